From an optimization exercise on the open Yosys and OpenROAD flow, aimed at small area; shortcuts taken in it are not production practice.
At most, simulation tests tie the RTL to the original design; equivalence was not proved.
Order is by start time. A run may have started before the one above it ended, and the first run may already hold edits.
The series may have gaps, and a smaller design here may also do less where the tests do not look.
The RTL of runs 2 to 5 was laid out without a check of its function.
Power figures rest on the tool's default switching activity, not on a simulated workload.

### flow/run.sh
#!/bin/bash
# synth_recipe.tcl (not shown) runs the flow's synth.tcl, then flattens the netlist and writes it again
# the make line also repeats each setting of config.mk as NAME=value (left out here)
make -C /OpenROAD-flow-scripts/flow DESIGN_CONFIG=/design/flow/config.mk WORK_HOME=/design/flow/orfs CLKGATE_MAP_FILE= SYNTH_SCRIPT=/design/flow/synth_recipe.tcl finish
### flow/config.mk
export PLATFORM = sky130hd
export DESIGN_NAME = Top_Module
export DESIGN_NICKNAME = Top_Module
export VERILOG_FILES = /design/flow/design.v
export SDC_FILE = /design/flow/constraint.sdc
export NUM_CORES = 8
export LEC_CHECK = 0
export CAP_MARGIN = 20
export CORE_MARGIN = 2
export CORE_UTILIZATION = 40
export PLACE_DENSITY = 0.6
export SLEW_MARGIN = 20
### flow/constraint.sdc
create_clock -name core_clock -period 10.0 [get_ports {clk}]
set_input_delay 2.0000 -clock core_clock [delete_from_list [all_inputs] [get_ports {clk}]]
set_output_delay 2.0000 -clock core_clock [all_outputs]
set_load 0.01 [all_outputs]
### flow/design.v
module custom_clock (
    input clk,
    input rst,
    input [25:0] max_count,
    output reg slow_clk,
    output rise              
);
    reg [25:0] count;
    assign rise = (count == max_count) && !slow_clk;
    always @ (posedge clk) begin
        if (rst) begin
            count <= 0;
            slow_clk <= 0;
        end else begin
            count <= count + 1;
            if (count == max_count) begin
                slow_clk <= ~slow_clk;
                count <= 0;
            end
        end
    end
endmodule
module debouncer (
    input clk,
    input rst,
    input btn,
    output reg pulse
);
    localparam LOCKOUT = 200;
    reg btn_prev;
    reg [7:0] hold;
    always @ (posedge clk) begin
        if (rst) begin
            btn_prev <= 0;
            hold <= 0;
            pulse <= 0;
        end else begin
            btn_prev <= btn;
            pulse <= 0;
            if (hold != 0)
                hold <= hold - 1;
            else if (btn && !btn_prev) begin
                pulse <= 1;
                hold <= LOCKOUT;
            end
        end
    end
endmodule
module led_position(
    input clk,
    input rst,
    input start_flag,
    input move_en,
    output reg [3:0] position
);
    always @(posedge clk) begin
        if (rst) begin
            position <= 4'd0;
        end else if (move_en) begin
            if (!start_flag) begin
                position <= 4'd0;
            end else begin
                if (position == 4'd8)
                    position <= 4'd0;
                else
                    position <= position + 1;
            end
        end
    end
endmodule
module pos_decoder_9bit(
    input clk,
    input rst,
    input [3:0] pos,
    output reg [8:0] led
);
    always @(posedge clk) begin
        if (rst) led <= 9'b000000000;
        else
        case (pos)
            4'd0: led <= 9'b000000001;
            4'd1: led <= 9'b000000010;
            4'd2: led <= 9'b000000100;
            4'd3: led <= 9'b000001000;
            4'd4: led <= 9'b000010000;
            4'd5: led <= 9'b000100000;
            4'd6: led <= 9'b001000000;
            4'd7: led <= 9'b010000000;
            4'd8: led <= 9'b100000000;
            default: led <= 9'b000000000;
        endcase
    end
endmodule
module check_win(
    input clk,
    input rst,
    input reset_flag,
    input [17:0] grid_state,
    output reg is_win
    );
    always @ (posedge clk) begin
        if (rst || reset_flag) is_win <= 0;
        else begin
            if ((grid_state[17:16] == grid_state[11:10] && grid_state[11:10] == grid_state[5:4] && grid_state[17:16] != 0) ||
                (grid_state[15:14] == grid_state[9:8] && grid_state[9:8] == grid_state[3:2] && grid_state[15:14] != 0) ||
                (grid_state[13:12] == grid_state[7:6] && grid_state[7:6] == grid_state[1:0] && grid_state[13:12] != 0)) begin
                is_win <= 1;
            end
            else if ((grid_state[17:16] == grid_state[15:14] && grid_state[15:14] == grid_state[13:12] && grid_state[17:16] != 0) ||
                     (grid_state[11:10] == grid_state[9:8] && grid_state[9:8] == grid_state[7:6] && grid_state[11:10] != 0) ||
                     (grid_state[5:4] == grid_state[3:2] && grid_state[3:2] == grid_state[1:0] && grid_state[5:4] != 0)) begin
                is_win <= 1;
            end
            else if ((grid_state[17:16] == grid_state[9:8] && grid_state[9:8] == grid_state[1:0] && grid_state[17:16] != 0) ||
                     (grid_state[13:12] == grid_state[9:8] && grid_state[9:8] == grid_state[5:4] && grid_state[13:12] != 0)) begin
                is_win <= 1;
            end
            else begin is_win <= 0; end 
        end     
    end        
endmodule
module ai_max(input clk, input [8:0] x, input [8:0] o, output [3:0] Move);
    reg [3:0] temp1, move;
    function [3:0] n_moves(input [8:0] x, input [8:0] o);
    begin
        n_moves = (x[0]+x[1]+x[2]+x[3]+x[4]+x[5]+x[6]+x[7]+x[8])+(o[0]+o[1]+o[2]+o[3]+o[4]+o[5]+o[6]+o[7]+o[8]);
    end
    endfunction
    function [3:0] get_empty_move(input [8:0] board);
    begin
        if(!board[0]) get_empty_move = 0;
        else if(!board[1]) get_empty_move = 1;
        else if(!board[2]) get_empty_move = 2;
        else if(!board[3]) get_empty_move = 3;
        else if(!board[4]) get_empty_move = 4;
        else if(!board[5]) get_empty_move = 5;
        else if(!board[6]) get_empty_move = 6;
        else if(!board[7]) get_empty_move = 7;
        else if(!board[8]) get_empty_move = 8;
        else get_empty_move = 9;
    end
    endfunction
    function [3:0] get_winning_move(input [8:0] o, input [8:0] x);
    begin
        if(!x[0] && !o[0] && x[1] && x[2]) get_winning_move = 0;
        else if(!x[1] && !o[1] && x[0] && x[2]) get_winning_move = 1;
        else if(!x[2] && !o[2] && x[0] && x[1]) get_winning_move = 2;
        else if(!x[3] && !o[3] && x[4] && x[5]) get_winning_move = 3;
        else if(!x[4] && !o[4] && x[3] && x[5]) get_winning_move = 4;
        else if(!x[5] && !o[5] && x[3] && x[4]) get_winning_move = 5;
        else if(!x[6] && !o[6] && x[7] && x[8]) get_winning_move = 6;
        else if(!x[7] && !o[7] && x[6] && x[8]) get_winning_move = 7;
        else if(!x[8] && !o[8] && x[6] && x[7]) get_winning_move = 8;
        else if(!x[0] && !o[0] && x[3] && x[6]) get_winning_move = 0;
        else if(!x[3] && !o[3] && x[0] && x[6]) get_winning_move = 3;
        else if(!x[6] && !o[6] && x[0] && x[3]) get_winning_move = 6;
        else if(!x[1] && !o[1] && x[4] && x[7]) get_winning_move = 1;
        else if(!x[4] && !o[4] && x[1] && x[7]) get_winning_move = 4;
        else if(!x[7] && !o[7] && x[1] && x[4]) get_winning_move = 7;
        else if(!x[2] && !o[2] && x[5] && x[8]) get_winning_move = 2;
        else if(!x[5] && !o[5] && x[2] && x[8]) get_winning_move = 5;
        else if(!x[8] && !o[8] && x[2] && x[5]) get_winning_move = 8;
        else if(!x[0] && !o[0] && x[4] && x[8]) get_winning_move = 0;
        else if(!x[4] && !o[4] && x[0] && x[8]) get_winning_move = 4;
        else if(!x[8] && !o[8] && x[0] && x[4]) get_winning_move = 8;
        else if(!x[2] && !o[2] && x[4] && x[6]) get_winning_move = 2;
        else if(!x[4] && !o[4] && x[2] && x[6]) get_winning_move = 4;
        else if(!x[6] && !o[6] && x[2] && x[4]) get_winning_move = 6;
        else get_winning_move = 9;
    end
    endfunction
    function [3:0] create_fork(input [8:0] o, input [8:0] x);
        reg [3:0] i, fork_count;
        reg [3:0] candidate;
        reg [3:0] sim_x, sim_o;
        begin
            candidate = 9;
            for(i = 0; i < 9; i = i + 1) begin
                if(!o[i] && !x[i]) begin
                    fork_count = 0;
                    if(i < 3) begin
                        sim_x = ((i==0 ? 1 : x[0]) + (i==1 ? 1 : x[1]) + (i==2 ? 1 : x[2]));
                        sim_o = (o[0] + o[1] + o[2]);
                        if((sim_x == 2) && (sim_o == 0))
                            fork_count = fork_count + 1;
                    end else if(i < 6) begin
                        sim_x = ((i==3 ? 1 : x[3]) + (i==4 ? 1 : x[4]) + (i==5 ? 1 : x[5]));
                        sim_o = (o[3] + o[4] + o[5]);
                        if((sim_x == 2) && (sim_o == 0))
                            fork_count = fork_count + 1;
                    end else begin
                        sim_x = ((i==6 ? 1 : x[6]) + (i==7 ? 1 : x[7]) + (i==8 ? 1 : x[8]));
                        sim_o = (o[6] + o[7] + o[8]);
                        if((sim_x == 2) && (sim_o == 0))
                            fork_count = fork_count + 1;
                    end
                    if(i % 3 == 0) begin
                        sim_x = ((i==0 ? 1 : x[0]) + (i==3 ? 1 : x[3]) + (i==6 ? 1 : x[6]));
                        sim_o = (o[0] + o[3] + o[6]);
                        if((sim_x == 2) && (sim_o == 0))
                            fork_count = fork_count + 1;
                    end else if(i % 3 == 1) begin
                        sim_x = ((i==1 ? 1 : x[1]) + (i==4 ? 1 : x[4]) + (i==7 ? 1 : x[7]));
                        sim_o = (o[1] + o[4] + o[7]);
                        if((sim_x == 2) && (sim_o == 0))
                            fork_count = fork_count + 1;
                    end else if(i % 3 == 2) begin
                        sim_x = ((i==2 ? 1 : x[2]) + (i==5 ? 1 : x[5]) + (i==8 ? 1 : x[8]));
                        sim_o = (o[2] + o[5] + o[8]);
                        if((sim_x == 2) && (sim_o == 0))
                            fork_count = fork_count + 1;
                    end
                    if((i == 0) || (i == 4) || (i == 8)) begin
                        sim_x = ((i==0 ? 1 : x[0]) + (i==4 ? 1 : x[4]) + (i==8 ? 1 : x[8]));
                        sim_o = (o[0] + o[4] + o[8]);
                        if((sim_x == 2) && (sim_o == 0))
                            fork_count = fork_count + 1;
                    end
                    if((i == 2) || (i == 4) || (i == 6)) begin
                        sim_x = ((i==2 ? 1 : x[2]) + (i==4 ? 1 : x[4]) + (i==6 ? 1 : x[6]));
                        sim_o = (o[2] + o[4] + o[6]);
                        if((sim_x == 2) && (sim_o == 0))
                            fork_count = fork_count + 1;
                    end
                    if(fork_count >= 2)
                        candidate = i;
                end
            end
            create_fork = candidate;
        end
    endfunction
    function [3:0] prevent_fork(input [8:0] x, input [8:0] o);
        reg [3:0] i, fork_count;
        begin
            for(i = 0; i < 9; i = i + 1) begin
                if(!o[i]) begin
                    fork_count = 0;
                    if(!x[3*(i/3)] && !x[3*(i/3)+1] && !x[3*(i/3)+2])
                        fork_count = fork_count + 1;
                    if(!x[i%3] && !x[i%3+3] && !x[i%3+6])
                        fork_count = fork_count + 1;
                    if((i==0)||(i==2)||(i==4)||(i==6)||(i==8)) begin
                        if(!x[0] && !x[4] && !x[8])
                            fork_count = fork_count + 1;
                        if(!x[2] && !x[4] && !x[6])
                            fork_count = fork_count + 1;
                    end
                    if(fork_count > 1)
                        prevent_fork = i;
                end
            end
            prevent_fork = 9;
        end
    endfunction
    always @(*) begin
        temp1 = 9;
        case(n_moves(x,o))
            0: move = 4;
            1: move = (x[4] | o[4]) ? 0 : 4;
            2: begin
                if(o[4] | x[4]) begin
                    if(((x|o) & 9'b111_000_111) != 9'b000_000_000) begin
                        move = 3;
                    end 
                    else move = 1;
                end
                else move = 4;
            end
            3,4,5,6,7: begin
                temp1 = get_winning_move(o,x);
                if(temp1 != 9)
                    move = temp1;
                else begin
                    temp1 = get_winning_move(x,o);
                    if(temp1 != 9)
                        move = temp1;
                    else begin
                        temp1 = create_fork(o,x);
                        if(temp1 != 9)
                            move = temp1;
                        else begin
                            temp1 = create_fork(x,o);
                            if(temp1 != 9)
                                move = temp1;
                            else
                                move = get_empty_move(x|o);
                        end
                    end
                end
            end
            8: move = get_empty_move(x|o);
            default: move = get_empty_move(x|o);
        endcase
    end
    assign Move = move;
endmodule
module ai_medium (input clk, input [8:0] x, input [8:0] o, output [3:0] Move);
    reg [3:0] temp1, move;
    function [3:0] n_moves(input [8:0] x, input [8:0] o);
    begin
        n_moves = (x[0]+x[1]+x[2]+x[3]+x[4]+x[5]+x[6]+x[7]+x[8])+(o[0]+o[1]+o[2]+o[3]+o[4]+o[5]+o[6]+o[7]+o[8]);
    end
    endfunction
    function [3:0] get_empty_move(input [8:0] board);
    begin
        if(!board[0]) get_empty_move = 0;
        else if(!board[1]) get_empty_move = 1;
        else if(!board[2]) get_empty_move = 2;
        else if(!board[3]) get_empty_move = 3;
        else if(!board[4]) get_empty_move = 4;
        else if(!board[5]) get_empty_move = 5;
        else if(!board[6]) get_empty_move = 6;
        else if(!board[7]) get_empty_move = 7;
        else if(!board[8]) get_empty_move = 8;
        else get_empty_move = 9;
    end
    endfunction
    function [3:0] get_winning_move(input [8:0] o, input [8:0] x);
    begin
        if(!x[0] && !o[0] && x[1] && x[2]) get_winning_move = 0;
        else if(!x[1] && !o[1] && x[0] && x[2]) get_winning_move = 1;
        else if(!x[2] && !o[2] && x[0] && x[1]) get_winning_move = 2;
        else if(!x[3] && !o[3] && x[4] && x[5]) get_winning_move = 3;
        else if(!x[4] && !o[4] && x[3] && x[5]) get_winning_move = 4;
        else if(!x[5] && !o[5] && x[3] && x[4]) get_winning_move = 5;
        else if(!x[6] && !o[6] && x[7] && x[8]) get_winning_move = 6;
        else if(!x[7] && !o[7] && x[6] && x[8]) get_winning_move = 7;
        else if(!x[8] && !o[8] && x[6] && x[7]) get_winning_move = 8;
        else if(!x[0] && !o[0] && x[3] && x[6]) get_winning_move = 0;
        else if(!x[3] && !o[3] && x[0] && x[6]) get_winning_move = 3;
        else if(!x[6] && !o[6] && x[0] && x[3]) get_winning_move = 6;
        else if(!x[1] && !o[1] && x[4] && x[7]) get_winning_move = 1;
        else if(!x[4] && !o[4] && x[1] && x[7]) get_winning_move = 4;
        else if(!x[7] && !o[7] && x[1] && x[4]) get_winning_move = 7;
        else if(!x[2] && !o[2] && x[5] && x[8]) get_winning_move = 2;
        else if(!x[5] && !o[5] && x[2] && x[8]) get_winning_move = 5;
        else if(!x[8] && !o[8] && x[2] && x[5]) get_winning_move = 8;
        else if(!x[0] && !o[0] && x[4] && x[8]) get_winning_move = 0;
        else if(!x[4] && !o[4] && x[0] && x[8]) get_winning_move = 4;
        else if(!x[8] && !o[8] && x[0] && x[4]) get_winning_move = 8;
        else if(!x[2] && !o[2] && x[4] && x[6]) get_winning_move = 2;
        else if(!x[4] && !o[4] && x[2] && x[6]) get_winning_move = 4;
        else if(!x[6] && !o[6] && x[2] && x[4]) get_winning_move = 6;
        else get_winning_move = 9;
    end
    endfunction
    always @(*) begin
        temp1 = 9;
        case(n_moves(x,o))
            0: move = 4;
            1: move = (x[4] | o[4]) ? 0 : 4;
            2: begin
                if(o[4] | x[4]) begin
                    if(((x|o)  & 9'b111_000_111) != 9'b000_000_000) begin
                        move = 3;
                    end 
                    else move = 1;
                end
                else move = 4;
            end
            3,4,5,6,7: begin
                temp1 = get_winning_move(o,x);
                if(temp1 != 9)
                    move = temp1;
                else begin
                    temp1 = get_winning_move(x,o);
                    if(temp1 != 9)
                        move = temp1;
                    else begin
                        move = get_empty_move(x|o);
                        end
                    end
                end
            8: move = get_empty_move(x|o);
            default: move = get_empty_move(x|o);
        endcase
    end
    assign Move = move;
endmodule
module ai_intigrated(input clk, input rst, input start, input [17:0] board, input [1:0] level , input btnC, output  [17:0] out_board, output [8:0] mv);
reg[3:0] move, random_move;
wire [3:0] medium_move, max_move;
wire med_done, max_done;
 wire [8:0] o = { board[16], board[14], board[12], board[10],
                    board[8], board[6], board[4], board[2], board[0] };
   wire [8:0] x = { board[17], board[15], board[13], board[11],
                    board[9], board[7], board[5], board[3], board[1] };
ai_level_medium med(clk, board,start, medium_move, med_done);
ai_level_max max(clk, board,start, max_move, max_done);
assign mv = move;
reg [17:0] board2;
function [3:0] get_empty_move(input [8:0] board);
    begin
        if(!board[0]) get_empty_move = 0;
        else if(!board[3]) get_empty_move = 3;
        else if(!board[6]) get_empty_move = 6;
        else if(!board[1]) get_empty_move = 1;
        else if(!board[4]) get_empty_move = 4;
        else if(!board[7]) get_empty_move = 7;
        else if(!board[2]) get_empty_move = 2;
        else if(!board[5]) get_empty_move = 5;
        else if(!board[8]) get_empty_move = 8;
        else get_empty_move = 9;
    end
    endfunction
reg [3:0] random_next, move_next;
always@(posedge clk) begin
       if (rst) begin
           random_move <= 0;
           move <= 0;
           board2 <= 0;
       end else begin
       begin
       if(random_move > 7)
                   random_next = 0;
               else random_next = random_move + 1;
            case(level) 
                0: move_next = random_next;
                1: move_next = medium_move;
                2,3:  move_next = max_move;
            endcase
        end
        if((x|o) == 0)
            move_next = 4;
        random_move <= random_next;
        move <= move_next;
        board2 <= board | (2'b10 << (move_next * 2));
       end
    end
    assign out_board = board2;
endmodule 
module ai_level_max (
    input clk,
    input [17:0] board,
    input think,
    output  [3:0] move,  
    output animate
);
    wire [8:0] o = { board[16], board[14], board[12], board[10],
                     board[8], board[6], board[4], board[2], board[0] };
    wire [8:0] x = { board[17], board[15], board[13], board[11],
                     board[9], board[7], board[5], board[3], board[1] };
    reg [1:0] state;
    localparam IDLE        = 2'd0,
               ANIMATE     = 2'd1,
               OUTPUT_MOVE = 2'd2;
    reg [31:0] counter;
    parameter TWO_SEC_COUNT = 200_000_000; 
    reg think_prev;
    wire [3:0] ai_move;
    ai_max max (
        .clk(clk),
        .x(x),
        .o(o),
        .Move(move)
    );
    assign animate = 1;
endmodule
module ai_level_medium (
    input clk,
    input [17:0] board,
    input think,
    output  [3:0] move,  
    output animate
);
    wire [8:0] o = { board[16], board[14], board[12], board[10],
                     board[8], board[6], board[4], board[2], board[0] };
    wire [8:0] x = { board[17], board[15], board[13], board[11],
                     board[9], board[7], board[5], board[3], board[1] };
    reg [1:0] state;
    localparam IDLE        = 2'd0,
               ANIMATE     = 2'd1,
               OUTPUT_MOVE = 2'd2;
    reg [31:0] counter;
    parameter TWO_SEC_COUNT = 200_000_000; 
    reg think_prev;
    wire [3:0] ai_move;
    ai_medium ai_inst (
        .clk(clk),
        .x(x),
        .o(o),
        .Move(move)
    );
    assign animate = 1;
endmodule
module playerVSai(
    input clk,
    input rst,
    input btnC, btnReset,
    input reset_flag,
    input [1:0] ai_level,
    input [8:0] sw,
    output reg [8:0] led,
    output [17:0] grid_state_disp,
    output reg ai_waiting,  
    output reg [1:0] game_result
);
    localparam AI_THINK = 2_000;
    reg [1:0] player_icon;   
    reg [8:0] confirmed_leds;
    reg [8:0] selected_led;
    wire [8:0] valid_sw = sw & ~confirmed_leds;
    reg turn; 
    reg start_ai;
    reg [31:0] wait_count;   
    wire [8:0] mv;
    wire animate;
    reg [17:0] grid_state;
    wire [3:0] grid_box;
    wire [17:0] ai_grid_state;
    wire is_win;
    ai_intigrated ai_inst (clk, rst, start_ai, grid_state, ai_level, btnC, ai_grid_state, mv );
    check_win win (clk, rst, reset_flag, grid_state, is_win);
    wire clk40Hz, clk10Hz, blink_10hz;
    wire clk40Hz_rise, clk10Hz_rise, blink_10hz_rise;
    custom_clock clk_5hz (clk, rst, 25, clk40Hz, clk40Hz_rise);  
    custom_clock clk_10hz (clk, rst, 100, clk10Hz, clk10Hz_rise);  
    custom_clock clk_20hz (clk, rst, 50, blink_10hz, blink_10hz_rise);  
    wire [3:0] position;
    wire [8:0] running_led;
    led_position win_pos (clk, rst, is_win, clk40Hz_rise, position);
    pos_decoder_9bit win_decode (clk, rst, position, running_led);
    reg blink_toggle;
    wire [8:0] alt_blink_pattern = blink_toggle ? 9'b111100000 : 9'b000001111;
    always @(posedge clk) begin
        if (rst)
            blink_toggle <= 0;
        else if (clk10Hz_rise) begin
            if (game_result == 2'b11)
                blink_toggle <= ~blink_toggle;
            else
                blink_toggle <= 0;
        end
    end
    assign grid_state_disp = grid_state | ((selected_led != 0) ? 2'b11 << ((grid_box - 1) * 2) : 0);
    assign grid_box = (selected_led == 9'b000000001) ? 1 :
                      (selected_led == 9'b000000010) ? 2 :
                      (selected_led == 9'b000000100) ? 3 :
                      (selected_led == 9'b000001000) ? 4 :
                      (selected_led == 9'b000010000) ? 5 :
                      (selected_led == 9'b000100000) ? 6 :
                      (selected_led == 9'b001000000) ? 7 :
                      (selected_led == 9'b010000000) ? 8 :
                      (selected_led == 9'b100000000) ? 9 : 0;
    always @(posedge clk) begin
        if (rst) begin
            led <= 0;
            player_icon <= 2'b10;   
            confirmed_leds <= 0;
            selected_led <= 0;
            grid_state <= 0;
            game_result <= 0;
            turn <= 1;
            ai_waiting <= 0;
            start_ai <= 0;
            wait_count <= 0;
        end
        else if (reset_flag) begin
            led <= 0;
            player_icon <= 2'b10;
            confirmed_leds <= 0;
            selected_led <= 0;
            grid_state <= 0;
            game_result <= 0;
            turn <= 1;
            ai_waiting <= 0;
            start_ai <= 1;
            wait_count <= 0;
        end 
        else begin
            if (is_win) begin  
                game_result <= (player_icon == 2'b01) ? 2'b10 : 2'b01;
                turn <= (player_icon == 2'b01) ? 1 : 0;
            end else if (confirmed_leds == 9'b111111111) begin  
                game_result <= 2'b11;
            end else begin
                if (ai_waiting) begin
                    if (wait_count > 0) begin
                        wait_count <= wait_count - 1;
                        start_ai <= 0;
                    end
                    else begin
                        start_ai <= 1;
                    end
                end
                else begin
                    start_ai <= 0;
                end
                if (player_icon == 2'b01) begin
                    if (btnC && selected_led != 0 && grid_box != 0) begin
                        confirmed_leds <= confirmed_leds | selected_led;
                        grid_state <= grid_state | (2'b01 << ((grid_box - 1) * 2));
                        turn <= ~turn;
                        player_icon <= 2'b10;  
                        selected_led <= 0;
                        ai_waiting <= 1;
                        wait_count <= AI_THINK;
                    end 
                    else begin
                        selected_led <= valid_sw;
                    end
                end
                else if (player_icon == 2'b10 && start_ai == 1) begin
                    if(grid_state[mv * 2] | grid_state[mv* 2 + 1]) begin
                        ai_waiting <= 1;
                         wait_count <= 5;
                         start_ai <= 1;
                    end else begin
                    grid_state <= ai_grid_state;
                    confirmed_leds <= confirmed_leds | (1 << mv);
                    turn <= ~turn;
                    ai_waiting <= 0; 
                    player_icon <= 2'b01;  
                    end
                end
            end
             if (game_result == 2'b01) begin
                  led <= running_led;   
              end else if (game_result == 2'b10) begin
                  led <= {9{clk10Hz}};   
              end else if (game_result == 2'b11) begin
                  led <= alt_blink_pattern;   
              end else begin
                  led <= confirmed_leds | (blink_10hz ? selected_led : 0);  
              end                        
        end
    end
    assign animate = ai_waiting;
endmodule
module playerVSplayer(
    input clk,
    input rst,
    input btnC, btnReset,
    input reset_flag,
    input [8:0] sw,
    output reg [8:0] led,
    output [17:0] grid_state_disp,
    output reg turn,  
    output reg [1:0] game_result
);
    reg [1:0] player_icon;   
    reg [8:0] confirmed_leds;
    reg [8:0] selected_led;
    wire [8:0] valid_sw = sw & ~confirmed_leds;
    reg [17:0] grid_state;
    wire [3:0] grid_box;
    wire is_win;
    assign grid_state_disp = grid_state | ((selected_led != 0) ? 2'b11 << ((grid_box - 1) * 2) : 0);
    wire clk40Hz, clk10Hz, blink_10hz;
    wire clk40Hz_rise, clk10Hz_rise, blink_10hz_rise;
    custom_clock clk_5hz (clk, rst, 25, clk40Hz, clk40Hz_rise);  
    custom_clock clk_10hz (clk, rst, 100, clk10Hz, clk10Hz_rise);  
    custom_clock clk_20hz (clk, rst, 50, blink_10hz, blink_10hz_rise);  
    wire [3:0] position;
    wire [8:0] running_led;
    led_position win_pos (clk, rst, is_win, clk40Hz_rise, position);
    pos_decoder_9bit win_decode (clk, rst, position, running_led);
    reg blink_toggle;
    wire [8:0] alt_blink_pattern = blink_toggle ? 9'b111100000 : 9'b000001111;
    always @(posedge clk) begin
        if (rst)
            blink_toggle <= 0;
        else if (clk10Hz_rise) begin
            if (game_result == 2'b11)
                blink_toggle <= ~blink_toggle;
            else
                blink_toggle <= 0;
        end
    end
    check_win win (clk, rst, reset_flag, grid_state, is_win);
    assign grid_box = (selected_led == 9'b000000001) ? 1 :
                      (selected_led == 9'b000000010) ? 2 :
                      (selected_led == 9'b000000100) ? 3 :
                      (selected_led == 9'b000001000) ? 4 :
                      (selected_led == 9'b000010000) ? 5 :
                      (selected_led == 9'b000100000) ? 6 :
                      (selected_led == 9'b001000000) ? 7 :
                      (selected_led == 9'b010000000) ? 8 :
                      (selected_led == 9'b100000000) ? 9 : 0;
    always @(posedge clk) begin
        if (rst || reset_flag || btnReset) begin
            led <= 0;
            player_icon <= 2'b01;
            confirmed_leds <= 0;
            selected_led <= 0;
            grid_state <= 0;
            game_result <= 0;
            turn <= 0;
        end else begin
            if (is_win) begin  
                led <= running_led;
                game_result <= (player_icon == 2'b01) ? 2'b10: 2'b01;
                turn <= (player_icon == 2'b01) ? 0 : 1;
            end else if (confirmed_leds == 9'b111111111) begin  
                led <= alt_blink_pattern;
                game_result <= 2'b11;
            end else begin  
                if (btnC && selected_led != 0 && grid_box != 0) begin
                    confirmed_leds <= confirmed_leds | selected_led;
                    grid_state <= grid_state | (player_icon << ((grid_box - 1) * 2));
                    player_icon <= (player_icon == 2'b01) ? 2'b10 : 2'b01;  
                    turn <= ~turn;
                    selected_led <= 0;
                end else begin
                    selected_led <= valid_sw;
                end
                led <= confirmed_leds | (blink_10hz ? selected_led : 0);
            end
        end            
    end
endmodule
module handle_screen_state (
    input clk,
    input rst,
    input btnC, btnU, btnD, btnL, btnR,
    input [8:0] sw,
    input [1:0] pvp_game_status,
    input [1:0] pvp_game_status_final,
    input [1:0] ai_game_status,
    output reg [1:0] level_ai,
    output reg grid_reset_flag,
    output grid_reset_any,
    output reg general_reset,
    output reg [4:0] state
    );
    parameter HOME = 5'd0, MODE_SELECT_PVP = 5'd1, MODE_SELECT_AI = 5'd2, 
        PVP = 5'd3, PVP_RESULT = 5'd4, PVP_FINAL = 5'd7,
        AI = 5'd5, AI_RESULT = 5'd6;    
    localparam FIVE_SEC = 5_000, TEN_SEC = 10_000;
    wire deb_btnC, deb_btnU, deb_btnD, deb_btnL, deb_btnR;
    debouncer debounce_C (clk, rst, btnC, deb_btnC);
    debouncer debounce_U (clk, rst, btnU, deb_btnU);
    debouncer debounce_D (clk, rst, btnD, deb_btnD);
    debouncer debounce_L (clk, rst, btnL, deb_btnL);
    debouncer debounce_R (clk, rst, btnR, deb_btnR);
    reg [30:0] count;  
    assign grid_reset_any = grid_reset_flag ||
        (!rst && (state == HOME || state == MODE_SELECT_PVP || state == MODE_SELECT_AI ||
                  (state == PVP_RESULT && pvp_game_status_final == 2'b00 && count == FIVE_SEC) ||
                  ((state == PVP_FINAL || state == AI_RESULT) && count == TEN_SEC)));
    always @ (posedge clk) begin
        if (rst) begin
            state <= HOME;
            grid_reset_flag <= 0;
            general_reset <= 0;
            level_ai <= 0;
            count <= 0;
        end else if (state == HOME) begin
            general_reset <= 1;
            state <= ((deb_btnC) && sw == 0) ? MODE_SELECT_PVP : HOME;
                grid_reset_flag <= 1; 
                level_ai <= 0;
        end else if (state == MODE_SELECT_PVP) begin
            general_reset <= 1;
            state <= (deb_btnC && sw == 0) ? PVP :  
                (deb_btnL) ? HOME :  
                (deb_btnD) ? MODE_SELECT_AI : MODE_SELECT_PVP;
            grid_reset_flag <= 1;                
        end else if (state == MODE_SELECT_AI) begin
            general_reset <= 1;
            state <= (deb_btnC  && sw == 0) ? AI :  
                (deb_btnL) ? HOME :  
                (deb_btnU) ? MODE_SELECT_PVP : MODE_SELECT_AI;
            grid_reset_flag <= 1;                
        end else if (state == PVP) begin
            general_reset <= 0;
            state <= (deb_btnL) ? MODE_SELECT_PVP :  
                (pvp_game_status == 2'b00) ? PVP : PVP_RESULT;  
            grid_reset_flag <= 0;
        end else if (state == PVP_RESULT) begin
            general_reset <= 0;
            if (pvp_game_status_final != 00) state <= PVP_FINAL;
            else begin
                if (count == FIVE_SEC) begin
                    count <= 0;
                    state <= PVP;
                    grid_reset_flag <= 1;
                end else begin
                    count <= count + 1;
                end
            end
        end else if (state == PVP_FINAL) begin
            general_reset <= 0;
            if (count == TEN_SEC) begin
                count <= 0;
                state <= MODE_SELECT_PVP;  
                grid_reset_flag <= 1;
            end else begin
                count <= count + 1;
            end
        end else if (state == AI) begin
            general_reset <= 0;
            state <= (deb_btnL) ? MODE_SELECT_AI :  
                (ai_game_status == 2'b00) ? AI : AI_RESULT;  
            grid_reset_flag <= 0;
        end else if (state == AI_RESULT) begin
            general_reset <= 0;
            if (count == TEN_SEC) begin
                count <= 0;
                grid_reset_flag <= 1;
                if (ai_game_status == 2'b01) begin  
                    if (level_ai == 2'b10) begin  
                        level_ai <= 0;
                        state <= MODE_SELECT_AI;
                    end else begin
                        level_ai <= level_ai + 1;
                        state <= AI;
                    end
                end else if (ai_game_status == 2'b10) begin  
                    level_ai <= 0;
                    state <= AI;  
                end else if (ai_game_status == 2'b11) begin  
                    level_ai <= level_ai;
                    state <= AI;  
                end
            end else begin
                count <= count + 1;
            end
        end
    end
endmodule
module scoreboard(input clk, rst, reset, input [1:0] round_result, output reg [1:0] win_result, output reg [7:0] SEG, output reg [3:0] AN);
    parameter [7:0] symbol_o = 8'b10100011;
    parameter [7:0] symbol_x = 8'b10001001;
    wire clk500hz, clk500hz_rise;
    custom_clock segment_clock (clk, rst, 1, clk500hz, clk500hz_rise);
    reg round_done;
    reg [1:0] x_score, o_score;
    reg [1:0] prev_result;
    always @ (posedge clk) begin
        if (rst) begin
            prev_result <= 0;
            round_done <= 0;
        end else begin
            prev_result <= round_result;
            round_done <= (prev_result != round_result);
        end
        if (rst || reset) begin
            x_score <= 0;
            o_score <= 0;
        end else if (round_done) begin 
            if (round_result == 2'b01)  
                x_score <= x_score + 1;
            else if (round_result == 2'b10)  
                o_score <= o_score + 1;
        end
    end
    wire [7:0] x_score_seg, o_score_seg;
    decoder x_score_decode (clk, rst, {2'b00, x_score}, x_score_seg);
    decoder o_score_decode (clk, rst, {2'b00, o_score}, o_score_seg);
    reg [1:0] count;
    always @ (posedge clk) begin
        if (rst) begin
            count <= 0;
            SEG <= 0;
            AN <= 0;
        end else if (clk500hz_rise) begin
            count <= count + 1;
            if (count == 0) begin
                SEG <= symbol_o;
                AN <= 4'b0111;
            end
            if (count == 1) begin
                SEG <= o_score_seg & 8'b01111111;
                AN <= 4'b1011;
            end
            if (count == 2) begin
                SEG <= symbol_x;
                AN <= 4'b1101;
            end
            if (count == 3) begin
                SEG <= x_score_seg;
                AN <= 4'b1110;
            end
        end
    end
    always @ (posedge clk) begin
        if (rst) win_result <= 0;
        else if (x_score == 3) win_result <= 01;
        else if (o_score == 3) win_result <= 10;
        else win_result <= 00;
    end
endmodule
module timer(input clk, rst, hold, reset, output reg [7:0] SEG, output reg [3:0] AN);
    reg [3:0] AN_blk;
    wire clk500hz, clk2hz, clk1hz;
    wire clk500hz_rise, clk2hz_rise, clk1hz_rise;
    custom_clock segment_clock (clk, rst, 1, clk500hz, clk500hz_rise);
    custom_clock counter_clock (clk, rst, 500, clk1hz, clk1hz_rise);
    custom_clock blink_clock (clk, rst, 250, clk2hz, clk2hz_rise);
    wire [3:0] second, ten_second, minute, ten_minute;
    wire [7:0] digit1, digit2, digit3, digit4;
    count counter (clk, rst, clk1hz_rise, hold, reset, second, ten_second, minute, ten_minute);
    decoder seconds (clk, rst, second, digit1);
    decoder ten_seconds (clk, rst, ten_second, digit2);
    decoder minutes (clk, rst, minute, digit3);
    decoder ten_minutes (clk, rst, ten_minute, digit4);
    reg [1:0] count;
    always @ (posedge clk) begin
        if (rst)
            AN_blk <= 4'b0000;
        else if (clk2hz_rise) begin
            if (hold) AN_blk <= ~AN_blk;
            else AN_blk <= 4'b0000;
        end
    end
    always @ (posedge clk) begin
        if (rst) begin
            count <= 0;
            SEG <= 0;
            AN <= 0;
        end else if (clk500hz_rise) begin
            count <= count + 1;
            if (count == 0) begin
                SEG <= digit4;
                AN <= 4'b0111 | AN_blk;
            end
            if (count == 1) begin
                SEG <= digit3 & 8'b01111111;
                AN <= 4'b1011 | AN_blk;
            end
            if (count == 2) begin
                SEG <= digit2;
                AN <= 4'b1101 | AN_blk;
            end
            if (count == 3) begin
                SEG <= digit1;
                AN <= 4'b1110 | AN_blk;
            end
        end
    end
endmodule
module decoder(input clk, rst, input [3:0] number, output reg [7:0] segment);
    always @ (posedge clk) begin
        if (rst)
            segment <= 8'b00000000;
        else begin
        if (number == 0)
            segment <= 8'b11000000;
        if (number == 1)
            segment <= 8'b11111001;
        if (number == 2)
            segment <= 8'b10100100;
        if (number == 3)
            segment <= 8'b10110000;
        if (number == 4)
            segment <= 8'b10011001;
        if (number == 5)
            segment <= 8'b10010010;
        if (number == 6)
            segment <= 8'b10000010;
        if (number == 7)
            segment <= 8'b11111000;
        if (number == 8)
            segment <= 8'b10000000;
        if (number == 9)
            segment <= 8'b10010000;
        end
    end
endmodule
module count(input clk, rst, tick, hold, reset,
        output reg [3:0] second, ten_second, minute, ten_minute);
    always @ (posedge clk) begin
        if (rst || reset) begin
            second <= 0;
            ten_second <= 0;
            minute <= 0;
            ten_minute <= 0;
        end
        else if (tick) begin
        second <= second == 9 ? 0 : second + 1;
        if (hold) begin
            second <= second;
            ten_second <= ten_second;
            minute <= minute;
            ten_minute <= ten_minute;
        end
        else if (ten_minute == 9 && minute == 9 && 
                ten_second == 5 && second == 9) begin
            second <= 9;
            ten_second <= 5;
            minute <= 9;
            ten_minute <= 9;
        end
        else if (second == 9) begin
            ten_second <= ten_second == 5 ? 0 : ten_second + 1;
            if (ten_second == 5) begin
                minute <= minute == 9 ? 0 : minute + 1;
                if (minute == 9)
                    ten_minute <= ten_minute + 1;
            end
        end
        end
    end
endmodule
module Top_Module (
    input clk,
    input rst,
    input [8:0] sw, 
    input btnC, btnU, btnD, btnL, btnR,
    output reg [15:0] led,
    output reg [7:0] seg,
    output reg [3:0] an,
    output [4:0] screen_state,
    output reg [17:0] grid_state,
    output reg turn,
    output ai_waiting,
    output [1:0] game_status_pvp,
    output [1:0] game_status_pvp_final,
    output [1:0] game_status_ai,
    output [1:0] ai_level
    );
    wire grid_reset_flag, grid_reset_any;
    wire [8:0] led_pvp, led_ai;
    wire [3:0] an_pvp, an_ai;
    wire [7:0] seg_pvp, seg_ai;
    wire [17:0] grid_state_pvp, grid_state_ai;
    wire turn_pvp;
    wire general_reset;
    playerVSplayer pVpInput (clk, rst, btnC, btnR, grid_reset_any, sw, led_pvp, grid_state_pvp, turn_pvp, game_status_pvp);
    playerVSai pVaiInput (clk, rst, btnC, btnR, grid_reset_any, ai_level, sw, led_ai, grid_state_ai, ai_waiting, game_status_ai);
    handle_screen_state update_screen_state (clk, rst, btnC, btnU, btnD, btnL, btnR, sw[8:0], game_status_pvp, game_status_pvp_final, game_status_ai, ai_level, grid_reset_flag, grid_reset_any, general_reset, screen_state);  
    scoreboard pvp_score (clk, rst, general_reset, game_status_pvp, game_status_pvp_final, seg_pvp, an_pvp);
    reg ai_round_done, ai_timer_hold, ai_timer_reset;
    wire ai_timer_reset_any = ai_timer_reset || (!rst && (general_reset || grid_reset_flag));
    timer ai_timer (clk, rst, ai_timer_hold, ai_timer_reset_any, seg_ai, an_ai);
    reg [1:0] ai_prev_result;
    always @ (posedge clk) begin
        if (rst) begin
            ai_prev_result <= 0;
            ai_round_done <= 0;
            ai_timer_reset <= 0;
            ai_timer_hold <= 0;
        end else begin
        ai_prev_result <= game_status_ai;
        ai_round_done <= (ai_prev_result != game_status_ai);
        if (general_reset || grid_reset_flag) ai_timer_reset <= 1;
        else ai_timer_reset <= 0;
        if (game_status_ai != 2'b00) ai_timer_hold <= 1;
        else ai_timer_hold <= 0; 
        end
    end
        parameter HOME = 5'd0, MODE_SELECT_PVP = 5'd1, MODE_SELECT_AI = 5'd2, 
            PVP = 5'd3, PVP_RESULT = 5'd4, PVP_FINAL = 5'd7,
            AI = 5'd5, AI_RESULT = 5'd6;
        always @ (*) begin        
            led = 16'd0;
            an = 4'b1111;
            seg = 8'b11111111;
            grid_state = 18'd0;
            turn = 1'b0;
            if (screen_state == PVP || screen_state == PVP_RESULT || screen_state == PVP_FINAL) begin
                led[8:0] = led_pvp;
                an = an_pvp;
                seg = seg_pvp;
                grid_state = grid_state_pvp;
                turn = turn_pvp;
            end else if (screen_state == AI || screen_state == AI_RESULT) begin
                led[8:0] = led_ai;
                an = an_ai;
                seg = seg_ai;
                grid_state = grid_state_ai;
            end
        end
    endmodule
==> out/summary.txt, run 1 <==
initial antenna violation count -> 0
Main synth FF type -> dfxtp_1
sequential element share of the synthesized area -> 37.15%
Worst path max stage delay -> 0.56 ns
Resize count post-CTS -> 0
die width -> 297.2 um
#FFs+latches synth -> 638
post-synthesis cell type count -> 108
GRT Total Usage -> 19.08%
min Tclk post-route -> 6.466 ns
global route overflow -> 0
largest net degree at the start of global routing -> 77
total number of yosys warnings -> 26
Clock Latency Late Sink -> 0.61 ns
crit path DAT -> 6.97 ns
Rel. slew slack -> 27.08%
drt first pass iters -> 6
static leakage -> 14.30 nW
Post-Synthesis Cell Area -> 34380 sq um
RSZ-0062 raised after global routing -> no
pre-CTS setup slack -> 3.697 ns
Layout area overhead -> 11.22%
DP HPWL -> 59880 um
Setup WS post-layout -> 3.534 ns
Buffers on Ports -> 67
layout cell share with drive strength beyond 1 -> 5.344%
DR iter-0 viols -> 2098
row cnt -> 107
number of global-route vias before repair -> 27130
Max Transition Viols Final -> 0
Synth area leaders -> dfxtp_1 (37%), nor2_1 (7.7%), xor2_1 (5.0%)
Avg WL per Cell -> 16.11 um
top-area cell type share of the netlist area -> 37.15%
syn avg cell area -> 8.092 sq um
fillers -> 8580
most frequent CP cell -> fa_1
Post-synth EDFFs -> 0
Worst Tran Pin Value -> 1.094 ns
Startpoint Class -> flip-flop
worst clock skew -> 0.02653 ns
CTS Hold Bufs -> 0
fmax -> 154.6 MHz
Final Setup Violations -> 0
RD Place Congestion -> 0.9445
Max VDD drop -> 0.1238 mV
Final Hold Viols -> 0
Root Driver -> clkbuf_16
CTS max path bufs -> 3
Yosys top cell by area -> dfxtp_1
Period Utilization, post-route -> 64.66%
I/O pin count -> 77
Worst Path Required -> 10.51 ns
Final TNS setup -> 0 ns
# Max-Cap Violations -> 0
cells along the critical path -> buf_4 -> inv_1 -> fa_1 -> fa_1 -> inv_1 -> fa_1 -> fa_1 -> inv_1 -> fa_1 -> inv_1 -> ha_1 -> a21o_1 -> a21oi_1 -> xor2_1 -> nand2b_1 -> and4b_1 -> a31oi_2 -> o32ai_4 -> nand2_2 -> or3_1 -> o22ai_1
pwr/cell area -> 156.4 nW/um^2
Cells after Synth -> 4249
TritonCTS clock tree -> built
slowest CP cell -> fa_1
post-route ant nets -> 0
Core Util, Final -> 44.91%
H-tree Lvls -> 3
Synth async-reset ratio -> 0%
Crit Path Category -> reg2reg
Crit. End Element -> flip-flop
Final #Nets -> 4369
critical path peak fanout -> 31
Hold/Removal Path Class -> reg2reg
Routed WL -> 86900 um
drt drc -> 0
Post-CTS Repair Setup Buffers -> 0
vias per cell -> 5.403
Num CTS Buffers -> 71
first-pass GRT wire length -> 142100 um
Die ar. -> 88320 sq um
DIE HEIGHT -> 297.2 um
Core Box Area -> 85150 sq um
status -> finished clean
Clock Pin Slew Worst Setup and Hold Paths -> 0.06 ns
Power, Total -> 5.979 mW
worst reg-to-reg setup slack -> 3.53 ns
via count -> 29150
TritonCTS Sinks -> 638
Starting Density -> 40.38%
where the power goes:
part           total (mW)  switching [mW]  internal, mW
clock                2.72            1.08          1.64
combinational       0.531           0.309         0.222
sequential           2.73          0.0873          2.64
total                5.98            1.48          4.50
kinds of logic after synthesis:
logic type / Yosys count / share of synthesized area, %
xor+xnor: 328 / 8.355
simple gates: 1936 / 28.19
flops: 638 / 37.15
fa+ha+maj: 155 / 6.223
other cells: 1 / 0.01091
buf+inv: 399 / 4.713
mux: 36 / 1.132
compound gates: 756 / 14.23
area by class of cell:
cell class	count	area, sq um	share of cell area (%)
Multi-Input combinational cell	3220	20040	52.41
Timing Repair Buffer	104	949.7	2.484
Clock inverter	23	386.6	1.011
Inverter	164	615.6	1.610
Antenna cell	2	5.005	0.01309
Clock buffer	99	2036	5.324
Sequential cell	638	12770	33.40
Tap cell	1144	1431	3.743
per-layer routing:
metal / share of wire (%) / vias up / track usage (%)
met2: 43 / 654 / 29.91
met1: 49 / 13620 / 26.85
met3: 5.4 / 143 / 3.352
met4: 2.5 / 0 / 5.339
li1: - / 14730 / -
met5: 0 / - / 0
cells in the mapped netlist (all sizes together) (8+ instances only):
cell type and n:
or4 16, nor4bb 22, o21ai 155, nor2 707, o31ai 21, nor2b 40
nor3b 29, a21o 11, a21oi 268, o22a 12, and4 15, or2 36
xnor2 131, a22o 24, nand3 181, xor2 197, nand3b 13, ha 127
a31oi 49, nand2b 52, clkbuf 173, a32oi 8, nor3 154, fa 27
dfxtp 638, a221oi 8, and3 87, and2 28, inv 164, o211ai 10
nor4b 15, nand4 66, o21a 14, o22ai 22, nand4b 26, nor4 88
a211oi 53, or3 49, and4bb 8, mux2i 31, a311oi 15, buf 62
nand2 287
cell usage in the layout, fill, tap and decap left out, drive strengths merged, types with 127 or more instances in the layout:
cell   synthesis  routed
nand2        287     287
dfxtp        638     638
nor3         154     154
a21oi        268     268
xor2         197     197
ha           127     127
nor2         707     707
xnor2        131     131
inv          164     166
o21ai        155     155
nand3        181     181
critical path, delay by kind of cell (launching register included):
family,cells,cell delay [ns]
buffers and inverters,5,0.75
AO/OA/AOI/OAI,5,0.98
AND/OR/NAND/NOR,4,1.08
adder cells (fa/ha/maj),6,2.86
flip-flops,1,0.31
XOR/XNOR,1,0.39
sequential cells by signal (all words and copies together) (netlist names), 9 cells and up:
name                           flops
pVaiInput.wait_count              32
update_screen_state.count         31
ai_timer.blink_clock.count        26
ai_timer.counter_clock.count      26
ai_timer.segment_clock.count      26
pVaiInput.clk_10hz.count          26
pVaiInput.clk_20hz.count          26
pVaiInput.clk_5hz.count           26
pVpInput.clk_10hz.count           26
pVpInput.clk_20hz.count           26
pVpInput.clk_5hz.count            26
pvp_score.segment_clock.count     26
pVaiInput.ai_inst.board2          18
pVaiInput.grid_state              18
pVpInput.grid_state               18
pVaiInput.confirmed_leds           9
pVaiInput.led                      9
pVaiInput.selected_led             9
pVaiInput.win_decode.led           9
pVpInput.confirmed_leds            9
pVpInput.led                       9
pVpInput.selected_led              9
pVpInput.win_decode.led            9
path summary, 6_finish.rpt:
kind                                                         start                                                to  depth (start not counted)
hold reg to reg   pvp_score.x_score_decode.segment[4]$_SDFFE_PP0P_  pvp_score.x_score_decode.segment[4]$_SDFFE_PP0P_                          2
setup reg to reg              pVaiInput.grid_state[5]$_SDFFE_PP0P_           pVaiInput.ai_inst.board2[13]$_SDFF_PP0_                         21
setup / recovery              pVaiInput.grid_state[5]$_SDFFE_PP0P_           pVaiInput.ai_inst.board2[13]$_SDFF_PP0_                         21
hold / removal    pvp_score.x_score_decode.segment[4]$_SDFFE_PP0P_  pvp_score.x_score_decode.segment[4]$_SDFFE_PP0P_                          2
through the flow:
stage               instance area (sq um)  instances  hold WS (ns)
floorplan                           34410       4257        0.4256
global placement                    35800       5270        0.4419
detailed placement                  35800       5270        0.4501
CTS                                 38230       5392        0.4585
global route                        38230       5392        0.4803
finish                              38240       5394        0.4566
==> run 2: changes to the inputs <==
==> flow/design.v (replaced) <==
module ai_max(input clk, input [8:0] x, input [8:0] o, output [3:0] Move);
    reg [3:0] temp1, move;
    function [3:0] n_moves(input [8:0] x, input [8:0] o);
    begin
        n_moves = (x[0]+x[1]+x[2]+x[3]+x[4]+x[5]+x[6]+x[7]+x[8])+(o[0]+o[1]+o[2]+o[3]+o[4]+o[5]+o[6]+o[7]+o[8]);
    end
    endfunction
    function [3:0] get_empty_move(input [8:0] board);
    begin
        if(!board[0]) get_empty_move = 0;
        else if(!board[1]) get_empty_move = 1;
        else if(!board[2]) get_empty_move = 2;
        else if(!board[3]) get_empty_move = 3;
        else if(!board[4]) get_empty_move = 4;
        else if(!board[5]) get_empty_move = 5;
        else if(!board[6]) get_empty_move = 6;
        else if(!board[7]) get_empty_move = 7;
        else if(!board[8]) get_empty_move = 8;
        else get_empty_move = 9;
    end
    endfunction
    function [3:0] get_winning_move(input [8:0] o, input [8:0] x);
    begin
        if(!x[0] && !o[0] && x[1] && x[2]) get_winning_move = 0;
        else if(!x[1] && !o[1] && x[0] && x[2]) get_winning_move = 1;
        else if(!x[2] && !o[2] && x[0] && x[1]) get_winning_move = 2;
        else if(!x[3] && !o[3] && x[4] && x[5]) get_winning_move = 3;
        else if(!x[4] && !o[4] && x[3] && x[5]) get_winning_move = 4;
        else if(!x[5] && !o[5] && x[3] && x[4]) get_winning_move = 5;
        else if(!x[6] && !o[6] && x[7] && x[8]) get_winning_move = 6;
        else if(!x[7] && !o[7] && x[6] && x[8]) get_winning_move = 7;
        else if(!x[8] && !o[8] && x[6] && x[7]) get_winning_move = 8;
        else if(!x[0] && !o[0] && x[3] && x[6]) get_winning_move = 0;
        else if(!x[3] && !o[3] && x[0] && x[6]) get_winning_move = 3;
        else if(!x[6] && !o[6] && x[0] && x[3]) get_winning_move = 6;
        else if(!x[1] && !o[1] && x[4] && x[7]) get_winning_move = 1;
        else if(!x[4] && !o[4] && x[1] && x[7]) get_winning_move = 4;
        else if(!x[7] && !o[7] && x[1] && x[4]) get_winning_move = 7;
        else if(!x[2] && !o[2] && x[5] && x[8]) get_winning_move = 2;
        else if(!x[5] && !o[5] && x[2] && x[8]) get_winning_move = 5;
        else if(!x[8] && !o[8] && x[2] && x[5]) get_winning_move = 8;
        else if(!x[0] && !o[0] && x[4] && x[8]) get_winning_move = 0;
        else if(!x[4] && !o[4] && x[0] && x[8]) get_winning_move = 4;
        else if(!x[8] && !o[8] && x[0] && x[4]) get_winning_move = 8;
        else if(!x[2] && !o[2] && x[4] && x[6]) get_winning_move = 2;
        else if(!x[4] && !o[4] && x[2] && x[6]) get_winning_move = 4;
        else if(!x[6] && !o[6] && x[2] && x[4]) get_winning_move = 6;
        else get_winning_move = 9;
    end
    endfunction
    function [3:0] create_fork(input [8:0] o, input [8:0] x);
        reg [3:0] i, fork_count;
        reg [3:0] candidate;
        reg [3:0] sim_x, sim_o;
        begin
            candidate = 9;
            for(i = 0; i < 9; i = i + 1) begin
                if(!o[i] && !x[i]) begin
                    fork_count = 0;
                    if(i < 3) begin
                        sim_x = ((i==0 ? 1 : x[0]) + (i==1 ? 1 : x[1]) + (i==2 ? 1 : x[2]));
                        sim_o = (o[0] + o[1] + o[2]);
                        if((sim_x == 2) && (sim_o == 0))
                            fork_count = fork_count + 1;
                    end else if(i < 6) begin
                        sim_x = ((i==3 ? 1 : x[3]) + (i==4 ? 1 : x[4]) + (i==5 ? 1 : x[5]));
                        sim_o = (o[3] + o[4] + o[5]);
                        if((sim_x == 2) && (sim_o == 0))
                            fork_count = fork_count + 1;
                    end else begin
                        sim_x = ((i==6 ? 1 : x[6]) + (i==7 ? 1 : x[7]) + (i==8 ? 1 : x[8]));
                        sim_o = (o[6] + o[7] + o[8]);
                        if((sim_x == 2) && (sim_o == 0))
                            fork_count = fork_count + 1;
                    end
                    if(i % 3 == 0) begin
                        sim_x = ((i==0 ? 1 : x[0]) + (i==3 ? 1 : x[3]) + (i==6 ? 1 : x[6]));
                        sim_o = (o[0] + o[3] + o[6]);
                        if((sim_x == 2) && (sim_o == 0))
                            fork_count = fork_count + 1;
                    end else if(i % 3 == 1) begin
                        sim_x = ((i==1 ? 1 : x[1]) + (i==4 ? 1 : x[4]) + (i==7 ? 1 : x[7]));
                        sim_o = (o[1] + o[4] + o[7]);
                        if((sim_x == 2) && (sim_o == 0))
                            fork_count = fork_count + 1;
                    end else if(i % 3 == 2) begin
                        sim_x = ((i==2 ? 1 : x[2]) + (i==5 ? 1 : x[5]) + (i==8 ? 1 : x[8]));
                        sim_o = (o[2] + o[5] + o[8]);
                        if((sim_x == 2) && (sim_o == 0))
                            fork_count = fork_count + 1;
                    end
                    if((i == 0) || (i == 4) || (i == 8)) begin
                        sim_x = ((i==0 ? 1 : x[0]) + (i==4 ? 1 : x[4]) + (i==8 ? 1 : x[8]));
                        sim_o = (o[0] + o[4] + o[8]);
                        if((sim_x == 2) && (sim_o == 0))
                            fork_count = fork_count + 1;
                    end
                    if((i == 2) || (i == 4) || (i == 6)) begin
                        sim_x = ((i==2 ? 1 : x[2]) + (i==4 ? 1 : x[4]) + (i==6 ? 1 : x[6]));
                        sim_o = (o[2] + o[4] + o[6]);
                        if((sim_x == 2) && (sim_o == 0))
                            fork_count = fork_count + 1;
                    end
                    if(fork_count >= 2)
                        candidate = i;
                end
            end
            create_fork = candidate;
        end
    endfunction
    function [3:0] prevent_fork(input [8:0] x, input [8:0] o);
        reg [3:0] i, fork_count;
        begin
            for(i = 0; i < 9; i = i + 1) begin
                if(!o[i]) begin
                    fork_count = 0;
                    if(!x[3*(i/3)] && !x[3*(i/3)+1] && !x[3*(i/3)+2])
                        fork_count = fork_count + 1;
                    if(!x[i%3] && !x[i%3+3] && !x[i%3+6])
                        fork_count = fork_count + 1;
                    if((i==0)||(i==2)||(i==4)||(i==6)||(i==8)) begin
                        if(!x[0] && !x[4] && !x[8])
                            fork_count = fork_count + 1;
                        if(!x[2] && !x[4] && !x[6])
                            fork_count = fork_count + 1;
                    end
                    if(fork_count > 1)
                        prevent_fork = i;
                end
            end
            prevent_fork = 9;
        end
    endfunction
    always @(*) begin
        temp1 = 9;
        case(n_moves(x,o))
            0: move = 4;
            1: move = (x[4] | o[4]) ? 0 : 4;
            2: begin
                if(o[4] | x[4]) begin
                    if(((x|o) & 9'b111_000_111) != 9'b000_000_000) begin
                        move = 3;
                    end 
                    else move = 1;
                end
                else move = 4;
            end
            3,4,5,6,7: begin
                temp1 = get_winning_move(o,x);
                if(temp1 != 9)
                    move = temp1;
                else begin
                    temp1 = get_winning_move(x,o);
                    if(temp1 != 9)
                        move = temp1;
                    else begin
                        temp1 = create_fork(o,x);
                        if(temp1 != 9)
                            move = temp1;
                        else begin
                            temp1 = create_fork(x,o);
                            if(temp1 != 9)
                                move = temp1;
                            else
                                move = get_empty_move(x|o);
                        end
                    end
                end
            end
            8: move = get_empty_move(x|o);
            default: move = get_empty_move(x|o);
        endcase
    end
    assign Move = move;
endmodule
module ai_medium (input clk, input [8:0] x, input [8:0] o, output [3:0] Move);
    reg [3:0] temp1, move;
    function [3:0] n_moves(input [8:0] x, input [8:0] o);
    begin
        n_moves = (x[0]+x[1]+x[2]+x[3]+x[4]+x[5]+x[6]+x[7]+x[8])+(o[0]+o[1]+o[2]+o[3]+o[4]+o[5]+o[6]+o[7]+o[8]);
    end
    endfunction
    function [3:0] get_empty_move(input [8:0] board);
    begin
        if(!board[0]) get_empty_move = 0;
        else if(!board[1]) get_empty_move = 1;
        else if(!board[2]) get_empty_move = 2;
        else if(!board[3]) get_empty_move = 3;
        else if(!board[4]) get_empty_move = 4;
        else if(!board[5]) get_empty_move = 5;
        else if(!board[6]) get_empty_move = 6;
        else if(!board[7]) get_empty_move = 7;
        else if(!board[8]) get_empty_move = 8;
        else get_empty_move = 9;
    end
    endfunction
    function [3:0] get_winning_move(input [8:0] o, input [8:0] x);
    begin
        if(!x[0] && !o[0] && x[1] && x[2]) get_winning_move = 0;
        else if(!x[1] && !o[1] && x[0] && x[2]) get_winning_move = 1;
        else if(!x[2] && !o[2] && x[0] && x[1]) get_winning_move = 2;
        else if(!x[3] && !o[3] && x[4] && x[5]) get_winning_move = 3;
        else if(!x[4] && !o[4] && x[3] && x[5]) get_winning_move = 4;
        else if(!x[5] && !o[5] && x[3] && x[4]) get_winning_move = 5;
        else if(!x[6] && !o[6] && x[7] && x[8]) get_winning_move = 6;
        else if(!x[7] && !o[7] && x[6] && x[8]) get_winning_move = 7;
        else if(!x[8] && !o[8] && x[6] && x[7]) get_winning_move = 8;
        else if(!x[0] && !o[0] && x[3] && x[6]) get_winning_move = 0;
        else if(!x[3] && !o[3] && x[0] && x[6]) get_winning_move = 3;
        else if(!x[6] && !o[6] && x[0] && x[3]) get_winning_move = 6;
        else if(!x[1] && !o[1] && x[4] && x[7]) get_winning_move = 1;
        else if(!x[4] && !o[4] && x[1] && x[7]) get_winning_move = 4;
        else if(!x[7] && !o[7] && x[1] && x[4]) get_winning_move = 7;
        else if(!x[2] && !o[2] && x[5] && x[8]) get_winning_move = 2;
        else if(!x[5] && !o[5] && x[2] && x[8]) get_winning_move = 5;
        else if(!x[8] && !o[8] && x[2] && x[5]) get_winning_move = 8;
        else if(!x[0] && !o[0] && x[4] && x[8]) get_winning_move = 0;
        else if(!x[4] && !o[4] && x[0] && x[8]) get_winning_move = 4;
        else if(!x[8] && !o[8] && x[0] && x[4]) get_winning_move = 8;
        else if(!x[2] && !o[2] && x[4] && x[6]) get_winning_move = 2;
        else if(!x[4] && !o[4] && x[2] && x[6]) get_winning_move = 4;
        else if(!x[6] && !o[6] && x[2] && x[4]) get_winning_move = 6;
        else get_winning_move = 9;
    end
    endfunction
    always @(*) begin
        temp1 = 9;
        case(n_moves(x,o))
            0: move = 4;
            1: move = (x[4] | o[4]) ? 0 : 4;
            2: begin
                if(o[4] | x[4]) begin
                    if(((x|o)  & 9'b111_000_111) != 9'b000_000_000) begin
                        move = 3;
                    end 
                    else move = 1;
                end
                else move = 4;
            end
            3,4,5,6,7: begin
                temp1 = get_winning_move(o,x);
                if(temp1 != 9)
                    move = temp1;
                else begin
                    temp1 = get_winning_move(x,o);
                    if(temp1 != 9)
                        move = temp1;
                    else begin
                        move = get_empty_move(x|o);
                        end
                    end
                end
            8: move = get_empty_move(x|o);
            default: move = get_empty_move(x|o);
        endcase
    end
    assign Move = move;
endmodule
module Top_Module (
    input clk,
    input rst,
    input [8:0] sw,
    input btnC, btnU, btnD, btnL, btnR,
    output [15:0] led,
    output [7:0] seg,
    output [3:0] an,
    output [4:0] screen_state,
    output [17:0] grid_state,
    output turn,
    output ai_waiting,
    output [1:0] game_status_pvp,
    output [1:0] game_status_pvp_final,
    output [1:0] game_status_ai,
    output [1:0] ai_level
    );
    localparam HOME = 3'd0, MS_PVP = 3'd1, MS_AI = 3'd2, PVP = 3'd3,
               PVP_RESULT = 3'd4, PVP_FINAL = 3'd7, AI = 3'd5, AI_RESULT = 3'd6;
    reg [4:0] c25;  reg s25;
    reg [5:0] c50;  reg s50;
    reg [6:0] c100; reg s100;
    reg [7:0] c250; reg s250;
    reg [8:0] c500; reg s500;
    wire w25 = (c25 == 5'd25);
    wire w50 = (c50 == 6'd50);
    wire w100 = (c100 == 7'd100);
    wire w250 = (c250 == 8'd250);
    wire w500 = (c500 == 9'd500);
    wire rise25 = w25 & ~s25;
    wire rise100 = w100 & ~s100;
    wire rise250 = w250 & ~s250;
    wire tick_d = (c500 == 9'd0) & s500;    
    always @(posedge clk) begin
        if (rst) begin
            c25 <= 0; s25 <= 0; c50 <= 0; s50 <= 0; c100 <= 0; s100 <= 0;
            c250 <= 0; s250 <= 0; c500 <= 0; s500 <= 0;
        end else begin
            c25 <= w25 ? 5'd0 : c25 + 5'd1;    s25 <= s25 ^ w25;
            c50 <= w50 ? 6'd0 : c50 + 6'd1;    s50 <= s50 ^ w50;
            c100 <= w100 ? 7'd0 : c100 + 7'd1; s100 <= s100 ^ w100;
            c250 <= w250 ? 8'd0 : c250 + 8'd1; s250 <= s250 ^ w250;
            c500 <= w500 ? 9'd0 : c500 + 9'd1; s500 <= s500 ^ w500;
        end
    end
    reg [3:0] ph;
    always @(posedge clk) ph <= rst ? 4'd14 : ph + 4'd1;
    wire seg_rise = (ph[1:0] == 2'b11);
    wire [1:0] idx = ph[3:2];
    wire [1:0] nidx = ph[3:2] + 2'd1;
    wire deb_C, deb_U, deb_D, deb_L;
    debouncer dC (clk, rst, btnC, deb_C);
    debouncer dU (clk, rst, btnU, deb_U);
    debouncer dD (clk, rst, btnD, deb_D);
    debouncer dL (clk, rst, btnL, deb_L);
    reg [2:0] state;
    reg grid_reset_flag, general_reset;
    reg [1:0] level;
    reg [13:0] count;
    reg [1:0] gr_p, gr_a;
    wire [1:0] win_result;
    wire sw0 = (sw == 9'd0);
    wire c5k = (count == 14'd5000);
    wire c10k = (count == 14'd10000);
    wire grid_reset_any = grid_reset_flag ||
        (!rst && (state == HOME || state == MS_PVP || state == MS_AI ||
                  (state == PVP_RESULT && win_result == 2'b00 && c5k) ||
                  ((state == PVP_FINAL || state == AI_RESULT) && c10k)));
    reg [2:0] ns;
    always @(*) begin
        ns = state;
        if (rst) ns = HOME;
        else case (state)
            HOME:   ns = (deb_C && sw0) ? MS_PVP : HOME;
            MS_PVP: ns = (deb_C && sw0) ? PVP : deb_L ? HOME : deb_D ? MS_AI : MS_PVP;
            MS_AI:  ns = (deb_C && sw0) ? AI : deb_L ? HOME : deb_U ? MS_PVP : MS_AI;
            PVP:    ns = deb_L ? MS_PVP : (gr_p == 2'b00) ? PVP : PVP_RESULT;
            PVP_RESULT: ns = (win_result != 2'b00) ? PVP_FINAL : c5k ? PVP : PVP_RESULT;
            PVP_FINAL:  ns = c10k ? MS_PVP : PVP_FINAL;
            AI:     ns = deb_L ? MS_AI : (gr_a == 2'b00) ? AI : AI_RESULT;
            AI_RESULT: ns = (c10k && gr_a == 2'b01) ? ((level == 2'b10) ? MS_AI : AI) :
                            (c10k && gr_a[1]) ? AI : AI_RESULT;
            default: ns = state;
        endcase
    end
    always @(posedge clk) begin
        state <= ns;
        if (rst) begin
            grid_reset_flag <= 0;
            general_reset <= 0;
            level <= 0;
            count <= 0;
        end else case (state)
            HOME: begin
                general_reset <= 1; grid_reset_flag <= 1; level <= 0;
            end
            MS_PVP, MS_AI: begin
                general_reset <= 1; grid_reset_flag <= 1;
            end
            PVP, AI: begin
                general_reset <= 0; grid_reset_flag <= 0;
            end
            PVP_RESULT: begin
                general_reset <= 0;
                if (win_result == 2'b00) begin
                    if (c5k) begin count <= 0; grid_reset_flag <= 1; end
                    else count <= count + 14'd1;
                end
            end
            PVP_FINAL: begin
                general_reset <= 0;
                if (c10k) begin count <= 0; grid_reset_flag <= 1; end
                else count <= count + 14'd1;
            end
            AI_RESULT: begin
                general_reset <= 0;
                if (c10k) begin
                    count <= 0; grid_reset_flag <= 1;
                    if (gr_a == 2'b01) level <= (level == 2'b10) ? 2'b00 : level + 2'd1;
                    else if (gr_a == 2'b10) level <= 0;
                end else count <= count + 14'd1;
            end
        endcase
    end
    reg [17:0] grid_p;
    reg [8:0] sel_p;
    reg turn_p;           
    reg win_p;
    reg blink_p;
    reg [3:0] pos_p;
    reg [8:0] run_p;
    wire [8:0] xs_p = {grid_p[16], grid_p[14], grid_p[12], grid_p[10], grid_p[8], grid_p[6], grid_p[4], grid_p[2], grid_p[0]};
    wire [8:0] os_p = {grid_p[17], grid_p[15], grid_p[13], grid_p[11], grid_p[9], grid_p[7], grid_p[5], grid_p[3], grid_p[1]};
    wire [8:0] conf_p = xs_p | os_p;
    wire oh_p = (sel_p != 0) && ((sel_p & (sel_p - 9'd1)) == 0);
    wire full_p = (conf_p == 9'h1ff);
    function [17:0] spread;    
        input [8:0] m;
        input [1:0] v;
        integer k;
        begin
            for (k = 0; k < 9; k = k + 1) spread[2*k +: 2] = m[k] ? v : 2'b00;
        end
    endfunction
    function haswin;
        input [8:0] a;
        begin
            haswin = (a[0]&a[1]&a[2]) | (a[3]&a[4]&a[5]) | (a[6]&a[7]&a[8]) |
                     (a[0]&a[3]&a[6]) | (a[1]&a[4]&a[7]) | (a[2]&a[5]&a[8]) |
                     (a[0]&a[4]&a[8]) | (a[2]&a[4]&a[6]);
        end
    endfunction
    function [8:0] dec9;
        input [3:0] p;
        begin
            dec9 = (p <= 4'd8) ? (9'd1 << p) : 9'd0;
        end
    endfunction
    wire rst_gp = rst || grid_reset_any || btnR;
    always @(posedge clk) begin
        if (rst_gp) begin
            grid_p <= 0; sel_p <= 0; gr_p <= 0; turn_p <= 0;
        end else if (win_p) begin
            gr_p <= turn_p ? 2'b01 : 2'b10;
        end else if (full_p) begin
            gr_p <= 2'b11;
        end else if (btnC && oh_p) begin
            grid_p <= grid_p | spread(sel_p, turn_p ? 2'b10 : 2'b01);
            turn_p <= ~turn_p;
            sel_p <= 0;
        end else begin
            sel_p <= sw & ~conf_p;
        end
        if (rst || grid_reset_any) win_p <= 0;
        else win_p <= haswin(xs_p) | haswin(os_p);
        if (rst) pos_p <= 0;
        else if (rise25) pos_p <= (!win_p || pos_p == 4'd8) ? 4'd0 : pos_p + 4'd1;
        run_p <= rst ? 9'd0 : dec9(pos_p);
        if (rst) blink_p <= 0;
        else if (rise100) blink_p <= (gr_p == 2'b11) ? ~blink_p : 1'b0;
    end
    wire [8:0] led_p_next = rst_gp ? 9'd0 :
                            win_p ? run_p :
                            full_p ? (blink_p ? 9'b111100000 : 9'b000001111) :
                            conf_p | (s50 ? sel_p : 9'd0);
    wire [17:0] disp_p = grid_p | (oh_p ? spread(sel_p, 2'b11) : 18'd0);
    reg [17:0] grid_a;
    reg [8:0] sel_a;
    reg ai_turn;          
    reg aw, start_ai;
    reg [10:0] wc;
    reg win_a;
    reg blink_a;
    reg [3:0] pos_a;
    reg [8:0] run_a;
    reg [3:0] rnd;
    wire [8:0] ps_a = {grid_a[16], grid_a[14], grid_a[12], grid_a[10], grid_a[8], grid_a[6], grid_a[4], grid_a[2], grid_a[0]};
    wire [8:0] as_a = {grid_a[17], grid_a[15], grid_a[13], grid_a[11], grid_a[9], grid_a[7], grid_a[5], grid_a[3], grid_a[1]};
    wire [8:0] conf_a = ps_a | as_a;
    wire oh_a = (sel_a != 0) && ((sel_a & (sel_a - 9'd1)) == 0);
    wire full_a = (conf_a == 9'h1ff);
    wire [3:0] med_move, max_move;
    ai_medium med (clk, as_a, ps_a, med_move);
    ai_max mx (clk, as_a, ps_a, max_move);
    wire [3:0] mv = (conf_a == 9'd0) ? 4'd4 :
                    (level == 2'd0) ? rnd :
                    (level == 2'd1) ? med_move : max_move;
    wire [8:0] mv_oh = 9'd1 << mv;
    wire mv_taken = |(conf_a & mv_oh);
    always @(posedge clk) begin
        if (rst) rnd <= 0;
        else rnd <= (rnd > 4'd7) ? 4'd0 : rnd + 4'd1;
        if (rst || grid_reset_any) begin
            grid_a <= 0; sel_a <= 0; gr_a <= 0; ai_turn <= 1; aw <= 0; wc <= 0;
            start_ai <= !rst;
        end else if (win_a) begin
            gr_a <= ai_turn ? 2'b01 : 2'b10;
        end else if (full_a) begin
            gr_a <= 2'b11;
        end else begin
            if (aw) begin
                if (wc != 0) begin wc <= wc - 11'd1; start_ai <= 0; end
                else start_ai <= 1;
            end else start_ai <= 0;
            if (!ai_turn) begin
                if (btnC && oh_a) begin
                    grid_a <= grid_a | spread(sel_a, 2'b01);
                    ai_turn <= 1;
                    sel_a <= 0;
                    aw <= 1;
                    wc <= 11'd2000;
                end else sel_a <= sw & ~conf_a;
            end else if (start_ai) begin
                if (mv_taken) begin
                    aw <= 1; wc <= 11'd5; start_ai <= 1;
                end else begin
                    grid_a <= grid_a | spread(mv_oh, 2'b10);
                    aw <= 0;
                    ai_turn <= 0;
                end
            end
        end
        if (rst || grid_reset_any) win_a <= 0;
        else win_a <= haswin(ps_a) | haswin(as_a);
        if (rst) pos_a <= 0;
        else if (rise25) pos_a <= (!win_a || pos_a == 4'd8) ? 4'd0 : pos_a + 4'd1;
        run_a <= rst ? 9'd0 : dec9(pos_a);
        if (rst) blink_a <= 0;
        else if (rise100) blink_a <= (gr_a == 2'b11) ? ~blink_a : 1'b0;
    end
    wire [8:0] led_a_next = (rst || grid_reset_any) ? 9'd0 :
                            (gr_a == 2'b01) ? run_a :
                            (gr_a == 2'b10) ? {9{s100}} :
                            (gr_a == 2'b11) ? (blink_a ? 9'b111100000 : 9'b000001111) :
                            conf_a | (s50 ? sel_a : 9'd0);
    wire [17:0] disp_a = grid_a | (oh_a ? spread(sel_a, 2'b11) : 18'd0);
    wire ns_pvp = (ns == PVP) || (ns == PVP_RESULT) || (ns == PVP_FINAL);
    wire ns_ai = (ns == AI) || (ns == AI_RESULT);
    reg [8:0] led_r;
    always @(posedge clk)
        led_r <= ns_pvp ? led_p_next : ns_ai ? led_a_next : 9'd0;
    reg [1:0] prev_p;
    reg round_done;
    reg [1:0] xsc, osc;      
    reg [1:0] xsd, osd;      
    reg [1:0] cap_s;         
    always @(posedge clk) begin
        if (rst) begin
            prev_p <= 0; round_done <= 0;
        end else begin
            prev_p <= gr_p;
            round_done <= (prev_p != gr_p);
        end
        if (rst || general_reset) begin
            xsc <= 0; osc <= 0;
        end else if (round_done) begin
            if (gr_p == 2'b01) xsc <= xsc + 2'd1;
            else if (gr_p == 2'b10) osc <= osc + 2'd1;
        end
        if (rst) begin xsd <= 0; osd <= 0; end
        else begin xsd <= xsc; osd <= osc; end
        if (seg_rise) cap_s <= nidx[1] ? xsd : osd;
    end
    assign win_result = (xsd == 2'd3) ? 2'b01 : (osd == 2'd3) ? 2'b10 : 2'b00;
    reg tr;           
    reg rq;           
    reg hold, hold_d;
    reg blk, blk_cap;
    reg [3:0] t_s, t_m, t_tm;
    reg [2:0] t_ts;
    reg [3:0] cap_t;
    always @(posedge clk) begin
        tr <= !rst && (general_reset || grid_reset_flag);
        rq <= rst || tr;
        hold <= !rst && (gr_a != 2'b00);
        hold_d <= hold;
        if (rst) blk <= 0;
        else if (rise250) blk <= hold ? ~blk : 1'b0;
        if (rq || tr) begin
            t_s <= 0; t_ts <= 0; t_m <= 0; t_tm <= 0;
        end else if (tick_d && !hold_d) begin
            if (t_tm == 4'd9 && t_m == 4'd9 && t_ts == 3'd5 && t_s == 4'd9) begin
            end else begin
                t_s <= (t_s == 4'd9) ? 4'd0 : t_s + 4'd1;
                if (t_s == 4'd9) begin
                    t_ts <= (t_ts == 3'd5) ? 3'd0 : t_ts + 3'd1;
                    if (t_ts == 3'd5) begin
                        t_m <= (t_m == 4'd9) ? 4'd0 : t_m + 4'd1;
                        if (t_m == 4'd9) t_tm <= t_tm + 4'd1;
                    end
                end
            end
        end
        if (seg_rise) begin
            case (nidx)
                2'd0: cap_t <= t_tm;
                2'd1: cap_t <= t_m;
                2'd2: cap_t <= {1'b0, t_ts};
                default: cap_t <= t_s;
            endcase
            blk_cap <= blk;
        end
    end
    function [6:0] seg7;
        input [3:0] n;
        begin
            case (n)
                4'd0: seg7 = 7'b1000000;
                4'd1: seg7 = 7'b1111001;
                4'd2: seg7 = 7'b0100100;
                4'd3: seg7 = 7'b0110000;
                4'd4: seg7 = 7'b0011001;
                4'd5: seg7 = 7'b0010010;
                4'd6: seg7 = 7'b0000010;
                4'd7: seg7 = 7'b1111000;
                4'd8: seg7 = 7'b0000000;
                default: seg7 = 7'b0010000;
            endcase
        end
    endfunction
    wire scr_pvp = (state == PVP) || (state == PVP_RESULT) || (state == PVP_FINAL);
    wire scr_ai = (state == AI) || (state == AI_RESULT);
    wire [7:0] seg_p = (idx == 2'd0) ? 8'b10100011 :
                       (idx == 2'd2) ? 8'b10001001 :
                       {idx == 2'd3, seg7({2'b00, cap_s})};
    wire [7:0] seg_a = {idx != 2'd1, seg7(cap_t)};
    wire [3:0] an_pat = ~(4'b1000 >> idx);
    assign seg = scr_pvp ? seg_p : scr_ai ? seg_a : 8'hff;
    assign an = an_pat | {4{~(scr_pvp | scr_ai) | (scr_ai & blk_cap)}};
    assign led = {7'd0, led_r};
    assign screen_state = {2'b00, state};
    assign grid_state = scr_pvp ? disp_p : scr_ai ? disp_a : 18'd0;
    assign turn = scr_pvp & turn_p;
    assign ai_waiting = aw;
    assign game_status_pvp = gr_p;
    assign game_status_pvp_final = win_result;
    assign game_status_ai = gr_a;
    assign ai_level = level;
endmodule
module debouncer (
    input clk,
    input rst,
    input btn,
    output reg pulse
);
    reg btn_prev;
    reg [7:0] hold;
    always @(posedge clk) begin
        if (rst) begin
            btn_prev <= 0; hold <= 0; pulse <= 0;
        end else begin
            btn_prev <= btn;
            pulse <= 0;
            if (hold != 0) hold <= hold - 8'd1;
            else if (btn && !btn_prev) begin
                pulse <= 1;
                hold <= 8'd200;
            end
        end
    end
endmodule
==> out/summary.txt, run 2 <==
static leakage -> 7.562 nW
CTS Hold Bufs -> 0
Yosys top cell by area -> dfxtp_1
pwr/cell area -> 144.6 nW/um^2
global route overflow -> 0
fmax -> 136.6 MHz
number of global-route vias before repair -> 15050
Worst Tran Pin Value -> 1.130 ns
Crit. End Element -> flip-flop
Root Driver -> clkbuf_16
Main synth FF type -> dfxtp_1
CP endpoint -> wc[1]$_SDFFE_PP0P_
Final Hold Viols -> 0
worst reg-to-reg setup slack -> 2.68 ns
Hold/Removal Path Class -> reg2reg
GRT Total Usage -> 22.51%
Starting Density -> 40.24%
Post-Synthesis Cell Area -> 17220 sq um
n_diodes -> 0
Crit Path Category -> reg2reg
fillers -> 4231
critical path peak fanout -> 19
commonest non-fill, non-tap cell in the layout -> nor2_1
Final TNS setup -> 0 ns
RSZ-0062 raised after global routing -> no
worst clock skew -> 0.03602 ns
Max Transition Viols Final -> 0
Final Cell Area -> 19370 sq um
total number of yosys warnings -> 4
Post-CTS Repair Setup Buffers -> 0
Routed WL -> 51210 um
slowest CP cell -> dfxtp_1
initial antenna violation count -> 1
status -> finished clean
cells along the critical path -> inv_1 -> fa_1 -> inv_1 -> ha_1 -> ha_1 -> inv_1 -> fa_1 -> fa_1 -> inv_1 -> ha_1 -> a21o_1 -> a21oi_1 -> xnor2_1 -> nor3_1 -> nor4b_1 -> or4bb_1 -> or3_1 -> a31oi_1 -> nor2b_1 -> a2bb2oi_2 -> nand3_1 -> o32ai_1
top-count cell post-synth -> nor2_1
top flop regs -> grid_a x18, grid_p x18, count x14
FF-to-FF Start -> grid_a[3]$_SDFFE_PP0P_
syn avg cell area -> 7.990 sq um
Synth area leaders -> dfxtp_1 (30%), ha_1 (9.1%), nor2_1 (6.2%)
Clock Latency Late Sink -> 0.59 ns
most frequent CP cell -> inv_1
Core Box Area -> 42790 sq um
drt first pass iters -> 8
via count -> 15730
crit path DAT -> 7.78 ns
drt drc -> 0
Num CTS Buffers -> 29
row cnt -> 76
min Tclk post-route -> 7.319 ns
CP top delay family -> adder cells
TritonCTS clock tree -> built
H-tree Lvls -> 1
Period Utilization, post-route -> 73.19%
Startpoint Class -> flip-flop
Max VDD drop -> 0.1831 mV
TritonCTS Sinks -> 266
Worst path max stage delay -> 0.84 ns
Layout area overhead -> 12.47%
Reg2Reg Depth -> 22
post-synthesis cell type count -> 90
RD Place Congestion -> 0.9955
Clock Pin Slew Worst Setup and Hold Paths -> 0.07 ns
top-area cell type share of the netlist area -> 30.00%
Cell Area, Placed -> 18250 sq um
largest net degree at the start of global routing -> 68
Buf+Inv Stages, Crit Path -> 4
DR iter-0 viols -> 1201
die width -> 211.5 um
Synth top cells by count -> nor2_1 (285), dfxtp_1 (258), a21oi_1 (178)
Resize count post-CTS -> 0
sequential element share of the synthesized area -> 31.39%
first-pass GRT wire length -> 81130 um
# Max-Cap Violations -> 0
crit path launch -> grid_a[3]$_SDFFE_PP0P_
post-route ant nets -> 0
Avg WL per Cell -> 18.82 um
CTS max path bufs -> 3
layout cell share with drive strength beyond 1 -> 6.023%
commonest cells after routing, fill and taps aside -> nor2_1 (283), dfxtp_1 (258), a21oi_1 (177), nand2_1 (142), ha_1 (125)
Buffers on Ports -> 67
Post-synth EDFFs -> 8
DIE HEIGHT -> 211.5 um
Final Setup Violations -> 0
Worst Path Required -> 10.47 ns
I/O pin count -> 77
Worst R2R End -> wc[1]$_SDFFE_PP0P_
Synth async-reset ratio -> 0%
#FFs+latches synth -> 266
DP HPWL -> 37070 um
Rel. slew slack -> 24.66%
vias per cell -> 5.780
Final #Nets -> 2320
Cells after Synth -> 2155
CP Depth -> 22
Die ar. -> 44720 sq um
[run 2: layer usage]
layer / global-route usage (%) / part of all wire, %
met4: 10.00 / 4.2
met2: 38.23 / 47
met3: 2.967 / 6.0
met1: 28.52 / 42
met5: 0 / 0.025
[run 2: how the worst min path moves through the flow]
stage,startpoint,to,cells after the start
4_1_cts,hold$_DFF_P_,hold_d$_DFF_P_,0
6_report,hold$_DFF_P_,hold_d$_DFF_P_,0
3_5_place_dp,hold$_DFF_P_,hold_d$_DFF_P_,0
5_1_grt,hold$_DFF_P_,hold_d$_DFF_P_,0
2_1_floorplan,hold$_DFF_P_,hold_d$_DFF_P_,0
3_3_place_gp,hold$_DFF_P_,hold_d$_DFF_P_,0
[run 2: cells by family (layout without fill, tap and decap cells)]
| family | after synthesis | in the layout | synth area share, % |
|---|---|---|---|
| XOR/XNOR | 109 | 109 | 5.544 |
| adder cells (fa/ha/maj) | 153 | 153 | 12.22 |
| flip-flops | 266 | 266 | 31.39 |
| AND/OR/NAND/NOR | 865 | 865 | 25.42 |
| multiplexers | 15 | 15 | 0.9156 |
| AO/OA/AOI/OAI | 492 | 492 | 18.57 |
| buffers and inverters | 254 | 266 | 5.915 |
| other | 1 | 9 | 0.02178 |
[run 2: stage by stage]
step           setup WS [ns]  instances  utilization (%)  hold WS (ns)  power, mW
2_1_floorplan          3.489       2163                -        0.3311      1.508
3_3_place_gp           3.015       2668            42.64        0.3543      1.568
3_5_place_dp           2.898       2668            42.64        0.3476      1.583
4_1_cts                2.823       2721            45.25        0.3591      2.829
5_1_grt                2.358       2721            45.26        0.3719      2.942
6_report               2.681       2721            45.26        0.3567      2.800
[run 2: power by group]
group	internal, mW	switching (mW)
clock network	0.778	0.459
logic	0.163	0.204
registers	1.13	0.0613
total	2.08	0.724
[run 2: cell type report]
class / instances / area (sq um) / share of cell area (%)
multi-input combinational: 1643 / 10840 / 55.96
sequential: 266 / 5405 / 27.91
timing repair buffer: 95 / 878.3 / 4.535
clock buffer: 34 / 795.8 / 4.109
tap: 546 / 683.2 / 3.528
inverter: 118 / 442.9 / 2.287
clock inverter: 19 / 322.8 / 1.667
==> run 3: changes to the inputs <==
--- a/flow/config.mk
+++ b/flow/config.mk
@@ -6,7 +6,8 @@
 export NUM_CORES = 8
 export LEC_CHECK = 0
+export ABC_AREA = 1
 export CAP_MARGIN = 20
 export CORE_MARGIN = 2
-export CORE_UTILIZATION = 40
-export PLACE_DENSITY = 0.6
+export CORE_UTILIZATION = 70
+export PLACE_DENSITY = 0.8
 export SLEW_MARGIN = 20
==> out/summary.txt, run 3 <==
Final Setup Violations -> 0
slowest CP cell -> dfxtp_1
Worst path max stage delay -> 0.76 ns
static leakage -> 8.496 nW
Yosys top cell by area -> dfxtp_1
Max Transition Viols Final -> 0
Main synth FF type -> dfxtp_1
commonest non-fill, non-tap cell in the layout -> nand2_1
Num CTS Buffers -> 28
Hold Startpoint -> hold$_DFF_P_
DR iter-0 viols -> 1881
TritonCTS clock tree -> built
Worst Path Required -> 10.46 ns
DP HPWL -> 37260 um
I/O pin count -> 77
RD Place Congestion -> 1.037
crit path DAT -> 6.89 ns
global route overflow -> 0
FF-to-FF Start -> grid_a[5]$_SDFFE_PP0P_
TritonCTS Sinks -> 266
Layout area overhead -> 10.57%
total number of yosys warnings -> 4
Hold Path Sink -> hold_d$_DFF_P_
status -> finished clean
most frequent CP cell -> inv_1
worst reg-to-reg setup slack -> 3.57 ns
Worst Tran Pin Value -> 1.052 ns
number of global-route vias before repair -> 16040
#FFs+latches synth -> 266
Cells after Synth -> 2500
min Tclk post-route -> 6.427 ns
Avg WL per Cell -> 17.41 um
Post-synth EDFFs -> 8
fmax -> 155.6 MHz
post-synthesis cell type count -> 64
Period Utilization, post-route -> 64.27%
Post-CTS Repair Setup Buffers -> 0
drt drc -> 0
commonest cells after routing, fill and taps aside -> nand2_1 (477), inv_1 (384), nor2_1 (341), dfxtp_1 (258), a21oi_1 (157)
Hold Path Depth -> 0
Hold/Removal Path Class -> reg2reg
via count -> 17030
Clock Latency Late Sink -> 0.56 ns
vias per cell -> 5.881
pre-CTS setup slack -> 3.797 ns
GRT Total Usage -> 38.15%
Startpoint Class -> flip-flop
RSZ-0062 raised after global routing -> no
Reg2Reg Depth -> 31
top flop regs -> grid_a x18, grid_p x18, count x14
Max VDD drop -> 0.2142 mV
Clock Pin Slew Worst Setup and Hold Paths -> 0.07 ns
pwr/cell area -> 139.2 nW/um^2
die width -> 160.7 um
Final #Nets -> 2717
Final Cell Area -> 19010 sq um
Rel. slew slack -> 29.61%
Synth top cells by count -> nand2_1 (477), inv_1 (384), nor2_1 (342)
# Max-Cap Violations -> 0
CTS max path bufs -> 3
worst clock skew -> 0.02886 ns
Core Util, Final -> 78.42%
Root Driver -> clkbuf_16
Post-Synthesis Cell Area -> 17200 sq um
n_diodes -> 0
first-pass GRT wire length -> 80170 um
Routed WL -> 50400 um
largest net degree at the start of global routing -> 62
Core Box Area -> 24250 sq um
Final TNS setup -> 0 ns
row cnt -> 57
Final Hold Viols -> 0
Resize count post-CTS -> 0
Buffers on Ports -> 67
syn avg cell area -> 6.879 sq um
critical path peak fanout -> 17
Setup WS post-layout -> 3.573 ns
initial antenna violation count -> 0
top-area cell type share of the netlist area -> 30.03%
sequential element share of the synthesized area -> 31.43%
layout cell share with drive strength beyond 1 -> 5.134%
top-count cell post-synth -> nand2_1
drt first pass iters -> 7
Cell Area, Placed -> 18050 sq um
CTS Hold Bufs -> 0
post-route ant nets -> 0
Crit Path Category -> reg2reg
DIE HEIGHT -> 160.7 um
Die ar. -> 25840 sq um
Synth async-reset ratio -> 0%
Crit. End Element -> flip-flop
Starting Density -> 70.92%
Worst R2R End -> aw$_SDFFE_PP0P_
Synth area leaders -> dfxtp_1 (30%), nand2_1 (10%), ha_1 (9.1%)
H-tree Lvls -> 1
-- run 3: cell count changes after synthesis, moves of 45 or more --
cell      change
inv_1       +266
nor2_1       +57
clkbuf_1     -58
nand2_1     +335
o21ai_0      +72
nand2b_1     -45
-- run 3: logic make-up after synthesis --
kind of cell	synth area share (%)
other	0.02181
XOR/XNOR	1.572
multiplexers	0.05821
AND/OR/NAND/NOR	28.33
flip-flops	31.43
AO/OA/AOI/OAI	15.73
adder cells (fa/ha/maj)	12.12
buffers and inverters	10.74
-- run 3: worst max path at each step --
stage,start,to,slack [ns]
after global placement,grid_a[5]$_SDFFE_PP0P_,start_ai$_DFFE_PP_,3.96
final,grid_a[5]$_SDFFE_PP0P_,aw$_SDFFE_PP0P_,3.57
after detailed placement,grid_a[5]$_SDFFE_PP0P_,start_ai$_DFFE_PP_,3.80
after CTS,grid_a[5]$_SDFFE_PP0P_,aw$_SDFFE_PP0P_,3.75
after global routing,grid_a[5]$_SDFFE_PP0P_,start_ai$_DFFE_PP_,3.15
after floorplan,grid_a[5]$_SDFFE_PP0P_,start_ai$_DFFE_PP_,4.62
-- run 3: metrics by stage --
| step | total power [mW] | hold WS (ns) | instances |
|---|---|---|---|
| finish | 2.648 | 0.3630 | 2895 |
| global route | 2.751 | 0.3745 | 2895 |
| CTS | 2.637 | 0.3618 | 2895 |
| detailed placement | 1.579 | 0.3540 | 2844 |
| global placement | 1.555 | 0.3516 | 2844 |
| floorplan | 1.495 | 0.3311 | 2508 |
-- run 3: critical path, delay by kind of cell, from the launching register on --
family / cells / cell delay (ns)
DFF: 1 / 0.76
xor gates and xnor gates: 1 / 0.33
adders and majority gates: 6 / 2.40
buffers and inverters: 9 / 0.92
AOI/OAI and AO/OA: 5 / 0.82
and+or+nand+nor: 10 / 1.11
-- run 3: area by class of cell --
type | instances | area (sq um)
Clock inverter | 11 | 138.9
Multi-Input combinational cell | 1775 | 9977
Sequential cell | 266 | 5405
Fill cell | 1757 | 5234
Tap cell | 324 | 405.4
Inverter | 399 | 1498
Clock buffer | 40 | 827.0
Timing Repair Buffer | 80 | 763.2
-- run 3: report_power, final --
group	internal, mW	total [mW]	switching, mW
Combinational	0.135	0.381	0.246
Sequential	1.14	1.20	0.0545
Clock	0.630	1.07	0.438
Total	1.91	2.65	0.739
-- run 3: routing by layer --
layer	wire [um]	GRT usage, %	vias to the layer above
met5	0	0	-
met4	2347	17.13	0
met3	5026	8.729	177
met2	22500	61.70	845
met1	20520	48.95	7750
li1	-	-	8254
==> run 4: changes to the inputs <==
==> flow/design.v (replaced) <==
module ai_new(input [8:0] a, input [8:0] p, input fk, output [8:0] mv);
    wire [8:0] e = ~(a | p);
    function [7:0] two;  
        input [8:0] m; input [8:0] n;
        begin
            two[0] = (m[0]&m[1]&~n[2]) | (m[0]&m[2]&~n[1]) | (m[1]&m[2]&~n[0]);
            two[1] = (m[3]&m[4]&~n[5]) | (m[3]&m[5]&~n[4]) | (m[4]&m[5]&~n[3]);
            two[2] = (m[6]&m[7]&~n[8]) | (m[6]&m[8]&~n[7]) | (m[7]&m[8]&~n[6]);
            two[3] = (m[0]&m[3]&~n[6]) | (m[0]&m[6]&~n[3]) | (m[3]&m[6]&~n[0]);
            two[4] = (m[1]&m[4]&~n[7]) | (m[1]&m[7]&~n[4]) | (m[4]&m[7]&~n[1]);
            two[5] = (m[2]&m[5]&~n[8]) | (m[2]&m[8]&~n[5]) | (m[5]&m[8]&~n[2]);
            two[6] = (m[0]&m[4]&~n[8]) | (m[0]&m[8]&~n[4]) | (m[4]&m[8]&~n[0]);
            two[7] = (m[2]&m[4]&~n[6]) | (m[2]&m[6]&~n[4]) | (m[4]&m[6]&~n[2]);
        end
    endfunction
    function [7:0] one;  
        input [8:0] m; input [8:0] n;
        begin
            one[0] = ~(n[0]|n[1]|n[2]) & (m[0]^m[1]^m[2]) & ~(m[0]&m[1]&m[2]);
            one[1] = ~(n[3]|n[4]|n[5]) & (m[3]^m[4]^m[5]) & ~(m[3]&m[4]&m[5]);
            one[2] = ~(n[6]|n[7]|n[8]) & (m[6]^m[7]^m[8]) & ~(m[6]&m[7]&m[8]);
            one[3] = ~(n[0]|n[3]|n[6]) & (m[0]^m[3]^m[6]) & ~(m[0]&m[3]&m[6]);
            one[4] = ~(n[1]|n[4]|n[7]) & (m[1]^m[4]^m[7]) & ~(m[1]&m[4]&m[7]);
            one[5] = ~(n[2]|n[5]|n[8]) & (m[2]^m[5]^m[8]) & ~(m[2]&m[5]&m[8]);
            one[6] = ~(n[0]|n[4]|n[8]) & (m[0]^m[4]^m[8]) & ~(m[0]&m[4]&m[8]);
            one[7] = ~(n[2]|n[4]|n[6]) & (m[2]^m[4]^m[6]) & ~(m[2]&m[4]&m[6]);
        end
    endfunction
    function [8:0] wincell;
        input [7:0] l; input [8:0] e;
        reg [7:0] f;
        begin
            f[0] = l[0];
            f[1] = l[1] & ~l[0];
            f[2] = l[2] & ~|l[1:0];
            f[3] = l[3] & ~|l[2:0];
            f[4] = l[4] & ~|l[3:0];
            f[5] = l[5] & ~|l[4:0];
            f[6] = l[6] & ~|l[5:0];
            f[7] = l[7] & ~|l[6:0];
            wincell[0] = e[0] & (f[0]|f[3]|f[6]);
            wincell[1] = e[1] & (f[0]|f[4]);
            wincell[2] = e[2] & (f[0]|f[5]|f[7]);
            wincell[3] = e[3] & (f[1]|f[3]);
            wincell[4] = e[4] & (f[1]|f[4]|f[6]|f[7]);
            wincell[5] = e[5] & (f[1]|f[5]);
            wincell[6] = e[6] & (f[2]|f[3]|f[7]);
            wincell[7] = e[7] & (f[2]|f[4]);
            wincell[8] = e[8] & (f[2]|f[5]|f[6]);
        end
    endfunction
    function [8:0] forks;
        input [7:0] s; input [8:0] e;
        begin
            forks[0] = e[0] & ((s[0]&s[3]) | (s[0]&s[6]) | (s[3]&s[6]));
            forks[1] = e[1] & s[0] & s[4];
            forks[2] = e[2] & ((s[0]&s[5]) | (s[0]&s[7]) | (s[5]&s[7]));
            forks[3] = e[3] & s[1] & s[3];
            forks[4] = e[4] & ((s[1]&s[4]) | (s[1]&s[6]) | (s[1]&s[7]) | (s[4]&s[6]) | (s[4]&s[7]) | (s[6]&s[7]));
            forks[5] = e[5] & s[1] & s[5];
            forks[6] = e[6] & ((s[2]&s[3]) | (s[2]&s[7]) | (s[3]&s[7]));
            forks[7] = e[7] & s[2] & s[4];
            forks[8] = e[8] & ((s[2]&s[5]) | (s[2]&s[6]) | (s[5]&s[6]));
        end
    endfunction
    function [8:0] last1;
        input [8:0] v; integer i; reg seen;
        begin
            seen = 0;
            for (i = 8; i >= 0; i = i - 1) begin
                last1[i] = v[i] & ~seen; seen = seen | v[i];
            end
        end
    endfunction
    function [8:0] first1;
        input [8:0] v; integer i; reg seen;
        begin
            seen = 0;
            for (i = 0; i < 9; i = i + 1) begin
                first1[i] = v[i] & ~seen; seen = seen | v[i];
            end
        end
    endfunction
    wire [7:0] wa = two(a, p), wp = two(p, a);
    wire [8:0] fa = forks(one(a, p), e), fp = forks(one(p, a), e);
    wire few = ((a & (a - 9'd1)) == 9'd0);    
    wire [8:0] opening = e[4] ? 9'b000010000 :
                         ((~e & 9'b111000111) != 0) ? 9'b000001000 : 9'b000000010;
    assign mv = few ? opening :
                (|wa) ? wincell(wa, e) :
                (|wp) ? wincell(wp, e) :
                (fk && |fa) ? last1(fa) :
                (fk && |fp) ? last1(fp) :
                first1(e);
endmodule
module Top_Module (
    input clk,
    input rst,
    input [8:0] sw,
    input btnC, btnU, btnD, btnL, btnR,
    output [15:0] led,
    output [7:0] seg,
    output [3:0] an,
    output [4:0] screen_state,
    output [17:0] grid_state,
    output turn,
    output ai_waiting,
    output [1:0] game_status_pvp,
    output [1:0] game_status_pvp_final,
    output [1:0] game_status_ai,
    output [1:0] ai_level
    );
    localparam HOME = 3'd0, MS_PVP = 3'd1, MS_AI = 3'd2, PVP = 3'd3,
               PVP_RESULT = 3'd4, PVP_FINAL = 3'd7, AI = 3'd5, AI_RESULT = 3'd6;
    reg [4:0] c25;  reg s25;
    reg [5:0] c50;  reg s50;
    reg [6:0] c100; reg s100;
    reg [7:0] c250; reg s250;
    reg [8:0] c500; reg s500;
    wire w25 = (c25 == 5'd0);
    wire w50 = (c50 == 6'd0);
    wire w100 = (c100 == 7'd0);
    wire w250 = (c250 == 8'd0);
    wire w500 = (c500 == 9'd0);
    wire rise25_d = (c25 == 5'd18) & s25;   
    wire rise100 = w100 & ~s100;
    wire rise250 = w250 & ~s250;
    wire tick_d = (c500 == 9'd388) & s500;  
    always @(posedge clk) begin
        c25 <= (rst | w25) ? 5'd18 : {c25[3:0], ~(c25[4] ^ c25[1])};
        c50 <= (rst | w50) ? 6'd50 : {c50[4:0], ~(c50[5] ^ c50[0])};
        c100 <= (rst | w100) ? 7'd5 : {c100[5:0], ~(c100[6] ^ c100[2])};
        c250 <= (rst | w250) ? 8'd18 : {c250[6:0], ~(c250[7] ^ c250[6] ^ c250[1] ^ c250[0])};
        c500 <= (rst | w500) ? 9'd388 : {c500[7:0], ~(c500[8] ^ c500[3])};
        if (rst) begin
            s25 <= 0; s50 <= 0; s100 <= 0; s250 <= 0; s500 <= 0;
        end else begin
            s25 <= s25 ^ w25; s50 <= s50 ^ w50; s100 <= s100 ^ w100;
            s250 <= s250 ^ w250; s500 <= s500 ^ w500;
        end
    end
    reg [1:0] jc, idx;
    wire seg_rise = (jc == 2'b00);
    wire [1:0] nidx = {idx[0], ~idx[1]};
    always @(posedge clk) begin
        jc <= rst ? 2'b10 : {jc[0], ~jc[1]};
        if (rst) idx <= 2'b10;
        else if (seg_rise) idx <= nidx;
    end
    wire idx0 = (idx == 2'b00), idx1 = (idx == 2'b01), idx2 = (idx == 2'b11), idx3 = (idx == 2'b10);
    wire deb_C, deb_U, deb_D, deb_L;
    debouncer dC (clk, rst, btnC, deb_C);
    debouncer dU (clk, rst, btnU, deb_U);
    debouncer dD (clk, rst, btnD, deb_D);
    debouncer dL (clk, rst, btnL, deb_L);
    localparam [13:0] CZ = 14'd3988, C5K = 14'd128, C10K = 14'd289;
    reg [2:0] state;
    reg grid_reset_flag, general_reset;
    reg [1:0] level;
    reg [13:0] count;
    reg [1:0] gr_p, gr_a;
    wire [1:0] win_result;
    wire sw0 = (sw == 9'd0);
    wire c5k = (count == C5K);
    wire c10k = (count == C10K);
    wire [13:0] count_step = {count[12:0], ~(count[13] ^ count[0])};
    wire grid_reset_any = grid_reset_flag ||
        (!rst && (state == HOME || state == MS_PVP || state == MS_AI ||
                  (state == PVP_RESULT && win_result == 2'b00 && c5k) ||
                  ((state == PVP_FINAL || state == AI_RESULT) && c10k)));
    reg [2:0] ns;
    always @(*) begin
        ns = state;
        if (rst) ns = HOME;
        else case (state)
            HOME:   ns = (deb_C && sw0) ? MS_PVP : HOME;
            MS_PVP: ns = (deb_C && sw0) ? PVP : deb_L ? HOME : deb_D ? MS_AI : MS_PVP;
            MS_AI:  ns = (deb_C && sw0) ? AI : deb_L ? HOME : deb_U ? MS_PVP : MS_AI;
            PVP:    ns = deb_L ? MS_PVP : (gr_p == 2'b00) ? PVP : PVP_RESULT;
            PVP_RESULT: ns = (win_result != 2'b00) ? PVP_FINAL : c5k ? PVP : PVP_RESULT;
            PVP_FINAL:  ns = c10k ? MS_PVP : PVP_FINAL;
            AI:     ns = deb_L ? MS_AI : (gr_a == 2'b00) ? AI : AI_RESULT;
            AI_RESULT: ns = (c10k && gr_a == 2'b01) ? ((level == 2'b10) ? MS_AI : AI) :
                            (c10k && gr_a[1]) ? AI : AI_RESULT;
            default: ns = state;
        endcase
    end
    always @(posedge clk) begin
        state <= ns;
        if (rst) begin
            grid_reset_flag <= 0;
            general_reset <= 0;
            level <= 0;
            count <= CZ;
        end else case (state)
            HOME: begin
                general_reset <= 1; grid_reset_flag <= 1; level <= 0;
            end
            MS_PVP, MS_AI: begin
                general_reset <= 1; grid_reset_flag <= 1;
            end
            PVP, AI: begin
                general_reset <= 0; grid_reset_flag <= 0;
            end
            PVP_RESULT: begin
                general_reset <= 0;
                if (win_result == 2'b00) begin
                    if (c5k) begin count <= CZ; grid_reset_flag <= 1; end
                    else count <= count_step;
                end
            end
            PVP_FINAL: begin
                general_reset <= 0;
                if (c10k) begin count <= CZ; grid_reset_flag <= 1; end
                else count <= count_step;
            end
            AI_RESULT: begin
                general_reset <= 0;
                if (c10k) begin
                    count <= CZ; grid_reset_flag <= 1;
                    if (gr_a == 2'b01) level <= (level == 2'b10) ? 2'b00 : level + 2'd1;
                    else if (gr_a == 2'b10) level <= 0;
                end else count <= count_step;
            end
        endcase
    end
    function [17:0] spread;    
        input [8:0] m;
        input [1:0] v;
        integer k;
        begin
            for (k = 0; k < 9; k = k + 1) spread[2*k +: 2] = m[k] ? v : 2'b00;
        end
    endfunction
    function haswin;
        input [8:0] a;
        begin
            haswin = (a[0]&a[1]&a[2]) | (a[3]&a[4]&a[5]) | (a[6]&a[7]&a[8]) |
                     (a[0]&a[3]&a[6]) | (a[1]&a[4]&a[7]) | (a[2]&a[5]&a[8]) |
                     (a[0]&a[4]&a[8]) | (a[2]&a[4]&a[6]);
        end
    endfunction
    function onehot9;          
        input [8:0] v;
        reg [2:0] any, many;
        begin
            any = {|v[8:6], |v[5:3], |v[2:0]};
            many = {(v[8]&v[7]) | (v[8]&v[6]) | (v[7]&v[6]),
                    (v[5]&v[4]) | (v[5]&v[3]) | (v[4]&v[3]),
                    (v[2]&v[1]) | (v[2]&v[0]) | (v[1]&v[0])};
            onehot9 = (|any) & ~(|many) & ~((any[0]&any[1]) | (any[0]&any[2]) | (any[1]&any[2]));
        end
    endfunction
    localparam [3:0] P0 = 4'd6, P8 = 4'd0;
    function [3:0] pstep;
        input [3:0] p;
        pstep = {p[2:0], ~(p[3] ^ p[2])};
    endfunction
    function [8:0] pdec;      
        input [3:0] p;
        begin
            pdec[0] = (p == 4'd6);
            pdec[1] = (p == 4'd12);
            pdec[2] = (p == 4'd9);
            pdec[3] = (p == 4'd2);
            pdec[4] = (p == 4'd5);
            pdec[5] = (p == 4'd10);
            pdec[6] = (p == 4'd4);
            pdec[7] = (p == 4'd8);
            pdec[8] = (p == 4'd0);
        end
    endfunction
    reg [17:0] grid_p;
    reg [8:0] sel_p;
    reg turn_p;           
    reg win_p;
    reg blink_p;
    reg [3:0] pos_p;      
    reg win_pd;
    wire [8:0] xs_p = {grid_p[16], grid_p[14], grid_p[12], grid_p[10], grid_p[8], grid_p[6], grid_p[4], grid_p[2], grid_p[0]};
    wire [8:0] os_p = {grid_p[17], grid_p[15], grid_p[13], grid_p[11], grid_p[9], grid_p[7], grid_p[5], grid_p[3], grid_p[1]};
    wire [8:0] conf_p = xs_p | os_p;
    wire oh_p = onehot9(sel_p);
    wire full_p = &conf_p;
    wire rst_gp = rst || grid_reset_any || btnR;
    always @(posedge clk) begin
        if (rst_gp) begin
            grid_p <= 0; sel_p <= 0; gr_p <= 0; turn_p <= 0;
        end else if (win_p) begin
            gr_p <= turn_p ? 2'b01 : 2'b10;
        end else if (full_p) begin
            gr_p <= 2'b11;
        end else if (btnC && oh_p) begin
            grid_p <= grid_p | spread(sel_p, turn_p ? 2'b10 : 2'b01);
            turn_p <= ~turn_p;
            sel_p <= 0;
        end else begin
            sel_p <= sw & ~conf_p;
        end
        if (rst || grid_reset_any) win_p <= 0;
        else win_p <= haswin(xs_p) | haswin(os_p);
        win_pd <= win_p;
        if (rise25_d) pos_p <= (!win_pd || pos_p == P8) ? P0 : pstep(pos_p);
        if (rst) blink_p <= 0;
        else if (rise100) blink_p <= (gr_p == 2'b11) ? ~blink_p : 1'b0;
    end
    localparam [10:0] WC2000 = 11'd1838, WC5 = 11'd1984;
    reg [17:0] grid_a;
    reg [8:0] sel_a;
    reg ai_turn;          
    reg aw, start_ai;
    reg [10:0] wc;
    reg win_a;
    reg blink_a;
    reg [3:0] pos_a;
    reg win_ad;
    reg [3:0] rnd;        
    wire [8:0] ps_a = {grid_a[16], grid_a[14], grid_a[12], grid_a[10], grid_a[8], grid_a[6], grid_a[4], grid_a[2], grid_a[0]};
    wire [8:0] as_a = {grid_a[17], grid_a[15], grid_a[13], grid_a[11], grid_a[9], grid_a[7], grid_a[5], grid_a[3], grid_a[1]};
    wire [8:0] conf_a = ps_a | as_a;
    wire oh_a = onehot9(sel_a);
    wire full_a = &conf_a;
    wire [8:0] rnd_oh = pdec(rnd);
    wire [8:0] ai_oh;
    ai_new ai_move (as_a, ps_a, level[1], ai_oh);
    wire lvl0 = (level == 2'd0);
    wire [8:0] mv_oh = (lvl0 && conf_a != 9'd0) ? rnd_oh : ai_oh;
    wire mv_taken = lvl0 && |(conf_a & rnd_oh);
    wire rst_ga = rst || grid_reset_any;
    always @(posedge clk) begin
        rnd <= (rst || rnd == P8) ? P0 : pstep(rnd);
        if (rst_ga) begin
            grid_a <= 0; sel_a <= 0; gr_a <= 0; ai_turn <= 1; aw <= 0; wc <= 0;
            start_ai <= !rst;
        end else if (win_a) begin
            gr_a <= ai_turn ? 2'b01 : 2'b10;
        end else if (full_a) begin
            gr_a <= 2'b11;
        end else begin
            if (aw) begin
                if (wc != 0) begin wc <= {wc[9:0], ~(wc[10] ^ wc[1])}; start_ai <= 0; end
                else start_ai <= 1;
            end else start_ai <= 0;
            if (!ai_turn) begin
                if (btnC && oh_a) begin
                    grid_a <= grid_a | spread(sel_a, 2'b01);
                    ai_turn <= 1;
                    sel_a <= 0;
                    aw <= 1;
                    wc <= WC2000;
                end else sel_a <= sw & ~conf_a;
            end else if (start_ai) begin
                if (mv_taken) begin
                    aw <= 1; wc <= WC5; start_ai <= 1;
                end else begin
                    grid_a <= grid_a | spread(mv_oh, 2'b10);
                    aw <= 0;
                    ai_turn <= 0;
                end
            end
        end
        if (rst_ga) win_a <= 0;
        else win_a <= haswin(ps_a) | haswin(as_a);
        win_ad <= win_a;
        if (rise25_d) pos_a <= (!win_ad || pos_a == P8) ? P0 : pstep(pos_a);
        if (rst) blink_a <= 0;
        else if (rise100) blink_a <= (gr_a == 2'b11) ? ~blink_a : 1'b0;
    end
    wire ns_pvp = (ns == PVP) || (ns == PVP_RESULT) || (ns == PVP_FINAL);
    wire ns_ai = (ns == AI) || (ns == AI_RESULT);
    wire l_zero = ~(ns_pvp | ns_ai) | grid_reset_any | (~ns_ai & btnR);
    wire l_run = ns_ai ? (gr_a == 2'b01) : win_p;
    wire l_all = ns_ai & (gr_a == 2'b10);
    wire l_alt = ns_ai ? (gr_a == 2'b11) : full_p;
    wire [3:0] l_pos = ns_ai ? pos_a : pos_p;
    wire l_blink = ns_ai ? blink_a : blink_p;
    wire [8:0] l_conf = ns_ai ? conf_a : conf_p;
    wire [8:0] l_sel = ns_ai ? sel_a : sel_p;
    reg [8:0] led_r;
    always @(posedge clk)
        led_r <= l_zero ? 9'd0 :
                 l_run ? pdec(l_pos) :
                 l_all ? {9{s100}} :
                 l_alt ? (l_blink ? 9'b111100000 : 9'b000001111) :
                 l_conf | (s50 ? l_sel : 9'd0);
    reg [1:0] prev_p;
    reg round_done;
    reg [1:0] xsc, osc;      
    reg [1:0] xsd, osd;      
    reg [1:0] cap_s;         
    always @(posedge clk) begin
        if (rst) begin
            prev_p <= 0; round_done <= 0;
        end else begin
            prev_p <= gr_p;
            round_done <= (prev_p != gr_p);
        end
        if (rst || general_reset) begin
            xsc <= 0; osc <= 0;
        end else if (round_done) begin
            if (gr_p == 2'b01) xsc <= xsc + 2'd1;
            else if (gr_p == 2'b10) osc <= osc + 2'd1;
        end
        if (rst) begin xsd <= 0; osd <= 0; end
        else begin xsd <= xsc; osd <= osc; end
        if (seg_rise) cap_s <= nidx[1] ? xsd : osd;
    end
    assign win_result = (xsd == 2'd3) ? 2'b01 : (osd == 2'd3) ? 2'b10 : 2'b00;
    localparam [3:0] DZ = 4'd11, D5 = 4'd5, D9 = 4'd0;
    function [3:0] dstep;
        input [3:0] d;
        dstep = {d[2:0], ~(d[3] ^ d[2])};
    endfunction
    reg tr;           
    reg rq;           
    reg hold, hold_d;
    reg blk, blk_cap;
    reg [3:0] t_s, t_ts, t_m, t_tm;
    reg [3:0] cap_t;
    always @(posedge clk) begin
        tr <= !rst && (general_reset || grid_reset_flag);
        rq <= rst || tr;
        hold <= !rst && (gr_a != 2'b00);
        hold_d <= hold;
        if (rst) blk <= 0;
        else if (rise250) blk <= hold ? ~blk : 1'b0;
        if (rq || tr) begin
            t_s <= DZ; t_ts <= DZ; t_m <= DZ; t_tm <= DZ;
        end else if (tick_d && !hold_d &&
                     !(t_tm == D9 && t_m == D9 && t_ts == D5 && t_s == D9)) begin
            t_s <= (t_s == D9) ? DZ : dstep(t_s);
            if (t_s == D9) begin
                t_ts <= (t_ts == D5) ? DZ : dstep(t_ts);
                if (t_ts == D5) begin
                    t_m <= (t_m == D9) ? DZ : dstep(t_m);
                    if (t_m == D9) t_tm <= dstep(t_tm);
                end
            end
        end
        if (seg_rise) begin
            case (nidx)
                2'b00: cap_t <= t_tm;
                2'b01: cap_t <= t_m;
                2'b11: cap_t <= t_ts;
                default: cap_t <= t_s;
            endcase
            blk_cap <= blk;
        end
    end
    function [6:0] seg7;
        input [3:0] n;
        reg [9:0] d;
        integer k;
        begin
            d[0] = (n == 4'd11);
            d[1] = (n == 4'd6);
            d[2] = (n == 4'd12);
            d[3] = (n == 4'd9);
            d[4] = (n == 4'd2);
            d[5] = (n == 4'd5);
            d[6] = (n == 4'd10);
            d[7] = (n == 4'd4);
            d[8] = (n == 4'd8);
            d[9] = (n == 4'd0);
            seg7[0] = d[1] | d[4];
            seg7[1] = d[5] | d[6];
            seg7[2] = d[2];
            seg7[3] = d[1] | d[4] | d[7];
            seg7[4] = d[1] | d[3] | d[4] | d[5] | d[7] | d[9];
            seg7[5] = d[1] | d[2] | d[3] | d[7];
            seg7[6] = d[0] | d[1] | d[7];
        end
    endfunction
    function [6:0] seg7s;      
        input [1:0] n;
        reg [3:0] d;
        begin
            d = {n == 2'd3, n == 2'd2, n == 2'd1, n == 2'd0};
            seg7s[0] = d[1];
            seg7s[1] = 1'b0;
            seg7s[2] = d[2];
            seg7s[3] = d[1];
            seg7s[4] = d[1] | d[3];
            seg7s[5] = d[1] | d[2] | d[3];
            seg7s[6] = d[0] | d[1];
        end
    endfunction
    wire scr_pvp = (state == PVP) || (state == PVP_RESULT) || (state == PVP_FINAL);
    wire scr_ai = (state == AI) || (state == AI_RESULT);
    wire [7:0] seg_p = idx0 ? 8'b10100011 :
                       idx2 ? 8'b10001001 :
                       {idx3, seg7s(cap_s)};
    wire [7:0] seg_a = {~idx1, seg7(cap_t)};
    wire [3:0] an_pat = {~idx0, ~idx1, ~idx2, ~idx3};
    assign seg = scr_pvp ? seg_p : scr_ai ? seg_a : 8'hff;
    assign an = an_pat | {4{~(scr_pvp | scr_ai) | (scr_ai & blk_cap)}};
    assign led = {7'd0, led_r};
    assign screen_state = {2'b00, state};
    assign grid_state = scr_pvp ? (grid_p | (oh_p ? spread(sel_p, 2'b11) : 18'd0)) :
                        scr_ai ? (grid_a | (oh_a ? spread(sel_a, 2'b11) : 18'd0)) : 18'd0;
    assign turn = scr_pvp & turn_p;
    assign ai_waiting = aw;
    assign game_status_pvp = gr_p;
    assign game_status_pvp_final = win_result;
    assign game_status_ai = gr_a;
    assign ai_level = level;
endmodule
module debouncer (
    input clk,
    input rst,
    input btn,
    output pulse
);
    localparam [7:0] LOAD = 8'd130;
    reg btn_prev;
    reg [7:0] hold;
    assign pulse = (hold == LOAD);    
    always @(posedge clk) begin
        if (rst) begin
            btn_prev <= 0; hold <= 0;
        end else begin
            btn_prev <= btn;
            if (hold != 0) hold <= {hold[6:0], ~(hold[7] ^ hold[4])};
            else if (btn && !btn_prev) hold <= LOAD;
        end
    end
endmodule
--- a/flow/config.mk
+++ b/flow/config.mk
@@ -6,8 +6,7 @@
 export NUM_CORES = 8
 export LEC_CHECK = 0
-export ABC_AREA = 1
 export CAP_MARGIN = 20
 export CORE_MARGIN = 2
-export CORE_UTILIZATION = 70
-export PLACE_DENSITY = 0.8
+export CORE_UTILIZATION = 40
+export PLACE_DENSITY = 0.6
 export SLEW_MARGIN = 20
==> out/summary.txt, run 4 <==
TritonCTS Sinks -> 240
Avg WL per Cell -> 19.46 um
n_diodes -> 0
Post-Synthesis Cell Area -> 13350 sq um
TritonCTS clock tree -> built
Hold/Removal Path Class -> reg2reg
Worst Tran Pin Value -> 1.016 ns
Crit. End Element -> flip-flop
dpl cells -> 2116
Layout area overhead -> 14.25%
crit path DAT -> 5.98 ns
via count -> 12650
Starting Density -> 40.81%
pre-CTS setup slack -> 3.957 ns
Setup WS post-layout -> 4.430 ns
Synth area leaders -> dfxtp_1 (34%), a21oi_1 (5.8%), nor2_1 (5.1%)
die width -> 186.7 um
post-synthesis cell type count -> 79
GRT Total Usage -> 23.37%
Main synth FF type -> dfxtp_1
Resize count post-CTS -> 0
Worst Path Required -> 10.41 ns
RD Place Congestion -> 0.9524
Rel. slew slack -> 32.24%
static leakage -> 5.549 nW
Clock Latency Late Sink -> 0.57 ns
Final Hold Viols -> 0
Root Driver -> clkbuf_16
H-tree Lvls -> 1
row cnt -> 66
CTS max path bufs -> 3
I/O pin count -> 77
DP HPWL -> 30610 um
Final Setup Violations -> 0
min Tclk post-route -> 5.570 ns
area of the multi-input gates -> 7772 sq um
drt first pass iters -> 8
Num CTS Buffers -> 28
Max VDD drop -> 0.1539 mV
Die ar. -> 34840 sq um
Hold Path Depth -> 0
Post-CTS Repair Setup Buffers -> 0
top-area cell type share of the netlist area -> 33.60%
Register Area -> 4965 sq um
initial antenna violation count -> 1
Yosys top cell by area -> dfxtp_1
vias per cell -> 5.839
fmax -> 179.5 MHz
fillers -> 3247
Clock Pin Slew Worst Setup and Hold Paths -> 0.06 ns
largest net degree at the start of global routing -> 45
commonest cells after routing, fill and taps aside -> dfxtp_1 (224), nor2_1 (181), a21oi_1 (154), nand2_1 (150), o21ai_0 (105)
CTS Hold Bufs -> 0
Reg2Reg Depth -> 12
Routed WL -> 42150 um
DIE HEIGHT -> 186.7 um
commonest non-fill, non-tap cell in the layout -> dfxtp_1
Cells after Synth -> 1677
fin cells -> 2166
drt drc -> 0
post-route ant nets -> 0
first-pass GRT wire length -> 66260 um
#FFs+latches synth -> 240
Core Util, Final -> 46.63%
Max Transition Viols Final -> 0
Post-synth EDFFs -> 16
layout cell share with drive strength beyond 1 -> 5.858%
sequential element share of the synthesized area -> 37.20%
top flop regs -> grid_a x18, grid_p x18, count x14
Synth async-reset ratio -> 0%
worst clock skew -> 0.04194 ns
Startpoint Class -> input port
critical path peak fanout -> 26
Core Box Area -> 32700 sq um
syn avg cell area -> 7.959 sq um
Final TNS setup -> 0 ns
Crit Path Category -> in2reg
Buffers on Ports -> 67
status -> finished clean
pwr/cell area -> 146.3 nW/um^2
Final #Nets -> 1768
RSZ-0062 raised after global routing -> no
top-count cell post-synth -> dfxtp_1
Synth top cells by count -> dfxtp_1 (224), nor2_1 (181), a21oi_1 (154)
# Max-Cap Violations -> 0
number of global-route vias before repair -> 11860
DR iter-0 viols -> 1154
Period Utilization, post-route -> 55.70%
global route overflow -> 0
total number of yosys warnings -> 3
-- run 4: cell types whose count changed in the layout (fill, tap and decap cells not counted), moves of 31 or more --
cell and change:
inv_1 -327, nor2_1 -160, dfxtp_1 -34, ha_1 -77, nand3_1 -49, nor2b_1 +81
nor3_1 -31, nand2_1 -327, o21ai_0 -31
-- run 4: final timing paths --
kind                                             start  slack, ns                endpoint
worst max-delay path                             sw[2]       4.43     led_r[6]$_SDFF_PP0_
worst min-delay path                      hold$_DFF_P_       0.36          hold_d$_DFF_P_
worst max register to register  grid_a[9]$_SDFFE_PP0P_       5.19  grid_a[7]$_SDFFE_PP0P_
worst min register to register            hold$_DFF_P_       0.36          hold_d$_DFF_P_
-- run 4: cells by family (layout without fill, tap and decap cells) --
logic type | Yosys count | after routing | share of synthesized area [%]
AO/OA/AOI/OAI | 468 | 468 | 22.19
XOR/XNOR | 27 | 27 | 1.772
adder cells (fa/ha/maj) | 58 | 58 | 5.250
buffers and inverters | 159 | 198 | 4.790
flip-flops | 240 | 240 | 37.20
multiplexers | 21 | 21 | 2.053
other | 1 | 9 | 0.02810
AND/OR/NAND/NOR | 703 | 703 | 26.72
-- run 4: area by class of cell --
cell class              count  share of cell area, %
well taps                 442                  3.627
flip-flops and latches    240                  32.56
repair buffers             88                  5.399
inverters                  60                  1.477
multi-input cells        1286                  50.97
clock inverters            12                 0.9272
clock buffers              38                  5.038
-- run 4: critical path: stages --
cell             delay, ns
clkdlybuf4s50_1       0.45
or4_1                 0.55
or4b_4                0.55
nor4b_4               0.32
a2111oi_2             0.09
a211oi_4              0.32
xnor2_1               0.20
or2_1                 0.72
mux2_4                0.36
a221o_1               0.29
o2bb2ai_1             0.12
-- run 4: metrics by stage --
stage | hold slack, ns | power (mW) | cell area, sq um
after floorplan | 0.3311 | 1.203 | 13380
after global placement | 0.3502 | 1.248 | 14340
after detailed placement | 0.3488 | 1.250 | 14340
after CTS | 0.3592 | 2.252 | 15250
after global routing | 0.3641 | 2.325 | 15250
final | 0.3557 | 2.231 | 15250
-- run 4: report_power, final --
part | switching, mW | total [mW] | internal (mW)
combinational | 0.101 | 0.177 | 0.0766
clock | 0.409 | 1.00 | 0.591
sequential | 0.0384 | 1.05 | 1.02
total | 0.548 | 2.23 | 1.68
-- run 4: layer usage --
| layer | wire, um | GRT usage, % |
|---|---|---|
| met1 | 18190 | 30.36 |
| met2 | 19220 | 38.68 |
| met3 | 3048 | 4.269 |
| met4 | 1678 | 8.669 |
| met5 | 13 | 0 |
==> run 5: changes to the inputs <==
--- a/flow/config.mk
+++ b/flow/config.mk
@@ -8,5 +8,7 @@
 export CAP_MARGIN = 20
 export CORE_MARGIN = 2
-export CORE_UTILIZATION = 40
-export PLACE_DENSITY = 0.6
+export CORE_UTILIZATION = 70
+export CTS_BUF_LIST = sky130_fd_sc_hd__clkbuf_4
+export CTS_CLUSTER_SIZE = 30
+export PLACE_DENSITY = 0.8
 export SLEW_MARGIN = 20
==> out/summary.txt, run 5 <==
RD Place Congestion -> 0.9893
Synth area leaders -> dfxtp_1 (34%), a21oi_1 (5.8%), nor2_1 (5.1%)
top flop regs -> grid_a x18, grid_p x18, count x14
min Tclk post-route -> 5.693 ns
total number of yosys warnings -> 3
Max VDD drop -> 0.1361 mV
Core Util, Final -> 78.76%
DIE HEIGHT -> 142.1 um
Synth top cells by count -> dfxtp_1 (224), nor2_1 (181), a21oi_1 (154)
crit path DAT -> 3.69 ns
drt drc -> 0
sequential element share of the synthesized area -> 37.20%
Final Setup Violations -> 0
hold slack -> 0.3634 ns
fmax -> 175.7 MHz
RSZ-0062 raised after global routing -> no
via count -> 13480
TritonCTS clock tree -> built
top-area cell type share of the netlist area -> 33.60%
critical path peak fanout -> 16
number of global-route vias before repair -> 12690
static leakage -> 5.487 nW
Rel. slew slack -> 32.21%
Final TNS setup -> 0 ns
Core Box Area -> 18710 sq um
Clock Pin Slew Worst Setup and Hold Paths -> 0.07 ns
Power, Total -> 2.033 mW
TritonCTS Sinks -> 240
worst clock skew -> 0.02543 ns
I/O pin count -> 77
Die ar. -> 20190 sq um
Num CTS Buffers -> 58
DR iter-0 viols -> 1956
global route overflow -> 0
first-pass GRT wire length -> 65510 um
CTS Hold Bufs -> 0
Avg WL per Cell -> 20.68 um
Post-Synthesis Cell Area -> 13350 sq um
top-count cell post-synth -> dfxtp_1
Worst Path Required -> 8.00 ns
commonest cells after routing, fill and taps aside -> dfxtp_1 (224), nor2_1 (181), a21oi_1 (154), nand2_1 (150), o21ai_0 (105)
GRT Total Usage -> 40.40%
Resize count post-CTS -> 0
Routed WL -> 41340 um
post-synthesis cell type count -> 79
Post-synth EDFFs -> 16
Worst Tran Pin Value -> 1.008 ns
commonest non-fill, non-tap cell in the layout -> dfxtp_1
Hold/Removal Path Class -> reg2reg
Setup WS post-layout -> 4.307 ns
drt first pass iters -> 9
Post-CTS Repair Setup Buffers -> 0
initial antenna violation count -> 1
pwr/cell area -> 138.0 nW/um^2
Crit Path Category -> reg2out
Period Utilization, post-route -> 56.93%
#FFs+latches synth -> 240
status -> finished clean
vias per cell -> 6.743
largest net degree at the start of global routing -> 72
CTS max path bufs -> 3
Starting Density -> 71.35%
Final Hold Viols -> 0
Root Driver -> clkbuf_4
Startpoint Class -> flip-flop
Main synth FF type -> dfxtp_1
Layout area overhead -> 10.38%
row cnt -> 50
H-tree Lvls -> 2
post-route ant nets -> 0
pre-CTS setup slack -> 3.900 ns
Max Transition Viols Final -> 0
die width -> 142.1 um
Clock Latency Late Sink -> 0.71 ns
syn avg cell area -> 7.959 sq um
Synth async-reset ratio -> 0%
layout cell share with drive strength beyond 1 -> 7.766%
Final #Nets -> 1790
Crit. End Element -> output pin
DP HPWL -> 29210 um
Cells after Synth -> 1677
Buffers on Ports -> 67
# Max-Cap Violations -> 0
Yosys top cell by area -> dfxtp_1
run 5: cell counts after synthesis:
No cell type changed its count.
run 5: where the power goes:
part	switching [mW]	total (mW)	internal, mW
Combinational	0.109	0.185	0.0764
Sequential	0.0418	1.06	1.01
Clock	0.394	0.792	0.397
Total	0.545	2.03	1.49
run 5: cells by family (layout without fill, tap and decap cells):
family          count (synthesis)  in the layout  share of synthesized area, %
compound gates                468            468                         22.19
xor+xnor                       27             27                         1.772
fa+ha+maj                      58             58                         5.250
buf+inv                       159            238                         4.790
flops                         240            240                         37.20
mux                            21             21                         2.053
other cells                     1             10                       0.02810
simple gates                  703            703                         26.72
run 5: worst max-delay path, stage by stage, from the launching register on:
cell             delay, ns
dfxtp_1               0.46
nor3_1                0.35
nand2_1               0.11
nor4_1                0.38
a21oi_1               0.11
a2111oi_2             0.37
buf_4                 0.29
a21oi_1               0.09
o22ai_1               0.24
clkdlybuf4s50_1       0.59
run 5: per-stage QoR:
step                std cells  area [sq um]
floorplan                1685         13380
global placement         1900         14020
detailed placement       1900         14020
CTS                      1998         14730
global route             1999         14730
finish                   1999         14730
run 5: per-layer routing:
layer | vias up | part of all wire (%) | global-route usage, %
li1 | 6129 | - | -
met1 | 6206 | 38 | 50.47
met2 | 952 | 46 | 66.16
met3 | 193 | 11 | 9.926
met4 | 0 | 4.8 | 18.53
met5 | - | 0 | 0
run 5: worst paths after layout:
kind	startpoint	to	slack (ns)	depth (start not counted)
max	sel_p[8]$_SDFFE_PP0P_	grid_state[8]	4.31	9
min	hold$_DFF_P_	hold_d$_DFF_P_	0.36	0
max reg2reg	grid_a[9]$_SDFFE_PP0P_	grid_a[7]$_SDFFE_PP0P_	5.16	12
min reg2reg	hold$_DFF_P_	hold_d$_DFF_P_	0.36	0
run 5: final cells by class:
class	count	area [sq um]
clock inverter	17	97.59
tap	234	292.8
clock buffer	81	608.1
sequential	240	4965
multi-input combinational	1286	7777
inverter	60	225.2
antenna	1	2.502
fill	1350	3974
timing repair buffer	80	763.2
==> run 6: changes to the inputs <==
--- a/flow/design.v
+++ b/flow/design.v
@@ -1,95 +1,65 @@
 module ai_new(input [8:0] a, input [8:0] p, input fk, output [8:0] mv);
     wire [8:0] e = ~(a | p);
-    function [7:0] two;  
-        input [8:0] m; input [8:0] n;
-        begin
-            two[0] = (m[0]&m[1]&~n[2]) | (m[0]&m[2]&~n[1]) | (m[1]&m[2]&~n[0]);
-            two[1] = (m[3]&m[4]&~n[5]) | (m[3]&m[5]&~n[4]) | (m[4]&m[5]&~n[3]);
-            two[2] = (m[6]&m[7]&~n[8]) | (m[6]&m[8]&~n[7]) | (m[7]&m[8]&~n[6]);
-            two[3] = (m[0]&m[3]&~n[6]) | (m[0]&m[6]&~n[3]) | (m[3]&m[6]&~n[0]);
-            two[4] = (m[1]&m[4]&~n[7]) | (m[1]&m[7]&~n[4]) | (m[4]&m[7]&~n[1]);
-            two[5] = (m[2]&m[5]&~n[8]) | (m[2]&m[8]&~n[5]) | (m[5]&m[8]&~n[2]);
-            two[6] = (m[0]&m[4]&~n[8]) | (m[0]&m[8]&~n[4]) | (m[4]&m[8]&~n[0]);
-            two[7] = (m[2]&m[4]&~n[6]) | (m[2]&m[6]&~n[4]) | (m[4]&m[6]&~n[2]);
-        end
-    endfunction
-    function [7:0] one;  
-        input [8:0] m; input [8:0] n;
-        begin
-            one[0] = ~(n[0]|n[1]|n[2]) & (m[0]^m[1]^m[2]) & ~(m[0]&m[1]&m[2]);
-            one[1] = ~(n[3]|n[4]|n[5]) & (m[3]^m[4]^m[5]) & ~(m[3]&m[4]&m[5]);
-            one[2] = ~(n[6]|n[7]|n[8]) & (m[6]^m[7]^m[8]) & ~(m[6]&m[7]&m[8]);
-            one[3] = ~(n[0]|n[3]|n[6]) & (m[0]^m[3]^m[6]) & ~(m[0]&m[3]&m[6]);
-            one[4] = ~(n[1]|n[4]|n[7]) & (m[1]^m[4]^m[7]) & ~(m[1]&m[4]&m[7]);
-            one[5] = ~(n[2]|n[5]|n[8]) & (m[2]^m[5]^m[8]) & ~(m[2]&m[5]&m[8]);
-            one[6] = ~(n[0]|n[4]|n[8]) & (m[0]^m[4]^m[8]) & ~(m[0]&m[4]&m[8]);
-            one[7] = ~(n[2]|n[4]|n[6]) & (m[2]^m[4]^m[6]) & ~(m[2]&m[4]&m[6]);
-        end
-    endfunction
-    function [8:0] wincell;
-        input [7:0] l; input [8:0] e;
-        reg [7:0] f;
-        begin
-            f[0] = l[0];
-            f[1] = l[1] & ~l[0];
-            f[2] = l[2] & ~|l[1:0];
-            f[3] = l[3] & ~|l[2:0];
-            f[4] = l[4] & ~|l[3:0];
-            f[5] = l[5] & ~|l[4:0];
-            f[6] = l[6] & ~|l[5:0];
-            f[7] = l[7] & ~|l[6:0];
-            wincell[0] = e[0] & (f[0]|f[3]|f[6]);
-            wincell[1] = e[1] & (f[0]|f[4]);
-            wincell[2] = e[2] & (f[0]|f[5]|f[7]);
-            wincell[3] = e[3] & (f[1]|f[3]);
-            wincell[4] = e[4] & (f[1]|f[4]|f[6]|f[7]);
-            wincell[5] = e[5] & (f[1]|f[5]);
-            wincell[6] = e[6] & (f[2]|f[3]|f[7]);
-            wincell[7] = e[7] & (f[2]|f[4]);
-            wincell[8] = e[8] & (f[2]|f[5]|f[6]);
-        end
-    endfunction
-    function [8:0] forks;
+    wire [7:0] ma = {((a[2] & a[4]) | (a[2] & a[6]) | (a[4] & a[6])), ((a[0] & a[4]) | (a[0] & a[8]) | (a[4] & a[8])), ((a[2] & a[5]) | (a[2] & a[8]) | (a[5] & a[8])), ((a[1] & a[4]) | (a[1] & a[7]) | (a[4] & a[7])), ((a[0] & a[3]) | (a[0] & a[6]) | (a[3] & a[6])), ((a[6] & a[7]) | (a[6] & a[8]) | (a[7] & a[8])), ((a[3] & a[4]) | (a[3] & a[5]) | (a[4] & a[5])), ((a[0] & a[1]) | (a[0] & a[2]) | (a[1] & a[2]))};
+    wire [7:0] mp = {((p[2] & p[4]) | (p[2] & p[6]) | (p[4] & p[6])), ((p[0] & p[4]) | (p[0] & p[8]) | (p[4] & p[8])), ((p[2] & p[5]) | (p[2] & p[8]) | (p[5] & p[8])), ((p[1] & p[4]) | (p[1] & p[7]) | (p[4] & p[7])), ((p[0] & p[3]) | (p[0] & p[6]) | (p[3] & p[6])), ((p[6] & p[7]) | (p[6] & p[8]) | (p[7] & p[8])), ((p[3] & p[4]) | (p[3] & p[5]) | (p[4] & p[5])), ((p[0] & p[1]) | (p[0] & p[2]) | (p[1] & p[2]))};
+    wire [7:0] oa = {(a[2] | a[4] | a[6]), (a[0] | a[4] | a[8]), (a[2] | a[5] | a[8]), (a[1] | a[4] | a[7]), (a[0] | a[3] | a[6]), (a[6] | a[7] | a[8]), (a[3] | a[4] | a[5]), (a[0] | a[1] | a[2])};
+    wire [7:0] op = {(p[2] | p[4] | p[6]), (p[0] | p[4] | p[8]), (p[2] | p[5] | p[8]), (p[1] | p[4] | p[7]), (p[0] | p[3] | p[6]), (p[6] | p[7] | p[8]), (p[3] | p[4] | p[5]), (p[0] | p[1] | p[2])};
+    wire [7:0] wa = ma & ~op;           
+    wire [7:0] wp = mp & ~oa;           
+    wire [7:0] sa = oa & ~ma & ~op;     
+    wire [7:0] sp = op & ~mp & ~oa;     
+    function [8:0] forks;               
         input [7:0] s; input [8:0] e;
         begin
-            forks[0] = e[0] & ((s[0]&s[3]) | (s[0]&s[6]) | (s[3]&s[6]));
+            forks[0] = e[0] & ((s[0] & s[3]) | (s[0] & s[6]) | (s[3] & s[6]));
             forks[1] = e[1] & s[0] & s[4];
-            forks[2] = e[2] & ((s[0]&s[5]) | (s[0]&s[7]) | (s[5]&s[7]));
+            forks[2] = e[2] & ((s[0] & s[5]) | (s[0] & s[7]) | (s[5] & s[7]));
             forks[3] = e[3] & s[1] & s[3];
-            forks[4] = e[4] & ((s[1]&s[4]) | (s[1]&s[6]) | (s[1]&s[7]) | (s[4]&s[6]) | (s[4]&s[7]) | (s[6]&s[7]));
+            forks[4] = e[4] & ((s[1]|s[4]) & (s[6]|s[7]) | (s[1]&s[4]) | (s[6]&s[7]));
             forks[5] = e[5] & s[1] & s[5];
-            forks[6] = e[6] & ((s[2]&s[3]) | (s[2]&s[7]) | (s[3]&s[7]));
+            forks[6] = e[6] & ((s[2] & s[3]) | (s[2] & s[7]) | (s[3] & s[7]));
             forks[7] = e[7] & s[2] & s[4];
-            forks[8] = e[8] & ((s[2]&s[5]) | (s[2]&s[6]) | (s[5]&s[6]));
+            forks[8] = e[8] & ((s[2] & s[5]) | (s[2] & s[6]) | (s[5] & s[6]));
         end
     endfunction
-    function [8:0] last1;
+    function [8:0] first1;
         input [8:0] v; integer i; reg seen;
         begin
             seen = 0;
-            for (i = 8; i >= 0; i = i - 1) begin
-                last1[i] = v[i] & ~seen; seen = seen | v[i];
+            for (i = 0; i < 9; i = i + 1) begin
+                first1[i] = v[i] & ~seen; seen = seen | v[i];
+            end
+        end
+    endfunction
+    function [15:0] first16;
+        input [15:0] v; integer i; reg seen;
+        begin
+            seen = 0;
+            for (i = 0; i < 16; i = i + 1) begin
+                first16[i] = v[i] & ~seen; seen = seen | v[i];
             end
         end
     endfunction
-    function [8:0] first1;
-        input [8:0] v; integer i; reg seen;
+    wire [15:0] fl = first16({wp, wa});
+    wire [7:0] f = fl[7:0] | fl[15:8];
+    wire [8:0] wcell = e & {f[2]|f[5]|f[6], f[2]|f[4], f[2]|f[3]|f[7], f[1]|f[5], f[1]|f[4]|f[6]|f[7],
+                            f[1]|f[3], f[0]|f[5]|f[7], f[0]|f[4], f[0]|f[3]|f[6]};
+    function [17:0] last18;
+        input [17:0] v; integer i; reg seen;
         begin
             seen = 0;
-            for (i = 0; i < 9; i = i + 1) begin
-                first1[i] = v[i] & ~seen; seen = seen | v[i];
+            for (i = 17; i >= 0; i = i - 1) begin
+                last18[i] = v[i] & ~seen; seen = seen | v[i];
             end
         end
     endfunction
-    wire [7:0] wa = two(a, p), wp = two(p, a);
-    wire [8:0] fa = forks(one(a, p), e), fp = forks(one(p, a), e);
-    wire few = ((a & (a - 9'd1)) == 9'd0);    
-    wire [8:0] opening = e[4] ? 9'b000010000 :
-                         ((~e & 9'b111000111) != 0) ? 9'b000001000 : 9'b000000010;
+    wire [17:0] fsel = last18({forks(sa, e), forks(sp, e)});
+    wire [8:0] fcell = fsel[17:9] | fsel[8:0];
+    wire [2:0] ga = {|a[8:6], |a[5:3], |a[2:0]};
+    wire few = ~(((a[0] & a[1]) | (a[0] & a[2]) | (a[1] & a[2])) | ((a[3] & a[4]) | (a[3] & a[5]) | (a[4] & a[5])) | ((a[6] & a[7]) | (a[6] & a[8]) | (a[7] & a[8])) | ((ga[0] & ga[1]) | (ga[0] & ga[2]) | (ga[1] & ga[2])));
+    wire [8:0] opening = e[4] ? 9'b000010000 : (a[3] | a[5] | p[3] | p[5]) ? 9'b000000010 : 9'b000001000;
     assign mv = few ? opening :
-                (|wa) ? wincell(wa, e) :
-                (|wp) ? wincell(wp, e) :
-                (fk && |fa) ? last1(fa) :
-                (fk && |fp) ? last1(fp) :
+                (|{wa, wp}) ? wcell :
+                (fk && |fcell) ? fcell :
                 first1(e);
 endmodule
@@ -302,6 +272,5 @@
         win_pd <= win_p;
         if (rise25_d) pos_p <= (!win_pd || pos_p == P8) ? P0 : pstep(pos_p);
-        if (rst) blink_p <= 0;
-        else if (rise100) blink_p <= (gr_p == 2'b11) ? ~blink_p : 1'b0;
+        if (rise100) blink_p <= (gr_p == 2'b11) ? ~blink_p : 1'b0;
     end
     localparam [10:0] WC2000 = 11'd1838, WC5 = 11'd1984;
@@ -331,5 +300,5 @@
         rnd <= (rst || rnd == P8) ? P0 : pstep(rnd);
         if (rst_ga) begin
-            grid_a <= 0; sel_a <= 0; gr_a <= 0; ai_turn <= 1; aw <= 0; wc <= 0;
+            grid_a <= 0; sel_a <= 0; gr_a <= 0; ai_turn <= 1; aw <= 0;    
             start_ai <= !rst;
         end else if (win_a) begin
@@ -364,6 +333,5 @@
         win_ad <= win_a;
         if (rise25_d) pos_a <= (!win_ad || pos_a == P8) ? P0 : pstep(pos_a);
-        if (rst) blink_a <= 0;
-        else if (rise100) blink_a <= (gr_a == 2'b11) ? ~blink_a : 1'b0;
+        if (rise100) blink_a <= (gr_a == 2'b11) ? ~blink_a : 1'b0;
     end
     wire ns_pvp = (ns == PVP) || (ns == PVP_RESULT) || (ns == PVP_FINAL);
@@ -390,10 +358,6 @@
     reg [1:0] cap_s;         
     always @(posedge clk) begin
-        if (rst) begin
-            prev_p <= 0; round_done <= 0;
-        end else begin
-            prev_p <= gr_p;
-            round_done <= (prev_p != gr_p);
-        end
+        prev_p <= gr_p;
+        round_done <= (prev_p != gr_p);
         if (rst || general_reset) begin
             xsc <= 0; osc <= 0;
==> flow/flow/run.sh (new file) <==
#!/bin/bash
# Layout flow: the standard flow (standard.sh) with
#  - an area-oriented ABC mapping script (flow/abc_area.script) in a private
#    copy of the ORFS scripts; registers are mapped before ABC, as usual,
#  - port buffers of the smallest buffer cell,
#  - clock tree synthesis with small clusters of clkbuf_4 and no dummy loads.
# Each tool's output goes to a log file in this folder.
set -euo pipefail
W=$PWD
cp -r "$FLOW_HOME/scripts" "$W/scripts"
cp "$W/flow/abc_area.script" "$W/scripts/abc_area.script"
bash standard.sh SCRIPTS_DIR="$W/scripts" ABC_AREA=1 \
  BUFFER_PORTS_ARGS="-buffer_cell sky130_fd_sc_hd__buf_1" \
  CTS_ARGS="-sink_clustering_enable -repair_clock_nets -dont_use_dummy_load -buf_list sky130_fd_sc_hd__clkbuf_4 -sink_clustering_size 8 -sink_clustering_max_diameter 40" \
  finish > standard.log 2>&1
==> flow/flow/abc_area.script (new file) <==
strash
balance
rewrite
refactor
balance
rewrite
rewrite -z
balance
refactor -z
rewrite -z
balance
dch -f
map -a
topo
stime -c
==> flow/standard.sh (new file) <==
#!/bin/bash
# synth_recipe.tcl (not shown) runs the flow's synth.tcl, then flattens the netlist and writes it again
# the make line also repeats each setting of config.mk as NAME=value (left out here)
make -C /OpenROAD-flow-scripts/flow DESIGN_CONFIG=/design/flow/config.mk WORK_HOME=/design/flow/orfs CLKGATE_MAP_FILE= SYNTH_SCRIPT=/design/flow/synth_recipe.tcl "${@:-finish}"
--- a/flow/config.mk
+++ b/flow/config.mk
@@ -8,7 +8,5 @@
 export CAP_MARGIN = 20
 export CORE_MARGIN = 2
-export CORE_UTILIZATION = 70
-export CTS_BUF_LIST = sky130_fd_sc_hd__clkbuf_4
-export CTS_CLUSTER_SIZE = 30
-export PLACE_DENSITY = 0.8
+export CORE_UTILIZATION = 60
+export PLACE_DENSITY = 0.7
 export SLEW_MARGIN = 20
removed: flow/run.sh
==> out/summary.txt, run 6 <==
Clock Latency Late Sink -> 0.63 ns
fmax -> 179.9 MHz
via count -> 12260
drt first pass iters -> 5
top flop regs -> grid_a x18, grid_p x18, count x14
Buffers on Ports -> 67
die width -> 145.7 um
Crit. End Element -> flip-flop
vias per cell -> 5.883
Final Setup Violations -> 0
drt drc -> 0
Max VDD drop -> 0.1402 mV
Synth async-reset ratio -> 0%
layout cell share with drive strength beyond 1 -> 4.015%
Worst Path Required -> 10.49 ns
Num CTS Buffers -> 39
number of global-route vias before repair -> 11270
#FFs+latches synth -> 240
DIE HEIGHT -> 145.7 um
min Tclk post-route -> 5.560 ns
Startpoint Class -> input port
syn avg cell area -> 7.044 sq um
Hold Startpoint -> hold$_DFF_P_
# Max-Cap Violations -> 0
Starting Density -> 61.45%
TritonCTS clock tree -> built
Resize count post-CTS -> 0
DR iter-0 viols -> 891
post-synthesis cell type count -> 44
DP HPWL -> 27630 um
worst reg-to-reg setup slack -> 4.79 ns
RD Place Congestion -> 1.028
Power, Total -> 1.735 mW
Final Hold Viols -> 0
pwr/cell area -> 134.4 nW/um^2
Core Box Area -> 19590 sq um
GRT Total Usage -> 33.16%
Root Driver -> clkbuf_4
sequential element share of the synthesized area -> 42.32%
Core Util, Final -> 65.91%
Period Utilization, post-route -> 55.60%
largest net degree at the start of global routing -> 71
hold slack -> 0.3773 ns
top-area cell type share of the netlist area -> 35.09%
TritonCTS Sinks -> 240
top-count cell post-synth -> clkinv_1
I/O pin count -> 77
CTS max path bufs -> 3
Synth top cells by count -> clkinv_1 (301), nor2_1 (293), dfxtp_1 (211)
Worst Tran Pin Value -> 1.092 ns
RSZ-0062 raised after global routing -> no
commonest cells after routing, fill and taps aside -> clkinv_1 (301), nor2_1 (293), dfxtp_1 (211), nand2_1 (190), a21oi_1 (162)
commonest non-fill, non-tap cell in the layout -> clkinv_1
static leakage -> 4.427 nW
Rel. slew slack -> 26.90%
Yosys top cell by area -> dfxtp_1
total number of yosys warnings -> 3
initial antenna violation count -> 1
Die ar. -> 21210 sq um
Final #Nets -> 1848
Layout area overhead -> 7.244%
post-route ant nets -> 0
row cnt -> 51
crit path DAT -> 6.05 ns
Hold/Removal Path Class -> reg2reg
worst clock skew -> 0.06829 ns
crit path launch -> sw[5]
Crit Path Category -> in2reg
Synth area leaders -> dfxtp_1 (35%), clkinv_1 (9.4%), nor2_1 (9.1%)
FF-to-FF Start -> grid_a[17]$_SDFFE_PP0P_
Routed WL -> 35970 um
Post-synth EDFFs -> 29
first-pass GRT wire length -> 57300 um
CTS Hold Bufs -> 0
status -> finished clean
H-tree Lvls -> 2
Avg WL per Cell -> 17.26 um
Post-Synthesis Cell Area -> 12040 sq um
critical path peak fanout -> 26
Max Transition Viols Final -> 0
Main synth FF type -> dfxtp_1
Final TNS setup -> 0 ns
Cells after Synth -> 1709
global route overflow -> 0
Clock Pin Slew Worst Setup and Hold Paths -> 0.08 ns
Post-CTS Repair Setup Buffers -> 0
==> run 6: stage by stage <==
| stage | cells | worst slack, ns | cell area [sq um] |
|---|---|---|---|
| after global routing | 2084 | 3.958 | 12910 |
| after floorplan | 1717 | 4.919 | 12070 |
| after global placement | 2044 | 4.125 | 12620 |
| after CTS | 2083 | 4.576 | 12910 |
| final | 2084 | 4.440 | 12910 |
| after detailed placement | 2044 | 3.973 | 12620 |
==> run 6: worst paths after layout <==
path,endpoint,cells after the start
min reg2reg,hold_d$_DFF_P_,0
max reg2reg,grid_a[5]$_SDFFE_PP0P_,26
max,led_r[0]$_SDFF_PP0_,18
min,hold_d$_DFF_P_,0
==> run 6: cell families (layout without fill, tap and decap cells) <==
group | Yosys count | in the layout | share of synthesized area [%]
AOI/OAI and AO/OA | 426 | 426 | 20.35
xor gates and xnor gates | 7 | 7 | 0.5093
adders and majority gates | 12 | 12 | 1.247
buffers and inverters | 311 | 412 | 10.01
DFF | 240 | 240 | 42.32
other | 1 | 10 | 0.03115
and+or+nand+nor | 712 | 712 | 25.54
==> run 6: area by class of cell <==
cell class                 count  area (sq um)
fill                        1835          6679
multi-input combinational   1166          5769
sequential                   240          5095
inverter                     301          1130
tap                          265         331.6
clock buffer                  39         292.8
timing repair buffer          72         290.3
antenna                        1         2.502
==> run 6: report_power, final <==
part           switching [mW]  internal (mW)
Sequential             0.0382           1.03
Combinational           0.116         0.0610
Clock                   0.313          0.180
Total                   0.468           1.27
==> run 6: routing by layer <==
| layer | track usage [%] | vias up | wire (um) |
|---|---|---|---|
| met5 | 0 | - | 0 |
| li1 | - | 6016 | - |
| met1 | 41.43 | 5599 | 14720 |
| met2 | 53.63 | 515 | 16440 |
| met3 | 6.458 | 131 | 2669 |
| met4 | 19.46 | 0 | 2137 |
==> run 6: worst max-delay path: stages <==
cell and delay (ns):
buf_1 0.10, nor4_1 0.26, nand2_1 0.18, nor3_1 0.51, clkinv_1 0.20, o31ai_1 0.15, nor2_1 0.09, o21ai_0 0.24
nand3_1 0.11, o21a_1 0.20, nand2_1 0.56, clkinv_1 0.44, nand2_1 0.18, nor2_1 0.08, nor2_1 0.32, clkinv_1 0.13
o21ai_0 0.20, a21oi_1 0.09
==> run 7: changes to the inputs <==
--- a/flow/flow/run.sh
+++ b/flow/flow/run.sh
@@ -1,6 +1,4 @@
 #!/bin/bash
 # Layout flow: the standard flow (standard.sh) with
-#  - an area-oriented ABC mapping script (flow/abc_area.script) in a private
-#    copy of the ORFS scripts; registers are mapped before ABC, as usual,
 #  - port buffers of the smallest buffer cell,
 #  - clock tree synthesis with small clusters of clkbuf_4 and no dummy loads.
==> flow/flow/abc_area.script (replaced) <==
strash
&get -n
&deepsyn -T 60
&put
&get -n
&st
&dch -f
&nf -a -F 8 -A 4 -p
&put
topo
stime -c
==> out/summary.txt, run 7 <==
Final Cell Area -> 12140 sq um
Resize count post-CTS -> 0
fmax -> 187.8 MHz
first-pass GRT wire length -> 50780 um
Root Driver -> clkbuf_4
Final #Nets -> 1418
top-area cell type share of the netlist area -> 37.53%
Avg WL per Cell -> 19.79 um
Yosys top cell by area -> dfxtp_1
Starting Density -> 60.58%
Worst Path Required -> 8.00 ns
slowest CP cell -> dfxtp_1
Post-Synthesis Cell Area -> 11260 sq um
Clock Latency Late Sink -> 0.65 ns
Period Utilization, post-route -> 53.23%
Cell Area, Placed -> 11850 sq um
CTS Hold Bufs -> 0
Startpoint Class -> flip-flop
Main synth FF type -> dfxtp_1
GRT Total Usage -> 31.92%
Core Box Area -> 18580 sq um
Final TNS setup -> 0 ns
Register Area -> 5095 sq um
Clock Pin Slew Worst Setup and Hold Paths -> 0.08 ns
RD Place Congestion -> 0.9601
fillers -> 1676
Max VDD drop -> 0.1316 mV
Synth async-reset ratio -> 0%
Synth top cells by count -> dfxtp_1 (211), nor2_1 (142), nand2_1 (126)
Final Setup Violations -> 0
Die ar. -> 19870 sq um
Routed WL -> 32120 um
most frequent CP cell -> buf_4
Post-CTS Repair Setup Buffers -> 0
Hold/Removal Path Class -> reg2reg
Core Util, Final -> 65.36%
Worst Tran Pin Value -> 1.053 ns
dpl cells -> 1584
TritonCTS clock tree -> built
Rel. slew slack -> 29.23%
# Max-Cap Violations -> 0
commonest cells after routing, fill and taps aside -> dfxtp_1 (211), nor2_1 (142), nand2_1 (126), nor2b_1 (77), a21oi_1 (68)
sequential element share of the synthesized area -> 45.26%
number of global-route vias before repair -> 9732
row cnt -> 50
Crit Path Category -> reg2out
DR iter-0 viols -> 1033
drt drc -> 0
CP top delay family -> flip-flops
vias per cell -> 6.414
Worst path max stage delay -> 0.76 ns
cells along the critical path -> nand2b_1 -> o21ai_2 -> buf_4 -> nor2b_1 -> buf_4 -> and2_0 -> a22oi_1 -> nand2_1 -> buf_1
static leakage -> 4.216 nW
#FFs+latches synth -> 240
global route overflow -> 0
DP HPWL -> 23190 um
drt first pass iters -> 9
post-synthesis cell type count -> 69
via count -> 10410
critical path peak fanout -> 26
top flop regs -> grid_a x18, grid_p x18, count x14
total number of yosys warnings -> 3
TritonCTS Sinks -> 240
Buffers on Ports -> 67
top-count cell post-synth -> dfxtp_1
Layout area overhead -> 7.892%
Post-synth EDFFs -> 29
post-route ant nets -> 0
commonest non-fill, non-tap cell in the layout -> dfxtp_1
Crit. End Element -> output pin
layout cell share with drive strength beyond 1 -> 3.818%
crit path DAT -> 3.32 ns
largest net degree at the start of global routing -> 60
die width -> 141.0 um
initial antenna violation count -> 1
Final Hold Viols -> 0
worst clock skew -> 0.09684 ns
Synth area leaders -> dfxtp_1 (38%), edfxtp_1 (7.7%), nor2_1 (4.7%)
fin cells -> 1623
min Tclk post-route -> 5.323 ns
syn avg cell area -> 8.835 sq um
Max Transition Viols Final -> 0
pwr/cell area -> 132.2 nW/um^2
H-tree Lvls -> 2
Buf+Inv Stages, Crit Path -> 3
hold slack -> 0.3391 ns
Num CTS Buffers -> 38
area of the multi-input gates -> 5947 sq um
RSZ-0062 raised after global routing -> no
I/O pin count -> 77
status -> finished clean
CTS max path bufs -> 3
DIE HEIGHT -> 141.0 um
Cells after Synth -> 1274
run 7: final cells by class:
class	instances	share of cell area, %
Multi-Input combinational cell	983	48.97
Sequential cell	240	41.95
Timing Repair Buffer	78	2.782
Tap cell	234	2.411
Clock buffer	38	2.349
Inverter	49	1.515
Antenna cell	1	0.02061
run 7: final timing paths:
| kind | from | end | slack (ns) | cells after the start |
|---|---|---|---|---|
| worst max-delay path | state[2]$_DFF_P_ | grid_state[0] | 4.68 | 9 |
| worst min-delay path | hold$_DFF_P_ | hold_d$_DFF_P_ | 0.34 | 0 |
| worst max register to register | grid_a[13]$_SDFFE_PP0P_ | grid_a[9]$_SDFFE_PP0P_ | 4.81 | 15 |
| worst min register to register | hold$_DFF_P_ | hold_d$_DFF_P_ | 0.34 | 0 |
run 7: cell families (layout without fill, tap and decap cells):
group	count (synthesis)	in the layout	synth area share [%]
compound gates	357	357	22.38
xor+xnor	19	19	1.478
flops	240	240	45.26
fa+ha+maj	24	24	2.401
mux	5	5	0.4669
simple gates	569	569	25.68
other cells	1	10	0.03332
buf+inv	59	165	2.301
run 7: stage by stage:
stage	setup WS, ns	power [mW]
after floorplan	4.450	1.119
after global placement	4.451	1.146
after detailed placement	4.435	1.148
after CTS	4.715	1.622
after global routing	4.394	1.677
final	4.677	1.605
run 7: layer usage:
| metal | track usage (%) | part of all wire (%) |
|---|---|---|
| met1 | 43.91 | 44 |
| met2 | 48.09 | 42 |
| met3 | 7.643 | 10 |
| met4 | 14.11 | 4.0 |
| met5 | 0 | 0 |
run 7: worst register-to-register path: cells and delay by family, from the launching register on:
family | cells | cell delay, ns
and+or+nand+nor | 8 | 2.91
AOI/OAI and AO/OA | 6 | 1.46
DFF | 1 | 0.57
muxes | 1 | 0.22
run 7: where the power goes:
group / internal (mW) / switching [mW]
combinational: 0.0401 / 0.0542
clock: 0.175 / 0.304
sequential: 1.01 / 0.0234
total: 1.22 / 0.381
==> run 8: changes to the inputs <==
--- a/flow/design.v
+++ b/flow/design.v
@@ -134,4 +134,6 @@
     wire c5k = (count == C5K);
     wire c10k = (count == C10K);
+    wire scr_pvp = (state == PVP) || (state == PVP_RESULT) || (state == PVP_FINAL);
+    wire scr_ai = (state == AI) || (state == AI_RESULT);
     wire [13:0] count_step = {count[12:0], ~(count[13] ^ count[0])};
     wire grid_reset_any = grid_reset_flag ||
@@ -274,5 +276,5 @@
         if (rise100) blink_p <= (gr_p == 2'b11) ? ~blink_p : 1'b0;
     end
-    localparam [10:0] WC2000 = 11'd1838, WC5 = 11'd1984;
+    localparam [10:0] WC2000 = 11'd1838;
     reg [17:0] grid_a;
     reg [8:0] sel_a;
@@ -321,5 +323,5 @@
             end else if (start_ai) begin
                 if (mv_taken) begin
-                    aw <= 1; wc <= WC5; start_ai <= 1;
+                    aw <= 1; start_ai <= 1;
                 end else begin
                     grid_a <= grid_a | spread(mv_oh, 2'b10);
@@ -335,7 +337,7 @@
         if (rise100) blink_a <= (gr_a == 2'b11) ? ~blink_a : 1'b0;
     end
-    wire ns_pvp = (ns == PVP) || (ns == PVP_RESULT) || (ns == PVP_FINAL);
-    wire ns_ai = (ns == AI) || (ns == AI_RESULT);
-    wire l_zero = ~(ns_pvp | ns_ai) | grid_reset_any | (~ns_ai & btnR);
+    wire ns_ai = scr_ai;
+    wire l_zero = rst | ~(scr_pvp | scr_ai) | grid_reset_any | (scr_pvp & btnR) |
+                  (deb_L & (state == PVP || state == AI));
     wire l_run = ns_ai ? (gr_a == 2'b01) : win_p;
     wire l_all = ns_ai & (gr_a == 2'b10);
@@ -450,6 +452,4 @@
         end
     endfunction
-    wire scr_pvp = (state == PVP) || (state == PVP_RESULT) || (state == PVP_FINAL);
-    wire scr_ai = (state == AI) || (state == AI_RESULT);
     wire [7:0] seg_p = idx0 ? 8'b10100011 :
                        idx2 ? 8'b10001001 :
==> out/summary.txt, run 8 <==
drt drc -> 0
Starting Density -> 61.48%
initial antenna violation count -> 1
pwr/cell area -> 134.8 nW/um^2
fillers -> 1561
top-area cell type share of the netlist area -> 37.99%
Final Hold Viols -> 0
Hold Path Sink -> hold_d$_DFF_P_
worst reg-to-reg setup slack -> 4.51 ns
Final TNS setup -> 0 ns
Startpoint Class -> flip-flop
Num CTS Buffers -> 38
Worst Path Required -> 8.00 ns
Cells after Synth -> 1239
global route overflow -> 0
largest net degree at the start of global routing -> 90
critical path peak fanout -> 26
Max Transition Viols Final -> 0
Crit. End Element -> output pin
mux cell area share after synthesis -> 1.103%
Crit Path Category -> reg2out
status -> finished clean
Die ar. -> 19640 sq um
Rel. slew slack -> 26.47%
top flop regs -> grid_a x18, grid_p x18, count x14
DIE HEIGHT -> 140.1 um
Hold Path Depth -> 0
Synth async-reset ratio -> 0%
Hold Startpoint -> hold$_DFF_P_
commonest non-fill, non-tap cell in the layout -> dfxtp_1
RSZ-0062 raised after global routing -> no
Power, Total -> 1.609 mW
I/O pin count -> 77
Period Utilization, post-route -> 62.63%
total number of yosys warnings -> 3
Yosys top cell by area -> dfxtp_1
DP HPWL -> 22350 um
TritonCTS clock tree -> built
Register Area -> 5095 sq um
Root Driver -> clkbuf_4
Hold/Removal Path Class -> reg2reg
first-pass GRT wire length -> 50470 um
vias per cell -> 6.622
XOR/XNOR Fraction of Synth Area -> 1.339%
Clock Pin Slew Worst Setup and Hold Paths -> 0.08 ns
Post-Synthesis Cell Area -> 11120 sq um
Reg2Reg Depth -> 13
Max VDD drop -> 0.1235 mV
commonest cells after routing, fill and taps aside -> dfxtp_1 (211), nor2_1 (150), nand2_1 (99), a21oi_1 (85), buf_1 (66)
min Tclk post-route -> 6.263 ns
layout cell share with drive strength beyond 1 -> 3.569%
sequential element share of the synthesized area -> 45.82%
Adder-Cell Fraction of Synth Area -> 2.250%
Resize count post-CTS -> 0
Simple-Gate Fraction of Synth Area -> 24.78%
die width -> 140.1 um
via count -> 10430
drt first pass iters -> 28
#FFs+latches synth -> 240
GRT Total Usage -> 31.84%
fmax -> 159.7 MHz
Synth top cells by count -> dfxtp_1 (211), nor2_1 (151), nand2_1 (99)
static leakage -> 4.022 nW
Core Box Area -> 18090 sq um
top-count cell post-synth -> dfxtp_1
largest family of logic cells by synthesized area -> simple AND/OR/NAND/NOR gates
post-synthesis cell type count -> 66
Layout area overhead -> 7.371%
Avg WL per Cell -> 20.22 um
FF-to-FF Start -> grid_a[16]$_SDFFE_PP0P_
Final Setup Violations -> 0
worst clock skew -> 0.08019 ns
area of the multi-input gates -> 5801 sq um
number of global-route vias before repair -> 9618
Main synth FF type -> dfxtp_1
Routed WL -> 31850 um
Worst Tran Pin Value -> 1.094 ns
CTS Hold Bufs -> 0
H-tree Lvls -> 2
Buffers on Ports -> 67
Final #Nets -> 1375
row cnt -> 49
Clock Latency Late Sink -> 0.65 ns
TritonCTS Sinks -> 240
Synth area leaders -> dfxtp_1 (38%), edfxtp_1 (7.8%), nor2_1 (5.1%)
# Max-Cap Violations -> 0
CTS max path bufs -> 3
crit path DAT -> 4.26 ns
Post-synth EDFFs -> 29
syn avg cell area -> 8.975 sq um
post-route ant nets -> 0
RD Place Congestion -> 0.9735
Worst R2R End -> grid_a[17]$_SDFFE_PP0P_
Post-CTS Repair Setup Buffers -> 0
compound-gate portion of the synthesized area -> 22.28%
DR iter-0 viols -> 1185
-- run 8: cell types whose count changed in the layout (fill, tap and decap cells not counted), sizes merged, moves of 7 or more --
cell | previous run | this run
a221o | 0 | 16
nand2 | 126 | 99
a22oi | 35 | 5
buf | 77 | 69
a221oi | 1 | 9
a21oi | 68 | 85
nor3b | 16 | 9
nor2 | 142 | 151
or3 | 15 | 22
a31oi | 13 | 24
nor2b | 77 | 60
-- run 8: layout make-up --
cell class / instances / share of cell area [%]
tap: 229 / 2.400
sequential: 240 / 42.67
clock buffer: 38 / 2.389
inverter: 51 / 1.603
timing repair buffer: 70 / 2.327
multi-input combinational: 946 / 48.58
antenna: 1 / 0.02096
-- run 8: kinds of logic after synthesis --
kind of cell / Yosys count
xor gates and xnor gates: 17
adders and majority gates: 22
and+or+nand+nor: 538
DFF: 240
muxes: 7
buffers and inverters: 61
other: 1
AOI/OAI and AO/OA: 353
-- run 8: stage by stage --
| step | utilization [%] | cells | hold WS (ns) | setup slack, ns | area, sq um |
|---|---|---|---|---|---|
| final | 66.01 | 1575 | 0.3986 | 3.737 | 11940 |
| after global routing | 66.01 | 1575 | 0.3836 | 3.630 | 11940 |
| after floorplan | - | 1247 | 0.3311 | 5.216 | 11150 |
| after global placement | 64.37 | 1536 | 0.3897 | 4.539 | 11640 |
| after CTS | 65.94 | 1574 | 0.3941 | 3.752 | 11930 |
| after detailed placement | 64.37 | 1536 | 0.3890 | 4.452 | 11640 |
-- run 8: worst max-delay path, cell delays in order (launching register included) --
cell	delay (ns)
dfxtp_1	0.56
clkinv_1	0.31
or3_1	0.39
nand2_1	0.72
nor2_4	0.34
and2_0	0.47
a22o_1	0.34
a221o_1	0.33
buf_1	0.16
-- run 8: report_power, final --
group	internal [mW]	total [mW]	leakage [nW]	switching, mW
logic	0.0389	0.0882	1.88	0.0492
clock network	0.175	0.488	0.175	0.312
registers	1.01	1.03	1.96	0.0261
-- run 8: layer usage --
metal	GRT usage, %	part of all wire [%]	vias up
met2	48.59	43	645
met3	6.359	10	141
met1	43.50	42	4773
met4	15.68	4.8	0
li1	-	-	4870
met5	0	0	-
-- run 8: how the worst max path moves through the flow --
stage	end	start	cells after the start	slack [ns]
2_1_floorplan	grid_state[0]	state[2]$_SDFF_PP0_	7	5.22
3_3_place_gp	led_r[7]$_SDFF_PP0_	rst	10	4.54
3_5_place_dp	grid_state[2]	state[2]$_SDFF_PP0_	8	4.45
4_1_cts	grid_state[11]	state[2]$_SDFF_PP0_	8	3.75
5_1_grt	grid_state[11]	state[2]$_SDFF_PP0_	8	3.63
6_report	grid_state[11]	state[2]$_SDFF_PP0_	8	3.74
==> run 9: changes to the inputs <==
--- a/flow/design.v
+++ b/flow/design.v
@@ -1,66 +1,35 @@
 module ai_new(input [8:0] a, input [8:0] p, input fk, output [8:0] mv);
-    wire [8:0] e = ~(a | p);
-    wire [7:0] ma = {((a[2] & a[4]) | (a[2] & a[6]) | (a[4] & a[6])), ((a[0] & a[4]) | (a[0] & a[8]) | (a[4] & a[8])), ((a[2] & a[5]) | (a[2] & a[8]) | (a[5] & a[8])), ((a[1] & a[4]) | (a[1] & a[7]) | (a[4] & a[7])), ((a[0] & a[3]) | (a[0] & a[6]) | (a[3] & a[6])), ((a[6] & a[7]) | (a[6] & a[8]) | (a[7] & a[8])), ((a[3] & a[4]) | (a[3] & a[5]) | (a[4] & a[5])), ((a[0] & a[1]) | (a[0] & a[2]) | (a[1] & a[2]))};
-    wire [7:0] mp = {((p[2] & p[4]) | (p[2] & p[6]) | (p[4] & p[6])), ((p[0] & p[4]) | (p[0] & p[8]) | (p[4] & p[8])), ((p[2] & p[5]) | (p[2] & p[8]) | (p[5] & p[8])), ((p[1] & p[4]) | (p[1] & p[7]) | (p[4] & p[7])), ((p[0] & p[3]) | (p[0] & p[6]) | (p[3] & p[6])), ((p[6] & p[7]) | (p[6] & p[8]) | (p[7] & p[8])), ((p[3] & p[4]) | (p[3] & p[5]) | (p[4] & p[5])), ((p[0] & p[1]) | (p[0] & p[2]) | (p[1] & p[2]))};
-    wire [7:0] oa = {(a[2] | a[4] | a[6]), (a[0] | a[4] | a[8]), (a[2] | a[5] | a[8]), (a[1] | a[4] | a[7]), (a[0] | a[3] | a[6]), (a[6] | a[7] | a[8]), (a[3] | a[4] | a[5]), (a[0] | a[1] | a[2])};
-    wire [7:0] op = {(p[2] | p[4] | p[6]), (p[0] | p[4] | p[8]), (p[2] | p[5] | p[8]), (p[1] | p[4] | p[7]), (p[0] | p[3] | p[6]), (p[6] | p[7] | p[8]), (p[3] | p[4] | p[5]), (p[0] | p[1] | p[2])};
-    wire [7:0] wa = ma & ~op;           
-    wire [7:0] wp = mp & ~oa;           
-    wire [7:0] sa = oa & ~ma & ~op;     
-    wire [7:0] sp = op & ~mp & ~oa;     
-    function [8:0] forks;               
-        input [7:0] s; input [8:0] e;
-        begin
-            forks[0] = e[0] & ((s[0] & s[3]) | (s[0] & s[6]) | (s[3] & s[6]));
-            forks[1] = e[1] & s[0] & s[4];
-            forks[2] = e[2] & ((s[0] & s[5]) | (s[0] & s[7]) | (s[5] & s[7]));
-            forks[3] = e[3] & s[1] & s[3];
-            forks[4] = e[4] & ((s[1]|s[4]) & (s[6]|s[7]) | (s[1]&s[4]) | (s[6]&s[7]));
-            forks[5] = e[5] & s[1] & s[5];
-            forks[6] = e[6] & ((s[2] & s[3]) | (s[2] & s[7]) | (s[3] & s[7]));
-            forks[7] = e[7] & s[2] & s[4];
-            forks[8] = e[8] & ((s[2] & s[5]) | (s[2] & s[6]) | (s[5] & s[6]));
-        end
-    endfunction
-    function [8:0] first1;
-        input [8:0] v; integer i; reg seen;
-        begin
-            seen = 0;
-            for (i = 0; i < 9; i = i + 1) begin
-                first1[i] = v[i] & ~seen; seen = seen | v[i];
-            end
-        end
-    endfunction
-    function [15:0] first16;
-        input [15:0] v; integer i; reg seen;
-        begin
-            seen = 0;
-            for (i = 0; i < 16; i = i + 1) begin
-                first16[i] = v[i] & ~seen; seen = seen | v[i];
-            end
-        end
-    endfunction
-    wire [15:0] fl = first16({wp, wa});
-    wire [7:0] f = fl[7:0] | fl[15:8];
-    wire [8:0] wcell = e & {f[2]|f[5]|f[6], f[2]|f[4], f[2]|f[3]|f[7], f[1]|f[5], f[1]|f[4]|f[6]|f[7],
-                            f[1]|f[3], f[0]|f[5]|f[7], f[0]|f[4], f[0]|f[3]|f[6]};
-    function [17:0] last18;
-        input [17:0] v; integer i; reg seen;
-        begin
-            seen = 0;
-            for (i = 17; i >= 0; i = i - 1) begin
-                last18[i] = v[i] & ~seen; seen = seen | v[i];
-            end
-        end
-    endfunction
-    wire [17:0] fsel = last18({forks(sa, e), forks(sp, e)});
-    wire [8:0] fcell = fsel[17:9] | fsel[8:0];
-    wire [2:0] ga = {|a[8:6], |a[5:3], |a[2:0]};
-    wire few = ~(((a[0] & a[1]) | (a[0] & a[2]) | (a[1] & a[2])) | ((a[3] & a[4]) | (a[3] & a[5]) | (a[4] & a[5])) | ((a[6] & a[7]) | (a[6] & a[8]) | (a[7] & a[8])) | ((ga[0] & ga[1]) | (ga[0] & ga[2]) | (ga[1] & ga[2])));
-    wire [8:0] opening = e[4] ? 9'b000010000 : (a[3] | a[5] | p[3] | p[5]) ? 9'b000000010 : 9'b000001000;
-    assign mv = few ? opening :
-                (|{wa, wp}) ? wcell :
-                (fk && |fcell) ? fcell :
-                first1(e);
+    wire [3:0] mb;
+    assign mb[0] = (~a[1] & a[4] & ~p[5]) |
+        (~a[2] & p[0] & ~p[7] & ~fk) |
+        (~a[3] & a[4] & ~p[7]) |
+        (~a[1] & a[8] & p[0]) |
+        (p[0] & p[6] & ~p[7]) |
+        (~a[7] & p[6] & p[8]);
+    assign mb[1] = (a[1] & p[0] & ~p[6]) |
+        (a[1] & ~p[7]) |
+        (a[3] & ~a[6] & ~p[2] & p[5] & ~p[6] & fk) |
+        (a[3] & ~a[6] & ~a[7] & p[5] & p[8]) |
+        (a[0] & a[7]) |
+        (~a[3] & a[4] & ~p[3] & ~p[5]) |
+        (a[1] & ~a[2] & fk) |
+        (a[0] & ~a[3] & ~p[2]) |
+        (a[6] & p[0]) |
+        (a[0] & ~a[1] & ~p[6]);
+    assign mb[2] = (a[1] & ~p[7]) |
+        (a[2] & a[3] & ~p[6]) |
+        (~a[4]) |
+        (a[3] & ~p[5]) |
+        (~a[0] & a[1] & p[2]) |
+        (a[0] & ~a[1] & ~p[6]) |
+        (~a[7] & p[6] & p[8]) |
+        (a[2] & p[0] & ~p[6]) |
+        (a[3] & ~a[6] & ~p[0] & ~p[2] & ~p[6] & ~p[8] & fk);
+    assign mb[3] = (a[0] & ~a[3] & p[2]) |
+        (a[1] & a[2] & a[3] & ~p[8]) |
+        (~a[0] & ~a[1] & ~a[6] & ~a[8] & p[2] & p[5]) |
+        (a[0] & ~a[1] & p[6] & ~p[8]) |
+        (~a[2] & a[3] & ~a[8] & p[5] & p[6] & fk);
+    assign mv = 9'd1 << mb;
 endmodule
 module Top_Module (
--- a/flow/flow/run.sh
+++ b/flow/flow/run.sh
@@ -1,4 +1,6 @@
 #!/bin/bash
 # Layout flow: the standard flow (standard.sh) with
+#  - no adder extraction before ABC (ADDER_MAP_FILE empty), so ABC also
+#    optimises the few adders,
 #  - port buffers of the smallest buffer cell,
 #  - clock tree synthesis with small clusters of clkbuf_4 and no dummy loads.
@@ -9,4 +11,5 @@
 cp "$W/flow/abc_area.script" "$W/scripts/abc_area.script"
 bash standard.sh SCRIPTS_DIR="$W/scripts" ABC_AREA=1 \
+  ADDER_MAP_FILE= \
   BUFFER_PORTS_ARGS="-buffer_cell sky130_fd_sc_hd__buf_1" \
   CTS_ARGS="-sink_clustering_enable -repair_clock_nets -dont_use_dummy_load -buf_list sky130_fd_sc_hd__clkbuf_4 -sink_clustering_size 8 -sink_clustering_max_diameter 40" \
==> out/summary.txt, run 9 <==
Final Setup Violations -> 0
Final Hold Viols -> 0
Routed WL -> 26230 um
largest net degree at the start of global routing -> 56
Main synth FF type -> dfxtp_1
Core Box Area -> 16580 sq um
status -> finished clean
TritonCTS clock tree -> built
Clock Pin Slew Worst Setup and Hold Paths -> 0.09 ns
Resize count post-CTS -> 0
Final #Nets -> 1196
Root Driver -> clkbuf_4
Num CTS Buffers -> 38
Clock Latency Late Sink -> 0.62 ns
Layout area overhead -> 8.113%
Max Transition Viols Final -> 0
worst reg-to-reg setup slack -> 6.32 ns
Synth area leaders -> dfxtp_1 (41%), edfxtp_1 (8.6%), nor2_1 (3.7%)
Startpoint Class -> flip-flop
H-tree Lvls -> 2
Post-Synthesis Cell Area -> 10180 sq um
Worst R2R End -> led_r[8]$_SDFF_PP0_
critical path peak fanout -> 24
min Tclk post-route -> 5.281 ns
hold slack -> 0.3752 ns
post-route ant nets -> 0
Core Util, Final -> 66.36%
GRT Total Usage -> 28.56%
most frequent CP cell -> nand2_1
fmax -> 189.4 MHz
I/O pin count -> 77
Final TNS setup -> 0 ns
Worst Tran Pin Value -> 1.107 ns
crit path DAT -> 3.28 ns
pwr/cell area -> 145.8 nW/um^2
CP top delay family -> simple AND/OR/NAND/NOR gates
TritonCTS Sinks -> 240
drt first pass iters -> 6
DP HPWL -> 18560 um
worst clock skew -> 0.03898 ns
Post-synth EDFFs -> 29
syn avg cell area -> 9.523 sq um
DR iter-0 viols -> 1013
post-synthesis cell type count -> 62
DIE HEIGHT -> 134.3 um
number of global-route vias before repair -> 8161
Hold Path Depth -> 0
total number of yosys warnings -> 2
Rel. slew slack -> 26.03%
RD Place Congestion -> 0.9948
Max VDD drop -> 0.1229 mV
Reg2Reg Depth -> 7
Crit Path Category -> reg2out
Die ar. -> 18020 sq um
RSZ-0062 raised after global routing -> no
top-area cell type share of the netlist area -> 41.49%
cells along the critical path -> nor2_1 -> nand2_1 -> nand2_1 -> and2_0 -> a22o_1 -> a221o_1 -> buf_1
Worst Path Required -> 8.00 ns
FF-to-FF Start -> count[10]$_SDFFE_PP1P_
first-pass GRT wire length -> 41680 um
commonest non-fill, non-tap cell in the layout -> dfxtp_1
Setup WS post-layout -> 4.719 ns
Hold Startpoint -> hold$_DFF_P_
die width -> 134.3 um
row cnt -> 47
Period Utilization, post-route -> 52.81%
sequential element share of the synthesized area -> 50.05%
Buffers on Ports -> 67
initial antenna violation count -> 1
Starting Density -> 61.39%
Synth async-reset ratio -> 0%
dpl cells -> 1360
Crit. End Element -> output pin
Post-CTS Repair Setup Buffers -> 0
Hold Path Sink -> hold_d$_DFF_P_
fin cells -> 1399
top flop regs -> grid_a x18, grid_p x18, count x14
global route overflow -> 0
Hold/Removal Path Class -> reg2reg
Synth top cells by count -> dfxtp_1 (211), nor2_1 (101), nand2_1 (93)
CTS max path bufs -> 3
slowest CP cell -> dfxtp_1
Worst path max stage delay -> 0.59 ns
layout cell share with drive strength beyond 1 -> 4.329%
via count -> 8900
Avg WL per Cell -> 18.75 um
top-count cell post-synth -> dfxtp_1
pre-CTS setup slack -> 5.450 ns
static leakage -> 3.748 nW
fillers -> 1452
Yosys top cell by area -> dfxtp_1
vias per cell -> 6.362
CTS Hold Bufs -> 0
Cells after Synth -> 1069
drt drc -> 0
# Max-Cap Violations -> 0
Buf+Inv Stages, Crit Path -> 1
#FFs+latches synth -> 240
commonest cells after routing, fill and taps aside -> dfxtp_1 (211), nor2_1 (101), nand2_1 (93), buf_1 (66), nor2b_1 (58)
==> run 9: per-stage QoR <==
stage	cell area, sq um	total power [mW]
floorplan	10210	1.117
global placement	10720	1.144
detailed placement	10720	1.146
CTS	11000	1.618
global route	11010	1.678
finish	11010	1.605
==> run 9: layer usage <==
layer	wire (um)	GRT usage, %
met3	2003	6.085
met5	0	0
met1	11480	38.48
met4	755	10.18
met2	11990	45.63
==> run 9: how the worst max path moves through the flow <==
stage	from	endpoint	slack, ns	cells past startpoint
after floorplan	rst	grid_p[0]$_SDFFE_PP0P_	5.17	4
after global placement	rst	sel_p[2]$_SDFFE_PP0P_	5.49	6
after detailed placement	rst	sel_p[2]$_SDFFE_PP0P_	5.45	6
after CTS	state[0]$_SDFF_PP0_	grid_state[6]	4.77	7
after global routing	state[0]$_SDFF_PP0_	grid_state[6]	4.50	7
final	state[0]$_SDFF_PP0_	grid_state[6]	4.72	7
==> run 9: cells by family after synthesis <==
group / share of synthesized area (%)
AO/OA/AOI/OAI: 22.36
XOR/XNOR: 1.893
adder cells (fa/ha/maj): 0.09833
buffers and inverters: 2.139
flip-flops: 50.05
multiplexers: 1.217
other: 0.03684
AND/OR/NAND/NOR: 22.21
==> run 9: area by class of cell <==
class	instances	area [sq um]	share of cell area [%]
well taps	220	275.3	2.501
repair buffers	73	297.8	2.706
multi-input cells	789	4907	44.59
diodes	1	2.502	0.02274
flip-flops and latches	240	5095	46.29
clock buffers	38	285.3	2.592
inverters	38	142.6	1.296
==> run 9: worst reg2reg max path, delay by kind of cell, from the launching register on <==
family,cells,cell delay (ns)
simple gates,3,1.50
compound gates,4,1.68
flops,1,0.34
==> run 9: report_power, final <==
part	switching, mW	internal [mW]	total, mW
logic	0.0507	0.0394	0.0901
registers	0.0265	1.01	1.03
clock network	0.306	0.175	0.481
total	0.383	1.22	1.60
==> run 10: changes to the inputs <==
--- a/flow/design.v
+++ b/flow/design.v
@@ -93,5 +93,5 @@
     debouncer dD (clk, rst, btnD, deb_D);
     debouncer dL (clk, rst, btnL, deb_L);
-    localparam [13:0] CZ = 14'd3988, C5K = 14'd128, C10K = 14'd289;
+    localparam [13:0] CZ = 14'd15957, C5K = 14'd1392, C10K = 14'd0, C10K1 = 14'd1;
     reg [2:0] state;
     reg grid_reset_flag, general_reset;
@@ -102,12 +102,13 @@
     wire sw0 = (sw == 9'd0);
     wire c5k = (count == C5K);
-    wire c10k = (count == C10K);
+    wire c10k = (count == C10K);       
+    wire c10k1 = (count == C10K1);     
     wire scr_pvp = (state == PVP) || (state == PVP_RESULT) || (state == PVP_FINAL);
     wire scr_ai = (state == AI) || (state == AI_RESULT);
-    wire [13:0] count_step = {count[12:0], ~(count[13] ^ count[0])};
+    wire [13:0] count_step = {count[12:0], ~(count[13] ^ count[12])};
     wire grid_reset_any = grid_reset_flag ||
         (!rst && (state == HOME || state == MS_PVP || state == MS_AI ||
                   (state == PVP_RESULT && win_result == 2'b00 && c5k) ||
-                  ((state == PVP_FINAL || state == AI_RESULT) && c10k)));
+                  (state == PVP_FINAL && c10k1) || (state == AI_RESULT && c10k)));
     reg [2:0] ns;
     always @(*) begin
@@ -120,5 +121,5 @@
             PVP:    ns = deb_L ? MS_PVP : (gr_p == 2'b00) ? PVP : PVP_RESULT;
             PVP_RESULT: ns = (win_result != 2'b00) ? PVP_FINAL : c5k ? PVP : PVP_RESULT;
-            PVP_FINAL:  ns = c10k ? MS_PVP : PVP_FINAL;
+            PVP_FINAL:  ns = c10k1 ? MS_PVP : PVP_FINAL;
             AI:     ns = deb_L ? MS_AI : (gr_a == 2'b00) ? AI : AI_RESULT;
             AI_RESULT: ns = (c10k && gr_a == 2'b01) ? ((level == 2'b10) ? MS_AI : AI) :
@@ -129,9 +130,11 @@
     always @(posedge clk) begin
         state <= ns;
+        count <= (!rst && ((state == PVP_RESULT && !(win_result == 2'b00 && c5k)) ||
+                           (state == PVP_FINAL && !c10k1) ||
+                           (state == AI_RESULT && !c10k))) ? count_step : CZ;
         if (rst) begin
             grid_reset_flag <= 0;
             general_reset <= 0;
             level <= 0;
-            count <= CZ;
         end else case (state)
             HOME: begin
@@ -146,21 +149,17 @@
             PVP_RESULT: begin
                 general_reset <= 0;
-                if (win_result == 2'b00) begin
-                    if (c5k) begin count <= CZ; grid_reset_flag <= 1; end
-                    else count <= count_step;
-                end
+                if (win_result == 2'b00 && c5k) grid_reset_flag <= 1;
             end
             PVP_FINAL: begin
                 general_reset <= 0;
-                if (c10k) begin count <= CZ; grid_reset_flag <= 1; end
-                else count <= count_step;
+                if (c10k1) grid_reset_flag <= 1;
             end
             AI_RESULT: begin
                 general_reset <= 0;
                 if (c10k) begin
-                    count <= CZ; grid_reset_flag <= 1;
+                    grid_reset_flag <= 1;
                     if (gr_a == 2'b01) level <= (level == 2'b10) ? 2'b00 : level + 2'd1;
                     else if (gr_a == 2'b10) level <= 0;
-                end else count <= count_step;
+                end
             end
         endcase
@@ -278,8 +277,5 @@
             gr_a <= 2'b11;
         end else begin
-            if (aw) begin
-                if (wc != 0) begin wc <= {wc[9:0], ~(wc[10] ^ wc[1])}; start_ai <= 0; end
-                else start_ai <= 1;
-            end else start_ai <= 0;
+            start_ai <= aw && (wc == 0);
             if (!ai_turn) begin
                 if (btnC && oh_a) begin
@@ -288,5 +284,4 @@
                     sel_a <= 0;
                     aw <= 1;
-                    wc <= WC2000;
                 end else sel_a <= sw & ~conf_a;
             end else if (start_ai) begin
@@ -300,4 +295,5 @@
             end
         end
+        wc <= (!rst_ga && !win_a && !full_a && !ai_turn && btnC && oh_a) ? WC2000 : {wc[9:0], ~(wc[10] ^ wc[1])};
         if (rst_ga) win_a <= 0;
         else win_a <= haswin(ps_a) | haswin(as_a);
==> flow/flow/abc_area.script (replaced) <==
strash
&get -n
&deepsyn -J 200 -T 900
&put
&get -n
&st
&dch -f
&nf -a -F 8 -A 4 -p
&put
topo
stime -c
==> out/summary.txt, run 10 <==
status -> finished clean
die width -> 132.4 um
Adder-Cell Fraction of Synth Area -> 0.1012%
Post-CTS Repair Setup Buffers -> 0
Resize count post-CTS -> 0
Period Utilization, post-route -> 52.71%
Crit. End Element -> output pin
Worst path max stage delay -> 0.58 ns
Core Util, Final -> 67.01%
initial antenna violation count -> 1
most frequent CP cell -> and2_0
Hold Path Depth -> 0
Reg2Reg Depth -> 8
worst clock skew -> 0.04135 ns
Post-Synthesis Cell Area -> 9891 sq um
Final #Nets -> 1190
I/O pin count -> 77
Num CTS Buffers -> 37
layout cell share with drive strength beyond 1 -> 4.437%
FF-to-FF Start -> count[2]$_SDFF_PN1_
post-route ant nets -> 0
commonest cells after routing, fill and taps aside -> dfxtp_1 (222), nor2_1 (120), nand2_1 (87), a21oi_1 (75), buf_1 (66)
Final Hold Viols -> 0
TritonCTS Sinks -> 240
RSZ-0062 raised after global routing -> no
critical path peak fanout -> 29
Synth async-reset ratio -> 0%
fmax -> 189.7 MHz
Crit Path Category -> reg2out
CTS max path bufs -> 3
DR iter-0 viols -> 920
crit path DAT -> 3.27 ns
largest net degree at the start of global routing -> 67
top-count cell post-synth -> dfxtp_1
Hold/Removal Path Class -> reg2reg
mux cell area share after synthesis -> 1.139%
XOR/XNOR Fraction of Synth Area -> 2.125%
GRT Total Usage -> 29.31%
first-pass GRT wire length -> 41540 um
Rel. slew slack -> 27.13%
Final TNS setup -> 0 ns
post-synthesis cell type count -> 63
syn avg cell area -> 9.305 sq um
Worst R2R End -> led_r[3]$_SDFF_PP0_
CP top delay family -> simple AND/OR/NAND/NOR gates
Cells after Synth -> 1063
hold slack -> 0.3628 ns
largest family of logic cells by synthesized area -> simple AND/OR/NAND/NOR gates
Routed WL -> 25920 um
sequential element share of the synthesized area -> 50.40%
worst reg-to-reg setup slack -> 6.45 ns
Die ar. -> 17530 sq um
row cnt -> 46
Buffers on Ports -> 67
Root Driver -> clkbuf_4
static leakage -> 3.629 nW
Max VDD drop -> 0.1359 mV
Final Setup Violations -> 0
# Max-Cap Violations -> 0
H-tree Lvls -> 2
number of global-route vias before repair -> 8001
commonest non-fill, non-tap cell in the layout -> dfxtp_1
Synth area leaders -> dfxtp_1 (45%), edfxtp_1 (5.5%), nor2_1 (4.6%)
Max Transition Viols Final -> 0
Simple-Gate Fraction of Synth Area -> 24.16%
Starting Density -> 61.82%
Hold Startpoint -> hold$_DFF_P_
total number of yosys warnings -> 2
#FFs+latches synth -> 240
Worst Tran Pin Value -> 1.085 ns
via count -> 8665
drt drc -> 0
pwr/cell area -> 148.3 nW/um^2
CTS Hold Bufs -> 0
top-area cell type share of the netlist area -> 44.93%
Clock Latency Late Sink -> 0.62 ns
vias per cell -> 6.238
Post-synth EDFFs -> 18
Yosys top cell by area -> dfxtp_1
Layout area overhead -> 8.399%
Worst Path Required -> 8.00 ns
DP HPWL -> 18140 um
min Tclk post-route -> 5.271 ns
Hold Path Sink -> hold_d$_DFF_P_
drt first pass iters -> 6
global route overflow -> 0
RD Place Congestion -> 0.9274
Buf+Inv Stages, Crit Path -> 2
Core Box Area -> 16000 sq um
top flop regs -> grid_a x18, grid_p x18, count x14
cells along the critical path -> xor2_1 -> and2_0 -> buf_4 -> and2_0 -> nor2_1 -> a21oi_1 -> a221o_1 -> buf_1
TritonCTS clock tree -> built
Clock Pin Slew Worst Setup and Hold Paths -> 0.09 ns
Main synth FF type -> dfxtp_1
Startpoint Class -> flip-flop
compound-gate portion of the synthesized area -> 19.91%
Synth top cells by count -> dfxtp_1 (222), nor2_1 (120), nand2_1 (87)
Avg WL per Cell -> 18.66 um
DIE HEIGHT -> 132.4 um
slowest CP cell -> dfxtp_1
[run 10: routing by layer]
metal  GRT usage (%)  wire, um  up-vias
met5               0         0        -
met4           12.07       806        0
met3           5.498      1915       68
met2           46.23     11820      356
met1           39.80     11380     4062
li1                -         -     4179
[run 10: worst max path at each step]
stage | start | to | cells past startpoint
2_1_floorplan | count[1]$_SDFF_PN0_ | sel_a[0]$_SDFFE_PP0P_ | 6
3_3_place_gp | rst | sel_p[6]$_SDFFE_PP0P_ | 6
3_5_place_dp | rst | sel_p[3]$_SDFFE_PP0P_ | 6
4_1_cts | state[0]$_SDFF_PP0_ | grid_state[12] | 8
5_1_grt | state[0]$_SDFF_PP0_ | grid_state[13] | 8
6_report | state[0]$_SDFF_PP0_ | grid_state[13] | 8
[run 10: layout make-up]
type,instances,area (sq um)
flip-flops and latches,240,4985
well taps,216,270.3
multi-input cells,785,4743
repair buffers,74,307.8
inverters,36,135.1
clock buffers,37,277.8
diodes,1,2.502
fillers,1446,5279
[run 10: power by group]
part	internal, mW	switching (mW)
clock network	0.171	0.305
logic	0.0378	0.0494
registers	1.00	0.0266
[run 10: logic make-up (layout without fill, tap and decap cells)]
| logic type | after synthesis | in the layout |
|---|---|---|
| adders and majority gates | 1 | 1 |
| DFF | 240 | 240 |
| other | 1 | 10 |
| buffers and inverters | 46 | 147 |
| xor gates and xnor gates | 24 | 24 |
| and+or+nand+nor | 464 | 464 |
| AOI/OAI and AO/OA | 281 | 281 |
| muxes | 6 | 6 |
[run 10: stage by stage]
stage	instance area, sq um	std cells	worst slack, ns	power, mW
after global placement	10430	1351	5.343	1.133
after global routing	10720	1389	4.471	1.661
after CTS	10710	1388	4.732	1.606
final	10720	1389	4.729	1.590
after detailed placement	10430	1351	5.318	1.136
after floorplan	9921	1071	5.138	1.108
[run 10: worst reg2reg max path: stages (launching register included)]
cell and delay, ns:
dfxtp_1 0.31, or4_1 0.57, or3_1 0.39, o21ba_1 0.25
o311a_1 0.47, nand2b_1 0.66, o32ai_1 0.27, o311a_1 0.23
a211o_1 0.28
==> run 11: changes to the inputs <==
--- a/flow/flow/run.sh
+++ b/flow/flow/run.sh
@@ -3,4 +3,5 @@
 #  - no adder extraction before ABC (ADDER_MAP_FILE empty), so ABC also
 #    optimises the few adders,
+#  - one tie cell for all constant outputs (no tie fanout repair),
 #  - port buffers of the smallest buffer cell,
 #  - clock tree synthesis with small clusters of clkbuf_4 and no dummy loads.
@@ -11,5 +12,5 @@
 cp "$W/flow/abc_area.script" "$W/scripts/abc_area.script"
 bash standard.sh SCRIPTS_DIR="$W/scripts" ABC_AREA=1 \
-  ADDER_MAP_FILE= \
+  ADDER_MAP_FILE= SKIP_REPAIR_TIE_FANOUT=1 \
   BUFFER_PORTS_ARGS="-buffer_cell sky130_fd_sc_hd__buf_1" \
   CTS_ARGS="-sink_clustering_enable -repair_clock_nets -dont_use_dummy_load -buf_list sky130_fd_sc_hd__clkbuf_4 -sink_clustering_size 8 -sink_clustering_max_diameter 40" \
==> out/summary.txt, run 11 <==
Starting Density -> 61.82%
min Tclk post-route -> 5.246 ns
Pint -> 1.214 mW
post-route ant nets -> 0
Root Driver -> clkbuf_4
Post-CTS Repair Setup Buffers -> 0
Rel. slew slack -> 28.96%
Clock Latency Late Sink -> 0.65 ns
Crit Path Category -> reg2out
global route overflow -> 0
Final Hold Viols -> 0
dpl cells -> 1343
fin cells -> 1383
row cnt -> 46
DIE HEIGHT -> 132.4 um
FF-to-FF Start -> count[1]$_SDFF_PN0_
I/O pin count -> 77
pwr/cell area -> 149.4 nW/um^2
commonest cells after routing, fill and taps aside -> dfxtp_1 (222), nor2_1 (120), nand2_1 (87), a21oi_1 (75), buf_1 (66)
Final Cell Area -> 10700 sq um
total number of yosys warnings -> 2
Main synth FF type -> dfxtp_1
static leakage -> 3.615 nW
# Max-Cap Violations -> 0
Final Setup Violations -> 0
Cell Area, Placed -> 10400 sq um
top-area cell type share of the netlist area -> 44.93%
fillers -> 1435
Post-Synthesis Cell Area -> 9891 sq um
Hold Startpoint -> hold$_DFF_P_
Worst Tran Pin Value -> 1.056 ns
#FFs+latches synth -> 240
Synth top cells by count -> dfxtp_1 (222), nor2_1 (120), nand2_1 (87)
TritonCTS Sinks -> 240
Startpoint Class -> flip-flop
Core Box Area -> 16000 sq um
top-count cell post-synth -> dfxtp_1
DP HPWL -> 18320 um
Layout area overhead -> 8.197%
initial antenna violation count -> 1
DR iter-0 viols -> 911
Period Utilization, post-route -> 52.46%
layout cell share with drive strength beyond 1 -> 4.631%
status -> finished clean
sequential element share of the synthesized area -> 50.40%
Sw Pwr -> 0.3850 mW
register share of total power -> 64.3%
post-synthesis cell type count -> 63
critical path peak fanout -> 17
crit path DAT -> 3.25 ns
Yosys top cell by area -> dfxtp_1
Max VDD drop -> 0.1144 mV
Final TNS setup -> 0 ns
crit path launch -> state[0]$_SDFF_PP0_
fmax -> 190.6 MHz
RSZ-0062 raised after global routing -> no
Final #Nets -> 1184
Synth area leaders -> dfxtp_1 (45%), edfxtp_1 (5.5%), nor2_1 (4.6%)
switching share of total power -> 24.08%
Resize count post-CTS -> 0
Post-synth EDFFs -> 18
RD Place Congestion -> 0.9291
Routed WL -> 26140 um
vias per cell -> 6.316
drt drc -> 0
Worst Path Required -> 8.00 ns
number of global-route vias before repair -> 8023
largest net degree at the start of global routing -> 94
top flop regs -> grid_a x18, grid_p x18, count x14
Num CTS Buffers -> 38
worst clock skew -> 0.08261 ns
CTS max path bufs -> 3
Comb power frac -> 5.5%
TritonCTS clock tree -> built
Buffers on Ports -> 67
Crit. End Element -> output pin
first-pass GRT wire length -> 41540 um
syn avg cell area -> 9.305 sq um
commonest non-fill, non-tap cell in the layout -> dfxtp_1
Die ar. -> 17530 sq um
clock network power share -> 30.2%
H-tree Lvls -> 2
via count -> 8735
drt first pass iters -> 9
Max Transition Viols Final -> 0
Cells after Synth -> 1063
die width -> 132.4 um
Synth async-reset ratio -> 0%
Hold/Removal Path Class -> reg2reg
GRT Total Usage -> 29.27%
Power, Total -> 1.599 mW
CTS Hold Bufs -> 0
Clock Pin Slew Worst Setup and Hold Paths -> 0.09 ns
Avg WL per Cell -> 18.90 um
-- run 11: cell types whose count changed in the layout (fill, tap and decap cells not counted) --
cell,previous run,this run
buf_2,0,2
conb_1,9,1
-- run 11: final timing paths --
kind | end | slack (ns) | depth (start not counted)
max | grid_state[11] | 4.75 | 6
min | hold_d$_DFF_P_ | 0.38 | 0
min reg2reg | hold_d$_DFF_P_ | 0.38 | 0
max reg2reg | led_r[0]$_SDFF_PP0_ | 6.30 | 8
-- run 11: area by class of cell --
type	count	area, sq um	share of cell area (%)
sequential	240	4985	46.58
multi-input combinational	777	4713	44.04
timing repair buffer	75	310.3	2.900
clock buffer	38	285.3	2.666
tap	216	270.3	2.525
inverter	36	135.1	1.263
antenna	1	2.502	0.02338
-- run 11: worst max-delay path, stage by stage (launching register included) --
cell and delay [ns]:
dfxtp_1 0.64, xor2_1 0.57, nand2_1 0.61, nand2_1 0.25, a21oi_1 0.11, a221o_1 0.28, buf_1 0.13
-- run 11: kinds of logic (layout without fill, tap and decap cells) --
family / after synthesis / in the layout / share of synthesized area, %
AOI/OAI and AO/OA: 281 / 281 / 19.91
xor gates and xnor gates: 24 / 24 / 2.125
adders and majority gates: 1 / 1 / 0.1012
buffers and inverters: 46 / 149 / 2.125
DFF: 240 / 240 / 50.40
muxes: 6 / 6 / 1.139
other: 1 / 2 / 0.03791
and+or+nand+nor: 464 / 464 / 24.16
-- run 11: through the flow --
step | util, % | setup slack (ns) | hold slack (ns)
6_report | 66.88 | 4.754 | 0.3829
4_1_cts | 66.77 | 4.792 | 0.3835
3_3_place_gp | 64.99 | 5.521 | 0.3742
3_5_place_dp | 64.99 | 5.451 | 0.3650
5_1_grt | 66.88 | 4.523 | 0.3902
2_1_floorplan | - | 5.138 | 0.3228
-- run 11: layer usage --
metal / vias up / share of wire (%) / track usage (%)
li1: 4178 / - / -
met1: 4080 / 43 / 39.83
met2: 388 / 44 / 43.81
met3: 89 / 8.1 / 6.536
met4: 0 / 4.2 / 15.05
met5: - / 0 / 0
-- run 11: power by group through the flow --
stage / logic, mW / registers [mW] / clock network (mW)
2_1_floorplan: 0.0661 / 1.04 / 0
3_3_place_gp: 0.0850 / 1.05 / 0
3_5_place_dp: 0.0878 / 1.05 / 0
4_1_cts: 0.0881 / 1.03 / 0.497
5_1_grt: 0.0995 / 1.03 / 0.533
6_report: 0.0875 / 1.03 / 0.483
==> run 12: changes to the inputs <==
--- a/flow/flow/run.sh
+++ b/flow/flow/run.sh
@@ -3,5 +3,6 @@
 #  - no adder extraction before ABC (ADDER_MAP_FILE empty), so ABC also
 #    optimises the few adders,
-#  - one tie cell for all constant outputs (no tie fanout repair),
+#  - one tie cell for all constant outputs (no tie fanout repair) and no
+#    synthesis buffers on pass-through outputs (the port buffers follow),
 #  - port buffers of the smallest buffer cell,
 #  - clock tree synthesis with small clusters of clkbuf_4 and no dummy loads.
@@ -12,5 +13,5 @@
 cp "$W/flow/abc_area.script" "$W/scripts/abc_area.script"
 bash standard.sh SCRIPTS_DIR="$W/scripts" ABC_AREA=1 \
-  ADDER_MAP_FILE= SKIP_REPAIR_TIE_FANOUT=1 \
+  ADDER_MAP_FILE= SKIP_REPAIR_TIE_FANOUT=1 SYNTH_INSBUF=0 \
   BUFFER_PORTS_ARGS="-buffer_cell sky130_fd_sc_hd__buf_1" \
   CTS_ARGS="-sink_clustering_enable -repair_clock_nets -dont_use_dummy_load -buf_list sky130_fd_sc_hd__clkbuf_4 -sink_clustering_size 8 -sink_clustering_max_diameter 40" \
==> out/summary.txt, run 12 <==
status -> finished clean
static leakage -> 3.605 nW
Root Driver -> clkbuf_4
Final TNS setup -> 0 ns
pwr/cell area -> 149.4 nW/um^2
Die ar. -> 17400 sq um
Post-CTS Repair Setup Buffers -> 0
first-pass GRT wire length -> 42040 um
largest family of logic cells by synthesized area -> simple AND/OR/NAND/NOR gates
Final Setup Violations -> 0
post-route ant nets -> 0
Avg WL per Cell -> 18.65 um
top-area cell type share of the netlist area -> 45.28%
critical path peak fanout -> 22
Worst Tran Pin Value -> 1.136 ns
mux cell area share after synthesis -> 1.147%
number of global-route vias before repair -> 8181
compound-gate portion of the synthesized area -> 20.06%
DR iter-0 viols -> 837
GRT Total Usage -> 29.58%
worst clock skew -> 0.08820 ns
global route overflow -> 0
fillers -> 1411
drt first pass iters -> 7
top-count cell post-synth -> dfxtp_1
Yosys top cell by area -> dfxtp_1
area of the multi-input gates -> 4725 sq um
Resize count post-CTS -> 0
Post-Synthesis Cell Area -> 9816 sq um
H-tree Lvls -> 2
die width -> 131.9 um
Clock Latency Late Sink -> 0.64 ns
RSZ-0062 raised after global routing -> no
Post-synth EDFFs -> 18
drt drc -> 0
Setup WS post-layout -> 4.706 ns
crit path DAT -> 3.29 ns
row cnt -> 46
Clock Pin Slew Worst Setup and Hold Paths -> 0.09 ns
RD Place Congestion -> 0.9212
fmax -> 188.9 MHz
Max Transition Viols Final -> 0
Adder-Cell Fraction of Synth Area -> 0.1020%
post-synthesis cell type count -> 62
layout cell share with drive strength beyond 1 -> 4.639%
sequential element share of the synthesized area -> 50.78%
min Tclk post-route -> 5.294 ns
Core Util, Final -> 67.13%
commonest cells after routing, fill and taps aside -> dfxtp_1 (222), nor2_1 (120), nand2_1 (87), a21oi_1 (75), buf_1 (66)
Register Area -> 4985 sq um
XOR/XNOR Fraction of Synth Area -> 2.141%
# Max-Cap Violations -> 0
Final Hold Viols -> 0
syn avg cell area -> 9.322 sq um
initial antenna violation count -> 1
TritonCTS Sinks -> 240
Starting Density -> 61.57%
Num CTS Buffers -> 38
total number of yosys warnings -> 2
CTS Hold Bufs -> 0
Period Utilization, post-route -> 52.94%
Simple-Gate Fraction of Synth Area -> 24.35%
DIE HEIGHT -> 131.9 um
largest net degree at the start of global routing -> 55
Startpoint Class -> flip-flop
Synth top cells by count -> dfxtp_1 (222), nor2_1 (120), nand2_1 (87)
pre-CTS setup slack -> 5.179 ns
I/O pin count -> 77
CTS max path bufs -> 3
Crit. End Element -> output pin
Routed WL -> 25750 um
Cells after Synth -> 1053
Hold/Removal Path Class -> reg2reg
Main synth FF type -> dfxtp_1
Final #Nets -> 1182
Crit Path Category -> reg2out
vias per cell -> 6.306
Buffers on Ports -> 67
Rel. slew slack -> 23.65%
top flop regs -> grid_a x18, grid_p x18, count x14
Layout area overhead -> 9.038%
#FFs+latches synth -> 240
TritonCTS clock tree -> built
Max VDD drop -> 0.1237 mV
Synth area leaders -> dfxtp_1 (45%), edfxtp_1 (5.5%), nor2_1 (4.6%)
via count -> 8709
Core Box Area -> 15940 sq um
Worst Path Required -> 8.00 ns
commonest non-fill, non-tap cell in the layout -> dfxtp_1
Power, Total -> 1.599 mW
Cell Area, Placed -> 10400 sq um
DP HPWL -> 18010 um
Final Cell Area -> 10700 sq um
Synth async-reset ratio -> 0%
-- run 12: cell count changes in the layout (fill, tap and decap cells not counted), sizes merged --
cell and change:
clkbuf +1, buf -3
-- run 12: report_power, final --
part           switching [mW]  internal (mW)
registers              0.0266           1.00
clock network           0.308          0.175
logic                  0.0502         0.0378
-- run 12: through the flow --
| step | std cells | hold slack (ns) |
|---|---|---|
| after floorplan | 1053 | 0.3228 |
| after global placement | 1342 | 0.3437 |
| after detailed placement | 1342 | 0.3465 |
| after CTS | 1380 | 0.3607 |
| after global routing | 1381 | 0.3718 |
| final | 1381 | 0.3580 |
-- run 12: metal layers --
layer / GRT usage [%] / vias to the layer above / share of wire, %
met5: 0 / - / 0
met4: 14.19 / 0 / 3.9
met3: 5.383 / 81 / 8.3
met2: 45.72 / 437 / 45
met1: 40.27 / 4016 / 43
li1: - / 4175 / -
-- run 12: kinds of logic (layout without fill, tap and decap cells) --
| kind of cell | Yosys count | after routing |
|---|---|---|
| compound gates | 281 | 281 |
| xor+xnor | 24 | 24 |
| fa+ha+maj | 1 | 1 |
| buf+inv | 36 | 147 |
| flops | 240 | 240 |
| mux | 6 | 6 |
| other cells | 1 | 2 |
| simple gates | 464 | 464 |
-- run 12: cell type report --
class | count | share of cell area [%]
inverter | 36 | 1.263
clock buffer | 38 | 2.665
multi-input combinational | 777 | 44.14
antenna | 1 | 0.02338
tap | 216 | 2.525
sequential | 240 | 46.57
timing repair buffer | 73 | 2.806
-- run 12: worst max-delay path: stages (launching register included) --
cell and delay, ns:
dfxtp_1 0.61, xor2_1 0.56, nor2_1 0.11, buf_4 0.24
and2_0 0.31, a22o_1 0.32, a21oi_1 0.20, o21ai_0 0.15
buf_1 0.17
-- run 12: worst paths after layout --
check,slack (ns),startpoint,cells after the start,end
worst max-delay path,4.71,state[0]$_SDFF_PP0_,8,grid_state[9]
worst min-delay path,0.36,hold$_DFF_P_,0,hold_d$_DFF_P_
worst max register to register,6.33,count[1]$_SDFF_PN0_,8,led_r[3]$_SDFF_PP0_
worst min register to register,0.36,hold$_DFF_P_,0,hold_d$_DFF_P_

[port drivers added, routing unchanged]
In the flow no input, the clock included, has a driving cell. The finished layouts below were timed again as built, in two steps.
Step 1, drivers: a clkbuf_16 drives clk and a buf_2 each remaining input, both assumed.
Step 2 adds t to the input delays and takes it off the output delays; t is the mean of the earliest and latest rising clock arrival at the registers after step 1. Input paths then give back, and output paths get back, about the clock's delay inside the block.
Slacks: ideal / step 1 / step 2; pairs: ideal / step 1.
| run | t, ns | setup slack, ns | worst setup path after step 2 | worst data-port slew with drivers (ns) | cell pins on the clock port's net |
|---|---|---|---|---|---|
| run 1 | 0.663 | 3.534 / 3.534 / 3.534 | register to register | 0.09 | 1 |
| run 2 | 0.625 | 2.681 / 2.681 / 2.681 | register to register | 0.05 | 1 |
| run 3 | 0.602 | 3.573 / 3.573 / 3.573 | register to register | 0.05 | 1 |
| run 4 | 0.600 | 4.430 / 4.426 / 3.826 | input to register | 0.07 | 1 |
| run 5 | 0.734 | 4.307 / 4.265 / 3.773 | input to register | 0.05 | 1 |
| run 6 | 0.645 | 4.440 / 4.464 / 3.820 | input to register | 0.05 | 1 |
| run 7 | 0.645 | 4.677 / 4.634 / 4.358 | input to register | 0.06 | 1 |
| run 8 | 0.643 | 3.737 / 3.699 / 4.342 | register to output | 0.04 | 1 |
| run 9 | 0.634 | 4.719 / 4.682 / 5.316 | register to output | 0.04 | 1 |
| run 10 | 0.641 | 4.729 / 4.688 / 5.283 | input to register | 0.03 | 1 |
| run 11 | 0.644 | 4.754 / 4.717 / 5.361 | register to output | 0.03 | 1 |
| run 12 | 0.635 | 4.706 / 4.666 / 5.088 | input to register | 0.03 | 1 |
After both steps setup and hold are still met in every run listed. The setup slack of run 6, which loses most, moves by +0.024 ns with the drivers and by -0.620 ns with both steps.
